Source: an optimization exercise on an open RTL-to-GDS flow (aim: small area). Production flows keep margins and buffers that such runs may drop.
The RTL was checked by simulation tests, not by an equivalence proof against the original design.
The runs stand in the order in which they began. Some may have run side by side, so a run need not build on the results above it, and the first need not be the original design.
Not every run is shown, and edits may drop behaviour that the tests do not exercise.
Power is estimated from default activity; no workload was simulated.

==> design.v <==
/*verilator lint_off UNUSED*/
module c_decode (
    input logic [31:0] inst,input logic  pc,pc_missallign,  output logic next_comp16, output logic [31:0] compressed_inst_out
);
    logic [1:0] comp_opcode;
    logic [11:0] comp_load_i_type, comp_imm_stack_store,comp_imm_load_store, imm_Li, comp_i_tpye;
    logic [4:0] rs2, rs1,rd ; 
    logic [19:0] imm_jump, imm_LUI, imm_LUI_addi_16_sp;
    logic [2:0] comp_func3;
    logic [4:0] comp_rs1, comp_rs2, comp_rd;
    logic [15:0] comp_inst;
    logic illegal;	 
    logic [4:0]imm_sLLI;	 
    logic [7:0]imm;		 
    logic [11:0] comp_imm_branch, comp_addi_14_sp, imm_ANDI;
    logic [31:0] inst_load, inst_store, inst_load_stack, inst_store_stack, inst_jal , inst_j, inst_jalr,inst_jr, inst_branch_not, inst_branch_equal,inst_LI, inst_LUI, inst_r_type, inst_r_comp_type,inst_nop, inst_i_type, inst_addi_16_sp, inst_addi_14_sp, inst_SLLI, inst_sRLI, inst_sRAI, inst_ADD, inst_ANDI, inst_MV, inst_AND, inst_OR, inst_XOR, inst_SUB,inst_E_Break;	 
    logic [6:0] load_opcode, store_opcode, R_type_opcode, I_type_opcode, Jal_opcode, B_type_opcode, Jalr_opcode,LUI_opcode, AUIPC_opcode ;
    assign illegal =| comp_inst; 
    assign comp_opcode = comp_inst [1:0];
    assign comp_load_i_type = (({{6'b0},{comp_inst[3:2]},{comp_inst[12]}, {comp_inst[6:4]}}) << 2);  
    assign comp_imm_stack_store = (({{6'b0},{comp_inst[8:7]},{comp_inst[12:9]}}) << 2);   
    assign imm = comp_inst[12:5];    
    assign comp_imm_load_store = (({{7'b0},{comp_inst[5]},{comp_inst[12:10]}, {comp_inst[6]}}) << 2);  
    assign comp_imm_branch = {{3{comp_inst[12]}}, {comp_inst[12]},{comp_inst[6:5]},{comp_inst[2]}, {comp_inst[11:10]}, {comp_inst[4:3]}, {1'b0}};  
    assign rs2 = comp_inst [6:2];    
    assign rs1 = comp_inst [11:7];   
    assign rd =rs1;     	     
    assign comp_rs1 = {{2'b01},{comp_inst[9:7]}};    
    assign comp_rs2 = {{2'b01},{comp_inst[4:2]}};    
    assign comp_rd = {{2'b01},{comp_inst[4:2]}};     
    assign imm_jump =  (({{8{comp_inst[12]}},{comp_inst[12]}, {comp_inst[8]},{comp_inst[10:9]} , {comp_inst[6]} , {comp_inst[7]} , {comp_inst[2]} , {comp_inst[11]} , {comp_inst[5:3]} , 1'b0 }));  
    assign imm_Li = {{6{comp_inst[12]}} , {comp_inst[12]} , {comp_inst[6:2]}};
    assign imm_LUI = { {2{comp_inst[12]} },{comp_inst[12]} , {comp_inst [6:2]}, {12'b0}};
    assign imm_LUI_addi_16_sp =  {{10{comp_inst[12]}} ,{comp_inst[12]}, {comp_inst [4:3]},{comp_inst[5]},{comp_inst[2]},{comp_inst[6]} ,{4'b0} } ;
    assign comp_addi_14_sp = (({{4'b0}, {comp_inst[10:7]} ,  {comp_inst[12:11]},{comp_inst[5]} , {comp_inst[6]}} ) << 4);
    assign imm_sLLI = comp_inst[6:2] ;		     
    assign imm_ANDI = {{6{comp_inst[12]}} , {comp_inst[12]} , {comp_inst[6:2]}};
    assign comp_i_tpye = {{6{comp_inst[12]} }  ,  {comp_inst[12]}, {comp_inst [6:2]}};
    assign comp_func3 = comp_inst[15:13];
    assign load_opcode = 7'b0000011;
    assign store_opcode =7'b0100011;
    assign R_type_opcode =7'b0110011;
    assign I_type_opcode = 7'b0010011;
    assign B_type_opcode = 7'b1100011;
    assign Jal_opcode =7'b1101111;
    assign Jalr_opcode = 7'b1100111;
    assign LUI_opcode =7'b0110111;
    assign AUIPC_opcode= 7'b0010111;
    always_comb begin  
    if (pc_missallign) begin 
        comp_inst = inst[15:0];  
    end
    else begin 
        if(pc) comp_inst = inst[31:16];
        else comp_inst = inst[15:0]; 
    end
    end
    always_comb begin  
    if (illegal) begin  
    case (comp_opcode)
       2'b00 : next_comp16 =1'b1;
       2'b01 : next_comp16=1'b1;
       2'b10 : next_comp16=1'b1;
       2'b11 : next_comp16 =1'b0; 
        default: next_comp16 =1'b0;
    endcase
    end
    else next_comp16= 1'b0;
    end
    always_comb begin  
        if (~next_comp16) compressed_inst_out = inst;
        else begin 
            case (comp_opcode)
            2'b00 : begin 
                    case (comp_func3)
                    3'b000 :  compressed_inst_out = inst_addi_14_sp;
                    3'b010 :  compressed_inst_out = inst_load;
                    3'b110 :  compressed_inst_out = inst_store;
                    default compressed_inst_out = 32'h0000_0013; 
                    endcase
                end 
            2'b01 : begin 
                    case(comp_func3)
                    3'b000 : begin 
                            if (comp_inst[11:7] == 5'b0) compressed_inst_out = 32'h0000_0013; 
                            else compressed_inst_out = inst_i_type;
                            end
                    3'b001 : compressed_inst_out = inst_jal;
                    3'b010 : compressed_inst_out = inst_LI;
                    3'b011 : begin  if (rd == 5'h02 & rd!=5'h00)  compressed_inst_out = inst_addi_16_sp;
                                    else compressed_inst_out = inst_LUI;
                            end
                    3'b100 : begin 
                            case (comp_inst[11:10])
                            2'b00 : compressed_inst_out = inst_sRLI;
                            2'b01 : compressed_inst_out = inst_sRAI;
                            2'b10 : compressed_inst_out = inst_ANDI;
                            2'b11 : begin 
                                    case (comp_inst[6:5])
                                    2'b00 : compressed_inst_out = inst_SUB;
                                    2'b01 : compressed_inst_out = inst_XOR;
                                    2'b10 : compressed_inst_out = inst_OR;
                                    2'b11 : compressed_inst_out = inst_AND;
                                    endcase
                                    end
                            default compressed_inst_out = 32'h0000_0013;
                            endcase
                            end
                    3'b101 : compressed_inst_out = inst_j;
                    3'b110 : compressed_inst_out = inst_branch_equal;
                    3'b111 : compressed_inst_out = inst_branch_not;
                    endcase
                    end
            2'b10 : begin 
                    case (comp_func3)
                    3'b000 : compressed_inst_out = inst_SLLI;
                    3'b010 : compressed_inst_out =inst_load_stack;
                    3'b100 :  begin
                        case(comp_inst[12])
                        1'b0 : begin 
                            if((rs2 == 5'h00) & (rs1!=5'h00)) compressed_inst_out = inst_jr;
                            else compressed_inst_out = inst_MV;
                                end
                        1'b1 : begin
                            if ((rs1==5'h00) & (rs2 == 5'h00)) compressed_inst_out =inst_E_Break;
                            else if ((rs1!=5'h00) & (rs2 == 5'h00))compressed_inst_out= inst_jalr;
                            else compressed_inst_out = inst_ADD;
                        end
                        endcase
                                end 
                    3'b110 : compressed_inst_out = inst_store_stack;
                    default compressed_inst_out = 32'h0000_0013;
                    endcase
                    end
            2'b11 : compressed_inst_out = inst;
            endcase
        end
    end
    always_comb begin   
        inst_load_stack = { {comp_load_i_type}, {5'h02} , {comp_func3} , {rs1}, {load_opcode}};      
        inst_store_stack = {{comp_imm_stack_store[11:5]} , {rs2}, {5'h02},{3'b010}, {comp_imm_stack_store[4:0]}, {store_opcode}};    
        inst_load = {{comp_imm_load_store}, {comp_rs1}, {comp_func3}, {comp_rd}, {load_opcode}};     
        inst_store = {{comp_imm_load_store[11:5]}, {comp_rs2},{comp_rs1}, {3'b010}, {comp_imm_load_store[4:0]}, {store_opcode}};     
        inst_jal = {  {{imm_jump[19]},{imm_jump[9:0]},{imm_jump[10]},{imm_jump[18:11]}} , {5'h01}, {Jal_opcode}};   
        inst_j = {  {{imm_jump[19]},{imm_jump[9:0]},{imm_jump[10]},{imm_jump[18:11]}} , {5'h00}, {Jal_opcode}};     
        inst_jr = {{12'h0} , {rs1} , {3'b0}, {5'h00}, {Jalr_opcode}};    
        inst_jalr= {{12'h0} , {rs1} , {3'b0}, {5'h01}, {Jalr_opcode}};   
        inst_branch_equal = {{{comp_imm_branch[11]} , {comp_imm_branch [9:4]}} ,{5'h00} ,  {comp_rs1} , {3'b000} , {{comp_imm_branch[3:0]},{comp_imm_branch[10]}} ,  {B_type_opcode}};   
        inst_branch_not = {{{comp_imm_branch[11]} , {comp_imm_branch [9:4]}} ,{5'h00} ,  {comp_rs1} , {3'b001} , {{comp_imm_branch[3:0]},{comp_imm_branch[10]}} ,  {B_type_opcode}};     
        inst_LI = {{imm_Li}, {5'h00} , {3'b0} , {rd} , {I_type_opcode}};                                 
        inst_LUI = { {imm_LUI} , {rd} , {LUI_opcode}};                                                   
        inst_i_type = { {comp_i_tpye} , {rs1} , {comp_func3} , {rs1} , {I_type_opcode}}  ;               
        inst_addi_16_sp = {{imm_LUI_addi_16_sp} , {5'h02} , {LUI_opcode}};                               
        inst_addi_14_sp = {{comp_addi_14_sp}, {5'h02} , {comp_func3} , {comp_rd} , {I_type_opcode}};     
        inst_SLLI = {{7'b0} , {imm_sLLI} ,{rs1} , {3'b001}, {rs1}, {I_type_opcode}};                     
        inst_sRLI = {{7'b0} , {imm_sLLI} ,{comp_rs1} , {3'b101}, {comp_rs1}, {I_type_opcode}};           
        inst_sRAI = {{7'b0100000} , {imm_sLLI} ,{comp_rs1} , {3'b101}, {comp_rs1}, {I_type_opcode}};     
        inst_ANDI = {{imm_ANDI} ,{comp_rs1}, {3'b111}, {comp_rs1}, {I_type_opcode}};                     
        inst_ADD = {{7'b0}, {rs2}, {rs1}, {3'b0} , {rs1} , {R_type_opcode} };                            
        inst_MV ={{7'b0}, {rs2}, {5'b0}, {3'b0} , {rs1} , {R_type_opcode} };                             
        inst_AND = {{7'b0}, {comp_rs2}, {comp_rs1}, {3'b111} , {comp_rs1} , {R_type_opcode} };            
        inst_OR = {{7'b0}, {comp_rs2}, {comp_rs1}, {3'b110} , {comp_rs1} , {R_type_opcode} };             
        inst_XOR = {{7'b0}, {comp_rs2}, {comp_rs1}, {3'b100} , {comp_rs1} , {R_type_opcode} };            
        inst_SUB = {{7'b0100000}, {comp_rs2}, {comp_rs1}, {3'b000} , {comp_rs1} , {R_type_opcode} };      
	    inst_E_Break ={{12'b000000000001},{5'b0},{3'b0},{5'b0},{7'b1110011}};
    end
endmodule
module c_misalign (
    input   logic           clk, 
    input   logic           reset, 
    input   logic           sel_for_branch,
    input   logic   [31:0]  pc_in, 
    input   logic   [31:0]  inst_in,
    output  logic           stall_pc,
    output  logic           pc_misaligned_o,
    output  logic   [31:0]  pc_out, 
    output  logic   [31:0]  inst_out
);
    logic [15:0] upper_16;
    logic [31:0] conc_32_misallign;
    logic is_missaligned, next_misaligned;
    typedef enum logic[1:0] {s0 = 2'b00, s1= 2'b01, s2=2'b10} states;
    states current_state, next_state;
    always_comb begin  
        if((inst_in[17:16] == 2'b11) )begin
             is_missaligned =1'b1;
        end
        else is_missaligned =1'b0;
    end
    always_ff @( posedge clk  ) begin    
        if (reset) next_misaligned<=1'b0;
        else next_misaligned<=is_missaligned;
    end
    always_ff @( posedge clk ) begin  
        if (reset) upper_16 <=16'b0;
        else begin
        if (current_state != s1) begin 
            if (is_missaligned & (current_state == s0)) upper_16<= inst_in[31:16];
            else if ((next_misaligned)& (current_state == s2))upper_16<=conc_32_misallign[31:16];
        end
        else upper_16 <=upper_16;
    end
    end
    always_ff @( posedge clk ) begin  
        if (reset) conc_32_misallign<=32'b0;
        else begin 
            if (current_state == s1) conc_32_misallign<=inst_in;
            else if (current_state == s0) conc_32_misallign<=32'b0;
        end
    end
    always_ff @( posedge clk ) begin  
        if (reset) current_state<=s0;
        else current_state<=next_state;
    end
    always_comb begin   
        stall_pc = 1'b0;
        pc_out=pc_in;
        inst_out=inst_in;
        pc_misaligned_o =1'b0;
        case(current_state)
        s0 : begin  
                pc_out=pc_in;
                inst_out=inst_in;
                stall_pc=1'b0;
                pc_misaligned_o =1'b0;
                if (is_missaligned) next_state = s1;
                else begin 
                    next_state =s0;
                end
        end
        s1 : begin  
            pc_out = pc_in+32'd2;
            inst_out =32'h0000_0013;
            stall_pc =1'b1;
            pc_misaligned_o =1'b1;
            if (sel_for_branch) next_state = s0;   
            else  next_state =s2;            
        end
        s2 : begin   
            inst_out = {{conc_32_misallign[15:0]},{upper_16}};
            pc_out = pc_in; 
            pc_misaligned_o =1'b1;
            stall_pc = 1'b0;
            if (sel_for_branch) next_state=s0;
            else begin
                if (next_misaligned ) next_state =s1;         
                else next_state =s0;
            end
        end
        default next_state =s0;
        endcase
    end
endmodule
module c_top(
    input   logic           clk,
    input   logic           reset_i,
    input   logic   [31:0]  pc_i,
    input   logic   [31:0]  instr_i,
    input   logic           br_taken_i,
    output  logic   [31:0]  pc_realigned_o,
    output  logic           pc_half_o,
    output  logic           stall_o,
    output  logic   [31:0]  instr_o
);
    logic                   pc_misalign;
    logic           [31:0]  instruction;
c_misalign misalign (
    .clk                    (clk), 
    .reset                  (reset_i), 
    .sel_for_branch         (br_taken_i),
    .pc_in                  (pc_i), 
    .inst_in                (instr_i),
    .stall_pc               (stall_o),
    .pc_misaligned_o        (pc_misalign),
    .pc_out                 (pc_realigned_o), 
    .inst_out               (instruction)
);
c_decode decode (
    .inst                   (instruction),
    .pc                     (pc_i[1]),
    .pc_missallign        (pc_misalign),  
    .next_comp16            (pc_half_o), 
    .compressed_inst_out    (instr_o)
);
endmodule
==> run.sh <==
#!/bin/bash
# synth_recipe.tcl (not shown) runs the flow's synth.tcl, then flattens the netlist and writes it again
# the make line also repeats each setting of config.mk as NAME=value (left out here)
make -C /OpenROAD-flow-scripts/flow DESIGN_CONFIG=/design/flow/config.mk WORK_HOME=/design/flow/orfs CLKGATE_MAP_FILE= SYNTH_SCRIPT=/design/flow/synth_recipe.tcl finish
==> config.mk <==
export PLATFORM = sky130hd
export DESIGN_NAME = c_top
export DESIGN_NICKNAME = c_top
export VERILOG_FILES = /design/flow/design.v
export SDC_FILE = /design/flow/constraint.sdc
export NUM_CORES = 4
export LEC_CHECK = 0
export CAP_MARGIN = 20
export CORE_MARGIN = 2
export CORE_UTILIZATION = 40
export SLEW_MARGIN = 20
==> constraint.sdc <==
create_clock -name core_clock -period 10.0 [get_ports {clk}]
set_input_delay 2.0000 -clock core_clock [delete_from_list [all_inputs] [get_ports {clk}]]
set_output_delay 2.0000 -clock core_clock [all_outputs]
set_load 0.01 [all_outputs]
==> impl_results.md, run 1 <==
- Final Wtd Congestion: 1.017
- H-Tree Depth: 2
- Synth Area in XOR/XNOR: 0.05162
- Nets: ~910
- Area leader, netlist: dfxtp_1
- Core ar.: approximately 0.013 sq mm
- Global-route wire length before repair: 35790 um
- Max Clock Skew: between 0.009 and 0.01 ns
- Setup slack, reg-to-reg: 7.16 ns
- Outcome: complete, no violations
- Smallest hold slack: 0.4952 ns
- GRT Overall Usage: 0.3507
- Compound-Gate Fraction of Synth Area: 0.3240
- Area grow syn2layout: 30.56%
- Hold Startpoint: misalign.conc_32_misallign[17]$_SDFFE_PP0P_
- Vias in the first global route: approximately 6000
- Setup CP Type: in2out
- Reg2Reg Depth: 7
- Skew-Pair Late Insertion Delay: roughly 0.3 ns
- Vias per cell: ~6.5
- WHS Endpoint: misalign.upper_16[1]$_SDFFE_PP0P_
- Initial antenna violation count: 0
- Flops & latches, synth: 51
- Synthesized Nets: slightly above 800
- I/O Pins: ~130
- Starting Density: 0.4066
- Placed standard-cell area: 0.006487 sq mm
- Most used DFF post-synth: dfxtp_1
- Per-cell routed wire length: 24.34 um
- Fin. Hold Viols: 0
- Buffers on Ports: 130
- Nature of the critical path startpoint: input pin
- HPWL after detailed placement: ~19000 um
- Post-Synth Simple-Gate Area: 0.2842
- F_max: around 0.12 GHz
- Share of flip-flops with an asynchronous set or reset: 0
- Die H: between 100 and 150 um
- Cell leakage power: between 2 and 2.5 nW
- Post-route clock period utilization: 0.8361
- Synth Warn #: 2
- Synth Area in Adders: 0.01229
- Die area: between 0.01 and 0.015 sq mm
- Number of synthesized flops with an enable pin: 0
- # Post-CTS Setup Buffers: 0
- Hold-fix buffers, CTS: 0
- Max Buffers Root-to-Sink: 2
- RSZ-0062 raised after global routing: false
- VDD IR max: approximately 0.085 mV
- Worst EP required: 8.00 ns
- DRT Pass-1 Iters: 7
- Final Cell Area: 0.006645 sq mm
- Setup TNS: 0 ns
- Power per cell area: roughly 110 mW/mm^2
- Root Driver: clkbuf_16
- Share of layout cells above drive strength 1: 0.06429
- Initial DRC count: between 900 and 1000
- Setup violations, final: 0
- Largest net degree at the start of global routing: between 80 and 90
- Via count: ~6600
- Worst R2R Start: misalign.current_state[0]$_SDFF_PP0_
- Synth Instances: between 700 and 800
- Fin. max-slew vios: 0
- Synth Area per Inst: between 6 and 7 sq um
- Max_cap viols: 0
- Dpl ws: 1.807 ns
- Critical Path Sink Type: output pin
- Worst rel slew slack: 0.3630
- Combinational family with the most area after synthesis: compound AO/OA/AOI/OAI gates
- Netlist Area Pre-Place: a little over 0.005 sq mm
- CTS resizes: 0
- Crit-path max FO: 23
- Post-DRT Antenna Nets: 0
- Final worst slack: around 1.6 ns
- CTS sink cnt: just over 50
- Post-synth cell types: roughly 70
- Multiplexer share of the synthesized area: 0.05457
- Ant. Diodes: 0
- Power Total: between 0.7 and 0.8 mW
- Worst-margin pin slew: between 0.9 and 1 ns
- Remaining global-route overflow: 0
- Hold Crit Depth: 2
- Die X: ~120 um
- Drc violations: 0
- # rows: ~40
- Fillcell total: 1279
- Worst r2r dst: misalign.upper_16[4]$_SDFFE_PP0P_
- Tmin final: between 8 and 9 ns
- Synth area leaders: dfxtp_1, a21oi_1, nor2_1
- CTS Buf Count: 5
- Register area share after synthesis: 0.2006
- Worst hold path type: reg2reg
- Clock transition at path regs: approximately 0.070 ns
- Top-area cell type share of the netlist area: 0.2006
- TritonCTS clock tree: built
- Critical path data arrival time: around 6.4 ns
- DRT Wirelength: about 25000 um
-- routing by layer --
| layer | global-route usage | up-vias | share of wire |
|---|---|---|---|
| met5 | 0 | - | 0 |
| met4 | 0.1561 | 0 | 0.049 |
| met3 | 0.07621 | 100 | 0.12 |
| met2 | 0.5861 | 488 | 0.46 |
| met1 | 0.4339 | 3036 | 0.37 |
| li1 | - | 2936 | - |
-- state kept, by name (all words and copies together), names as in the netlist --
| register | count |
|---|---|
| misalign.conc_32_misallign | 32 |
| misalign.next_misaligned | 1 |
| misalign.upper_16 | 16 |
| misalign.current_state | 2 |
-- cell usage in the layout (no fill, tap or decap), types with 22 or more instances in the layout --
cell type and instances:
xnor2_1 25, nor2_1 92, a21oi_1 71, o21ai_0 60
clkdlybuf4s50_1 129, dfxtp_1 51, nand3_1 39, nand2_1 61
buf_4 22, mux2i_1 23, nor3b_1 32
-- through the flow --
step	util	cells
after floorplan	-	743
after global placement	0.5183	1004
after detailed placement	0.5183	1004
after CTS	0.5305	1012
after global routing	0.5309	1012
final	0.5309	1012
-- how the worst max path moves through the flow --
stage	end	slack, ns	cells after the start	startpoint
after global placement	instr_o[16]	1.90	12	pc_i[1]
after floorplan	instr_o[18]	4.03	8	pc_i[1]
final	instr_o[30]	1.64	12	pc_i[1]
after CTS	instr_o[30]	1.80	12	pc_i[1]
after detailed placement	instr_o[30]	1.81	12	pc_i[1]
after global routing	instr_o[20]	1.46	12	pc_i[1]
-- final cells by class --
class / instances / area, sq um / share of cell area
clock buffers: 5 / 125.1 / 0.01883
clock inverters: 3 / 27.53 / 0.004142
inverters: 21 / 78.83 / 0.01186
multi-input cells: 608 / 3716 / 0.5592
flip-flops and latches: 51 / 1021 / 0.1536
well taps: 172 / 215.2 / 0.03239
repair buffers: 152 / 1461 / 0.2199
-- power by group --
group	total [mW]	switching, mW	internal (mW)
sequential	0.214	0.00381	0.210
clock	0.180	0.0845	0.0956
combinational	0.349	0.210	0.140
total	0.744	0.298	0.446
-- cells by family (layout without fill, tap and decap cells) --
group	Yosys count	in the layout
XOR/XNOR	30	30
flip-flops	51	51
AO/OA/AOI/OAI	256	256
adder cells (fa/ha/maj)	5	5
buffers and inverters	84	181
multiplexers	27	27
AND/OR/NAND/NOR	290	290
-- worst max-delay path, cell delays in order --
cell and delay, ns:
clkdlybuf4s50_1 1.04, buf_4 0.31, mux2i_1 0.19, o21ai_0 0.29
nor3_1 0.71, nand4_1 0.22, o21ai_2 0.16, buf_4 0.26
inv_2 0.25, a211oi_1 0.32, a31oi_1 0.07, clkdlybuf4s50_1 0.51
-- cell usage after synthesis (5+ instances only) --
cell	n
nor3_1	11
o22ai_1	9
and3_1	19
dfxtp_1	51
o21ai_0	61
nand4_1	10
ha_1	5
mux2i_1	23
nand2_1	61
nand3_1	40
a211oi_1	19
inv_1	19
a21oi_1	72
o21ai_1	7
nor3b_1	32
xor2_1	5
buf_2	10
a21boi_0	5
a221oi_1	6
nor2_1	92
xnor2_1	25
buf_1	7
clkbuf_1	38
o221ai_1	11
o211ai_1	7
o21a_1	12
==> inputs of run 2 (changes only) <==
==> design.v (replaced) <==
module c_decode (
    input  logic [31:0] inst,
    input  logic        pc,
    output logic        next_comp16,
    output logic [31:0] compressed_inst_out
);
    logic [15:0] c;
    logic [2:0]  f3;
    logic [4:0]  rd, rs2, rdp, rs1p;
    logic [11:0] imm6;
    logic [19:0] jimm;
    logic [11:0] bimm;
    logic [31:0] x;
    localparam logic [31:0] NOP = 32'h0000_0013;
    assign c    = pc ? inst[31:16] : inst[15:0];
    assign f3   = c[15:13];
    assign rd   = c[11:7];
    assign rs2  = c[6:2];
    assign rdp  = {2'b01, c[4:2]};
    assign rs1p = {2'b01, c[9:7]};
    assign imm6 = {{7{c[12]}}, c[6:2]};
    assign jimm = {{9{c[12]}}, c[8], c[10:9], c[6], c[7], c[2], c[11], c[5:3], 1'b0};
    assign bimm = {{4{c[12]}}, c[6:5], c[2], c[11:10], c[4:3], 1'b0};
    assign next_comp16 = (c != 16'h0) & (c[1:0] != 2'b11);
    always_comb begin
        x = NOP;
        case (c[1:0])
        2'b00: case (f3)
            3'b000: x = {c[10:7], c[12:11], c[5], c[6], 4'b0, 5'h02, 3'b000, rdp, 7'b0010011};
            3'b010: x = {5'b0, c[5], c[12:10], c[6], 2'b0, rs1p, 3'b010, rdp, 7'b0000011};
            3'b110: x = {5'b0, c[5], c[12], rdp, rs1p, 3'b010, c[11:10], c[6], 2'b0, 7'b0100011};
            default: x = NOP;
            endcase
        2'b01: case (f3)
            3'b000: x = (rd == 5'b0) ? NOP : {imm6, rd, 3'b000, rd, 7'b0010011};
            3'b001: x = {jimm[19], jimm[9:0], jimm[10], jimm[18:11], 5'h01, 7'b1101111};
            3'b010: x = {imm6, 5'h00, 3'b000, rd, 7'b0010011};
            3'b011: x = (rd == 5'h02) ? {{11{c[12]}}, c[4:3], c[5], c[2], c[6], 4'b0, 5'h02, 7'b0110111}
                                      : {{3{c[12]}}, c[6:2], 12'b0, rd, 7'b0110111};
            3'b100: case (c[11:10])
                2'b00: x = {7'b0000000, c[6:2], rs1p, 3'b101, rs1p, 7'b0010011};
                2'b01: x = {7'b0100000, c[6:2], rs1p, 3'b101, rs1p, 7'b0010011};
                2'b10: x = {imm6, rs1p, 3'b111, rs1p, 7'b0010011};
                2'b11: case (c[6:5])
                    2'b00: x = {7'b0100000, rdp, rs1p, 3'b000, rs1p, 7'b0110011};
                    2'b01: x = {7'b0000000, rdp, rs1p, 3'b100, rs1p, 7'b0110011};
                    2'b10: x = {7'b0000000, rdp, rs1p, 3'b110, rs1p, 7'b0110011};
                    2'b11: x = {7'b0000000, rdp, rs1p, 3'b111, rs1p, 7'b0110011};
                    endcase
                endcase
            3'b101: x = {jimm[19], jimm[9:0], jimm[10], jimm[18:11], 5'h00, 7'b1101111};
            3'b110: x = {bimm[11], bimm[9:4], 5'h00, rs1p, 3'b000, bimm[3:0], bimm[10], 7'b1100011};
            3'b111: x = {bimm[11], bimm[9:4], 5'h00, rs1p, 3'b001, bimm[3:0], bimm[10], 7'b1100011};
            endcase
        2'b10: case (f3)
            3'b000: x = {7'b0, c[6:2], rd, 3'b001, rd, 7'b0010011};
            3'b010: x = {4'b0, c[3:2], c[12], c[6:4], 2'b0, 5'h02, 3'b010, rd, 7'b0000011};
            3'b100: if (!c[12]) x = (rs2 == 5'h0 && rd != 5'h0) ? {12'h0, rd, 3'b000, 5'h00, 7'b1100111}
                                                               : {7'b0, rs2, 5'h00, 3'b000, rd, 7'b0110011};
                    else if (rs2 == 5'h0) x = (rd == 5'h0) ? 32'h0010_0073 : {12'h0, rd, 3'b000, 5'h01, 7'b1100111};
                    else x = {7'b0, rs2, rd, 3'b000, rd, 7'b0110011};
            3'b110: x = {4'b0, c[8:7], c[12], rs2, 5'h02, 3'b010, c[11:9], 2'b0, 7'b0100011};
            default: x = NOP;
            endcase
        default: x = NOP;
        endcase
    end
    assign compressed_inst_out = next_comp16 ? x : inst;
endmodule
module c_misalign (
    input   logic           clk,
    input   logic           reset,
    input   logic           sel_for_branch,
    input   logic   [31:0]  inst_in,
    output  logic           st_s0,
    output  logic           st_s1,
    output  logic   [29:0]  split_inst
);
    logic [31:0] conc;
    logic [13:0] upper;
    logic        s1, s2;
    assign st_s1 = s1;
    assign st_s0 = ~s1 & ~s2;
    assign split_inst = {conc[15:0], upper};
    always_ff @(posedge clk) begin
        if (!s2) conc <= inst_in;
        upper <= conc[31:18];
    end
    always_ff @(posedge clk) begin
        if (reset) begin
            s1 <= 1'b0;
            s2 <= 1'b0;
        end else begin
            s1 <= (st_s0 & (inst_in[17:16] == 2'b11)) | (s2 & ~sel_for_branch & (conc[17:16] == 2'b11));
            s2 <= s1 & ~sel_for_branch;
        end
    end
endmodule
module c_top(
    input   logic           clk,
    input   logic           reset_i,
    input   logic   [31:0]  pc_i,
    input   logic   [31:0]  instr_i,
    input   logic           br_taken_i,
    output  logic   [31:0]  pc_realigned_o,
    output  logic           pc_half_o,
    output  logic           stall_o,
    output  logic   [31:0]  instr_o
);
    logic        s0, s1;
    logic [29:0] split_inst;
    logic        comp16;
    logic [31:0] expanded;
    c_misalign misalign (
        .clk            (clk),
        .reset          (reset_i),
        .sel_for_branch (br_taken_i),
        .inst_in        (instr_i),
        .st_s0          (s0),
        .st_s1          (s1),
        .split_inst     (split_inst)
    );
    c_decode decode (
        .inst                (instr_i),
        .pc                  (pc_i[1]),
        .next_comp16         (comp16),
        .compressed_inst_out (expanded)
    );
    assign stall_o        = s1;
    assign pc_realigned_o = {pc_i[31:1] + {30'b0, s1}, pc_i[0]};
    assign pc_half_o      = s0 & comp16;
    assign instr_o        = s0 ? expanded : s1 ? 32'h0000_0013 : {split_inst, 2'b11};
endmodule
==> impl_results.md, run 2 <==
- Outcome: complete, no violations
- Post-DRT Antenna Nets: 0 (unchanged)
- Share of flip-flops with an asynchronous set or reset: 0 (unchanged)
- I/O Pins: 133 (unchanged)
- CTS resizes: 0 (unchanged)
- CTS sink cnt: 48 (-5.9%)
- Die X: 109.7 um (-6.1%)
- Netlist Area Pre-Place: 0.004471 sq mm (-12%)
- Remaining global-route overflow: 0 (unchanged)
- Share of layout cells above drive strength 1: 0.1116 (+0.04735)
- DRT Wirelength: 19030 um (-23%)
- Max Clock Skew: 0.01366 ns (+0.004591 ns)
- Max Buffers Root-to-Sink: 2 (unchanged)
- Tmin final: 7.802 ns (-0.5592 ns)
- Setup violations, final: 0 (unchanged)
- Most flop-heavy register: misalign.conc
- CP max stage delay: 0.57 ns (-0.47 ns)
- Slowest stage cell, crit path: buf_2
- GRT Overall Usage: 0.3199 (-0.03074)
- Cell mode on critical path: buf_4
- Critical Path Sink Type: output pin
- Nets: 704 (-23%)
- Post-synth cell types: 84 (+18%)
- Buffers on Ports: 130 (unchanged)
- Flops & latches, synth: 48 (-5.9%)
- Synthesized Nets: 586 (-28%)
- Fillcell total: 1024 (-20%)
- Synth Instances: 517 (-30%)
- Power per cell area: 101.7 mW/mm^2 (-9.1%)
- Drc violations: 0 (unchanged)
- Register area share after synthesis: 0.2866 (+0.08600)
- Synth Area per Inst: 8.647 sq um (+26%)
- Fin. max-slew vios: 0 (unchanged)
- Setup TNS: 0 ns (unchanged)
- Setup CP Type: in2out
- Fin. Hold Viols: 0 (unchanged)
- RSZ-0062 raised after global routing: false
- Ant. Diodes: 0 (unchanged)
- Area leader, netlist: edfxtp_1
- Post-synth top cells: nand2_1, nor2_1, o21ai_0
- Final Wtd Congestion: 1.056 (+3.8%)
- F_max: 0.1282 GHz (+7.2%)
- Crit-path max FO: 32 (+39%)
- Area grow syn2layout: 32.10%
- Final Util: 0.5424 (+0.01152)
- Worst-margin pin slew: 1.067 ns (+0.1116 ns)
- Root Driver: clkbuf_8
- Per-cell routed wire length: 24.53 um (+0.79%)
- Largest net degree at the start of global routing: 45 (-46%)
- Top-area cell type share of the netlist area: 0.2149 (+0.01436)
- Die H: 109.7 um (-6.1%)
- Skew-Pair Late Insertion Delay: 0.34 ns (+0.04 ns)
- Critical path data arrival time: 5.80 ns (-0.56 ns)
- # rows: 38 (-7.3%)
- # Post-CTS Setup Buffers: 0 (unchanged)
- Worst rel slew slack: 0.2683 (-0.09473)
- Initial DRC count: 675 (-31%)
- TritonCTS clock tree: built
- Core ar.: 0.01089 sq mm (-13%)
- Smallest hold slack: 0.3434 ns (-0.1518 ns)
- Die area: 0.01204 sq mm (-12%)
- Initial antenna violation count: 0 (unchanged)
- Largest register FFs: 32 (unchanged)
- Commonest non-fill, non-tap cells in the layout: clkdlybuf4s50_1, nand2_1, nor2_1
- Worst EP required: 8.00 ns (about the same)
- Hold-fix buffers, CTS: 0 (unchanged)
- CTS Buf Count: 5 (unchanged)
- Synth Warn #: 2 (unchanged)
- Most numerous cell in the Yosys netlist: nand2_1
- VDD IR max: 0.07671 mV (-10%)
- Via count: 5048 (-23%)
- Synth area leaders: edfxtp_1, dfxtp_1, nand2_1
- H-Tree Depth: 2 (unchanged)
- Starting Density: 0.4106 (+0.003958)
- Number of synthesized flops with an enable pin: 32 (+32)
- DRT Pass-1 Iters: 7 (unchanged)
- Post-route clock period utilization: 0.7802 (-0.05592)
- HPWL after detailed placement: 14130 um (-25%)
- Cell leakage power: 2.120 nW (-10%)
- Global-route wire length before repair: 28460 um (-20%)
- Vias in the first global route: 4883 (-19%)
- CP cell instances: buf_2, buf_4, nor3b_1, o22ai_2, a21oi_4, a32o_1, buf_4, a221o_1, a21oi_2, a221oi_2, clkdlybuf4s50_1
- Top Registers: misalign.conc (32), misalign.upper (14)
- Nature of the critical path startpoint: input pin
- Vias per cell: 6.505 (+0.35%)
- Worst hold path type: reg2reg
- Most used DFF post-synth: edfxtp_1
- Commonest non-fill, non-tap cell in the layout: clkdlybuf4s50_1
- Max_cap viols: 0 (unchanged)
- Clock transition at path regs: 0.09 ns (+0.02 ns)
-- run 2: cell types whose count changed after synthesis, sizes merged, moves of 12 or more --
cell | previous run | this run
a211oi | 19 | 2
dfxtp | 51 | 16
a21oi | 72 | 39
nand3 | 40 | 21
nor3b | 32 | 3
clkbuf | 39 | 8
a221oi | 8 | 20
o21ai | 71 | 46
edfxtp | 0 | 32
o21a | 12 | 0
nor2 | 92 | 42
and3 | 20 | 6
-- run 2: final cells by class --
cell class | instances | area, sq um | share of cell area
Multi-Input combinational cell | 426 | 2942 | 0.4981
Timing Repair Buffer | 139 | 1364 | 0.2309
Sequential cell | 48 | 1281 | 0.2169
Tap cell | 140 | 175.2 | 0.02966
Clock buffer | 5 | 68.82 | 0.01165
Inverter | 15 | 56.30 | 0.009534
Clock inverter | 3 | 18.77 | 0.003178
-- run 2: logic make-up after synthesis --
kind of cell    count (synthesis)  synth area share
fa+ha+maj                       2          0.005597
flops                          48            0.2866
xor+xnor                       29           0.05681
buf+inv                        43           0.05541
compound gates                194            0.3249
mux                            28           0.07445
simple gates                  173            0.1962
-- run 2: power by group --
group	internal [mW]	switching (mW)	total, mW
Clock	0.0489	0.0732	0.122
Combinational	0.113	0.140	0.253
Sequential	0.223	0.00318	0.226
Total	0.384	0.216	0.601
-- run 2: stage by stage --
| step | setup WS (ns) | instance area, sq um | cells | total power, mW |
|---|---|---|---|---|
| 2_1_floorplan | 4.294 | 4471 | 517 | 0.3564 |
| 3_3_place_gp | 2.355 | 5818 | 768 | 0.4771 |
| 3_5_place_dp | 2.290 | 5818 | 768 | 0.4768 |
| 4_1_cts | 2.293 | 5906 | 776 | 0.5992 |
| 5_1_grt | 1.915 | 5906 | 776 | 0.6266 |
| 6_report | 2.198 | 5906 | 776 | 0.6005 |
-- run 2: per-layer routing --
metal	share of wire	track usage
met2	0.45	0.4929
met5	0	0
met4	0.045	0.1564
met3	0.10	0.08180
met1	0.41	0.4152
-- run 2: path summary, 6_finish.rpt --
check                         startpoint  slack, ns                         to  cells past startpoint
max                              pc_i[1]       2.20                instr_o[24]                     11
min          misalign.conc[19]$_DFFE_PN_       0.34  misalign.upper[1]$_DFF_P_                      0
max reg2reg       misalign.s2$_SDFF_PP0_       8.69     misalign.s1$_SDFF_PP0_                      5
min reg2reg  misalign.conc[19]$_DFFE_PN_       0.34  misalign.upper[1]$_DFF_P_                      0
-- run 2: critical path, delay by kind of cell --
kind	cells	cell delay, ns
buf+inv	4	1.94
simple gates	1	0.35
compound gates	6	1.46
==> inputs of run 3 (changes only) <==
==> flow/run.sh (new file) <==
#!/bin/bash
# Own layout flow: the standard ORFS flow (standard.sh) with two changes:
#  - synthesis maps the logic with an area-oriented ABC script (area.abc)
#    instead of ORFS's delay-oriented one; everything else in synthesis,
#    including register mapping and naming, is the standard flow's synthesis script;
#  - every port gets the smallest buffer (buf_1) rather than the default.
# Each step's full output goes to its own log in this folder.
set -euo pipefail
W=$(pwd)
F=$W/flow
export MY_ABC_SCRIPT=$F/area.abc
export BUFFER_PORTS_ARGS="-buffer_cell sky130_fd_sc_hd__buf_1"
ARGS=(SYNTH_SCRIPT=$F/synth.tcl "BUFFER_PORTS_ARGS=$BUFFER_PORTS_ARGS")
bash standard.sh "${ARGS[@]}" synth > synth.log 2>&1
bash standard.sh "${ARGS[@]}" finish > layout.log 2>&1
==> flow/area.abc (new file) <==
strash
&get -n
&deepsyn -T 60
&put
dch -f
map -a
topo
==> flow/synth.tcl (new file) <==
# The standard flow's synthesis script (synth_recipe.tcl), with ABC's mapping script
# replaced by flow/area.abc.
proc synth {args} { yosys synth -nofsm -noshare {*}$args }
proc abc {args} {
  set i [lsearch -exact $args -script]
  if { $i >= 0 } { lset args [expr {$i + 1}] $::env(MY_ABC_SCRIPT) }
  yosys abc {*}$args
}
source $::env(SCRIPTS_DIR)/synth.tcl
# left out here: clear keep_hierarchy, flatten, clean up, hide names made inside functions, write 1_2_yosys.v
==> standard.sh (new file) <==
#!/bin/bash
# synth_recipe.tcl (not shown) runs the flow's synth.tcl, then flattens the netlist and writes it again
# the make line also repeats each setting of config.mk as NAME=value (left out here)
make -C /OpenROAD-flow-scripts/flow DESIGN_CONFIG=/design/flow/config.mk WORK_HOME=/design/flow/orfs CLKGATE_MAP_FILE= SYNTH_SCRIPT=/design/flow/synth_recipe.tcl "${@:-finish}"
removed: run.sh
==> impl_results.md, run 3 <==
- Fin. max-slew vios: 0 (unchanged)
- Most flop-heavy register: misalign.conc
- Largest register FFs: 32 (unchanged)
- Core ar.: 0.008134 sq mm (-25%)
- Smallest hold slack: 0.3452 ns (+0.001745 ns)
- Fin. Hold Viols: 0 (unchanged)
- Initial DRC count: 376 (-44%)
- Worst-margin pin slew: 0.9882 ns (-0.07886 ns)
- F_max: 0.1193 GHz (-7.0%)
- RSZ-0062 raised after global routing: false
- Layout Cells excl Fill: 707 (-8.9%)
- Footprint of the multi-input gates: 0.001758 sq mm (-40%)
- Largest net degree at the start of global routing: 52 (+16%)
- Register area share after synthesis: 0.3858 (+0.09924)
- CP cell instances: buf_1, buf_4, o21ai_0, clkinv_1, nor2_1, clkinv_1, nor2_1, clkinv_1, nor2_1, clkinv_1, nor2_1, nand4_1, nand2_1, a31oi_1, clkinv_1, nand2_1, a41oi_1, buf_1
- Max_cap viols: 0 (unchanged)
- Vias in the first global route: 3672 (-25%)
- CTS resizes: 0 (unchanged)
- Setup violations, final: 0 (unchanged)
- Critical Path Sink Type: output pin
- Dpl cells: 699 (-9.0%)
- Post-synth top cells: clkinv_1, nand2_1, nor2_1
- Tmin final: 8.384 ns (+0.5829 ns)
- # rows: 33 (-13%)
- Global-route wire length before repair: 18810 um (-34%)
- Max Buffers Root-to-Sink: 2 (unchanged)
- Share of layout cells above drive strength 1: 0.02824 (-0.08340)
- Flops & latches, synth: 48 (unchanged)
- Register area: 0.001281 sq mm (unchanged)
- CTS Buf Count: 5 (unchanged)
- Per-cell routed wire length: 18.00 um (-27%)
- Area leader, netlist: edfxtp_1
- Netlist Area Pre-Place: 0.003321 sq mm (-26%)
- Ant. Diodes: 0 (unchanged)
- Synth Instances: 456 (-12%)
- Fillcell total: 891 (-13%)
- Via count: 3974 (-21%)
- I/O Pins: 133 (unchanged)
- Skew-Pair Late Insertion Delay: 0.31 ns (-0.03 ns)
- TritonCTS clock tree: built
- Die X: 95.12 um (-13%)
- GRT Overall Usage: 0.2752 (-0.04473)
- Worst rel slew slack: 0.3388 (+0.07049)
- Cell mode on critical path: clkinv_1
- Post-route clock period utilization: 0.8384 (+0.05829)
- Nature of the critical path startpoint: input pin
- Remaining global-route overflow: 0 (unchanged)
- Post-synth cell types: 30 (-64%)
- Worst EP required: 8.00 ns (about the same)
- Dpl ws: 1.768 ns (-0.5215 ns)
- Synth Warn #: 2 (unchanged)
- H-Tree Depth: 2 (unchanged)
- CTS sink cnt: 48 (unchanged)
- Setup CP Type: in2out
- Buffers on Ports: 130 (unchanged)
- Number of synthesized flops with an enable pin: 32 (unchanged)
- Final worst slack: 1.616 ns (-0.5829 ns)
- Die H: 95.12 um (-13%)
- Commonest non-fill, non-tap cell in the layout: buf_1
- Area grow syn2layout: 22.80%
- Synth Area per Inst: 7.282 sq um (-16%)
- Crit-path max FO: 25 (-22%)
- DRT Pass-1 Iters: 5 (-2)
- Slowest stage cell, crit path: o21ai_0
- # Post-CTS Setup Buffers: 0 (unchanged)
- Initial antenna violation count: 0 (unchanged)
- Max Clock Skew: 0.007977 ns (-0.005678 ns)
- Final Wtd Congestion: 1.102 (+4.4%)
- Top Registers: misalign.conc (32), misalign.upper (14)
- Commonest non-fill, non-tap cells in the layout: buf_1, clkinv_1, nand2_1
- Drc violations: 0 (unchanged)
- Critical path data arrival time: 6.38 ns (+0.58 ns)
- Vias per cell: 5.621 (-14%)
- Power per cell area: 120.8 mW/mm^2 (+19%)
- Nets: 670 (-4.8%)
- Power Total: 0.4926 mW (-18%)
- Synth area leaders: edfxtp_1, dfxtp_1, clkinv_1
- DRT Wirelength: 12730 um (-33%)
- HPWL after detailed placement: 10050 um (-29%)
- Worst hold path type: reg2reg
- Hold-fix buffers, CTS: 0 (unchanged)
- Most numerous cell in the Yosys netlist: clkinv_1
- Starting Density: 0.4082 (-0.002350)
- Top-area cell type share of the netlist area: 0.2894 (+0.07443)
- Outcome: complete, no violations
- Clock transition at path regs: 0.08 ns (about the same)
- Synthesized Nets: 525 (-10%)
- Most used DFF post-synth: edfxtp_1
- Setup TNS: 0 ns (unchanged)
- VDD IR max: 0.06981 mV (-9.0%)
- Root Driver: clkbuf_8
- Share of flip-flops with an asynchronous set or reset: 0 (unchanged)
- Post-DRT Antenna Nets: 0 (unchanged)
- Cell leakage power: 1.397 nW (-34%)
- Die area: 0.009047 sq mm (-25%)
- CP max stage delay: 0.62 ns (+0.05 ns)
[run 3: cell count changes in the layout (fill, tap and decap cells not counted), moves of 14 or more]
cell	change
inv_1	-15
buf_1	+130
o21ai_0	+14
clkdlybuf4s50_1	-129
nor2_1	+19
clkinv_1	+73
[run 3: logic make-up (layout without fill, tap and decap cells)]
kind of cell / Yosys count / after routing / share of synthesized area
simple gates: 163 / 163 / 0.2035
compound gates: 142 / 142 / 0.2472
buf+inv: 74 / 220 / 0.08478
flops: 48 / 48 / 0.3858
xor+xnor: 27 / 27 / 0.07121
fa+ha+maj: 2 / 2 / 0.007535
[run 3: final timing paths]
kind / startpoint / endpoint / slack, ns / cells after the start
min reg2reg: misalign.conc[26]$_DFFE_PN_ / misalign.upper[8]$_DFF_P_ / 0.35 / 0
max: pc_i[1] / instr_o[22] / 1.62 / 18
min: misalign.conc[26]$_DFFE_PN_ / misalign.upper[8]$_DFF_P_ / 0.35 / 0
max reg2reg: misalign.s2$_SDFF_PP0_ / misalign.conc[6]$_DFFE_PN_ / 8.60 / 2
[run 3: worst max-delay path: cells and delay by family]
kind / cells / cell delay, ns
AO/OA/AOI/OAI: 3 / 1.02
buffers and inverters: 8 / 1.75
AND/OR/NAND/NOR: 7 / 1.60
[run 3: metal layers]
layer,wire length (um),up-vias,global-route usage,part of all wire
met5,0,-,0,0
li1,-,1883,-,-
met4,493,0,0.1196,0.039
met1,5100,1811,0.3434,0.40
met3,1205,40,0.04190,0.095
met2,5926,240,0.4701,0.47
[run 3: layout make-up]
| class | instances | area share |
|---|---|---|
| clock buffer | 8 | 0.01964 |
| inverter | 73 | 0.06720 |
| multi-input combinational | 334 | 0.4311 |
| sequential | 48 | 0.3142 |
| tap | 105 | 0.03222 |
| timing repair buffer | 139 | 0.1356 |
[run 3: through the flow]
step,utilization,cell area [sq um]
2_1_floorplan,-,3321
6_report,0.5013,4078
5_1_grt,0.5013,4078
3_5_place_dp,0.4915,3998
3_3_place_gp,0.4908,3993
4_1_cts,0.5013,4078
[run 3: power breakdown]
group	switching, mW	leakage [nW]	internal, mW
logic	0.105	0.885	0.0471
clock network	0.0647	0.0395	0.0499
registers	0.00309	0.472	0.223
==> inputs of run 4 (changes only) <==
--- a/design.v
+++ b/design.v
@@ -77,21 +77,28 @@
     output  logic   [29:0]  split_inst
 );
-    logic [31:0] conc;
+    logic [15:0] conc_lo;
+    logic [13:0] conc_hi;
+    logic        mis_d;
     logic [13:0] upper;
-    logic        s1, s2;
-    assign st_s1 = s1;
-    assign st_s0 = ~s1 & ~s2;
-    assign split_inst = {conc[15:0], upper};
+    logic        st_a, st_b;        
+    logic        is_mis, s2;
+    assign is_mis     = inst_in[17] & inst_in[16];
+    assign st_s1      = st_a;
+    assign st_s0      = ~st_a & ~st_b;
+    assign s2         = ~st_a & st_b;
+    assign split_inst = {conc_lo, upper};
     always_ff @(posedge clk) begin
-        if (!s2) conc <= inst_in;
-        upper <= conc[31:18];
+        conc_lo <= inst_in[15:0];
+        conc_hi <= inst_in[31:18];
+        mis_d   <= is_mis;
+        if (!(st_a & st_b)) upper <= conc_hi;
     end
     always_ff @(posedge clk) begin
         if (reset) begin
-            s1 <= 1'b0;
-            s2 <= 1'b0;
+            st_a <= 1'b0;
+            st_b <= 1'b0;
         end else begin
-            s1 <= (st_s0 & (inst_in[17:16] == 2'b11)) | (s2 & ~sel_for_branch & (conc[17:16] == 2'b11));
-            s2 <= s1 & ~sel_for_branch;
+            st_a <= (st_s0 & is_mis) | (s2 & ~sel_for_branch & mis_d);
+            st_b <= (st_a & ~sel_for_branch) | (s2 & ~sel_for_branch & mis_d);
         end
     end
==> impl_results.md, run 4 <==
- Drc violations: 0 (unchanged)
- Synth Instances: 453 (-0.66%)
- Final Cell Area: 0.003887 sq mm (-4.7%)
- DRT Pass-1 Iters: 5 (unchanged)
- Setup violations, final: 0 (unchanged)
- Via count: 3944 (-0.75%)
- Worst hold path type: reg2reg
- RSZ-0062 raised after global routing: false
- Initial DRC count: 336 (-11%)
- GRT Overall Usage: 0.3012 (+0.02597)
- Area leader, netlist: dfxtp_1
- Max Clock Skew: 0.01180 ns (+0.003826 ns)
- Netlist Area Pre-Place: 0.003124 sq mm (-5.9%)
- # Post-CTS Setup Buffers: 0 (unchanged)
- Power per cell area: 123.6 mW/mm^2 (+2.3%)
- Skew-Pair Late Insertion Delay: 0.31 ns (about the same)
- Ant. Diodes: 0 (unchanged)
- Synthesized Nets: 522 (-0.57%)
- Fin. Hold Viols: 0 (unchanged)
- Number of synthesized flops with an enable pin: 14 (-56%)
- Clock transition at path regs: 0.09 ns (about the same)
- CTS resizes: 0 (unchanged)
- Per-cell routed wire length: 18.49 um (+2.7%)
- Register area share after synthesis: 0.3460 (-0.03982)
- HPWL after detailed placement: 10230 um (+1.9%)
- Synth Area per Inst: 6.897 sq um (-5.3%)
- Final worst slack: 1.595 ns (-0.02007 ns)
- F_max: 0.1190 GHz (-0.24%)
- Max_cap viols: 0 (unchanged)
- I/O Pins: 133 (unchanged)
- Critical Path Sink Type: output pin
- Smallest hold slack: 0.4107 ns (+0.06554 ns)
- Post-synth top cells: clkinv_1, nand2_1, nor2_1
- Crit-path max FO: 22 (-12%)
- CTS sink cnt: 47 (-2.1%)
- Max Buffers Root-to-Sink: 2 (unchanged)
- Hold Startpoint: misalign.conc_hi[12]$_DFF_P_
- Worst R2R Start: misalign.st_b$_SDFF_PP0_
- Flops & latches, synth: 47 (-2.1%)
- WHS Endpoint: misalign.upper[12]$_DFFE_PN_
- Critical path data arrival time: 6.40 ns (+0.02 ns)
- Worst rel slew slack: 0.3100 (-0.02873)
- Top Registers: misalign.conc_lo (16), misalign.conc_hi (14), misalign.upper (14)
- Starting Density: 0.4085 (about the same)
- Remaining global-route overflow: 0 (unchanged)
- Die X: 92.38 um (-2.9%)
- Worst EP required: 8.00 ns (about the same)
- TritonCTS clock tree: built
- Share of layout cells above drive strength 1: 0.03339 (+0.005150)
- Nature of the critical path startpoint: input pin
- Nets: 667 (-0.45%)
- Synth area leaders: dfxtp_1, edfxtp_1, clkinv_1
- Die H: 92.38 um (-2.9%)
- CTS Buf Count: 5 (unchanged)
- Post-DRT Antenna Nets: 0 (unchanged)
- Largest register FFs: 16 (-50%)
- Hold-fix buffers, CTS: 0 (unchanged)
- DRT Wirelength: 12960 um (+1.8%)
- Global-route wire length before repair: 19910 um (+5.8%)
- Commonest non-fill, non-tap cell in the layout: buf_1
- Worst-margin pin slew: 1.024 ns (+0.03593 ns)
- Most used DFF post-synth: dfxtp_1
- Share of flip-flops with an asynchronous set or reset: 0 (unchanged)
- Die area: 0.008533 sq mm (-5.7%)
- # rows: 32 (-3.0%)
- Final Wtd Congestion: 1.005 (-8.9%)
- Area grow syn2layout: 24.43%
- Setup CP Type: in2out
- Post-synth cell types: 32 (+6.7%)
- Dpl ws: 1.746 ns (-0.02227 ns)
- Setup slack, reg-to-reg: 7.80 ns (-0.80 ns)
- Reg2Reg Depth: 5 (+3)
- Placed standard-cell area: 0.003800 sq mm (-4.9%)
- Worst r2r dst: misalign.st_a$_SDFF_PP0_
- Cell leakage power: 1.346 nW (-3.6%)
- Tmin final: 8.405 ns (+0.02007 ns)
- Most flop-heavy register: misalign.conc_lo
- Top-area cell type share of the netlist area: 0.2115 (-0.07792)
- Post-route clock period utilization: 0.8405 (+0.002007)
- Commonest non-fill, non-tap cells in the layout: buf_1, clkinv_1, nand2_1
- Buffers on Ports: 130 (unchanged)
- Vias per cell: 5.626 (about the same)
- Core ar.: 0.007647 sq mm (-6.0%)
- Largest net degree at the start of global routing: 23 (-56%)
- Synth Warn #: 2 (unchanged)
- H-Tree Depth: 2 (unchanged)
- Initial antenna violation count: 0 (unchanged)
- Root Driver: clkbuf_8
- Vias in the first global route: 3798 (+3.4%)
- Hold Crit Depth: 0 (unchanged)
- Outcome: complete, no violations
- Most numerous cell in the Yosys netlist: clkinv_1
- VDD IR max: 0.07231 mV (+3.6%)
- Setup TNS: 0 ns (unchanged)
- Fin. max-slew vios: 0 (unchanged)
[run 4: critical path, stage by stage]
cell       delay [ns]
buf_1            0.23
buf_4            0.25
o21ai_0          0.38
clkinv_1         0.25
nor2_1           0.26
clkinv_1         0.12
nor2_1           0.14
clkinv_1         0.10
nor2_1           0.50
clkinv_1         0.18
nor2_1           0.45
a31oi_1          0.36
clkinv_1         0.52
a2111oi_0        0.23
o21ai_0          0.23
buf_1            0.18
[run 4: layout make-up]
| cell class | count | area [sq um] |
|---|---|---|
| sequential | 47 | 1081 |
| multi-input combinational | 327 | 1743 |
| clock inverter | 2 | 15.01 |
| fill | 803 | 3760 |
| timing repair buffer | 139 | 555.5 |
| tap | 102 | 127.6 |
| clock buffer | 6 | 72.57 |
| inverter | 78 | 292.8 |
[run 4: worst max path at each step]
stage | startpoint | end | cells after the start
floorplan | pc_i[1] | instr_o[1] | 13
global placement | pc_i[1] | instr_o[24] | 15
detailed placement | pc_i[1] | instr_o[24] | 17
CTS | pc_i[1] | instr_o[24] | 16
global route | pc_i[1] | instr_o[24] | 16
finish | pc_i[1] | instr_o[24] | 16
[run 4: stage by stage]
stage,instances,power [mW],util
floorplan,453,0.2922,-
global placement,693,0.3605,0.4969
global route,701,0.5006,0.5083
finish,701,0.4806,0.5083
detailed placement,693,0.3583,0.4969
CTS,701,0.4799,0.5083
[run 4: layer usage]
metal | GRT usage | part of all wire | routed length, um | up-vias
met3 | 0.05777 | 0.089 | 1154 | 37
met4 | 0.1194 | 0.035 | 451 | 0
met1 | 0.3758 | 0.40 | 5138 | 1817
met5 | 0 | 0 | 0 | -
met2 | 0.5116 | 0.48 | 6213 | 234
li1 | - | - | - | 1856
[run 4: logic make-up (layout without fill, tap and decap cells)]
group / count (synthesis) / in the layout / share of synthesized area
compound gates: 135 / 135 / 0.2539
xor+xnor: 27 / 27 / 0.07569
fa+ha+maj: 2 / 2 / 0.008008
buf+inv: 79 / 225 / 0.09612
flops: 47 / 47 / 0.3460
mux: 1 / 1 / 0.003604
simple gates: 162 / 162 / 0.2167
[run 4: report_power, final]
part	switching, mW	leakage (nW)	internal, mW
logic	0.103	0.874	0.0455
registers	0.00330	0.426	0.206
clock network	0.0728	0.0461	0.0507
total	0.179	1.35	0.302
==> inputs of run 5 (changes only) <==
--- a/design.v
+++ b/design.v
@@ -135,5 +135,15 @@
     );
     assign stall_o        = s1;
-    assign pc_realigned_o = {pc_i[31:1] + {30'b0, s1}, pc_i[0]};
+    logic [31:1] carry;
+    assign pc_realigned_o[0] = pc_i[0];
+    genvar i;
+    for (i = 1; i < 31; i++) begin : g_inc
+        logic co;
+        assign {co, pc_realigned_o[i]} = pc_i[i] + carry[i];
+        if (i != 15) assign carry[i+1] = co;
+    end
+    assign carry[1]  = s1;
+    assign carry[16] = s1 & (&pc_i[15:1]);
+    assign pc_realigned_o[31] = pc_i[31] ^ carry[31];
     assign pc_half_o      = s0 & comp16;
     assign instr_o        = s0 ? expanded : s1 ? 32'h0000_0013 : {split_inst, 2'b11};
==> flow/area.abc (replaced) <==
strash
&get -n
&deepsyn -T 60
&put
dch -f
amap
topo
==> impl_results.md, run 5 <==
- Outcome: complete, no violations
- Starting Density: 0.4096 (+0.001050)
- Setup slack, reg-to-reg: 8.25 ns (+0.45 ns)
- Max Buffers Root-to-Sink: 2 (unchanged)
- # rows: 31 (-3.1%)
- Worst R2R Start: misalign.st_a$_SDFF_PP0_
- Post-DRT Antenna Nets: 0 (unchanged)
- Global-route wire length before repair: 19390 um (-2.6%)
- Hold-fix buffers, CTS: 0 (unchanged)
- Area leader, netlist: dfxtp_1
- Commonest non-fill, non-tap cell in the layout: buf_1
- Remaining global-route overflow: 0 (unchanged)
- Per-cell routed wire length: 20.37 um (+10%)
- CTS Buf Count: 5 (unchanged)
- Worst rel slew slack: 0.4829 (+0.1729)
- Final Cell Area: 0.003759 sq mm (-3.3%)
- RSZ-0062 raised after global routing: false
- Die X: 89.72 um (-2.9%)
- Worst hold path type: reg2reg
- Top Registers: misalign.conc_lo (16), misalign.conc_hi (14), misalign.upper (14)
- Fin. Hold Viols: 0 (unchanged)
- I/O Pins: 133 (unchanged)
- GR met1 Demand/Resource: 0.4182 (+0.04233)
- Area grow syn2layout: 27.88%
- Placed standard-cell area: 0.003618 sq mm (-4.8%)
- Most flop-heavy register: misalign.conc_lo
- Largest net degree at the start of global routing: 20 (-13%)
- Power Total: 0.5289 mW (+10%)
- DRT Wirelength: 12400 um (-4.3%)
- Compound-Gate Fraction of Synth Area: 0.2827 (+0.02877)
- Synth Area per Inst: 8.097 sq um (+17%)
- Initial antenna violation count: 0 (unchanged)
- Vias in the first global route: 3582 (-5.7%)
- Fin. max-slew vios: 0 (unchanged)
- HPWL after detailed placement: 9669 um (-5.5%)
- Setup CP Type: in2out
- Die area: 0.008050 sq mm (-5.7%)
- Setup TNS: 0 ns (unchanged)
- Flops & latches, synth: 47 (unchanged)
- Setup crit start: pc_i[1]
- Share of flip-flops with an asynchronous set or reset: 0 (unchanged)
- Root Driver: clkbuf_8
- Crit-path max FO: 19 (-14%)
- Hold Startpoint: misalign.conc_hi[2]$_DFF_P_
- F_max: 0.1170 GHz (-1.7%)
- Most used DFF post-synth: dfxtp_1
- Final Wtd Congestion: 1.068 (+6.3%)
- Vias per cell: 6.084 (+8.1%)
- Critical Path Sink Type: output pin
- GRT Overall Usage: 0.3062 (+0.005051)
- Max Clock Skew: 0.004313 ns (-0.007490 ns)
- Setup violations, final: 0 (unchanged)
- Post-Synth Simple-Gate Area: 0.1622 (-0.05446)
- Clock transition at path regs: 0.10 ns (about the same)
- Ant. Diodes: 0 (unchanged)
- Number of synthesized flops with an enable pin: 14 (unchanged)
- Buffers on Ports: 130 (unchanged)
- Initial DRC count: 530 (+58%)
- Nature of the critical path startpoint: input pin
- Worst-margin pin slew: 0.7738 ns (-0.2503 ns)
- Post-synth cell types: 34 (+6.3%)
- DRT Pass-1 Iters: 5 (unchanged)
- Nets: 605 (-9.3%)
- Met3 Resource Use GR: 0.05281 (-0.004962)
- Synth Warn #: 2 (unchanged)
- Synth Instances: 363 (-20%)
- Synthesized Nets: 459 (-12%)
- Max_cap viols: 0 (unchanged)
- Critical path data arrival time: 6.55 ns (+0.15 ns)
- Synth area leaders: dfxtp_1, edfxtp_1, ha_1
- Layout Cells excl Fill: 609 (-13%)
- # Post-CTS Setup Buffers: 0 (unchanged)
- Commonest non-fill, non-tap cells in the layout: buf_1, nor2_1, clkinv_1
- Most numerous cell in the Yosys netlist: nor2_1
- Dpl cells: 601 (-13%)
- Met2 Usage GRT: 0.4893 (-0.02229)
- Via count: 3705 (-6.1%)
- Synth Area in Adders: 0.1235 (+0.1154)
- GR peak layer: met2
- Die H: 89.72 um (-2.9%)
- Tmin final: 8.551 ns (+0.1461 ns)
- CTS sink cnt: 47 (unchanged)
- TritonCTS clock tree: built
- Core ar.: 0.007176 sq mm (-6.2%)
- Largest register FFs: 16 (unchanged)
- Drc violations: 0 (unchanged)
- Power per cell area: 140.7 mW/mm^2 (+14%)
- Share of layout cells above drive strength 1: 0.03529 (+0.001905)
- VDD IR max: 0.08514 mV (+18%)
- Worst EP required: 8.00 ns (about the same)
- Post-synth top cells: nor2_1, clkinv_1, dfxtp_1, nand2_1, o21ai_0
- Combinational family with the most area after synthesis: compound AO/OA/AOI/OAI gates
- Synth Area in XOR/XNOR: 0 (-0.07569)
- CTS resizes: 0 (unchanged)
- Skew-Pair Late Insertion Delay: 0.31 ns (about the same)
- H-Tree Depth: 2 (unchanged)
- Top-area cell type share of the netlist area: 0.2248 (+0.01332)
- Multiplexer share of the synthesized area: 0 (-0.003604)
- Post-route clock period utilization: 0.8551 (+0.01461)
- Register area share after synthesis: 0.3678 (+0.02180)
- Netlist Area Pre-Place: 0.002939 sq mm (-5.9%)
- Cell leakage power: 1.443 nW (+7.2%)
==> run 5: cell count changes after synthesis, moves of 5 or more <==
cell      before  now
nand3_1       11    4
xnor2_1       14    0
nand2_1       64   33
ha_1           2   29
xor2_1        13    0
o22ai_1        7   22
a31oi_1       19    5
o21ai_0       51   31
a21oi_1       30   19
nor2_1        62   57
a222oi_1       0    5
clkinv_1      78   48
==> run 5: worst paths after layout <==
check,to,cells after the start
setup / recovery,instr_o[10],17
hold / removal,misalign.upper[2]$_DFFE_PN_,0
setup reg to reg,misalign.st_a$_SDFF_PP0_,3
hold reg to reg,misalign.upper[2]$_DFFE_PN_,0
==> run 5: area by class of cell <==
type / instances / area (sq um)
Clock inverter: 3 / 71.32
Sequential cell: 47 / 1081
Tap cell: 99 / 123.9
Timing Repair Buffer: 140 / 563.0
Inverter: 48 / 180.2
Fill cell: 724 / 3417
Multi-Input combinational cell: 267 / 1670
Clock buffer: 5 / 68.82
==> run 5: stage by stage <==
step / utilization / hold WS (ns) / worst slack [ns]
final: 0.5238 / 0.4100 / 1.449
after global routing: 0.5238 / 0.4224 / 0.9985
after CTS: 0.5238 / 0.4123 / 1.635
after detailed placement: 0.5043 / 0.3895 / 1.663
after global placement: 0.5043 / 0.3862 / 1.930
after floorplan: - / 0.3855 / 2.927
==> run 5: cell families after synthesis <==
| logic type | Yosys count |
|---|---|
| flip-flops | 47 |
| AND/OR/NAND/NOR | 114 |
| buffers and inverters | 49 |
| adder cells (fa/ha/maj) | 29 |
| AO/OA/AOI/OAI | 124 |
==> run 5: report_power, final <==
| part | total [mW] | switching (mW) | internal (mW) |
|---|---|---|---|
| Clock | 0.175 | 0.0736 | 0.102 |
| Sequential | 0.209 | 0.00300 | 0.206 |
| Combinational | 0.145 | 0.0978 | 0.0472 |
| Total | 0.529 | 0.174 | 0.354 |
==> run 5: metal layers <==
layer  routed length [um]  part of all wire
met5                    0                 0
met4                  433             0.035
met3                 1217             0.098
met2                 5584              0.45
met1                 5169              0.42
==> run 5: critical path: stages <==
cell      delay, ns
buf_1          0.06
buf_4          0.25
clkinv_1       0.27
o22ai_1        0.50
clkinv_1       0.39
nor3_1         0.55
clkinv_1       0.30
nor2_1         0.25
clkinv_1       0.23
nor2_1         0.16
a31oi_1        0.28
clkinv_1       0.44
nor2_1         0.19
clkinv_1       0.19
a31oi_1        0.07
a221o_1        0.28
buf_1          0.13
==> inputs of run 6 (changes only) <==
--- a/design.v
+++ b/design.v
@@ -135,15 +135,5 @@
     );
     assign stall_o        = s1;
-    logic [31:1] carry;
-    assign pc_realigned_o[0] = pc_i[0];
-    genvar i;
-    for (i = 1; i < 31; i++) begin : g_inc
-        logic co;
-        assign {co, pc_realigned_o[i]} = pc_i[i] + carry[i];
-        if (i != 15) assign carry[i+1] = co;
-    end
-    assign carry[1]  = s1;
-    assign carry[16] = s1 & (&pc_i[15:1]);
-    assign pc_realigned_o[31] = pc_i[31] ^ carry[31];
+    assign pc_realigned_o = {pc_i[31:1] + {30'b0, s1}, pc_i[0]};
     assign pc_half_o      = s0 & comp16;
     assign instr_o        = s0 ? expanded : s1 ? 32'h0000_0013 : {split_inst, 2'b11};
==> flow/area.abc (replaced) <==
strash
&get -n
&deepsyn -T 60
&put
dch -f
map -a
topo
--- a/config.mk
+++ b/config.mk
@@ -9,3 +9,6 @@
 export CORE_MARGIN = 2
 export CORE_UTILIZATION = 40
+export CTS_BUF_LIST = sky130_fd_sc_hd__clkbuf_8
+export CTS_CLUSTER_DIAMETER = 300
+export CTS_CLUSTER_SIZE = 50
 export SLEW_MARGIN = 20
==> impl_results.md, run 6 <==
- Worst R2R Start: misalign.st_b$_SDFF_PP0_
- Critical path data arrival time: 6.39 ns (-0.16 ns)
- Synth Area per Inst: 6.897 sq um (-15%)
- Most used DFF post-synth: dfxtp_1
- Share of flip-flops with an asynchronous set or reset: 0 (unchanged)
- Worst-margin pin slew: 1.024 ns (+0.2504 ns)
- Fin. Hold Viols: 0 (unchanged)
- Post-route clock period utilization: 0.8389 (-0.01614)
- Max_cap viols: 0 (unchanged)
- Final Util: 0.5083 (-0.01546)
- Final Wtd Congestion: 1.005 (-5.9%)
- Per-cell routed wire length: 18.55 um (-8.9%)
- Fillcell total: 803 (+11%)
- CP max stage delay: 0.53 ns (-0.02 ns)
- Comb pwr share: 0.309 (+0.035)
- Post-synth top cells: clkinv_1, nand2_1, nor2_1
- I/O Pins: 133 (unchanged)
- Switching power total: 0.1790 mW (+2.6%)
- Vias per cell: 5.649 (-7.1%)
- Synth Instances: 453 (+25%)
- Netlist Area Pre-Place: 0.003124 sq mm (+6.3%)
- Nature of the critical path startpoint: input pin
- Cell leakage power: 1.351 nW (-6.4%)
- # rows: 32 (+3.2%)
- Largest register FFs: 16 (unchanged)
- Switching Share: 0.3730 (+0.04308)
- Commonest non-fill, non-tap cell in the layout: buf_1
- Share of layout cells above drive strength 1: 0.03339 (-0.001905)
- CTS resizes: 0 (unchanged)
- Setup violations, final: 0 (unchanged)
- Clock transition at path regs: 0.09 ns (about the same)
- RSZ-0062 raised after global routing: false
- Slowest stage cell, crit path: clkinv_1
- Synth Warn #: 2 (unchanged)
- Reg power frac: 0.436 (+0.042)
- Ant. Diodes: 0 (unchanged)
- Global-route wire length before repair: 19910 um (+2.7%)
- Setup CP Type: in2out
- HPWL after detailed placement: 10230 um (+5.8%)
- Drc violations: 0 (unchanged)
- Outcome: complete, no violations
- Buffers on Ports: 130 (unchanged)
- Area leader, netlist: dfxtp_1
- Setup slack, reg-to-reg: 7.77 ns (-0.48 ns)
- Via count: 3960 (+6.9%)
- Max Clock Skew: 0.01147 ns (+0.007158 ns)
- Max Buffers Root-to-Sink: 2 (unchanged)
- Power Total: 0.4799 mW (-9.3%)
- Fin. max-slew vios: 0 (unchanged)
- Initial DRC count: 331 (-38%)
- Register area share after synthesis: 0.3460 (-0.02180)
- Cell mode on critical path: clkinv_1
- Setup TNS: 0 ns (unchanged)
- # Post-CTS Setup Buffers: 0 (unchanged)
- Core ar.: 0.007647 sq mm (+6.6%)
- Remaining global-route overflow: 0 (unchanged)
- Starting Density: 0.4085 (-0.001050)
- Most numerous cell in the Yosys netlist: clkinv_1
- Worst path top cell family by delay: buffers and inverters
- VDD IR max: 0.07233 mV (-15%)
- Hold-fix buffers, CTS: 0 (unchanged)
- Hold Startpoint: misalign.conc_hi[12]$_DFF_P_
- Largest net degree at the start of global routing: 23 (+15%)
- Post-synth cell types: 32 (-5.9%)
- Most flop-heavy register: misalign.conc_lo
- Synth area leaders: dfxtp_1, edfxtp_1, clkinv_1
- Dpl cells: 693 (+15%)
- Vias in the first global route: 3798 (+6.0%)
- Layout Cells excl Fill: 701 (+15%)
- Number of synthesized flops with an enable pin: 14 (unchanged)
- Die area: 0.008533 sq mm (+6.0%)
- Power per cell area: 123.5 mW/mm^2 (-12%)
- H-Tree Depth: 2 (unchanged)
- Crit-path max FO: 22 (+3)
- Area grow syn2layout: 24.43%
- Top Registers: misalign.conc_lo (16), misalign.conc_hi (14), misalign.upper (14)
- Post-DRT Antenna Nets: 0 (unchanged)
- Initial antenna violation count: 0 (unchanged)
- Die H: 92.38 um (+3.0%)
- CTS Buf Count: 5 (unchanged)
- Worst rel slew slack: 0.3100 (-0.1729)
- GRT Overall Usage: 0.3012 (-0.005051)
- F_max: 0.1192 GHz (+1.9%)
- Die X: 92.38 um (+3.0%)
- CTS sink cnt: 47 (unchanged)
- Skew-Pair Late Insertion Delay: 0.31 ns (about the same)
- DRT Pass-1 Iters: 6 (+1)
- Commonest non-fill, non-tap cells in the layout: buf_1, clkinv_1, nand2_1
- Critical Path Sink Type: output pin
- DRT Wirelength: 13010 um (+4.9%)
- CP cell instances: buf_1, buf_4, o21ai_0, clkinv_1, nor2_1, clkinv_1, nor2_1, clkinv_1, nor2_1, clkinv_1, nor2_1, a31oi_1, clkinv_1, a2111oi_0, o21ai_0, buf_1
- Worst path buffer plus inverter count: 8 (-1)
- Root Driver: clkbuf_8
- Smallest hold slack: 0.4107 ns (+0.0007120 ns)
- TritonCTS clock tree: built
- Synthesized Nets: 522 (+14%)
- Setup crit start: pc_i[1]
- Top-area cell type share of the netlist area: 0.2115 (-0.01332)
- Flops & latches, synth: 47 (unchanged)
- Clock power share: 0.255 (-0.076)
- Tmin final: 8.389 ns (-0.1614 ns)
- Worst hold path type: reg2reg
- Nets: 667 (+10%)
- Cell-internal power: 0.3009 mW (-15%)
- Worst EP required: 8.00 ns (about the same)
[run 6: worst paths after layout]
check / end / depth (start not counted)
min: misalign.upper[12]$_DFFE_PN_ / 0
max reg2reg: misalign.st_a$_SDFF_PP0_ / 5
max: instr_o[24] / 16
min reg2reg: misalign.upper[12]$_DFFE_PN_ / 0
[run 6: power by group through the flow]
stage / combinational (mW) / clock [mW] / sequential (mW)
after floorplan: 0.0800 / 0 / 0.212
after CTS: 0.146 / 0.124 / 0.209
final: 0.148 / 0.122 / 0.209
after global placement: 0.148 / 0 / 0.213
after detailed placement: 0.145 / 0 / 0.213
after global routing: 0.161 / 0.129 / 0.210
[run 6: through the flow]
stage	instance area (sq um)	setup slack [ns]
global route	3887	1.180
floorplan	3124	3.395
detailed placement	3800	1.746
CTS	3887	1.712
finish	3887	1.611
global placement	3800	1.878
[run 6: cells by family after synthesis]
kind of cell,share of synthesized area
AND/OR/NAND/NOR,0.2167
AO/OA/AOI/OAI,0.2539
buffers and inverters,0.09612
flip-flops,0.3460
XOR/XNOR,0.07569
adder cells (fa/ha/maj),0.008008
multiplexers,0.003604
[run 6: final cells by class]
type	instances	area (sq um)	share of cell area
tap	102	127.6	0.03283
clock inverter	3	18.77	0.004828
timing repair buffer	139	555.5	0.1429
multi-input combinational	327	1743	0.4483
clock buffer	5	68.82	0.01770
sequential	47	1081	0.2781
inverter	78	292.8	0.07531
[run 6: layer usage]
metal,part of all wire,vias to the layer above,global-route usage
met5,0,-,0
met4,0.040,0,0.1194
met3,0.085,48,0.05777
met2,0.48,236,0.5116
met1,0.40,1818,0.3758
li1,-,1858,-
==> inputs of run 7 (changes only) <==
--- a/design.v
+++ b/design.v
@@ -25,5 +25,5 @@
     always_comb begin
         x = NOP;
-        case (c[1:0])
+        casez (c[1:0])
         2'b00: case (f3)
             3'b000: x = {c[10:7], c[12:11], c[5], c[6], 4'b0, 5'h02, 3'b000, rdp, 7'b0010011};
@@ -32,5 +32,5 @@
             default: x = NOP;
             endcase
-        2'b01: case (f3)
+        2'b?1: case (f3)
             3'b000: x = (rd == 5'b0) ? NOP : {imm6, rd, 3'b000, rd, 7'b0010011};
             3'b001: x = {jimm[19], jimm[9:0], jimm[10], jimm[18:11], 5'h01, 7'b1101111};
@@ -63,5 +63,4 @@
             default: x = NOP;
             endcase
-        default: x = NOP;
         endcase
     end
@@ -135,5 +134,15 @@
     );
     assign stall_o        = s1;
-    assign pc_realigned_o = {pc_i[31:1] + {30'b0, s1}, pc_i[0]};
+    logic [31:1] carry;
+    assign pc_realigned_o[0] = pc_i[0];
+    genvar i;
+    for (i = 1; i < 31; i++) begin : g_inc
+        logic co;
+        assign {co, pc_realigned_o[i]} = pc_i[i] + carry[i];
+        if (i != 15) assign carry[i+1] = co;
+    end
+    assign carry[1]  = s1;
+    assign carry[16] = s1 & (&pc_i[15:1]);
+    assign pc_realigned_o[31] = pc_i[31] ^ carry[31];
     assign pc_half_o      = s0 & comp16;
     assign instr_o        = s0 ? expanded : s1 ? 32'h0000_0013 : {split_inst, 2'b11};
--- a/flow/run.sh
+++ b/flow/run.sh
@@ -4,5 +4,6 @@
 #    instead of ORFS's delay-oriented one; everything else in synthesis,
 #    including register mapping and naming, is the standard flow's synthesis script;
-#  - every port gets the smallest buffer (buf_1) rather than the default.
+#  - every port gets the smallest buffer (buf_1) rather than the default;
+#  - the clock tree is built from clkbuf_8 alone, without dummy loads.
 # Each step's full output goes to its own log in this folder.
 set -euo pipefail
@@ -11,4 +12,6 @@
 export MY_ABC_SCRIPT=$F/area.abc
 export BUFFER_PORTS_ARGS="-buffer_cell sky130_fd_sc_hd__buf_1"
+# clock tree: clkbuf_8 only, no dummy load cells
+export CTS_ARGS="-sink_clustering_enable -repair_clock_nets -dont_use_dummy_load -buf_list sky130_fd_sc_hd__clkbuf_8"
 ARGS=(SYNTH_SCRIPT=$F/synth.tcl "BUFFER_PORTS_ARGS=$BUFFER_PORTS_ARGS")
 bash standard.sh "${ARGS[@]}" synth > synth.log 2>&1
==> flow/area.abc (replaced) <==
strash
&get -n
&deepsyn -T 60
&put
dch -f
amap
topo
--- a/config.mk
+++ b/config.mk
@@ -8,7 +8,5 @@
 export CAP_MARGIN = 20
 export CORE_MARGIN = 2
-export CORE_UTILIZATION = 40
-export CTS_BUF_LIST = sky130_fd_sc_hd__clkbuf_8
-export CTS_CLUSTER_DIAMETER = 300
-export CTS_CLUSTER_SIZE = 50
+export CORE_UTILIZATION = 65
+export PLACE_DENSITY = 0.75
 export SLEW_MARGIN = 20
==> impl_results.md, run 7 <==
- DRT Pass-1 Iters: 13 (+7)
- Reg power frac: 0.457 (+0.021)
- Die H: 69.67 um (-25%)
- F_max: 0.1151 GHz (-3.5%)
- Buffers on Ports: 130 (unchanged)
- Flops & latches, synth: 47 (unchanged)
- Nets: 557 (-16%)
- RSZ-0062 raised after global routing: false
- Starting Density: 0.6859 (+0.2773)
- Worst-margin pin slew: 0.8849 ns (-0.1393 ns)
- Hold-fix buffers, CTS: 0 (unchanged)
- Critical path data arrival time: 6.69 ns (+0.30 ns)
- HPWL after detailed placement: 7620 um (-26%)
- Post-synth top cells: nor2_1, clkinv_1, dfxtp_1
- Final worst slack: 1.310 ns (-0.3004 ns)
- Area grow syn2layout: 22.63%
- Core ar.: 0.004086 sq mm (-47%)
- GRT Overall Usage: 0.4080 (+0.1068)
- Synthesized Nets: 419 (-20%)
- Setup crit start: pc_i[1]
- Synth Area per Inst: 8.677 sq um (+26%)
- Share of layout cells above drive strength 1: 0.01743 (-0.01596)
- Worst EP required: 8.00 ns (about the same)
- I/O Pins: 133 (unchanged)
- Root Driver: clkbuf_8
- Die X: 69.67 um (-25%)
- CTS resizes: 0 (unchanged)
- Post-route clock period utilization: 0.8690 (+0.03004)
- WHS Endpoint: misalign.upper[2]$_DFFE_PN_
- VDD IR max: 0.1020 mV (+41%)
- Setup slack, reg-to-reg: 8.52 ns (+0.75 ns)
- Synth Instances: 323 (-29%)
- # rows: 23 (-28%)
- Outcome: complete, no violations
- Synth area leaders: dfxtp_1, edfxtp_1, ha_1
- DRT Wirelength: 10010 um (-23%)
- Fillcell total: 268 (-67%)
- CTS sink cnt: 47 (unchanged)
- Most used DFF post-synth: dfxtp_1
- Per-cell routed wire length: 19.67 um (+6.0%)
- CTS Buf Count: 5 (unchanged)
- Max Clock Skew: 0.01380 ns (+0.002329 ns)
- Top Registers: misalign.conc_lo (16), misalign.conc_hi (14), misalign.upper (14)
- Worst r2r dst: misalign.st_a$_SDFF_PP0_
- TritonCTS clock tree: built
- Clock transition at path regs: 0.06 ns (-0.03 ns)
- Largest net degree at the start of global routing: 31 (+35%)
- Commonest non-fill, non-tap cell in the layout: buf_1
- Worst hold path type: reg2reg
- Critical Path Sink Type: output pin
- Dpl ws: 1.631 ns (-0.1150 ns)
- Netlist Area Pre-Place: 0.002803 sq mm (-10%)
- Max_cap viols: 0 (unchanged)
- Nature of the critical path startpoint: input pin
- Hold Startpoint: misalign.conc_hi[2]$_DFF_P_
- Most numerous cell in the Yosys netlist: nor2_1
- Comb pwr share: 0.322 (+0.013)
- Max Buffers Root-to-Sink: 2 (unchanged)
- Largest register FFs: 16 (unchanged)
- Drc violations: 0 (unchanged)
- H-Tree Depth: 2 (unchanged)
- Number of synthesized flops with an enable pin: 14 (unchanged)
- Final Wtd Congestion: 1.210 (+20%)
- # Post-CTS Setup Buffers: 0 (unchanged)
- Switching power total: 0.1605 mW (-10%)
- Crit-path max FO: 19 (-14%)
- Synth Warn #: 2 (unchanged)
- Post-synth cell types: 35 (+9.4%)
- Cell leakage power: 1.284 nW (-4.9%)
- Die area: 0.004853 sq mm (-43%)
- Most flop-heavy register: misalign.conc_lo
- Share of flip-flops with an asynchronous set or reset: 0 (unchanged)
- Area leader, netlist: dfxtp_1
- Global-route wire length before repair: 15790 um (-21%)
- Top-area cell type share of the netlist area: 0.2357 (+0.02426)
- Power per cell area: 133.2 mW/mm^2 (+7.9%)
- Remaining global-route overflow: 0 (unchanged)
- Worst rel slew slack: 0.4101 (+0.1001)
- Setup TNS: 0 ns (unchanged)
- Vias per cell: 6.912 (+22%)
- Fin. Hold Viols: 0 (unchanged)
- Via count: 3518 (-11%)
- Reg2Reg Depth: 3 (-2)
- Skew-Pair Late Insertion Delay: 0.30 ns (about the same)
- Vias in the first global route: 3339 (-12%)
- Initial antenna violation count: 0 (unchanged)
- Setup CP Type: in2out
- Worst R2R Start: misalign.st_a$_SDFF_PP0_
- Switching Share: 0.3507 (-0.02227)
- Tmin final: 8.690 ns (+0.3004 ns)
- Fin. max-slew vios: 0 (unchanged)
- Cell-internal power: 0.2972 mW (-1.2%)
- Hold Crit Depth: 0 (unchanged)
- Register area share after synthesis: 0.3857 (+0.03970)
- Commonest non-fill, non-tap cells in the layout: buf_1, nor2_1, clkinv_1
- Post-DRT Antenna Nets: 0 (unchanged)
- Clock power share: 0.220 (-0.035)
- Setup violations, final: 0 (unchanged)
- Initial DRC count: 773 (+130%)
- Ant. Diodes: 0 (unchanged)
run 7: changes by cell type in the layout (fill, tap and decap cells not counted), sizes merged, moves of 15 or more:
cell | before | now
nor2 | 62 | 47
a21oi | 30 | 11
a31oi | 19 | 3
o21ai | 51 | 18
nand2 | 64 | 24
clkinv | 78 | 37
ha | 2 | 29
run 7: worst max-delay path by stage:
stage / end / cells past startpoint
6_report: instr_o[15] / 23
5_1_grt: instr_o[15] / 23
4_1_cts: instr_o[15] / 23
3_5_place_dp: instr_o[15] / 23
3_3_place_gp: instr_o[10] / 18
2_1_floorplan: instr_o[12] / 18
run 7: layout make-up:
type | count | area, sq um | share of cell area
timing repair buffer | 132 | 503.0 | 0.1463
inverter | 37 | 138.9 | 0.04041
clock buffer | 5 | 68.82 | 0.02002
sequential | 47 | 1081 | 0.3145
multi-input combinational | 238 | 1583 | 0.4605
tap | 50 | 62.56 | 0.01820
run 7: power groups by stage:
| stage | clock (mW) | combinational [mW] | sequential, mW |
|---|---|---|---|
| final | 0.101 | 0.148 | 0.209 |
| after global routing | 0.107 | 0.157 | 0.210 |
| after CTS | 0.100 | 0.141 | 0.209 |
| after detailed placement | 0 | 0.139 | 0.213 |
| after global placement | 0 | 0.136 | 0.213 |
| after floorplan | 0 | 0.0848 | 0.212 |
run 7: logic make-up (layout without fill, tap and decap cells):
kind of cell               after synthesis  in the layout  share of synthesized area
adders and majority gates               29             29                     0.1295
and+or+nand+nor                        104            104                     0.1634
buffers and inverters                   38            174                    0.05223
DFF                                     47             47                     0.3857
AOI/OAI and AO/OA                      105            105                     0.2692
run 7: worst max-delay path, cell delays in order:
cell and delay, ns:
buf_1 0.07, buf_4 0.26, clkinv_1 0.30, buf_4 0.27
o22ai_1 0.51, clkinv_1 0.31, nand4_1 0.19, nor2_1 0.12
nand2_1 0.10, o32ai_1 0.10, nor2_1 0.22, clkinv_1 0.17
nor2_1 0.34, clkinv_1 0.15, nor2_1 0.29, clkinv_1 0.20
nor2_1 0.26, a311oi_1 0.10, nand2_1 0.15, clkinv_1 0.09
a21oi_1 0.17, a221o_1 0.14, buf_1 0.15
run 7: routing by layer:
layer	vias to the layer above	track usage	routed length, um
met5	-	0	0
met4	0	0.1688	572
met3	97	0.1497	1466
met2	317	0.6635	4610
met1	1574	0.4885	3365
li1	1530	-	-
run 7: per-stage QoR:
stage | hold WS (ns) | util | std cells | instance area (sq um) | power (mW)
2_1_floorplan | 0.3855 | - | 323 | 2803 | 0.2968
3_3_place_gp | 0.3862 | 0.8230 | 504 | 3363 | 0.3489
3_5_place_dp | 0.3897 | 0.8230 | 504 | 3363 | 0.3528
4_1_cts | 0.4090 | 0.8399 | 509 | 3432 | 0.4499
5_1_grt | 0.4114 | 0.8411 | 509 | 3437 | 0.4734
6_report | 0.4090 | 0.8411 | 509 | 3437 | 0.4577
==> inputs of run 8 (changes only) <==
--- a/config.mk
+++ b/config.mk
@@ -8,5 +8,4 @@
 export CAP_MARGIN = 20
 export CORE_MARGIN = 2
-export CORE_UTILIZATION = 65
-export PLACE_DENSITY = 0.75
+export CORE_UTILIZATION = 40
 export SLEW_MARGIN = 20
==> impl_results.md, run 8 <==
- Initial antenna violation count: 0 (unchanged)
- VDD IR max: 0.06121 mV (-40%)
- Final Wtd Congestion: 1.067 (-12%)
- Root Driver: clkbuf_8
- Synthesized Nets: 419 (unchanged)
- Max Buffers Root-to-Sink: 2 (unchanged)
- Synth area leaders: dfxtp_1, edfxtp_1, ha_1
- Clock power share: 0.226 (+0.006)
- Critical Path Sink Type: output pin
- Synth Area per Inst: 8.677 sq um (unchanged)
- Nature of the critical path startpoint: input pin
- Fin. Hold Viols: 0 (unchanged)
- TritonCTS clock tree: built
- Core ar.: 0.006794 sq mm (+66%)
- Area grow syn2layout: 27.19%
- Remaining global-route overflow: 0 (unchanged)
- Post-synth top cells: nor2_1, clkinv_1, dfxtp_1
- Switching Share: 0.3571 (+0.006359)
- Synth Warn #: 2 (unchanged)
- Post-DRT Antenna Nets: 0 (unchanged)
- Max_cap viols: 0 (unchanged)
- Tmin final: 8.619 ns (-0.07103 ns)
- Nets: 567 (+1.8%)
- Worst-margin pin slew: 0.9062 ns (+0.02132 ns)
- Critical path data arrival time: 6.62 ns (-0.07 ns)
- Via count: 3380 (-3.9%)
- Setup crit start: pc_i[1]
- # rows: 30 (+30%)
- Worst EP required: 8.00 ns (about the same)
- Clock transition at path regs: 0.09 ns (+0.03 ns)
- Layout Cells excl Fill: 565 (+11%)
- Top Registers: misalign.conc_lo (16), misalign.conc_hi (14), misalign.upper (14)
- Fin. max-slew vios: 0 (unchanged)
- Register area share after synthesis: 0.3857 (unchanged)
- Per-cell routed wire length: 19.64 um (-0.19%)
- Commonest non-fill, non-tap cells in the layout: buf_1, nor2_1, clkinv_1
- Setup CP Type: in2out
- Vias in the first global route: 3183 (-4.7%)
- Number of synthesized flops with an enable pin: 14 (unchanged)
- Global-route wire length before repair: 16620 um (+5.2%)
- F_max: 0.1160 GHz (+0.82%)
- Cell-internal power: 0.3008 mW (+1.2%)
- Most numerous cell in the Yosys netlist: nor2_1
- Worst R2R Start: misalign.st_a$_SDFF_PP0_
- Netlist Area Pre-Place: 0.002803 sq mm (unchanged)
- Die H: 87.71 um (+26%)
- Dpl cells: 560 (+11%)
- RSZ-0062 raised after global routing: false
- I/O Pins: 133 (unchanged)
- Crit path capture: instr_o[8]
- Flops & latches, synth: 47 (unchanged)
- Largest net degree at the start of global routing: 31 (unchanged)
- DRT Wirelength: 11090 um (+11%)
- Hold-fix buffers, CTS: 0 (unchanged)
- CTS sink cnt: 47 (unchanged)
- CTS Buf Count: 5 (unchanged)
- Starting Density: 0.4125 (-0.2733)
- Post-synth cell types: 35 (unchanged)
- Cell leakage power: 1.334 nW (+3.9%)
- Largest register FFs: 16 (unchanged)
- HPWL after detailed placement: 8809 um (+16%)
- Final Cell Area: 0.003565 sq mm (+3.7%)
- Initial DRC count: 435 (-44%)
- Setup slack, reg-to-reg: 8.57 ns (+0.05 ns)
- Max Clock Skew: 0.02883 ns (+0.01503 ns)
- Die area: 0.007692 sq mm (+58%)
- Worst rel slew slack: 0.3958 (-0.01421)
- Setup violations, final: 0 (unchanged)
- Synth Instances: 323 (unchanged)
- Placed standard-cell area: 0.003496 sq mm (+3.9%)
- Worst hold path type: reg2reg
- Most used DFF post-synth: dfxtp_1
- Area leader, netlist: dfxtp_1
- Power per cell area: 131.3 mW/mm^2 (-1.4%)
- Skew-Pair Late Insertion Delay: 0.31 ns (about the same)
- Vias per cell: 5.982 (-13%)
- Setup TNS: 0 ns (unchanged)
- Share of flip-flops with an asynchronous set or reset: 0 (unchanged)
- Smallest hold slack: 0.3845 ns (-0.02446 ns)
- Reg2Reg Depth: 1 (-2)
- Die X: 87.71 um (+26%)
- CTS resizes: 0 (unchanged)
- Ant. Diodes: 0 (unchanged)
- H-Tree Depth: 2 (unchanged)
- Commonest non-fill, non-tap cell in the layout: buf_1
- Buffers on Ports: 130 (unchanged)
- Reg power frac: 0.447 (-0.010)
- Comb pwr share: 0.326 (+0.004)
- Crit-path max FO: 19 (unchanged)
- Switching power total: 0.1671 mW (+4.1%)
- GRT Overall Usage: 0.2870 (-0.1210)
- Worst r2r dst: misalign.upper[0]$_DFFE_PN_
- Drc violations: 0 (unchanged)
- Most flop-heavy register: misalign.conc_lo
- DRT Pass-1 Iters: 7 (-6)
- Top-area cell type share of the netlist area: 0.2357 (unchanged)
- Share of layout cells above drive strength 1: 0.03838 (+0.02095)
- Post-route clock period utilization: 0.8619 (-0.007103)
- # Post-CTS Setup Buffers: 0 (unchanged)
- Outcome: complete, no violations
[run 8: cells by family (layout without fill, tap and decap cells)]
kind of cell | after synthesis | after routing | share of synthesized area
simple gates | 104 | 104 | 0.1634
buf+inv | 38 | 184 | 0.05223
fa+ha+maj | 29 | 29 | 0.1295
compound gates | 105 | 105 | 0.2692
flops | 47 | 47 | 0.3857
[run 8: how the worst min path moves through the flow]
stage / from / to / slack (ns) / depth (start not counted)
after CTS: misalign.conc_hi[5]$_DFF_P_ / misalign.upper[5]$_DFFE_PN_ / 0.40 / 0
after floorplan: misalign.conc_hi[0]$_DFF_P_ / misalign.upper[0]$_DFFE_PN_ / 0.39 / 0
after global routing: misalign.conc_hi[5]$_DFF_P_ / misalign.upper[5]$_DFFE_PN_ / 0.41 / 0
final: misalign.conc_hi[5]$_DFF_P_ / misalign.upper[5]$_DFFE_PN_ / 0.38 / 0
after detailed placement: misalign.conc_hi[11]$_DFF_P_ / misalign.upper[11]$_DFFE_PN_ / 0.39 / 0
after global placement: misalign.conc_hi[4]$_DFF_P_ / misalign.upper[4]$_DFFE_PN_ / 0.39 / 0
[run 8: layout make-up]
class | count | area, sq um
fillers | 688 | 3229
multi-input cells | 238 | 1578
flip-flops and latches | 47 | 1081
repair buffers | 142 | 578.1
inverters | 37 | 138.9
well taps | 96 | 120.1
clock buffers | 5 | 68.82
[run 8: critical path: stages]
cell and delay, ns:
buf_1 0.07, buf_4 0.25, clkinv_1 0.30, buf_4 0.27, o22ai_1 0.56, nand4_1 0.25
nor2_1 0.36, nand2_1 0.14, o32ai_1 0.37, nor2_1 0.13, clkinv_1 0.12, nor2_1 0.13
nor2_1 0.26, a21oi_1 0.12, o31ai_1 0.14, clkinv_1 0.23, nor2_1 0.29, clkinv_1 0.21
o21ai_0 0.23, buf_1 0.17
[run 8: metrics by stage]
stage	total power [mW]	util	setup slack, ns
finish	0.4679	0.5247	1.381
global route	0.4883	0.5247	1.059
CTS	0.4668	0.5247	1.616
detailed placement	0.3622	0.5145	1.652
global placement	0.3655	0.5145	1.531
floorplan	0.2968	-	2.825
[run 8: routing by layer]
metal / share of wire / global-route usage / vias up
li1: - / - / 1545
met1: 0.42 / 0.3711 / 1569
met2: 0.45 / 0.4628 / 224
met3: 0.096 / 0.05938 / 42
met4: 0.042 / 0.1203 / 0
met5: 0 / 0.03247 / -
[run 8: power by group through the flow]
stage / logic (mW) / registers (mW) / clock network [mW]
after global placement: 0.152 / 0.213 / 0
after CTS: 0.149 / 0.209 / 0.108
final: 0.153 / 0.209 / 0.106
after global routing: 0.166 / 0.210 / 0.113
after detailed placement: 0.149 / 0.214 / 0
after floorplan: 0.0848 / 0.212 / 0
==> inputs of run 9 (changes only) <==
--- a/flow/run.sh
+++ b/flow/run.sh
@@ -1,5 +1,5 @@
 #!/bin/bash
-# Own layout flow: the standard ORFS flow (standard.sh) with two changes:
-#  - synthesis maps the logic with an area-oriented ABC script (area.abc)
+# Own layout flow: the standard ORFS flow (standard.sh) with these changes:
+#  - synthesis maps the logic with area-oriented ABC scripts (see synth.tcl)
 #    instead of ORFS's delay-oriented one; everything else in synthesis,
 #    including register mapping and naming, is the standard flow's synthesis script;
@@ -10,5 +10,6 @@
 W=$(pwd)
 F=$W/flow
-export MY_ABC_SCRIPT=$F/area.abc
+export MY_ABC_SEEDS="1 2 3 4 5 6"
+export MY_ABC_SECONDS=40
 export BUFFER_PORTS_ARGS="-buffer_cell sky130_fd_sc_hd__buf_1"
 # clock tree: clkbuf_8 only, no dummy load cells
==> flow/synth.tcl (replaced) <==
# The standard flow's synthesis script (synth_recipe.tcl), with ABC's delay-oriented
# mapping replaced by an area-oriented one: ABC's deep synthesis (&deepsyn)
# followed by area mapping (amap), tried with several random seeds; the
# smallest result is kept. Register mapping and naming are untouched.
proc synth {args} { yosys synth -nofsm -noshare {*}$args }
proc chip_area {} {
  set lib_args {}
  foreach lib $::env(LIB_FILES) { lappend lib_args -liberty $lib }
  set s [tee -q -s result.string stat {*}$lib_args]
  regexp {Chip area for module '[^']*': ([0-9.]+)} $s -> area
  return $area
}
proc abc {args} {
  set i [lsearch -exact $args -script]
  design -save pre_abc
  set best ""
  foreach seed $::env(MY_ABC_SEEDS) {
    set script $::env(RESULTS_DIR)/area_abc_$seed.script
    set f [open $script w]
    puts $f "strash\n&get -n\n&deepsyn -T $::env(MY_ABC_SECONDS) -S $seed\n&put\ndch -f\namap\ntopo"
    close $f
    design -load pre_abc
    lset args [expr {$i + 1}] $script
    yosys abc {*}$args
    set area [chip_area]
    puts "area-oriented ABC, seed $seed: chip area $area"
    if { $best eq "" || $area < $best } {
      set best $area
      design -save best_abc
    }
  }
  design -load best_abc
  puts "area-oriented ABC: kept chip area $best"
}
source $::env(SCRIPTS_DIR)/synth.tcl
# left out here: clear keep_hierarchy, flatten, clean up, hide names made inside functions, write 1_2_yosys.v
--- a/config.mk
+++ b/config.mk
@@ -9,3 +9,4 @@
 export CORE_MARGIN = 2
 export CORE_UTILIZATION = 40
+export GPL_TIMING_DRIVEN = 0
 export SLEW_MARGIN = 20
removed: flow/area.abc
==> impl_results.md, run 9 <==
- Final Wtd Congestion: 0.9484 (-11%)
- Post-route clock period utilization: 0.9720 (+0.1102)
- Crit path capture: instr_o[19]
- Max_cap viols: 0 (unchanged)
- H-Tree Depth: 2 (unchanged)
- Worst-margin pin slew: 1.114 ns (+0.2075 ns)
- Layout Cells excl Fill: 534 (-5.5%)
- VDD IR max: 0.08065 mV (+32%)
- Share of flip-flops with an asynchronous set or reset: 0 (unchanged)
- Worst rel slew slack: 0.2575 (-0.1383)
- Nets: 552 (-2.6%)
- Worst EP required: 8.00 ns (about the same)
- Cell leakage power: 1.272 nW (-4.7%)
- Ant. Diodes: 0 (unchanged)
- Synth Warn #: 2 (unchanged)
- Synth Area per Inst: 8.762 sq um (+0.98%)
- Dpl cells: 529 (-5.5%)
- Drc violations: 0 (unchanged)
- DRT Pass-1 Iters: 5 (-2)
- Post-DRT Antenna Nets: 0 (unchanged)
- Fin. Hold Viols: 0 (unchanged)
- Largest register FFs: 16 (unchanged)
- Number of synthesized flops with an enable pin: 14 (unchanged)
- Via count: 3328 (-1.5%)
- Dpl ws: 0.3561 ns (-1.296 ns)
- CTS Buf Count: 5 (unchanged)
- Critical path data arrival time: 7.72 ns (+1.10 ns)
- Top Registers: misalign.conc_lo (16), misalign.conc_hi (14), misalign.upper (14)
- Critical Path Sink Type: output pin
- Power Total: 0.4557 mW (-2.6%)
- Share of layout cells above drive strength 1: 0.01982 (-0.01856)
- Crit-path max FO: 19 (unchanged)
- Vias per cell: 6.232 (+4.2%)
- Starting Density: 0.4124 (about the same)
- Buffers on Ports: 131 (+0.77%)
- Outcome: complete, no violations
- Tmin final: 9.720 ns (+1.102 ns)
- Register area share after synthesis: 0.3880 (+0.002252)
- DRT Wirelength: 11300 um (+1.8%)
- Die X: 87.46 um (-0.28%)
- Skew-Pair Late Insertion Delay: 0.31 ns (about the same)
- Smallest hold slack: 0.3936 ns (+0.009077 ns)
- Post-synth cell types: 39 (+11%)
- Vias in the first global route: 3151 (-1.0%)
- Setup crit start: pc_i[1]
- CTS sink cnt: 47 (unchanged)
- Most used DFF post-synth: dfxtp_1
- Netlist Area Pre-Place: 0.002786 sq mm (-0.58%)
- Final worst slack: 0.2795 ns (-1.102 ns)
- Setup TNS: 0 ns (unchanged)
- Commonest non-fill, non-tap cell in the layout: buf_1
- Flops & latches, synth: 47 (unchanged)
- Power per cell area: 131.5 mW/mm^2 (+0.15%)
- Clock transition at path regs: 0.09 ns (about the same)
- Setup CP Type: in2out
- TritonCTS clock tree: built
- I/O Pins: 133 (unchanged)
- Root Driver: clkbuf_8
- Commonest non-fill, non-tap cells in the layout: buf_1, nor2_1, dfxtp_1
- Synth area leaders: dfxtp_1, edfxtp_1, ha_1
- Most flop-heavy register: misalign.conc_lo
- Remaining global-route overflow: 0 (unchanged)
- Top-area cell type share of the netlist area: 0.2371 (+0.001376)
- Post-synth top cells: nor2_1, dfxtp_1, clkinv_1
- Global-route wire length before repair: 16740 um (+0.70%)
- RSZ-0062 raised after global routing: false
- # rows: 30 (unchanged)
- Hold Startpoint: misalign.conc_hi[7]$_DFF_P_
- HPWL after detailed placement: 8638 um (-1.9%)
- Nature of the critical path startpoint: input pin
- Max Buffers Root-to-Sink: 2 (unchanged)
- F_max: 0.1029 GHz (-11%)
- Initial DRC count: 308 (-29%)
- Max Clock Skew: 0.02247 ns (-0.006356 ns)
- Worst r2r dst: misalign.upper[1]$_DFFE_PN_
- Die area: 0.007649 sq mm (-0.56%)
- Setup violations, final: 0 (unchanged)
- Largest net degree at the start of global routing: 31 (unchanged)
- Die H: 87.46 um (-0.28%)
- GRT Overall Usage: 0.2914 (+0.004369)
- Setup slack, reg-to-reg: 8.51 ns (-0.06 ns)
- Most numerous cell in the Yosys netlist: nor2_1
- Synthesized Nets: 414 (-1.2%)
- Fin. max-slew vios: 0 (unchanged)
- Worst hold path type: reg2reg
- Worst R2R Start: misalign.st_a$_SDFF_PP0_
- Per-cell routed wire length: 21.16 um (+7.8%)
- Area leader, netlist: dfxtp_1
- Synth Instances: 318 (-1.5%)
- Core ar.: 0.006756 sq mm (-0.55%)
- Initial antenna violation count: 0 (unchanged)
- Hold-fix buffers, CTS: 0 (unchanged)
- Reg2Reg Depth: 1 (unchanged)
- Fillcell total: 695 (+1.0%)
- Area grow syn2layout: 24.38%
[run 9: cell count changes in the layout (fill, tap and decap cells not counted), moves of 4 or more]
cell	delta
buf_4	-11
clkinv_1	-6
a221oi_1	+4
nand3_1	-7
nand2_1	-7
a222oi_1	-6
a21oi_1	+5
o21ai_0	+5
[run 9: area by class of cell]
type,count,area (sq um),area share
Buffer,1,7.507,0.002166
Clock buffer,5,68.82,0.01986
Timing Repair Buffer,131,491.7,0.1419
Multi-Input combinational cell,238,1593,0.4596
Tap cell,80,100.1,0.02888
Sequential cell,47,1081,0.3119
Inverter,32,123.9,0.03574
[run 9: power breakdown]
part	internal, mW	switching, mW
clock network	0.0452	0.0583
logic	0.0452	0.0982
registers	0.206	0.00317
[run 9: cell families (layout without fill, tap and decap cells)]
kind of cell | Yosys count | count (layout) | synth area share
adders and majority gates | 29 | 29 | 0.1302
and+or+nand+nor | 92 | 92 | 0.1428
AOI/OAI and AO/OA | 117 | 117 | 0.2932
buffers and inverters | 33 | 169 | 0.04580
DFF | 47 | 47 | 0.3880
[run 9: through the flow]
| step | instance area, sq um | util |
|---|---|---|
| after CTS | 3462 | 0.5124 |
| final | 3466 | 0.5130 |
| after global routing | 3466 | 0.5130 |
| after global placement | 3378 | 0.5000 |
| after detailed placement | 3393 | 0.5022 |
| after floorplan | 2786 | - |
[run 9: timing repair]
item                                    CTS  global route
buffers inserted                          0             0
endpoints found under the hold margin     0             0
endpoints found under the setup margin    0             4
resized for setup                         0             1
[run 9: per-layer routing]
metal,track usage,up-vias,routed length (um)
li1,-,1513,-
met1,0.3776,1572,4801
met3,0.05308,37,943
met4,0.1049,0,359
met5,0,-,0
met2,0.4835,206,5193
[run 9: worst max-delay path: stages]
cell,delay (ns)
buf_1,0.80
clkinvlp_4,0.72
o22ai_1,0.64
nor2_1,0.10
a21oi_1,0.27
nand2_1,0.24
nor2_1,0.31
clkinv_1,0.21
nor2_1,0.16
clkinv_1,0.22
nor2_1,0.37
clkinv_1,0.29
nor2_1,0.66
clkinv_1,0.33
o2111ai_1,0.20
buf_1,0.17
[run 9: worst min path at each step]
stage / cells past startpoint / endpoint / slack [ns]
global placement: 0 / misalign.upper[4]$_DFFE_PN_ / 0.39
floorplan: 0 / misalign.upper[0]$_DFFE_PN_ / 0.39
CTS: 0 / misalign.upper[7]$_DFFE_PN_ / 0.40
finish: 0 / misalign.upper[7]$_DFFE_PN_ / 0.39
detailed placement: 0 / misalign.upper[9]$_DFFE_PN_ / 0.39
global route: 0 / misalign.upper[7]$_DFFE_PN_ / 0.41
==> inputs of run 10 (changes only) <==
--- a/config.mk
+++ b/config.mk
@@ -10,3 +10,4 @@
 export CORE_UTILIZATION = 40
 export GPL_TIMING_DRIVEN = 0
+export SETUP_SLACK_MARGIN = 0.3
 export SLEW_MARGIN = 20
==> impl_results.md, run 10 <==
- Outcome: complete, no violations
- Synthesized Nets: 414 (unchanged)
- Largest register FFs: 16 (unchanged)
- Fin. max-slew vios: 0 (unchanged)
- Post-DRT Antenna Nets: 0 (unchanged)
- Area grow syn2layout: 25.24%
- Largest net degree at the start of global routing: 31 (unchanged)
- Max_cap viols: 0 (unchanged)
- Met2 Wirelength: 5249 um (+1.1%)
- Power per cell area: 131.4 mW/mm^2 (about the same)
- Share of layout cells above drive strength 1: 0.02845 (+0.008623)
- Clock transition at path regs: 0.09 ns (about the same)
- Final Util: 0.5165 (+0.003518)
- Critical Path Sink Type: output pin
- Setup violations, final: 0 (unchanged)
- Wl on met1: 4794 um (-0.15%)
- Global-route wire length before repair: 16740 um (unchanged)
- Synth area leaders: dfxtp_1, edfxtp_1, ha_1
- Buffers on Ports: 131 (unchanged)
- Synth Area per Inst: 8.762 sq um (unchanged)
- Dpl cells: 529 (unchanged)
- Synth Instances: 318 (unchanged)
- Cell leakage power: 1.289 nW (+1.4%)
- Post-route clock period utilization: 0.9101 (-0.06193)
- Worst rel slew slack: 0.2910 (+0.03347)
- Hold-fix buffers, CTS: 0 (unchanged)
- Smallest hold slack: 0.3941 ns (+0.0005200 ns)
- Register area: 0.001081 sq mm (unchanged)
- Commonest non-fill, non-tap cell in the layout: buf_1
- Hold Startpoint: misalign.conc_hi[7]$_DFF_P_
- Nets: 555 (+0.54%)
- Setup slack, reg-to-reg: 8.52 ns (about the same)
- Most flop-heavy register: misalign.conc_lo
- Top Registers: misalign.conc_lo (16), misalign.conc_hi (14), misalign.upper (14)
- Hold Crit Depth: 0 (unchanged)
- Top layer used by detailed routing: met4
- HPWL after detailed placement: 8638 um (unchanged)
- Synth Warn #: 2 (unchanged)
- Metal3 WL: 855 um (-9.3%)
- Skew-Pair Late Insertion Delay: 0.31 ns (about the same)
- GRT Overall Usage: 0.2914 (unchanged)
- Final Wtd Congestion: 0.9484 (unchanged)
- Layout Cells excl Fill: 537 (+0.56%)
- Vias in the first global route: 3151 (unchanged)
- DRT Wirelength: 11240 um (-0.49%)
- Register area share after synthesis: 0.3880 (unchanged)
- Remaining global-route overflow: 0 (unchanged)
- Worst-margin pin slew: 1.064 ns (-0.05021 ns)
- CTS Buf Count: 5 (unchanged)
- Placed standard-cell area: 0.003393 sq mm (unchanged)
- Core ar.: 0.006756 sq mm (unchanged)
- Footprint of the multi-input gates: 0.001593 sq mm (unchanged)
- CTS sink cnt: 47 (unchanged)
- Initial DRC count: 284 (-7.8%)
- Fillcell total: 694 (-0.14%)
- Drc violations: 0 (unchanged)
- TritonCTS clock tree: built
- Area leader, netlist: dfxtp_1
- WHS Endpoint: misalign.upper[7]$_DFFE_PN_
- Die H: 87.46 um (unchanged)
- Most numerous cell in the Yosys netlist: nor2_1
- Netlist Area Pre-Place: 0.002786 sq mm (unchanged)
- Setup TNS: 0 ns (unchanged)
- Critical path data arrival time: 7.10 ns (-0.62 ns)
- Via count: 3301 (-0.81%)
- Most used DFF post-synth: dfxtp_1
- Starting Density: 0.4124 (unchanged)
- Per-cell routed wire length: 20.94 um (-1.0%)
- Post-synth top cells: nor2_1, dfxtp_1, clkinv_1
- Fin. Hold Viols: 0 (unchanged)
- Commonest non-fill, non-tap cells in the layout: buf_1, nor2_1, dfxtp_1
- VDD IR max: 0.08057 mV (-0.10%)
- Die X: 87.46 um (unchanged)
- RSZ-0062 raised after global routing: false
- Flops & latches, synth: 47 (unchanged)
- Top-area cell type share of the netlist area: 0.2371 (unchanged)
- Initial antenna violation count: 0 (unchanged)
- DRT Pass-1 Iters: 5 (unchanged)
- Vias per cell: 6.147 (-1.4%)
- Crit-path max FO: 19 (unchanged)
- F_max: 0.1099 GHz (+6.8%)
- Die area: 0.007649 sq mm (unchanged)
- Max Buffers Root-to-Sink: 2 (unchanged)
- Reg2Reg Depth: 1 (unchanged)
- Root Driver: clkbuf_8
- Tmin final: 9.101 ns (-0.6193 ns)
- Worst R2R Start: misalign.st_a$_SDFF_PP0_
- Nature of the critical path startpoint: input pin
- Share of flip-flops with an asynchronous set or reset: 0 (unchanged)
- I/O Pins: 133 (unchanged)
- Setup CP Type: in2out
- Worst r2r dst: misalign.upper[1]$_DFFE_PN_
- # rows: 30 (unchanged)
- H-Tree Depth: 2 (unchanged)
- Post-synth cell types: 39 (unchanged)
- Final Cell Area: 0.003490 sq mm (+0.69%)
- Ant. Diodes: 0 (unchanged)
- Worst EP required: 8.00 ns (about the same)
- Max Clock Skew: 0.02412 ns (+0.001649 ns)
- Worst hold path type: reg2reg
- Number of synthesized flops with an enable pin: 14 (unchanged)
==> run 10: cell count changes in the layout (fill, tap and decap cells not counted) <==
cell	delta
buf_4	+3
buf_1	-1
clkbuf_2	+1
==> run 10: cell type report <==
cell class / count / share of cell area
Timing Repair Buffer: 134 / 0.1477
Sequential cell: 47 / 0.3098
Multi-Input combinational cell: 238 / 0.4564
Tap cell: 80 / 0.02868
Buffer: 1 / 0.002151
Clock buffer: 5 / 0.01972
Inverter: 32 / 0.03550
==> run 10: layer usage <==
metal,GRT usage,vias to the layer above
li1,-,1522
met1,0.3776,1564
met2,0.4835,182
met3,0.05308,33
met4,0.1049,0
met5,0,-
==> run 10: logic make-up (layout without fill, tap and decap cells) <==
group,after synthesis,in the layout,share of synthesized area
AND/OR/NAND/NOR,92,92,0.1428
flip-flops,47,47,0.3880
adder cells (fa/ha/maj),29,29,0.1302
buffers and inverters,33,172,0.04580
AO/OA/AOI/OAI,117,117,0.2932
==> run 10: worst max-delay path by stage <==
| stage | from | end |
|---|---|---|
| floorplan | pc_i[1] | instr_o[4] |
| global placement | pc_i[1] | instr_o[4] |
| detailed placement | pc_i[1] | instr_o[19] |
| CTS | pc_i[1] | instr_o[19] |
| global route | pc_i[1] | instr_o[19] |
| finish | pc_i[1] | instr_o[19] |
==> run 10: what timing repair did <==
action                                 CTS  global route
endpoints found under the hold margin    0             0
setup buffers                            0             3
resized for setup                        0             3
setup endpoints to repair                0            19
==> run 10: stage by stage <==
step	total power [mW]	setup WS (ns)
after floorplan	0.2922	2.992
after global placement	0.3530	-0.09030
after detailed placement	0.3528	0.3561
after CTS	0.4565	0.3358
after global routing	0.4788	0.7281
final	0.4584	0.8988
==> run 10: critical path, cell delays in order <==
cell and delay [ns]:
clkbuf_2 0.33, clkinvlp_4 0.16, buf_4 0.15, buf_4 0.18, o22ai_1 0.35, nand4_1 0.39, nor2_1 0.09, a21oi_1 0.28
nand2_1 0.24, nor2_1 0.30, clkinv_1 0.21, nor2_1 0.16, clkinv_1 0.21, nor2_1 0.36, clkinv_1 0.29, nor2_1 0.64
clkinv_1 0.34, o2111ai_1 0.20, buf_1 0.17
==> run 10: power by group <==
group	switching, mW	total (mW)	internal (mW)
combinational	0.0980	0.144	0.0460
sequential	0.00315	0.209	0.206
clock	0.0603	0.106	0.0452
total	0.162	0.458	0.297
==> inputs of run 11 (changes only) <==
--- a/flow/run.sh
+++ b/flow/run.sh
@@ -10,5 +10,5 @@
 W=$(pwd)
 F=$W/flow
-export MY_ABC_SEEDS="1 2 3 4 5 6"
+export MY_ABC_SEEDS="1 2 3 4 5 6 7 8 9 10"
 export MY_ABC_SECONDS=40
 export BUFFER_PORTS_ARGS="-buffer_cell sky130_fd_sc_hd__buf_1"
--- a/config.mk
+++ b/config.mk
@@ -10,4 +10,4 @@
 export CORE_UTILIZATION = 40
 export GPL_TIMING_DRIVEN = 0
-export SETUP_SLACK_MARGIN = 0.3
+export SETUP_SLACK_MARGIN = 0.2
 export SLEW_MARGIN = 20
==> impl_results.md, run 11 <==
- Outcome: complete, no violations
- Largest net degree at the start of global routing: 31 (unchanged)
- Crit path capture: instr_o[19]
- Crit-path max FO: 19 (unchanged)
- CP cell instances: clkdlybuf4s15_1, clkinvlp_4, buf_4, buf_4, o22ai_1, nand4_1, nor2_1, a21oi_1, nand2_1, nor2_1, clkinv_1, nor2_1, clkinv_1, nor2_1, clkinv_1, nor2_1, clkinv_1, o2111ai_1, buf_1
- Worst-margin pin slew: 1.064 ns (unchanged)
- Cell leakage power: 1.290 nW (about the same)
- Final Util: 0.5172 (+0.0007410)
- VDD IR max: 0.08057 mV (about the same)
- Setup slack, reg-to-reg: 8.52 ns (about the same)
- Initial DRC count: 284 (unchanged)
- Area grow syn2layout: 25.42%
- Via count: 3301 (unchanged)
- Slowest stage cell, crit path: clkdlybuf4s15_1
- Fillcell total: 693 (-0.14%)
- Commonest non-fill, non-tap cell in the layout: buf_1
- Final worst slack: 0.4375 ns (-0.4613 ns)
- Post-Synth Simple-Gate Area: 0.1428 (unchanged)
- Most used DFF post-synth: dfxtp_1
- Remaining global-route overflow: 0 (unchanged)
- Post-synth top cells: nor2_1, dfxtp_1, clkinv_1
- Hold-fix buffers, CTS: 0 (unchanged)
- Die H: 87.46 um (unchanged)
- Area leader, netlist: dfxtp_1
- Worst hold path type: reg2reg
- Share of flip-flops with an asynchronous set or reset: 0 (unchanged)
- Share of layout cells above drive strength 1: 0.02626 (-0.002188)
- Final Cell Area: 0.003495 sq mm (+0.14%)
- Register area: 0.001081 sq mm (unchanged)
- Nature of the critical path startpoint: input pin
- Commonest non-fill, non-tap cells in the layout: buf_1, nor2_1, dfxtp_1
- Most flop-heavy register: misalign.conc_lo
- Tmin final: 9.563 ns (+0.4613 ns)
- Post-synth cell types: 39 (unchanged)
- RSZ-0062 raised after global routing: false
- Hold Startpoint: misalign.conc_hi[7]$_DFF_P_
- Max Buffers Root-to-Sink: 2 (unchanged)
- Worst path top cell family by delay: buffers and inverters
- Register area share after synthesis: 0.3880 (unchanged)
- TritonCTS clock tree: built
- Footprint of the multi-input gates: 0.001593 sq mm (unchanged)
- Starting Density: 0.4124 (unchanged)
- Flops & latches, synth: 47 (unchanged)
- Largest register FFs: 16 (unchanged)
- Core ar.: 0.006756 sq mm (unchanged)
- WP depth: 19 (unchanged)
- Reg2Reg Depth: 1 (unchanged)
- Synth Instances: 318 (unchanged)
- Vias in the first global route: 3151 (unchanged)
- F_max: 0.1046 GHz (-4.8%)
- DRT Pass-1 Iters: 5 (unchanged)
- Post-DRT Antenna Nets: 0 (unchanged)
- Setup TNS: 0 ns (unchanged)
- Initial antenna violation count: 0 (unchanged)
- Max Clock Skew: 0.02412 ns (unchanged)
- Worst R2R Start: misalign.st_a$_SDFF_PP0_
- Setup violations, final: 0 (unchanged)
- Critical Path Sink Type: output pin
- Worst EP required: 8.00 ns (about the same)
- Combinational family with the most area after synthesis: compound AO/OA/AOI/OAI gates
- Netlist Area Pre-Place: 0.002786 sq mm (unchanged)
- Placed standard-cell area: 0.003393 sq mm (unchanged)
- Compound-Gate Fraction of Synth Area: 0.2932 (unchanged)
- Setup crit start: pc_i[1]
- Synth Warn #: 2 (unchanged)
- Synth Area in Adders: 0.1302 (unchanged)
- Dpl cells: 529 (unchanged)
- Layout Cells excl Fill: 537 (unchanged)
- Nets: 555 (unchanged)
- Worst rel slew slack: 0.2910 (unchanged)
- Top-area cell type share of the netlist area: 0.2371 (unchanged)
- Skew-Pair Late Insertion Delay: 0.31 ns (about the same)
- H-Tree Depth: 2 (unchanged)
- HPWL after detailed placement: 8638 um (unchanged)
- Max_cap viols: 0 (unchanged)
- Clock transition at path regs: 0.09 ns (about the same)
- Synth Area per Inst: 8.762 sq um (unchanged)
- Vias per cell: 6.147 (unchanged)
- Die area: 0.007649 sq mm (unchanged)
- I/O Pins: 133 (unchanged)
- DRT Wirelength: 11250 um (about the same)
- Root Driver: clkbuf_8
- Per-cell routed wire length: 20.94 um (about the same)
- Smallest hold slack: 0.3941 ns (unchanged)
- Most numerous cell in the Yosys netlist: nor2_1
- Dpl ws: 0.3561 ns (unchanged)
- GRT Overall Usage: 0.2914 (unchanged)
- Worst r2r dst: misalign.upper[1]$_DFFE_PN_
- CTS Buf Count: 5 (unchanged)
- Buffers on Ports: 131 (unchanged)
- Fin. max-slew vios: 0 (unchanged)
- Drc violations: 0 (unchanged)
- Number of synthesized flops with an enable pin: 14 (unchanged)
- CTS sink cnt: 47 (unchanged)
- # rows: 30 (unchanged)
- Post-route clock period utilization: 0.9563 (+0.04613)
- Critical path data arrival time: 7.56 ns (+0.46 ns)
- Global-route wire length before repair: 16740 um (unchanged)
- Synthesized Nets: 414 (unchanged)
- Power Total: 0.4585 mW (about the same)
- Die X: 87.46 um (unchanged)
- Final Wtd Congestion: 0.9484 (unchanged)
- Fin. Hold Viols: 0 (unchanged)
- Power per cell area: 131.2 mW/mm^2 (-0.12%)
- Ant. Diodes: 0 (unchanged)
- Synth area leaders: dfxtp_1, edfxtp_1, ha_1
- CP max stage delay: 0.66 ns (+0.02 ns)
- Top Registers: misalign.conc_lo (16), misalign.conc_hi (14), misalign.upper (14)
- Worst path buffer plus inverter count: 9 (unchanged)
- Multiplexer share of the synthesized area: 0 (unchanged)
- Setup CP Type: in2out
- Synth Area in XOR/XNOR: 0 (unchanged)
- Cell mode on critical path: nor2_1
-- run 11: cell count changes in the layout (fill, tap and decap cells not counted), sizes merged --
cell	before	now
clkbuf	6	5
clkdlybuf4s15	0	1
-- run 11: per-layer routing --
| metal | wire length (um) | track usage |
|---|---|---|
| met5 | 0 | 0 |
| met4 | 344 | 0.1049 |
| met3 | 855 | 0.05308 |
| met2 | 5249 | 0.4835 |
| met1 | 4797 | 0.3776 |
-- run 11: cells by family (layout without fill, tap and decap cells) --
logic type	Yosys count	count (layout)
AND/OR/NAND/NOR	92	92
AO/OA/AOI/OAI	117	117
buffers and inverters	33	172
adder cells (fa/ha/maj)	29	29
flip-flops	47	47
-- run 11: what timing repair did --
| item | CTS | global route |
|---|---|---|
| buffers inserted | 0 | 3 |
| gates resized for setup | 0 | 2 |
| setup endpoints to repair | 0 | 17 |
-- run 11: area by class of cell --
type	instances	area share
Timing Repair Buffer	134	0.1489
Tap cell	80	0.02864
Multi-Input combinational cell	238	0.4558
Clock buffer	5	0.01969
Inverter	32	0.03545
Buffer	1	0.002148
Sequential cell	47	0.3093
-- run 11: how the worst min path moves through the flow --
stage / to / cells after the start
floorplan: misalign.upper[0]$_DFFE_PN_ / 0
global placement: misalign.upper[4]$_DFFE_PN_ / 0
CTS: misalign.upper[7]$_DFFE_PN_ / 0
global route: misalign.upper[7]$_DFFE_PN_ / 0
detailed placement: misalign.upper[9]$_DFFE_PN_ / 0
finish: misalign.upper[7]$_DFFE_PN_ / 0
-- run 11: power by group --
group / total (mW) / switching (mW) / internal (mW)
logic: 0.144 / 0.0981 / 0.0461
registers: 0.209 / 0.00315 / 0.206
clock network: 0.106 / 0.0603 / 0.0452
total: 0.459 / 0.162 / 0.297
==> inputs of run 12 (changes only) <==
--- a/flow/run.sh
+++ b/flow/run.sh
@@ -10,5 +10,5 @@
 W=$(pwd)
 F=$W/flow
-export MY_ABC_SEEDS="1 2 3 4 5 6 7 8 9 10"
+export MY_ABC_SEEDS="1 2 3 4 5 6"
 export MY_ABC_SECONDS=40
 export BUFFER_PORTS_ARGS="-buffer_cell sky130_fd_sc_hd__buf_1"
--- a/config.mk
+++ b/config.mk
@@ -8,6 +8,7 @@
 export CAP_MARGIN = 20
 export CORE_MARGIN = 2
-export CORE_UTILIZATION = 40
+export CORE_UTILIZATION = 55
 export GPL_TIMING_DRIVEN = 0
-export SETUP_SLACK_MARGIN = 0.2
+export PLACE_DENSITY = 0.7
+export SETUP_SLACK_MARGIN = 0.3
 export SLEW_MARGIN = 20
==> impl_results.md, run 12 <==
- Outcome: complete, no violations
- CTS Buf Count: 5 (unchanged)
- DRT Wirelength: 10460 um (-7.0%)
- Die X: 75.18 um (-14%)
- Worst-margin pin slew: 1.149 ns (+0.08562 ns)
- Remaining global-route overflow: 0 (unchanged)
- Post-synth cell types: 39 (unchanged)
- Initial antenna violation count: 0 (unchanged)
- Register area share after synthesis: 0.3880 (unchanged)
- Most numerous cell in the Yosys netlist: nor2_1
- Fin. Hold Viols: 0 (unchanged)
- Commonest non-fill, non-tap cells in the layout: buf_1, nor2_1, dfxtp_1
- Worst R2R Start: misalign.st_a$_SDFF_PP0_
- Most flop-heavy register: misalign.conc_lo
- Post-Synth Simple-Gate Area: 0.1428 (unchanged)
- Hold-fix buffers, CTS: 0 (unchanged)
- Area leader, netlist: dfxtp_1
- Compound-Gate Fraction of Synth Area: 0.2932 (unchanged)
- Largest register FFs: 16 (unchanged)
- Synth area leaders: dfxtp_1, edfxtp_1, ha_1
- Multiplexer share of the synthesized area: 0 (unchanged)
- Combinational family with the most area after synthesis: compound AO/OA/AOI/OAI gates
- Initial DRC count: 449 (+58%)
- TritonCTS clock tree: built
- Synth Warn #: 2 (unchanged)
- Crit-path max FO: 19 (unchanged)
- Vias per cell: 6.503 (+5.8%)
- Setup TNS: 0 ns (unchanged)
- WHS Endpoint: misalign.upper[13]$_DFFE_PN_
- # rows: 25 (-17%)
- Synth Area in XOR/XNOR: 0 (unchanged)
- Synthesized Nets: 414 (unchanged)
- Fillcell total: 413 (-40%)
- Setup violations, final: 0 (unchanged)
- Vias in the first global route: 3261 (+3.5%)
- RSZ-0062 raised after global routing: false
- Worst r2r dst: misalign.st_a$_SDFF_PP0_
- Commonest non-fill, non-tap cell in the layout: buf_1
- Dpl ws: 0.5623 ns (+0.2062 ns)
- DRT Pass-1 Iters: 5 (unchanged)
- Reg2Reg Depth: 3 (+2)
- Clock transition at path regs: 0.08 ns (about the same)
- Worst hold path type: reg2reg
- Global-route wire length before repair: 15760 um (-5.9%)
- # Post-CTS Setup Buffers: 0 (unchanged)
- Post-route clock period utilization: 0.9669 (+0.01062)
- Ant. Diodes: 0 (unchanged)
- Power Total: 0.4571 mW (-0.30%)
- Worst EP required: 8.00 ns (about the same)
- GRT Overall Usage: 0.3786 (+0.08721)
- Synth Instances: 318 (unchanged)
- Synth Area per Inst: 8.762 sq um (unchanged)
- Cell leakage power: 1.285 nW (-0.34%)
- Register area: 0.001081 sq mm (unchanged)
- Nets: 554 (-0.18%)
- Critical path data arrival time: 7.67 ns (+0.11 ns)
- Hold Crit Depth: 0 (unchanged)
- I/O Pins: 133 (unchanged)
- Max Clock Skew: 0.01718 ns (-0.006942 ns)
- Largest net degree at the start of global routing: 20 (-35%)
- Netlist Area Pre-Place: 0.002786 sq mm (unchanged)
- Hold Startpoint: misalign.conc_hi[13]$_DFF_P_
- Skew-Pair Late Insertion Delay: 0.32 ns (about the same)
- CTS resizes: 0 (unchanged)
- Footprint of the multi-input gates: 0.001583 sq mm (-0.63%)
- VDD IR max: 0.1023 mV (+27%)
- Share of flip-flops with an asynchronous set or reset: 0 (unchanged)
- Area grow syn2layout: 24.52%
- Die area: 0.005651 sq mm (-26%)
- Worst rel slew slack: 0.2339 (-0.05708)
- Max Buffers Root-to-Sink: 2 (unchanged)
- Smallest hold slack: 0.4114 ns (+0.01729 ns)
- Critical Path Sink Type: output pin
- Top Registers: misalign.conc_lo (16), misalign.conc_hi (14), misalign.upper (14)
- Buffers on Ports: 131 (unchanged)
- Via count: 3401 (+3.0%)
- CTS sink cnt: 47 (unchanged)
- Synth Area in Adders: 0.1302 (unchanged)
- Nature of the critical path startpoint: input pin
- Post-DRT Antenna Nets: 0 (unchanged)
- H-Tree Depth: 2 (unchanged)
- Core ar.: 0.004817 sq mm (-29%)
- Per-cell routed wire length: 20.00 um (-4.5%)
- Power per cell area: 131.7 mW/mm^2 (+0.41%)
- Flops & latches, synth: 47 (unchanged)
- Post-synth top cells: nor2_1, dfxtp_1, clkinv_1
- Max_cap viols: 0 (unchanged)
- Tmin final: 9.669 ns (+0.1062 ns)
- Final Util: 0.7203 (+0.2030)
- F_max: 0.1034 GHz (-1.1%)
- Die H: 75.18 um (-14%)
- Fin. max-slew vios: 0 (unchanged)
- Final worst slack: 0.3313 ns (-0.1062 ns)
- Number of synthesized flops with an enable pin: 14 (unchanged)
- Starting Density: 0.5784 (+0.1660)
- Final Wtd Congestion: 1.068 (+13%)
- Share of layout cells above drive strength 1: 0.02412 (-0.002135)
- Setup slack, reg-to-reg: 8.50 ns (-0.02 ns)
- HPWL after detailed placement: 8064 um (-6.6%)
- Drc violations: 0 (unchanged)
- Root Driver: clkbuf_8
- Top-area cell type share of the netlist area: 0.2371 (unchanged)
- Setup CP Type: in2out
- Most used DFF post-synth: dfxtp_1
run 12: cell types whose count changed in the layout (fill, tap and decap cells not counted):
cell,delta
buf_4,-3
clkdlybuf4s15_1,-1
buf_8,+2
nor2b_2,+1
buf_1,+1
nor2_2,+1
nor2_4,-1
nor2b_4,-1
run 12: cell families (layout without fill, tap and decap cells):
kind of cell    count (synthesis)  after routing
compound gates                117            117
fa+ha+maj                      29             29
buf+inv                        33            171
flops                          47             47
simple gates                   92             92
run 12: area by class of cell:
class,instances,share of cell area
multi-input cells,238,0.4562
well taps,67,0.02416
flip-flops and latches,47,0.3116
clock buffers,5,0.01983
repair buffers,133,0.1504
plain buffers,1,0.002164
inverters,32,0.03570
run 12: worst max-delay path, stage by stage:
cell and delay (ns):
buf_1 0.82, clkinvlp_4 0.73, o22ai_1 0.67, nor2_1 0.11, a21oi_1 0.27, nand2_1 0.24, nor2_1 0.30, clkinv_1 0.20
nor2_1 0.16, clkinv_1 0.20, nor2_1 0.36, clkinv_1 0.28, nor2_1 0.59, clkinv_1 0.32, o2111ai_1 0.20, buf_1 0.18
run 12: power breakdown:
part / internal [mW] / switching [mW] / leakage, nW
Clock: 0.0452 / 0.0606 / 0.0359
Sequential: 0.206 / 0.00330 / 0.426
Combinational: 0.0459 / 0.0964 / 0.824
Total: 0.297 / 0.160 / 1.29
run 12: through the flow:
step | cell area, sq um | cells
finish | 3470 | 523
global route | 3470 | 523
floorplan | 2786 | 318
detailed placement | 3397 | 518
CTS | 3466 | 523
global placement | 3362 | 516
run 12: how the worst max path moves through the flow:
stage	endpoint	startpoint	slack, ns
2_1_floorplan	instr_o[4]	pc_i[1]	2.99
4_1_cts	instr_o[19]	pc_i[1]	0.54
5_1_grt	instr_o[19]	pc_i[1]	0.28
6_report	instr_o[19]	pc_i[1]	0.33
3_5_place_dp	instr_o[19]	pc_i[1]	0.56
3_3_place_gp	instr_o[23]	pc_i[1]	0.42
run 12: per-layer routing:
| layer | routed length (um) | up-vias | GRT usage |
|---|---|---|---|
| li1 | - | 1523 | - |
| met1 | 4027 | 1575 | 0.4696 |
| met2 | 4943 | 265 | 0.6189 |
| met3 | 1190 | 38 | 0.1004 |
| met4 | 299 | 0 | 0.1696 |
| met5 | 0 | - | 0 |
==> inputs of run 13 (changes only) <==
--- a/config.mk
+++ b/config.mk
@@ -6,9 +6,8 @@
 export NUM_CORES = 4
 export LEC_CHECK = 0
-export CAP_MARGIN = 20
+export CAP_MARGIN = 5
 export CORE_MARGIN = 2
-export CORE_UTILIZATION = 55
+export CORE_UTILIZATION = 40
 export GPL_TIMING_DRIVEN = 0
-export PLACE_DENSITY = 0.7
 export SETUP_SLACK_MARGIN = 0.3
-export SLEW_MARGIN = 20
+export SLEW_MARGIN = 5
==> impl_results.md, run 13 <==
- Root Driver: clkbuf_8
- Max Buffers Root-to-Sink: 2 (unchanged)
- Layout Cells excl Fill: 539 (+3.1%)
- Most used DFF post-synth: dfxtp_1
- Footprint of the multi-input gates: 0.001583 sq mm (unchanged)
- Placed standard-cell area: 0.003413 sq mm (+0.48%)
- VDD IR max: 0.07329 mV (-28%)
- Post-synth top cells: nor2_1, dfxtp_1, clkinv_1
- Post-route clock period utilization: 0.8890 (-0.07791)
- Fin. max-slew vios: 0 (unchanged)
- Final worst slack: 1.110 ns (+0.7791 ns)
- Share of flip-flops with an asynchronous set or reset: 0 (unchanged)
- CTS sink cnt: 47 (unchanged)
- Register area share after synthesis: 0.3880 (unchanged)
- TritonCTS clock tree: built
- Worst EP required: 8.00 ns (about the same)
- Area leader, netlist: dfxtp_1
- DRT Wirelength: 11330 um (+8.3%)
- Register area: 0.001081 sq mm (unchanged)
- Initial antenna violation count: 0 (unchanged)
- Max Clock Skew: 0.01968 ns (+0.002499 ns)
- Commonest non-fill, non-tap cell in the layout: buf_1
- Per-cell routed wire length: 21.02 um (+5.1%)
- Worst-margin pin slew: 1.086 ns (-0.06281 ns)
- Die H: 87.46 um (+16%)
- Final Wtd Congestion: 0.9484 (-11%)
- Global-route wire length before repair: 17020 um (+8.0%)
- Worst hold path type: reg2reg
- Ant. Diodes: 0 (unchanged)
- Die area: 0.007649 sq mm (+35%)
- Fillcell total: 710 (+72%)
- Setup violations, final: 0 (unchanged)
- Vias per cell: 6.100 (-6.2%)
- HPWL after detailed placement: 8869 um (+10%)
- Via count: 3288 (-3.3%)
- Vias in the first global route: 3226 (-1.1%)
- CTS Buf Count: 5 (unchanged)
- Critical path data arrival time: 6.89 ns (-0.78 ns)
- Worst rel slew slack: 0.2758 (+0.04187)
- Starting Density: 0.4124 (-0.1660)
- F_max: 0.1125 GHz (+8.8%)
- Max_cap viols: 0 (unchanged)
- Synth Area per Inst: 8.762 sq um (unchanged)
- Largest net degree at the start of global routing: 20 (unchanged)
- Dpl cells: 531 (+2.5%)
- Share of layout cells above drive strength 1: 0.03268 (+0.008557)
- Crit-path max FO: 19 (unchanged)
- Number of synthesized flops with an enable pin: 14 (unchanged)
- Post-synth cell types: 39 (unchanged)
- Clock transition at path regs: 0.08 ns (about the same)
- Most numerous cell in the Yosys netlist: nor2_1
- Smallest hold slack: 0.4004 ns (-0.01104 ns)
- Tmin final: 8.890 ns (-0.7791 ns)
- H-Tree Depth: 2 (unchanged)
- Core ar.: 0.006756 sq mm (+40%)
- DRT Pass-1 Iters: 6 (+1)
- Critical Path Sink Type: output pin
- Netlist Area Pre-Place: 0.002786 sq mm (unchanged)
- Flops & latches, synth: 47 (unchanged)
- GRT Overall Usage: 0.2985 (-0.08010)
- Setup CP Type: in2out
- Synth area leaders: dfxtp_1, edfxtp_1, ha_1
- Post-DRT Antenna Nets: 0 (unchanged)
- Most flop-heavy register: misalign.conc_lo
- Remaining global-route overflow: 0 (unchanged)
- I/O Pins: 133 (unchanged)
- Die X: 87.46 um (+16%)
- Nets: 557 (+0.54%)
- Largest register FFs: 16 (unchanged)
- RSZ-0062 raised after global routing: false
- Cell leakage power: 1.303 nW (+1.4%)
- Synth Instances: 318 (unchanged)
- Power per cell area: 130.9 mW/mm^2 (-0.64%)
- Initial DRC count: 287 (-36%)
- Setup slack, reg-to-reg: 8.53 ns (+0.03 ns)
- Top-area cell type share of the netlist area: 0.2371 (unchanged)
- Synth Warn #: 2 (unchanged)
- Final Cell Area: 0.003510 sq mm (+1.2%)
- Area grow syn2layout: 25.95%
- Skew-Pair Late Insertion Delay: 0.31 ns (about the same)
- Dpl ws: 0.4111 ns (-0.1513 ns)
- Top Registers: misalign.conc_lo (16), misalign.conc_hi (14), misalign.upper (14)
- Nature of the critical path startpoint: input pin
- Outcome: complete, no violations
- Buffers on Ports: 131 (unchanged)
- # rows: 30 (+20%)
- Synthesized Nets: 414 (unchanged)
- Commonest non-fill, non-tap cells in the layout: buf_1, nor2_1, dfxtp_1
- Drc violations: 0 (unchanged)
- Fin. Hold Viols: 0 (unchanged)
## run 13: cell counts after synthesis
No cell type changed its count.
## run 13: per-stage QoR
stage | util | TNS, ns | total power [mW]
after detailed placement | 0.5052 | 0 | 0.3539
after floorplan | - | 0 | 0.2922
after global placement | 0.5000 | -0.2133 | 0.3530
final | 0.5194 | 0 | 0.4594
after global routing | 0.5194 | 0 | 0.4817
after CTS | 0.5154 | 0 | 0.4591
## run 13: metal layers
layer  GRT usage  wire [um]  vias to the layer above
met5           0          0                        -
met4      0.1021        297                        0
met3     0.06635        785                       25
met2      0.4821       5241                      168
met1      0.3926       5003                     1574
li1            -          -                     1521
## run 13: worst paths after layout
check / startpoint / to / depth (start not counted)
setup / recovery: pc_i[1] / instr_o[31] / 18
hold / removal: misalign.conc_hi[10]$_DFF_P_ / misalign.upper[10]$_DFFE_PN_ / 0
setup reg to reg: misalign.st_a$_SDFF_PP0_ / misalign.st_a$_SDFF_PP0_ / 4
hold reg to reg: misalign.conc_hi[10]$_DFF_P_ / misalign.upper[10]$_DFFE_PN_ / 0
## run 13: layout make-up
cell class / count / share of cell area
multi-input combinational: 238 / 0.4510
sequential: 47 / 0.3080
timing repair buffer: 136 / 0.1554
inverter: 32 / 0.03529
tap: 80 / 0.02852
clock buffer: 5 / 0.01961
buffer: 1 / 0.002139
## run 13: timing repair
action | 4_1_cts | 5_1_grt
hold buffers | 0 | 0
endpoints found under the setup margin | 0 | 21
setup buffers | 0 | 3
gates resized for setup | 0 | 3
## run 13: kinds of logic after synthesis
kind of cell,after synthesis,share of synthesized area
flip-flops,47,0.3880
AND/OR/NAND/NOR,92,0.1428
AO/OA/AOI/OAI,117,0.2932
buffers and inverters,33,0.04580
adder cells (fa/ha/maj),29,0.1302
## run 13: worst max-delay path, cell delays in order
cell and delay, ns:
clkbuf_2 0.34, clkinvlp_4 0.28, buf_4 0.18, o22ai_1 0.35
nand4_1 0.39, nor2_1 0.10, a21oi_1 0.23, nand2_1 0.21
nor2_1 0.30, clkinv_1 0.21, nor2_1 0.17, clkinv_1 0.21
nor2_1 0.37, clkinv_1 0.28, nor2_1 0.59, clkinv_1 0.31
o211ai_1 0.18, buf_1 0.18
## run 13: power by group
group          internal, mW  leakage [nW]  switching (mW)  total (mW)
logic                0.0469         0.841          0.0980       0.145
clock network        0.0452        0.0359          0.0605       0.106
registers             0.206         0.426         0.00314       0.209
total                 0.298          1.30           0.162       0.459
==> inputs of run 14 (changes only) <==
--- a/flow/run.sh
+++ b/flow/run.sh
@@ -10,5 +10,5 @@
 W=$(pwd)
 F=$W/flow
-export MY_ABC_SEEDS="1 2 3 4 5 6"
+export MY_ABC_SEEDS="1 2 3 4 5"
 export MY_ABC_SECONDS=40
 export BUFFER_PORTS_ARGS="-buffer_cell sky130_fd_sc_hd__buf_1"
--- a/flow/synth.tcl
+++ b/flow/synth.tcl
@@ -1,6 +1,7 @@
 # The standard flow's synthesis script (synth_recipe.tcl), with ABC's delay-oriented
 # mapping replaced by an area-oriented one: ABC's deep synthesis (&deepsyn)
-# followed by area mapping (amap), tried with several random seeds; the
-# smallest result is kept. Register mapping and naming are untouched.
+# followed by area mapping (amap), with and without structural choices,
+# tried with several random seeds; the smallest result is kept. Register
+# mapping and naming are untouched.
 proc synth {args} { yosys synth -nofsm -noshare {*}$args }
 proc chip_area {} {
@@ -16,7 +17,11 @@
   set best ""
   foreach seed $::env(MY_ABC_SEEDS) {
-    set script $::env(RESULTS_DIR)/area_abc_$seed.script
+  foreach choices {0 1} {
+    # with choices: structural choices (dch) before mapping; without: map
+    # deepsyn's network as it is
+    set script $::env(RESULTS_DIR)/area_abc_${seed}_$choices.script
     set f [open $script w]
-    puts $f "strash\n&get -n\n&deepsyn -T $::env(MY_ABC_SECONDS) -S $seed\n&put\ndch -f\namap\ntopo"
+    set map [expr {$choices ? "dch -f\namap" : "amap"}]
+    puts $f "strash\n&get -n\n&deepsyn -T $::env(MY_ABC_SECONDS) -S $seed\n&put\n$map\ntopo"
     close $f
     design -load pre_abc
@@ -24,9 +29,10 @@
     yosys abc {*}$args
     set area [chip_area]
-    puts "area-oriented ABC, seed $seed: chip area $area"
+    puts "area-oriented ABC, seed $seed, choices $choices: chip area $area"
     if { $best eq "" || $area < $best } {
       set best $area
       design -save best_abc
     }
+  }
   }
   design -load best_abc
--- a/config.mk
+++ b/config.mk
@@ -6,8 +6,8 @@
 export NUM_CORES = 4
 export LEC_CHECK = 0
-export CAP_MARGIN = 5
+export CAP_MARGIN = 20
 export CORE_MARGIN = 2
 export CORE_UTILIZATION = 40
 export GPL_TIMING_DRIVEN = 0
 export SETUP_SLACK_MARGIN = 0.3
-export SLEW_MARGIN = 5
+export SLEW_MARGIN = 20
==> impl_results.md, run 14 <==
- Die H: 86.98 um (-0.55%)
- Placed standard-cell area: 0.003361 sq mm (-1.5%)
- Most flop-heavy register: misalign.conc_lo
- CTS sink cnt: 47 (unchanged)
- GRT Overall Usage: 0.2783 (-0.02021)
- Final Wtd Congestion: 0.9651 (+1.8%)
- Core ar.: 0.006719 sq mm (-0.56%)
- Post-synth top cells: nor2_1, clkinv_1, dfxtp_1
- CTS Buf Count: 5 (unchanged)
- I/O Pins: 133 (unchanged)
- Critical path data arrival time: 7.19 ns (+0.30 ns)
- Worst hold path type: reg2reg
- Share of flip-flops with an asynchronous set or reset: 0 (unchanged)
- Top-area cell type share of the netlist area: 0.2399 (+0.002801)
- DRT Wirelength: 10760 um (-5.0%)
- Clock power share: 0.230 (about the same)
- Switching Share: 0.3495 (-0.002355)
- Register area: 0.001081 sq mm (unchanged)
- Setup violations, final: 0 (unchanged)
- Comb pwr share: 0.313 (-0.002)
- Final Cell Area: 0.003451 sq mm (-1.7%)
- Fin. Hold Viols: 0 (unchanged)
- Worst EP required: 8.00 ns (about the same)
- Starting Density: 0.4099 (-0.002538)
- Via count: 3188 (-3.0%)
- Remaining global-route overflow: 0 (unchanged)
- Commonest non-fill, non-tap cell in the layout: buf_1
- Max_cap viols: 0 (unchanged)
- Register area share after synthesis: 0.3925 (+0.004583)
- Ant. Diodes: 0 (unchanged)
- Largest register FFs: 16 (unchanged)
- Root Driver: clkbuf_8
- Worst rel slew slack: 0.4214 (+0.1456)
- Synth area leaders: dfxtp_1, edfxtp_1, ha_1
- Area leader, netlist: dfxtp_1
- DRT Pass-1 Iters: 5 (-1)
- Initial antenna violation count: 0 (unchanged)
- Post-route clock period utilization: 0.9193 (+0.03033)
- Area grow syn2layout: 25.31%
- Flops & latches, synth: 47 (unchanged)
- Hold-fix buffers, CTS: 0 (unchanged)
- Most used DFF post-synth: dfxtp_1
- VDD IR max: 0.07003 mV (-4.4%)
- Synth Warn #: 2 (unchanged)
- Initial DRC count: 286 (-0.35%)
- Synth Area per Inst: 9.029 sq um (+3.0%)
- H-Tree Depth: 2 (unchanged)
- Critical Path Sink Type: output pin
- Die X: 86.98 um (-0.55%)
- Nature of the critical path startpoint: input pin
- Vias per cell: 6.119 (+0.31%)
- Vias in the first global route: 2983 (-7.5%)
- Nets: 539 (-3.2%)
- TritonCTS clock tree: built
- Share of layout cells above drive strength 1: 0.02948 (-0.003201)
- F_max: 0.1088 GHz (-3.3%)
- Synth Instances: 305 (-4.1%)
- Largest net degree at the start of global routing: 31 (+55%)
- Crit-path max FO: 19 (unchanged)
- Smallest hold slack: 0.4090 ns (+0.008639 ns)
- Tmin final: 9.193 ns (+0.3033 ns)
- Skew-Pair Late Insertion Delay: 0.30 ns (about the same)
- Layout Cells excl Fill: 521 (-3.3%)
- Power Total: 0.4569 mW (-0.55%)
- Top Registers: misalign.conc_lo (16), misalign.conc_hi (14), misalign.upper (14)
- Dpl cells: 516 (-2.8%)
- Synthesized Nets: 401 (-3.1%)
- Worst-margin pin slew: 0.8571 ns (-0.2293 ns)
- Max Clock Skew: 0.01516 ns (-0.004511 ns)
- HPWL after detailed placement: 8315 um (-6.2%)
- Number of synthesized flops with an enable pin: 14 (unchanged)
- RSZ-0062 raised after global routing: false
- Setup CP Type: in2out
- Drc violations: 0 (unchanged)
- Die area: 0.007565 sq mm (-1.1%)
- Setup TNS: 0 ns (unchanged)
- Outcome: complete, no violations
- Commonest non-fill, non-tap cells in the layout: buf_1, nor2_1, clkinv_1
- Fin. max-slew vios: 0 (unchanged)
- Buffers on Ports: 131 (unchanged)
- Cell-internal power: 0.2972 mW (-0.19%)
- Most numerous cell in the Yosys netlist: nor2_1
- Power per cell area: 132.4 mW/mm^2 (+1.1%)
- Per-cell routed wire length: 20.65 um (-1.7%)
- Netlist Area Pre-Place: 0.002754 sq mm (-1.2%)
- # rows: 30 (unchanged)
- Fillcell total: 694 (-2.3%)
- Reg power frac: 0.457 (+0.002)
- Clock transition at path regs: 0.08 ns (about the same)
- Cell leakage power: 1.268 nW (-2.7%)
- Max Buffers Root-to-Sink: 2 (unchanged)
- Post-DRT Antenna Nets: 0 (unchanged)
- Switching power total: 0.1597 mW (-1.2%)
- Footprint of the multi-input gates: 0.001560 sq mm (-1.4%)
- Post-synth cell types: 35 (-10%)
- Global-route wire length before repair: 16100 um (-5.4%)
run 14: changes by cell type after synthesis, moves of 3 or more:
cell	change
a21oi_1	-13
a221oi_1	-7
a222oi_1	+9
clkinv_1	+5
nor2_1	-9
o211ai_1	+3
o221ai_1	-3
run 14: cells by family after synthesis:
group	count (synthesis)	share of synthesized area
AND/OR/NAND/NOR	84	0.1354
buffers and inverters	38	0.05316
flip-flops	47	0.3925
adder cells (fa/ha/maj)	29	0.1318
AO/OA/AOI/OAI	107	0.2871
run 14: critical path, cell delays in order:
cell and delay, ns:
clkbuf_2 0.42, clkinv_2 0.43, o22ai_1 0.60, clkinv_1 0.36, nor2_1 0.29, nand4_1 0.19, clkinv_1 0.14, a32oi_1 0.16
nand2_1 0.17, clkinv_1 0.15, nand2_1 0.26, nor3_1 0.12, nand2_1 0.28, nand2_1 0.18, o211ai_1 0.17, clkinv_1 0.16
o22ai_1 0.24, o21ai_0 0.17, nor2_1 0.22, o21ai_0 0.17, o211ai_1 0.12, buf_1 0.17
run 14: power groups by stage:
stage / clock network [mW] / registers [mW] / logic [mW]
after floorplan: 0 / 0.212 / 0.0817
after global placement: 0 / 0.213 / 0.140
after detailed placement: 0 / 0.213 / 0.140
after CTS: 0.108 / 0.209 / 0.141
after global routing: 0.112 / 0.210 / 0.156
final: 0.105 / 0.209 / 0.143
run 14: worst paths after layout:
path	startpoint	to	slack [ns]	depth (start not counted)
max	pc_i[1]	instr_o[7]	0.81	22
min	misalign.conc_hi[3]$_DFF_P_	misalign.upper[3]$_DFFE_PN_	0.41	0
max reg2reg	misalign.st_a$_SDFF_PP0_	misalign.st_a$_SDFF_PP0_	8.54	3
min reg2reg	misalign.conc_hi[3]$_DFF_P_	misalign.upper[3]$_DFFE_PN_	0.41	0
run 14: area by class of cell:
| type | instances | share of cell area |
|---|---|---|
| multi-input cells | 220 | 0.4521 |
| flip-flops and latches | 47 | 0.3133 |
| repair buffers | 131 | 0.1429 |
| inverters | 37 | 0.04061 |
| well taps | 80 | 0.02901 |
| clock buffers | 5 | 0.01994 |
| plain buffers | 1 | 0.002175 |
run 14: through the flow:
step	utilization	setup slack, ns
floorplan	-	2.909
global placement	0.4980	-0.2091
detailed placement	0.5002	-0.04932
CTS	0.5115	0.3012
global route	0.5136	0.4123
finish	0.5136	0.8071
run 14: repair_timing:
| action | in CTS | in global routing |
|---|---|---|
| cloned | 0 | 0 |
| gates resized for setup | 2 | 4 |
| pin swaps | 0 | 0 |
| setup buffers | 0 | 0 |
| endpoints found under the setup margin | 4 | 4 |
run 14: layer usage:
metal | share of wire | vias to the layer above | global-route usage | wire (um)
li1 | - | 1484 | - | -
met1 | 0.43 | 1516 | 0.3740 | 4677
met2 | 0.48 | 178 | 0.4684 | 5141
met3 | 0.077 | 10 | 0.04550 | 829
met4 | 0.010 | 0 | 0.06250 | 111
met5 | 0 | - | 0 | 0
==> inputs of run 15 (changes only) <==
--- a/flow/run.sh
+++ b/flow/run.sh
@@ -10,5 +10,5 @@
 W=$(pwd)
 F=$W/flow
-export MY_ABC_SEEDS="1 2 3 4 5"
+export MY_ABC_SEEDS="1 2 3 4 5 6 7 8"
 export MY_ABC_SECONDS=40
 export BUFFER_PORTS_ARGS="-buffer_cell sky130_fd_sc_hd__buf_1"
==> impl_results.md, run 15 <==
- Outcome: complete, no violations
- GRT Overall Usage: 0.2698 (-0.008441)
- Commonest non-fill, non-tap cell in the layout: buf_1
- Drc violations: 0 (unchanged)
- Commonest non-fill, non-tap cells in the layout: buf_1, nor2_1, clkinv_1
- Smallest hold slack: 0.4061 ns (-0.002924 ns)
- Dpl ws: -0.1346 ns (-0.08525 ns)
- Die H: 87.13 um (+0.17%)
- DRT Pass-1 Iters: 5 (unchanged)
- Synth Warn #: 2 (unchanged)
- Synthesized Nets: 403 (+0.50%)
- Global-route wire length before repair: 15660 um (-2.7%)
- Vias in the first global route: 3001 (+0.60%)
- Post-DRT Antenna Nets: 0 (unchanged)
- Top-area cell type share of the netlist area: 0.2390 (-0.0008688)
- Root Driver: clkbuf_8
- Max_cap viols: 0 (unchanged)
- Largest register FFs: 16 (unchanged)
- CP cell instances: buf_1, buf_8, clkinv_2, o22ai_1, clkinv_1, nor2_1, nand4_1, nand4bb_1, o21ai_0, nor3_1, nand2_1, nor2_1, o21ai_0, o21a_1, nor2_1, nor2_1, clkinv_1, o21ai_0, clkinv_1, o22ai_1, o21ai_0, o31ai_1, buf_1
- Register area share after synthesis: 0.3911 (-0.001422)
- Largest net degree at the start of global routing: 31 (unchanged)
- Post-synth top cells: nor2_1, clkinv_1, dfxtp_1
- CP max stage delay: 0.46 ns (-0.14 ns)
- Top Registers: misalign.conc_lo (16), misalign.conc_hi (14), misalign.upper (14)
- Synth Area per Inst: 9.003 sq um (-0.29%)
- Setup violations, final: 0 (unchanged)
- Max Clock Skew: 0.008572 ns (-0.006592 ns)
- Ant. Diodes: 0 (unchanged)
- Nets: 542 (+0.56%)
- Setup CP Type: in2out
- Share of layout cells above drive strength 1: 0.02477 (-0.004704)
- Core ar.: 0.006756 sq mm (+0.56%)
- Tmin final: 9.293 ns (+0.1004 ns)
- Worst EP required: 8.00 ns (about the same)
- Initial DRC count: 235 (-18%)
- Layout Cells excl Fill: 524 (+0.58%)
- HPWL after detailed placement: 8007 um (-3.7%)
- Flops & latches, synth: 47 (unchanged)
- Cell leakage power: 1.270 nW (+0.16%)
- Starting Density: 0.4091 (-0.0007955)
- Netlist Area Pre-Place: 0.002764 sq mm (+0.36%)
- Share of flip-flops with an asynchronous set or reset: 0 (unchanged)
- I/O Pins: 133 (unchanged)
- Most flop-heavy register: misalign.conc_lo
- Skew-Pair Late Insertion Delay: 0.30 ns (about the same)
- Setup TNS: 0 ns (unchanged)
- Post-route clock period utilization: 0.9293 (+0.01004)
- DRT Wirelength: 10400 um (-3.3%)
- Number of synthesized flops with an enable pin: 14 (unchanged)
- Area leader, netlist: dfxtp_1
- Worst rel slew slack: 0.3775 (-0.04384)
- CTS Buf Count: 5 (unchanged)
- Post-synth cell types: 37 (+5.7%)
- Synth area leaders: dfxtp_1, edfxtp_1, ha_1
- Max Buffers Root-to-Sink: 2 (unchanged)
- Worst hold path type: reg2reg
- Fillcell total: 695 (+0.14%)
- # Post-CTS Setup Buffers: 0 (unchanged)
- Nature of the critical path startpoint: input pin
- Initial antenna violation count: 0 (unchanged)
- Critical path data arrival time: 7.29 ns (+0.10 ns)
- Remaining global-route overflow: 0 (unchanged)
- Worst-margin pin slew: 0.9337 ns (+0.07663 ns)
- H-Tree Depth: 2 (unchanged)
- Final worst slack: 0.7066 ns (-0.1004 ns)
- Register area: 0.001081 sq mm (unchanged)
- Most used DFF post-synth: dfxtp_1
- Fin. max-slew vios: 0 (unchanged)
- # rows: 30 (unchanged)
- Via count: 3163 (-0.78%)
- RSZ-0062 raised after global routing: false
- Clock transition at path regs: 0.08 ns (about the same)
- Per-cell routed wire length: 19.85 um (-3.9%)
- Dpl cells: 518 (+0.39%)
- TritonCTS clock tree: built
- Synth Instances: 307 (+0.66%)
- Power per cell area: 130.7 mW/mm^2 (-1.3%)
- Buffers on Ports: 131 (unchanged)
- Footprint of the multi-input gates: 0.001564 sq mm (+0.24%)
- VDD IR max: 0.06722 mV (-4.0%)
- Area grow syn2layout: 25.22% (about the same)
- F_max: 0.1076 GHz (-1.1%)
- Vias per cell: 6.036 (-1.4%)
- Die area: 0.007591 sq mm (+0.35%)
- Crit-path max FO: 16 (-3)
- Most numerous cell in the Yosys netlist: nor2_1
- Critical Path Sink Type: output pin
- Slowest stage cell, crit path: o22ai_1
- Final Wtd Congestion: 0.9471 (-1.9%)
- CTS sink cnt: 47 (unchanged)
- Die X: 87.13 um (+0.17%)
- Fin. Hold Viols: 0 (unchanged)
-- run 15: cell count changes in the layout (fill, tap and decap cells not counted), moves of 3 or more --
cell      change
o22ai_1       +3
o21a_1        +3
nand2_1       -8
o211ai_1      -4
o21ai_0       +3
o311ai_0      -3
a21oi_1       +7
-- run 15: what timing repair did --
item	CTS	global route
resized for setup	3	0
endpoints found under the setup margin	4	0
hold buffers	0	0
-- run 15: worst paths after layout --
path,from,to,slack (ns),depth (start not counted)
worst max-delay path,pc_i[1],instr_o[7],0.71,23
worst max register to register,misalign.st_b$_SDFF_PP0_,misalign.st_a$_SDFF_PP0_,8.44,5
worst min-delay path,misalign.conc_hi[0]$_DFF_P_,misalign.upper[0]$_DFFE_PN_,0.41,0
worst min register to register,misalign.conc_hi[0]$_DFF_P_,misalign.upper[0]$_DFFE_PN_,0.41,0
-- run 15: where the power goes --
part / total (mW) / internal, mW / leakage (nW) / switching [mW]
sequential: 0.209 / 0.206 / 0.426 / 0.00321
combinational: 0.140 / 0.0453 / 0.808 / 0.0944
clock: 0.104 / 0.0452 / 0.0359 / 0.0586
total: 0.452 / 0.296 / 1.27 / 0.156
-- run 15: area by class of cell --
class | count | area share
inverter | 35 | 0.03832
tap | 80 | 0.02892
sequential | 47 | 0.3124
buffer | 1 | 0.002169
timing repair buffer | 132 | 0.1464
clock buffer | 5 | 0.01988
multi-input combinational | 224 | 0.4519
-- run 15: kinds of logic after synthesis --
| logic type | count (synthesis) | synth area share |
|---|---|---|
| flip-flops | 47 | 0.3911 |
| AND/OR/NAND/NOR | 83 | 0.1403 |
| buffers and inverters | 36 | 0.05025 |
| adder cells (fa/ha/maj) | 29 | 0.1313 |
| AO/OA/AOI/OAI | 112 | 0.2870 |
-- run 15: metrics by stage --
step                  util  cell area, sq um  total power, mW
floorplan                -              2764           0.2914
global placement    0.4967              3356           0.3500
detailed placement  0.4978              3363           0.3487
CTS                 0.5100              3446           0.4521
global route        0.5122              3461           0.4736
finish              0.5122              3461           0.4524
-- run 15: layer usage --
layer	track usage	part of all wire
met5	0	0
met2	0.4490	0.46
met4	0.08531	0.020
met1	0.3539	0.44
met3	0.05118	0.081
-- run 15: worst max-delay path: cells and delay by family --
kind / cells / cell delay (ns)
buffers and inverters: 7 / 1.72
and+or+nand+nor: 8 / 1.52
AOI/OAI and AO/OA: 8 / 2.03

[re-timing with driven ports]
How much do the figures lean on ideal ports? The routed layouts below were timed once more, with nothing changed but the port constraints.
Step 1 assumes that a clkbuf_16 drives the clock port and a buf_2 every other input.
Step 2, shift: input delay + t, output delay - t, t = (earliest + latest rising clock arrival at the registers) / 2. This alone moves slack from input paths to output paths.
a / b / c = ideal ports / drivers / drivers and shift; a / b = the first two.
| run | t, ns | setup WS [ns] | worst setup path after step 2 |
|---|---|---|---|
| run 1 | 0.337 | 1.639 / 1.606 / 1.606 | input to output |
| run 2 | 0.370 | 2.198 / 2.170 / 2.170 | input to output |
| run 3 | 0.333 | 1.616 / 1.594 / 1.594 | input to output |
| run 4 | 0.340 | 1.595 / 1.570 / 1.570 | input to output |
| run 5 | 0.345 | 1.449 / 1.428 / 1.428 | input to output |
| run 6 | 0.339 | 1.611 / 1.586 / 1.586 | input to output |
| run 7 | 0.323 | 1.310 / 1.281 / 1.281 | input to output |
| run 8 | 0.332 | 1.381 / 1.360 / 1.360 | input to output |
| run 9 | 0.325 | 0.280 / 0.245 / 0.245 | input to output |
| run 10 | 0.330 | 0.899 / 0.875 / 0.875 | input to output |
| run 11 | 0.330 | 0.437 / 0.411 / 0.411 | input to output |
| run 12 | 0.338 | 0.331 / 0.298 / 0.298 | input to output |
| run 13 | 0.329 | 1.110 / 1.087 / 1.087 | input to output |
| run 14 | 0.330 | 0.807 / 0.784 / 0.784 | input to output |
| run 15 | 0.323 | 0.707 / 0.683 / 0.683 | input to output |
After both steps every run listed still meets setup and hold. The setup slack of run 9, which loses most, moves by -0.035 ns with the drivers and by -0.035 ns with both steps.
